What follows belongs to an exercise in optimizing a design on an open flow for small area and a short achievable clock period; a production flow would make more cautious choices. The RTL was checked by simulation tests, not by an equivalence proof against the original design. Order is by start time. A run may have started before the one above it ended, and the first run may already hold edits. Not every run is shown, and edits may drop behaviour that the tests do not exercise.

==> design.v <==
module ohs_boost_l2 #(
  parameter data_width = 32,
  parameter data_decimal = 22
)(
  input aclk, 
  input resetn, 
  input ce,
  input signed [data_width-1:0] kL,
  input signed [data_width-1:0] kRL,
  input signed [data_width-1:0] kC,
  input signed [data_width-1:0] kR,
  input signed [data_width-1:0] vdc,
  input S1_pwm,
  output wire signed [data_width-1:0] iL,
  output wire signed [data_width-1:0] vL,
  output reg signed [data_width-1:0] iC,
  output wire signed [data_width-1:0] vC,
  output wire signed [data_width-1:0] iLoad
);
wire signed [(data_width*2)-1:0] vL_k_ds;
reg signed [data_width-1:0] v2;
wire signed [data_width-1:0] vL_k;
reg signed [data_width-1:0] v1L;
reg signed [data_width-1:0] iL_1;
wire signed [(data_width*2)-1:0] vRL_k_ds;
wire signed [data_width-1:0] vRL_k;
reg signed [data_width-1:0] iCR;
wire signed [(data_width*2)-1:0] iC_k_ds;
wire signed [data_width-1:0] iC_k;
reg signed [data_width-1:0] vC_1;
wire signed [(data_width*2)-1:0] iR_k_ds;
wire signed [data_width-1:0] iR_k;
assign vRL_k_ds = $signed({{data_width{iL[data_width-1]}}, iL} * {{data_width{kRL[data_width-1]}}, kRL});
assign vRL_k = $signed(vRL_k_ds >>> data_decimal);
always @(posedge aclk)
  if (!resetn)
    v1L <= {data_width{1'b0}};
  else
    v1L <= vdc - vRL_k;
assign vL = v1L-v2;
assign vL_k_ds = $signed({{data_width{vL[data_width-1]}}, vL} * {{data_width{kL[data_width-1]}}, kL});
assign vL_k = $signed(vL_k_ds >>> data_decimal);
assign iL = vL_k + iL_1;
always @(posedge aclk)
  if (!resetn)
    iL_1 <= {data_width{1'b0}};
  else 
    if (ce)
      iL_1 <= iL;
  always @(posedge aclk)
    if (!resetn)
      iCR <= {data_width{1'b0}};
    else
      iCR <= S1_pwm? {data_width{1'b0}}: iL;
  always @(posedge aclk)
    if (!resetn)
      iC <= {data_width{1'b0}};
    else 
      iC <= iCR - iLoad;
  assign iC_k_ds = $signed({{data_width{iC[data_width-1]}}, iC} * {{data_width{kC[data_width-1]}}, kC});
  assign iC_k = $signed(iC_k_ds >>> data_decimal);
  assign vC = iC_k + vC_1;
  always @(posedge aclk)
    if (!resetn)
      vC_1 <= {data_width{1'b0}};
    else 
      if (ce)
        vC_1 <= vC;
  always @(posedge aclk)
    if (!resetn)
      v2 <= {data_width{1'b0}};
    else 
      v2 <= S1_pwm? {data_width{1'b0}}: vC;
  assign iR_k_ds = $signed({{data_width{vC[data_width-1]}}, vC} * {{data_width{kR[data_width-1]}}, kR});
  assign iR_k = $signed(iR_k_ds >>> data_decimal); 
  assign iLoad = iR_k;
endmodule
==> run.sh <==
#!/bin/bash
# synth_recipe.tcl (not shown) runs the flow's synth.tcl, then flattens the netlist and writes it again
# the make line also repeats each setting of config.mk as NAME=value (left out here)
make -C /OpenROAD-flow-scripts/flow DESIGN_CONFIG=/design/flow/config.mk WORK_HOME=/design/flow/orfs CLKGATE_MAP_FILE= SYNTH_SCRIPT=/design/flow/synth_recipe.tcl finish
==> config.mk <==
export PLATFORM = sky130hd
export DESIGN_NAME = ohs_boost_l2
export DESIGN_NICKNAME = ohs_boost_l2
export VERILOG_FILES = /design/flow/design.v
export SDC_FILE = /design/flow/constraint.sdc
export NUM_CORES = 4
export LEC_CHECK = 0
export CAP_MARGIN = 20
export CORE_MARGIN = 2
export CORE_UTILIZATION = 40
export SLEW_MARGIN = 20
==> constraint.sdc <==
create_clock -name core_clock -period 34.0 [get_ports {aclk}]
set_input_delay 6.8000 -clock core_clock [delete_from_list [all_inputs] [get_ports {aclk}]]
set_output_delay 6.8000 -clock core_clock [all_outputs]
set_load 0.01 [all_outputs]
==> flow_summary_export.csv, run 1 <==
group,metric,value,unit
synth,ys_types,80,
synth,synthTopCellsByCount,"3,966 x inv_1, 3,809 x fa_1, 2,298 x nand2_1",
status,outcome,"finished clean",
sta,worst_pin_slew,1.157,ns
global_route,grt_overflow,0,
worst_setup_path,slowest_stage,"clkdlybuf4s50_1",
sta,clock.fmax,30.13,MHz
placement,gp_congestion,0.8945,
global_route,grt_max_degree,66,
worst_hold_path,hold_class,"flip-flop to flip-flop",
detailed_routing,wl,423800,um
global_route,grt_pass1_wl,667000,um
final_layout,fin_cells,19710,
synth,synth-edff-count,0,
sta,post-route-min-period,33.19,ns
placement,placedCellCount,19660,
sta,hold_violations,0,
cts,clk_pin_slew_worst_paths,0.08,ns
synth,ys_warn_count,1,
synth,synth_top_area_share,54.91,%
sta,skew,0.02666,ns
synth,yosysTopAreaCell,"fa_1",
final_layout,fin_util,42.86,%
floorplanning,coreArea,345900,um2
worst_setup_path,critPathArrivalTime,26.39,ns
synth,synth_most_common_cell,"inv_1",
worst_setup_path,timing.rr.start,"v1L[0]",
detailed_routing,wl_per_cell,21.50,um
worst_hold_path,hold_depth,2,
detailed_routing,drtAntennaViolNets,0,
detailed_routing,drt_iter0_markers,6627,
sta,setup_viol_count_final,0,
global_route,grt.total_usage,25.11,%
detailed_routing,drc_errors,0,
synth,syn_inst,15270,
cts,cts_tree,"done",
synth,ys_seq_area_share,2.768,%
worst_setup_path,reg2reg_slack,8.01,ns
final_layout,nNetsFinal,19920,
worst_setup_path,reg2reg_to,"v1L[31]",
global_route,antenna_found_initial,30,
cts,worst_skew_pair.late_latency,0.51,ns
sta,maxSlewHeadroom,22.34,%
synth,synth_area_leaders,"fa_1 55%, inv_1 11%, ha_1 7.5%, and2_1 7.3%, nand2_1 6.2%",
detailed_routing,vias_per_cell,5.049,
worst_hold_path,hold_path.startpoint,"iL_1[14]",
detailed_routing,dr.pass1.iters,6,
synth,async_reset_ff_share,0,%
cts,numCtsBuffers,17,
floorplanning,die_area,351900,um2
worst_setup_path,worstSetupEndpointType,"output pin",
final_layout,nFillCells,34100,
worst_setup_path,rr_worst_depth,90,
worst_setup_path,crit_top_cell,"fa_1",
sta,setup_tns,0,ns
global_route,grt_pass1_vias,108900,
worst_setup_path,path_max_fanout,21,
worst_hold_path,min_to,"iL_1[14]",
floorplanning,die_w,593.2,um
synth,avgSynthCellArea,9.092,um2
cts,cts_max_path_buffers,2,
worst_setup_path,slowest_delay,0.65,ns
worst_setup_path,path_class,"input port to output pin",
run,drv_cap,0,
final_layout,drive_gt1_share,3.088,%
worst_setup_path,startpoint_type,"input port",
worst_setup_path,cp.required,27.20,ns
cts,htree_levels,4,
floorplanning,die_h,593.2,um
final_layout,syn_to_final_growth,6.767,%
placement,hpwlAfterDp,327300,um
floorplanning,io_pins,324,
cts,cts_root_buffer,"clkbuf_16",
detailed_routing,via_count,99530,
cts,cts_num_sinks,192,
sta,finalCritPeriodShare,97.63,%
worst_setup_path,path_delay_family,"adder cells",
worst_setup_path,crit_buf_inv,14,
synth,synthFlopType,"dfxtp_1",
cts,cts-hold-fix-buffers,0,
floorplanning,start_util,40.14,%
synth,synth_nets,20080,
sta,fin_ws,0.8055,ns
placement,dp_slack,0.4018,ns
floorplanning,row_count,216,
synth,yosys_register_bits,192,
synth,synth_area,138900,um2
sta,final_max_slew_viol_count,0,
placement,io_buffers,323,
-- per-stage QoR --
step                      hold slack [ns]  cell area [um2]
after floorplan                    0.4671           138900
after global placement             0.4842           147500
after detailed placement           0.4903           147500
after CTS                          0.5011           148100
after global routing               0.5350           148300
final                              0.4994           148300
-- flip-flops by register name, indices dropped and copies added, names as in the netlist --
register / flops
v1L: 32
iCR: 32
vC_1: 32
iL_1: 32
v2: 32
iC: 32
-- logic make-up (layout without fill, tap and decap cells) --
group	after synthesis	count (layout)	synth area share [%]
AO/OA/AOI/OAI	607	607	2.843
XOR/XNOR	348	348	2.325
adder cells (fa/ha/maj)	4645	4645	62.44
buffers and inverters	4735	4582	12.80
flip-flops	192	192	2.768
multiplexers	60	60	0.4325
other	0	14	0
AND/OR/NAND/NOR	4687	4687	16.39
-- cell usage in the layout (no fill, tap or decap), types with 10 or more instances in the layout --
master	instances
inv_1	3965
fa_1	3809
nand2_1	2298
and2_1	1618
ha_1	836
nor2_1	307
clkdlybuf4s50_1	271
buf_4	259
xnor2_1	186
dfxtp_1	186
a21oi_1	178
nor2b_1	160
o21ai_0	105
nand2b_1	92
a21o_1	85
xor2_1	71
nor3_1	64
mux2i_1	60
xnor2_2	56
o21a_1	51
buf_2	45
nand3_1	39
o21bai_1	28
a211oi_1	27
nand4_1	20
xor2_4	18
and3_1	17
clkbuf_16	17
a31oi_1	15
diode_2	14
or2_2	13
or3_1	12
and4_1	10
a21boi_0	10
-- worst max-delay path by stage --
| stage | endpoint | startpoint | cells after the start |
|---|---|---|---|
| finish | iLoad[22] | kC[2] | 72 |
| global route | iLoad[22] | kC[2] | 72 |
| CTS | iLoad[22] | kC[5] | 70 |
| detailed placement | iLoad[22] | kC[5] | 73 |
| global placement | iLoad[22] | kC[5] | 70 |
| floorplan | iLoad[31] | kC[5] | 61 |
-- what timing repair did --
item / 4_1_cts / 5_1_grt
setup buffers: 0 / 2
endpoints found under the setup margin: 0 / 10
resized for setup: 0 / 9
hold endpoints to repair: 0 / 0
-- per-layer routing --
metal / wire [um] / GRT usage [%] / part of all wire [%]
met1: 177300 / 34.15 / 42
met2: 195200 / 40.39 / 46
met3: 32890 / 4.011 / 7.8
met4: 18410 / 9.564 / 4.3
met5: 40 / 0 / 0.0094
-- worst min-delay path: stages (launching register included) --
cell and delay [ns]:
dfxtp_1 0.32, nor2_1 0.08, a211oi_1 0.05
-- layout make-up --
cell class | instances | area, um2 | share of cell area, %
Tap cell | 4578 | 5728 | 3.863
Timing Repair Buffer | 582 | 4985 | 3.362
Clock buffer | 18 | 429.2 | 0.2895
Sequential cell | 192 | 3851 | 2.597
Inverter | 3968 | 14900 | 10.05
Antenna cell | 14 | 35.03 | 0.02363
Multi-Input combinational cell | 10350 | 118200 | 79.70
Clock inverter | 14 | 180.2 | 0.1215
Power of run 1 is not shown: default switching activity piles up to over one toggle a cycle in this logic, so the estimate is an artifact.
--- run 2: outline of the changes from run 1 ---
design.v: 77 -> 6724 lines; modules unchanged: 0
  ohs_boost_l2: edited, 77 -> 6716 lines, shown in part
  ohs_fa: new, 4 lines
  ohs_ha: new, 4 lines
==> module ohs_boost_l2, changes in run 2, first 79 of 6767 lines <==
@@ -4,4 +4,4 @@
 )(
-  input aclk, 
-  input resetn, 
+  input aclk,
+  input resetn,
   input ce,
@@ -15,3 +15,3 @@
   output wire signed [data_width-1:0] vL,
-  output reg signed [data_width-1:0] iC,
+  output wire signed [data_width-1:0] iC,
   output wire signed [data_width-1:0] vC,
@@ -19,59 +19,6698 @@
 );
-wire signed [(data_width*2)-1:0] vL_k_ds;
-reg signed [data_width-1:0] v2;
-wire signed [data_width-1:0] vL_k;
-reg signed [data_width-1:0] v1L;
-reg signed [data_width-1:0] iL_1;
-wire signed [(data_width*2)-1:0] vRL_k_ds;
-wire signed [data_width-1:0] vRL_k;
-reg signed [data_width-1:0] iCR;
-wire signed [(data_width*2)-1:0] iC_k_ds;
-wire signed [data_width-1:0] iC_k;
-reg signed [data_width-1:0] vC_1;
-wire signed [(data_width*2)-1:0] iR_k_ds;
-wire signed [data_width-1:0] iR_k;
-assign vRL_k_ds = $signed({{data_width{iL[data_width-1]}}, iL} * {{data_width{kRL[data_width-1]}}, kRL});
-assign vRL_k = $signed(vRL_k_ds >>> data_decimal);
+reg [31:0] vL_r, iL_1, iCR, iC_r, vC_1;
+wire [31:0] v2n, v2x;
+wire m1_one0;
+wire m1_two0;
+wire m1_neg0;
+wire [32:0] m1_pp0;
+wire m1_ns0;
+wire m1_one1;
+wire m1_two1;
+wire m1_neg1;
+wire [32:0] m1_pp1;
+wire m1_ns1;
+wire m1_one2;
+wire m1_two2;
+wire m1_neg2;
+wire [32:0] m1_pp2;
+wire m1_ns2;
+wire m1_one3;
+wire m1_two3;
+wire m1_neg3;
+wire [32:0] m1_pp3;
+wire m1_ns3;
+wire m1_one4;
+wire m1_two4;
+wire m1_neg4;
+wire [32:0] m1_pp4;
+wire m1_ns4;
+wire m1_one5;
+wire m1_two5;
+wire m1_neg5;
+wire [32:0] m1_pp5;
+wire m1_ns5;
+wire m1_one6;
+wire m1_two6;
+wire m1_neg6;
+wire [32:0] m1_pp6;
+wire m1_ns6;
+wire m1_one7;
+wire m1_two7;
+wire m1_neg7;
+wire [32:0] m1_pp7;
+wire m1_ns7;
+wire m1_one8;
+wire m1_two8;
+wire m1_neg8;
+wire [32:0] m1_pp8;
+wire m1_ns8;
+wire m1_one9;
+wire m1_two9;
+wire m1_neg9;
==> module ohs_fa as of run 2 <==
module ohs_fa(input a, input b, input c, output s, output co);
assign s = a ^ b ^ c;
assign co = (a & b) | (a & c) | (b & c);
endmodule
==> module ohs_ha as of run 2 <==
module ohs_ha(input a, input b, output s, output co);
assign s = a ^ b;
assign co = a & b;
endmodule
--- a/config.mk
+++ b/config.mk
@@ -7,2 +7,3 @@
 export LEC_CHECK = 0
+export ABC_AREA = 1
 export CAP_MARGIN = 20
@@ -11 +12,3 @@
 export SLEW_MARGIN = 20
+export SYNTH_HIERARCHICAL = 1
+export SYNTH_MINIMUM_KEEP_SIZE = 0
==> flow_summary_export.csv, run 2 <==
group,metric,value,unit
floorplanning,start_util,40.19,%
worst_setup_path,startpoint_type,"input port",
final_layout,drive_gt1_share,5.152,%
detailed_routing,drc_errors,0,
worst_setup_path,crit_top_cell,"fa_1",
synth,avgSynthCellArea,8.160,um2
sta,skew,0.04319,ns
worst_setup_path,timing.rr.start,"iC_r[9]",
worst_setup_path,path_max_fanout,26,
synth,yosys_register_bits,160,
placement,io_buffers,323,
detailed_routing,wl_met3,68790,um
sta,clock.fmax,35.07,MHz
synth,synthTopCellsByCount,"1,779 x xor2_1, 1,774 x nand2_1, 1,771 x fa_1",
cts,post_cts_buffers,0,
cts,post_cts_resized,0,
synth,synth_nets,14070,
cts,cts_num_sinks,160,
floorplanning,die_area,242700,um2
worst_hold_path,hold_class,"flip-flop to flip-flop",
synth,ys_types,71,
synth,ys_warn_count,7,
synth,synthFlopType,"dfxtp_1",
detailed_routing,drt_iter0_markers,13000,
sta,maxSlewHeadroom,17.12,%
cts,numCtsBuffers,17,
worst_hold_path,min_to,"vC_1[30]",
cts,cts_max_path_buffers,2,
cts,clk_pin_slew_worst_paths,0.06,ns
synth,async_reset_ff_share,0,%
detailed_routing,via_count,95740,
sta,worst_pin_slew,1.237,ns
status,outcome,"finished clean",
floorplanning,row_count,179,
cts,cts_tree,"done",
sta,rsz0062_at_grt,"false",
final_layout,layout_common_cells,"1,779 x xor2_1, 1,771 x fa_1, 1,751 x nand2_1",
placement,gp_congestion,1.066,
final_layout,nFillCells,23760,
synth,ys_seq_area_share,3.354,%
worst_setup_path,rr_worst_depth,56,
detailed_routing,drt-met1-wl,174100,um
cts,cts-hold-fix-buffers,0,
global_route,grt_overflow,0,
synth,synth-edff-count,0,
final_layout,nNetsFinal,13730,
cts,cts_root_buffer,"clkbuf_16",
global_route,grt_pass1_vias,97000,
sta,final_max_slew_viol_count,0,
sta,post-route-min-period,28.51,ns
synth,synth_area_leaders,"fa_1 37%, xor2_1 16%, o22ai_1 9.9%, nand2_1 7.0%, ha_1 5.7%",
final_layout,layout_commonest_cell,"xor2_1",
detailed_routing,drtAntennaViolNets,0,
detailed_routing,topRoutingLayerUsed,"met5",
synth,syn_inst,11700,
worst_hold_path,hold_depth,2,
floorplanning,die_h,492.6,um
worst_setup_path,reg2reg_to,"iC_r[31]",
sta,finalCritPeriodShare,83.86,%
worst_setup_path,path_class,"input port to output pin",
worst_setup_path,worstSetupEndpointType,"output pin",
run,drv_cap,0,
detailed_routing,vias_per_cell,6.578,
placement,hpwlAfterDp,347500,um
global_route,antenna_found_initial,24,
worst_setup_path,slowest_stage,"clkinv_1",
global_route,grt_pass1_wl,696000,um
floorplanning,die_w,492.6,um
final_layout,syn_to_final_growth,6.688,%
cts,worst_skew_pair.late_latency,0.56,ns
worst_setup_path,slowest_delay,1.10,ns
sta,hold_violations,0,
worst_hold_path,hold_path.startpoint,"vC_1[30]",
synth,yosysTopAreaCell,"fa_1",
detailed_routing,wl_per_cell,33.61,um
worst_setup_path,reg2reg_slack,16.97,ns
global_route,grt.total_usage,39.33,%
synth,synth_area,95490,um2
synth,synth_most_common_cell,"xor2_1",
sta,setup_tns,0,ns
floorplanning,io_pins,324,
synth,synth_top_area_share,37.13,%
detailed_routing,route.met2.wl,200600,um
floorplanning,coreArea,237600,um2
detailed_routing,dr.pass1.iters,9,
worst_setup_path,cp.required,27.20,ns
sta,setup_viol_count_final,0,
worst_setup_path,critPathArrivalTime,21.71,ns
detailed_routing,wl,489200,um
cts,htree_levels,4,
global_route,grt_max_degree,70,
-- run 2: changes by cell type after synthesis, moves of 160 or more --
cell,change
a21oi_1,+290
nor2b_1,-160
o22ai_1,+1505
nand3_1,+301
and2_1,-1618
inv_1,-3174
ha_1,-403
xnor2_1,-226
o21ai_0,+355
nor2_1,+281
xor2_1,+1688
nand2_1,-524
fa_1,-2038
-- run 2: cell type report --
type	instances	area (um2)	area share, %
clock inverters	14	168.9	0.1658
repair buffers	643	5640	5.536
multi-input cells	9660	85090	83.53
inverters	880	3309	3.248
flip-flops and latches	160	3243	3.183
well taps	3167	3963	3.890
diodes	12	30.03	0.02948
clock buffers	18	429.2	0.4213
-- run 2: worst max path at each step --
stage,startpoint,end,slack (ns)
after floorplan,kC[24],iLoad[30],10.19
after global placement,kC[26],iLoad[30],5.99
after detailed placement,kC[26],iLoad[30],5.89
after CTS,kC[26],iLoad[30],5.87
after global routing,kC[28],iLoad[30],5.05
final,kC[27],iLoad[30],5.49
-- run 2: per-layer routing --
layer | track usage (%) | vias to the layer above
met3 | 14.38 | 2167
met4 | 29.11 | 22
met5 | 0.7828 | -
met2 | 56.63 | 8073
li1 | - | 38260
met1 | 47.98 | 47220
-- run 2: logic make-up after synthesis --
group | Yosys count | share of synthesized area [%]
and+or+nand+nor | 2893 | 12.33
AOI/OAI and AO/OA | 2765 | 17.23
adders and majority gates | 2204 | 42.80
buffers and inverters | 1883 | 7.775
xor gates and xnor gates | 1798 | 16.51
DFF | 160 | 3.354
-- run 2: Yosys stat by module, one instance, submodules excluded --
module,area [um2],cells
ohs_fa,20.02,1
ohs_boost_l2,58190,9784
ohs_ha,12.51,1
-- run 2: through the flow --
stage | cell area (um2) | hold slack, ns | cells | worst slack (ns) | util (%)
6_report | 101900 | 0.5309 | 14550 | 5.488 | 42.87
2_1_floorplan | 95490 | 0.4555 | 11700 | 10.19 | -
3_5_place_dp | 101200 | 0.4938 | 14510 | 5.892 | 42.57
4_1_cts | 101800 | 0.5221 | 14540 | 5.874 | 42.82
3_3_place_gp | 101100 | 0.4718 | 14500 | 5.985 | 42.55
5_1_grt | 101900 | 0.5444 | 14550 | 5.053 | 42.86
-- run 2: worst max-delay path: cells and delay by family --
family / cells / cell delay [ns]
AOI/OAI and AO/OA: 5 / 1.23
adders and majority gates: 14 / 6.26
and+or+nand+nor: 19 / 3.45
xor gates and xnor gates: 2 / 0.67
buffers and inverters: 5 / 3.22
Power of run 2 is left out for the same reason.
==> run 3: too many edits to list; what changed since run 2 <==
design.v: 6724 -> 9208 lines; modules unchanged: 2
  ohs_boost_l2: edited, 6716 -> 9200 lines, shown in part
==> module ohs_boost_l2, changes in run 3, first 111 of 2536 lines <==
@@ -1082,4 +1082,299 @@
 wire [53:0] m1_rb;
-wire [53:0] m1_sum;
 wire [31:0] m1_y;
+wire [53:0] m1_g;
+wire [53:0] m1_p;
+wire m1_G985;
+wire m1_P986;
+wire m1_G987;
+wire m1_P988;
+wire m1_G989;
+wire m1_P990;
+wire m1_G991;
+wire m1_P992;
+wire m1_G993;
+wire m1_P994;
+wire m1_G995;
+wire m1_P996;
+wire m1_G997;
+wire m1_P998;
+wire m1_G999;
+wire m1_P1000;
+wire m1_G1001;
+wire m1_P1002;
+wire m1_G1003;
+wire m1_P1004;
+wire m1_G1005;
+wire m1_P1006;
+wire m1_G1007;
+wire m1_P1008;
+wire m1_G1009;
+wire m1_P1010;
+wire m1_G1011;
+wire m1_P1012;
+wire m1_G1013;
+wire m1_P1014;
+wire m1_G1015;
+wire m1_P1016;
+wire m1_G1017;
+wire m1_P1018;
+wire m1_G1019;
+wire m1_P1020;
+wire m1_G1021;
+wire m1_P1022;
+wire m1_G1023;
+wire m1_P1024;
+wire m1_G1025;
+wire m1_P1026;
+wire m1_G1027;
+wire m1_P1028;
+wire m1_G1029;
+wire m1_P1030;
+wire m1_G1031;
+wire m1_P1032;
+wire m1_G1033;
+wire m1_P1034;
+wire m1_G1035;
+wire m1_P1036;
+wire m1_G1037;
+wire m1_P1038;
+wire m1_G1039;
+wire m1_P1040;
+wire m1_G1041;
+wire m1_P1042;
+wire m1_G1043;
+wire m1_P1044;
+wire m1_G1045;
+wire m1_P1046;
+wire m1_G1047;
+wire m1_P1048;
+wire m1_G1049;
+wire m1_P1050;
+wire m1_G1051;
+wire m1_P1052;
+wire m1_G1053;
+wire m1_P1054;
+wire m1_G1055;
+wire m1_P1056;
+wire m1_G1057;
+wire m1_P1058;
+wire m1_G1059;
+wire m1_P1060;
+wire m1_G1061;
+wire m1_P1062;
+wire m1_G1063;
+wire m1_P1064;
+wire m1_G1065;
+wire m1_P1066;
+wire m1_G1067;
+wire m1_P1068;
+wire m1_G1069;
+wire m1_P1070;
+wire m1_G1071;
+wire m1_P1072;
+wire m1_G1073;
+wire m1_P1074;
+wire m1_G1075;
+wire m1_P1076;
+wire m1_G1077;
+wire m1_P1078;
+wire m1_G1079;
+wire m1_P1080;
+wire m1_G1081;
+wire m1_P1082;
+wire m1_G1083;
+wire m1_P1084;
+wire m1_G1085;
+wire m1_P1086;
+wire m1_G1087;
+wire m1_P1088;
+wire m1_G1089;
==> flow_summary_export.csv, run 3 <==
group,metric,value,unit
status,outcome,"finished clean",
cts,htree_levels,4,
worst_setup_path,cp.required,27.20,ns
sta,fin_ws,5.747,ns
final_layout,drive_gt1_share,6.070,%
worst_setup_path,crit_start,"kC[28]",
final_layout,nFillCells,22050,
synth,synth_top_area_share,39.28,%
synth,ys_types,58,
synth,synth_most_common_cell,"xor2_1",
placement,io_buffers,323,
worst_hold_path,hold_path.startpoint,"iL_1[1]",
floorplanning,coreArea,224900,um2
sta,finalCritPeriodShare,83.10,%
sta,setup_viol_count_final,0,
detailed_routing,wl,401100,um
worst_setup_path,path_delay_family,"adder cells",
sta,worst_pin_slew,1.146,ns
synth,synth_nets,12830,
sta,setup_tns,0,ns
cts,cts_num_sinks,160,
final_layout,nNetsFinal,12450,
worst_setup_path,critPathArrivalTime,21.45,ns
detailed_routing,wl_per_cell,30.64,um
floorplanning,die_h,479.6,um
synth,yosys_register_bits,160,
detailed_routing,dr.pass1.iters,9,
global_route,grt_pass1_vias,87130,
sta,skew,0.03653,ns
floorplanning,die_area,230000,um2
placement,gp_congestion,0.9783,
detailed_routing,vias_per_cell,6.440,
global_route,grt.total_usage,34.36,%
worst_setup_path,crit_buf_inv,7,
sta,final_max_slew_viol_count,0,
worst_setup_path,worstSetupEndpointType,"output pin",
detailed_routing,drc_errors,0,
worst_setup_path,crit_top_cell,"fa_1",
worst_setup_path,path_class,"input port to output pin",
synth,yosysTopAreaCell,"fa_1",
sta,hold_violations,0,
global_route,grt_overflow,0,
placement,dp_slack,5.911,ns
floorplanning,io_pins,324,
synth,synth-edff-count,0,
worst_setup_path,timing.rr.start,"iC_r[7]",
synth,async_reset_ff_share,0,%
final_layout,syn_to_final_growth,6.802,%
cts,cts_max_path_buffers,2,
cts,numCtsBuffers,17,
floorplanning,die_w,479.6,um
global_route,grt_pass1_wl,588300,um
global_route,grt_max_degree,67,
cts,post_cts_buffers,0,
synth,synth_area,90460,um2
floorplanning,start_util,40.22,%
synth,syn_inst,10470,
cts,worst_skew_pair.late_latency,0.53,ns
worst_setup_path,path_max_fanout,36,
final_layout,fin_util,42.96,%
sta,rsz0062_at_grt,"false",
synth,synthTopCellsByCount,"1,818 x xor2_1, 1,775 x fa_1, 1,711 x o22ai_1",
cts,post_cts_resized,0,
floorplanning,row_count,174,
detailed_routing,drtAntennaViolNets,0,
synth,ys_warn_count,7,
sta,clock.fmax,35.39,MHz
cts,cts_root_buffer,"clkbuf_16",
cts,cts_tree,"done",
run,drv_cap,0,
detailed_routing,via_count,84320,
detailed_routing,drt_iter0_markers,11290,
cts,clk_pin_slew_worst_paths,0.10,ns
placement,hpwlAfterDp,278800,um
sta,post-route-min-period,28.25,ns
synth,avgSynthCellArea,8.639,um2
synth,synthFlopType,"dfxtp_1",
synth,ys_seq_area_share,3.541,%
global_route,antenna_found_initial,12,
sta,maxSlewHeadroom,23.32,%
worst_setup_path,slowest_delay,0.89,ns
worst_hold_path,hold_class,"flip-flop to flip-flop",
worst_setup_path,slowest_stage,"clkinv_1",
worst_setup_path,startpoint_type,"input port",
final_layout,layout_common_cells,"1,818 x xor2_1, 1,775 x fa_1, 1,711 x o22ai_1",
final_layout,layout_commonest_cell,"xor2_1",
synth,synth_area_leaders,"fa_1 39%, xor2_1 18%, o22ai_1 12%, ha_1 5.8%, nand2_1 4.4%",
cts,cts-hold-fix-buffers,0,
==> run 3: layout make-up <==
cell class | count | area (um2) | share of cell area (%)
multi-input cells | 8460 | 80390 | 83.20
repair buffers | 650 | 5603 | 5.799
well taps | 2992 | 3744 | 3.875
flip-flops and latches | 160 | 3243 | 3.357
inverters | 797 | 2992 | 3.096
clock buffers | 18 | 439.2 | 0.4546
clock inverters | 14 | 201.4 | 0.2085
diodes | 2 | 5.005 | 0.005180
==> run 3: cell families after synthesis <==
| family | synth area share (%) |
|---|---|
| AO/OA/AOI/OAI | 17.23 |
| adder cells (fa/ha/maj) | 45.09 |
| AND/OR/NAND/NOR | 8.443 |
| buffers and inverters | 7.950 |
| XOR/XNOR | 17.75 |
| flip-flops | 3.541 |
==> run 3: metrics by stage <==
| stage | instance area [um2] | std cells | hold WS (ns) |
|---|---|---|---|
| detailed placement | 95960 | 13060 | 0.4869 |
| floorplan | 90460 | 10470 | 0.4555 |
| finish | 96620 | 13090 | 0.5119 |
| global placement | 95960 | 13060 | 0.4876 |
| global route | 96610 | 13090 | 0.5558 |
| CTS | 96600 | 13090 | 0.5179 |
==> run 3: routing by layer <==
layer	track usage, %	wire length [um]
met1	42.53	142800
met2	51.58	172100
met3	10.65	53640
met4	22.62	32450
met5	0	112
==> run 3: tightest hold or removal path: stages (launching register included) <==
cell,delay (ns)
dfxtp_1,0.36
o211ai_1,0.09
inv_1,0.05
==> run 3: per-module statistics from Yosys, one instance, submodules excluded <==
module / cells inside / times used / flops+latches / area, um2
ohs_ha: 1 / 149 / 0 / 12.51
ohs_boost_l2: 8552 / 1 / 160 / 53160
ohs_fa: 1 / 1770 / 0 / 20.02
==> run 3: worst paths after layout <==
kind                    end  slack [ns]  depth (start not counted)
setup / recovery  iLoad[30]        5.75                         48
hold / removal      iL_1[1]        0.51                          2
setup reg to reg   iC_r[18]       16.73                         65
hold reg to reg     iL_1[1]        0.51                          2
Power of run 3 is left out for the same reason.
==> inputs of run 4 (changes only) <==
==> flow/run.sh (new file) <==
#!/bin/bash
set -euo pipefail
MARGIN=9
bash standard.sh synth > synth.log 2>&1
bash standard.sh SETUP_SLACK_MARGIN=$MARGIN finish > layout.log 2>&1
==> standard.sh (new file) <==
#!/bin/bash
# synth_recipe.tcl (not shown) runs the flow's synth.tcl, then flattens the netlist and writes it again
# the make line also repeats each setting of config.mk as NAME=value (left out here)
make -C /OpenROAD-flow-scripts/flow DESIGN_CONFIG=/design/flow/config.mk WORK_HOME=/design/flow/orfs CLKGATE_MAP_FILE= SYNTH_SCRIPT=/design/flow/synth_recipe.tcl "${@:-finish}"
removed: run.sh
==> flow_summary_export.csv, run 4 <==
group,metric,value,unit
synth,synth_area_leaders,"fa_1 39%, xor2_1 18%, o22ai_1 12%, ha_1 5.8%, nand2_1 4.4%",
worst_setup_path,worstSetupEndpointType,"output pin",
synth,ys_types,58,
synth,yosys_register_bits,160,
synth,synthTopCellsByCount,"1,818 x xor2_1, 1,775 x fa_1, 1,711 x o22ai_1",
cts,htree_levels,4,
synth,synth_top_area_share,39.28,%
final_layout,layout_common_cells,"1,780 x xor2_1, 1,676 x fa_1, 1,638 x o22ai_1",
synth,synth-edff-count,0,
worst_setup_path,cp.required,27.20,ns
floorplanning,start_util,40.22,%
global_route,grt_pass1_vias,89290,
global_route,grt_max_degree,67,
synth,synth_area,90460,um2
placement,io_buffers,323,
sta,finalCritPeriodShare,74.00,%
sta,worst_pin_slew,1.171,ns
sta,final_max_slew_viol_count,0,
final_layout,nNetsFinal,12720,
worst_setup_path,path_class,"input port to output pin",
worst_hold_path,hold_class,"flip-flop to flip-flop",
final_layout,drive_gt1_share,12.90,%
worst_setup_path,slowest_stage,"fa_1",
sta,clock.fmax,39.75,MHz
sta,setup_tns,0,ns
synth,synthFlopType,"dfxtp_1",
detailed_routing,via_count,86970,
floorplanning,row_count,174,
floorplanning,coreArea,224900,um2
synth,synth_nets,12830,
synth,avgSynthCellArea,8.639,um2
floorplanning,die_w,479.6,um
floorplanning,die_h,479.6,um
detailed_routing,wl_per_cell,31.47,um
cts,cts_max_path_buffers,2,
detailed_routing,drtAntennaViolNets,0,
cts,clk_pin_slew_worst_paths,0.10,ns
sta,hold_ws,0.5126,ns
global_route,grt_pass1_wl,611300,um
synth,syn_inst,10470,
worst_setup_path,slowest_delay,0.60,ns
synth,async_reset_ff_share,0,%
cts,numCtsBuffers,17,
synth,synth_most_common_cell,"xor2_1",
global_route,grt_overflow,0,
sta,hold_violations,0,
sta,skew,0.03932,ns
run,drv_cap,0,
detailed_routing,drt_iter0_markers,12300,
worst_setup_path,critPathArrivalTime,18.36,ns
worst_setup_path,crit_top_cell,"fa_1",
placement,gp_congestion,0.9783,
worst_setup_path,path_max_fanout,11,
final_layout,syn_to_final_growth,14.00,%
global_route,grt.total_usage,35.91,%
sta,maxSlewHeadroom,21.91,%
placement,hpwlAfterDp,278800,um
detailed_routing,wl,421000,um
cts,cts_root_buffer,"clkbuf_16",
final_layout,fin_util,45.85,%
detailed_routing,dr.pass1.iters,9,
synth,ys_warn_count,7,
final_layout,layout_commonest_cell,"xor2_1",
cts,worst_skew_pair.late_latency,0.54,ns
synth,yosysTopAreaCell,"fa_1",
synth,ys_seq_area_share,3.541,%
cts,cts_num_sinks,160,
sta,post-route-min-period,25.16,ns
cts,cts-hold-fix-buffers,0,
status,outcome,"finished clean",
floorplanning,io_pins,324,
detailed_routing,vias_per_cell,6.500,
cts,cts_tree,"done",
global_route,antenna_found_initial,15,
detailed_routing,drc_errors,0,
floorplanning,die_area,230000,um2
worst_setup_path,startpoint_type,"input port",
sta,setup_viol_count_final,0,
sta,rsz0062_at_grt,"true",
run 4: logic make-up (layout without fill, tap and decap cells):
| kind of cell | after synthesis | count (layout) | share of synthesized area [%] |
|---|---|---|---|
| other | 0 | 10 | 0 |
| AO/OA/AOI/OAI | 2575 | 2576 | 17.23 |
| AND/OR/NAND/NOR | 1857 | 1861 | 8.443 |
| flip-flops | 160 | 160 | 3.541 |
| XOR/XNOR | 1833 | 1833 | 17.75 |
| buffers and inverters | 1851 | 1752 | 7.950 |
| adder cells (fa/ha/maj) | 2195 | 2195 | 45.09 |
run 4: modules after synthesis, one instance, submodules excluded:
module / area [um2] / copies in the design
ohs_boost_l2: 53160 / 1
ohs_fa: 20.02 / 1770
ohs_ha: 12.51 / 149
run 4: critical path: cells and delay by family:
| kind | cells | cell delay, ns |
|---|---|---|
| buffers and inverters | 8 | 1.66 |
| and+or+nand+nor | 5 | 0.63 |
| xor gates and xnor gates | 2 | 0.36 |
| AOI/OAI and AO/OA | 16 | 3.32 |
| adders and majority gates | 12 | 5.56 |
run 4: timing repair:
item,CTS,global route
pin swaps,138,176
cloned,51,3
gates resized for setup,545,336
endpoints found under the setup margin,32,30
setup buffers,164,60
run 4: final cells by class:
type | count | area [um2]
diodes | 10 | 25.02
clock inverters | 14 | 201.4
multi-input cells | 8465 | 82810
inverters | 797 | 3098
repair inverters | 7 | 47.55
clock buffers | 18 | 439.2
well taps | 2992 | 3744
flip-flops and latches | 160 | 3243
fillers | 21330 | 121800
repair buffers | 916 | 9519
run 4: per-stage QoR:
stage,setup slack (ns),instance area (um2),instances
2_1_floorplan,9.093,90460,10470
3_3_place_gp,5.954,95960,13060
3_5_place_dp,5.911,95960,13060
4_1_cts,8.849,101300,13310
5_1_grt,8.533,103100,13370
6_report,8.842,103100,13380
run 4: per-layer routing:
metal  wire, um  track usage, %  vias up  part of all wire [%]
met5        303          0.2278        -                 0.072
met4      37680           25.17       14                   9.0
met3      60000           12.82     2005                    14
met2     177900           53.05     7324                    42
met1     145200           43.48    42860                    34
li1           -               -    34770                     -
run 4: path summary, 6_finish.rpt:
path	from	endpoint	slack [ns]	depth (start not counted)
max reg2reg	iC_r[9]	iC_r[18]	17.40	71
min	iL_1[1]	iL_1[1]	0.51	2
min reg2reg	iL_1[1]	iL_1[1]	0.51	2
max	kC[30]	iLoad[30]	8.84	43
Power of run 4 is left out for the same reason.
## Run 5: large edit since run 4, in outline
design.v: 9208 -> 8569 lines; modules unchanged: 2
  ohs_boost_l2: edited, 9200 -> 8561 lines, shown in part
==> module ohs_boost_l2, changes in run 5, first 113 of 6143 lines <==
@@ -1060,22 +1060,2 @@
 wire m1_c964;
-wire m1_s965;
-wire m1_c966;
-wire m1_s967;
-wire m1_c968;
-wire m1_s969;
-wire m1_c970;
-wire m1_s971;
-wire m1_c972;
-wire m1_s973;
-wire m1_c974;
-wire m1_s975;
-wire m1_c976;
-wire m1_s977;
-wire m1_c978;
-wire m1_s979;
-wire m1_c980;
-wire m1_s981;
-wire m1_c982;
-wire m1_s983;
-wire m1_c984;
 wire [53:0] m1_ra;
@@ -1085,2 +1065,22 @@
 wire [53:0] m1_p;
+wire m1_G965;
+wire m1_P966;
+wire m1_G967;
+wire m1_P968;
+wire m1_G969;
+wire m1_P970;
+wire m1_G971;
+wire m1_P972;
+wire m1_G973;
+wire m1_P974;
+wire m1_G975;
+wire m1_P976;
+wire m1_G977;
+wire m1_P978;
+wire m1_G979;
+wire m1_P980;
+wire m1_G981;
+wire m1_P982;
+wire m1_G983;
+wire m1_P984;
 wire m1_G985;
@@ -1261,120 +1261,2 @@
 wire m1_P1160;
-wire m1_G1161;
-wire m1_P1162;
-wire m1_G1163;
-wire m1_P1164;
-wire m1_G1165;
-wire m1_P1166;
-wire m1_G1167;
-wire m1_P1168;
-wire m1_G1169;
-wire m1_P1170;
-wire m1_G1171;
-wire m1_P1172;
-wire m1_G1173;
-wire m1_P1174;
-wire m1_G1175;
-wire m1_P1176;
-wire m1_G1177;
-wire m1_P1178;
-wire m1_G1179;
-wire m1_P1180;
-wire m1_G1181;
-wire m1_P1182;
-wire m1_G1183;
-wire m1_P1184;
-wire m1_G1185;
-wire m1_P1186;
-wire m1_G1187;
-wire m1_P1188;
-wire m1_G1189;
-wire m1_P1190;
-wire m1_G1191;
-wire m1_P1192;
-wire m1_G1193;
-wire m1_P1194;
-wire m1_G1195;
-wire m1_P1196;
-wire m1_G1197;
-wire m1_P1198;
-wire m1_G1199;
-wire m1_P1200;
-wire m1_G1201;
-wire m1_P1202;
-wire m1_G1203;
-wire m1_P1204;
-wire m1_G1205;
-wire m1_P1206;
-wire m1_G1207;
-wire m1_P1208;
-wire m1_G1209;
-wire m1_P1210;
-wire m1_G1211;
-wire m1_P1212;
-wire m1_G1213;
-wire m1_P1214;
-wire m1_G1215;
-wire m1_P1216;
-wire m1_G1217;
-wire m1_P1218;
-wire m1_G1219;
-wire m1_P1220;
-wire m1_G1221;
-wire m1_P1222;
-wire m1_G1223;
-wire m1_P1224;
-wire m1_G1225;
==> flow_summary_export.csv, run 5 <==
group,metric,value,unit
status,outcome,"finished clean",
worst_setup_path,cp.required,27.20,ns
global_route,antenna_found_initial,21,
sta,rsz0062_at_grt,"true",
cts,cts_max_path_buffers,2,
detailed_routing,drtAntennaViolNets,0,
detailed_routing,dr.pass1.iters,8,
worst_setup_path,crit_top_cell,"fa_1",
worst_hold_path,min_to,"iL_1[31]",
synth,synth_area_leaders,"fa_1 42%, xor2_1 20%, o22ai_1 14%, ha_1 6.2%, dfxtp_1 3.6%",
synth,async_reset_ff_share,0,%
synth,yosysTopAreaCell,"fa_1",
worst_setup_path,worstSetupEndpointType,"output pin",
synth,ys_types,42,
sta,setup_viol_count_final,0,
synth,synthFlopType,"dfxtp_1",
cts,htree_levels,4,
synth,synth_most_common_cell,"xor2_1",
synth,synth_top_area_share,41.88,%
floorplanning,row_count,171,
synth,ys_seq_area_share,3.650,%
floorplanning,start_util,40.33,%
placement,gp_congestion,0.9863,
worst_setup_path,critPathArrivalTime,18.24,ns
global_route,grt_overflow,0,
final_layout,layout_commonest_cell,"xor2_1",
sta,final_max_slew_viol_count,0,
global_route,grt_max_degree,69,
detailed_routing,wl,413300,um
final_layout,drive_gt1_share,14.22,%
sta,finalCritPeriodShare,73.65,%
final_layout,nFillCells,20010,
detailed_routing,wl_per_cell,34.04,um
synth,synth-edff-count,0,
synth,syn_inst,9381,
worst_setup_path,startpoint_type,"input port",
worst_hold_path,hold_path.startpoint,"iL_1[31]",
floorplanning,die_w,472.4,um
worst_setup_path,slowest_delay,0.64,ns
worst_setup_path,path_max_fanout,14,
worst_setup_path,timing.rr.start,"iC_r[21]",
sta,skew,0.04144,ns
worst_setup_path,path_class,"input port to output pin",
synth,avgSynthCellArea,9.356,um2
worst_setup_path,reg2reg_to,"iC_r[31]",
synth,ys_warn_count,7,
final_layout,nNetsFinal,11700,
floorplanning,die_h,472.4,um
global_route,grt.total_usage,35.82,%
global_route,grt_pass1_wl,589500,um
final_layout,final-seq-area,3243,um2
cts,clk_pin_slew_worst_paths,0.08,ns
worst_setup_path,rr_worst_depth,56,
worst_hold_path,hold_class,"flip-flop to flip-flop",
floorplanning,die_area,223200,um2
cts,cts_tree,"done",
final_layout,syn_to_final_growth,15.24,%
run,drv_cap,0,
synth,synthTopCellsByCount,"1,994 x xor2_1, 1,894 x o22ai_1, 1,836 x fa_1",
global_route,grt_pass1_vias,85780,
sta,clock.fmax,39.93,MHz
sta,worst_pin_slew,1.210,ns
cts,worst_skew_pair.late_latency,0.55,ns
sta,post-route-min-period,25.04,ns
placement,hpwlAfterDp,255300,um
cts,cts_root_buffer,"clkbuf_16",
detailed_routing,via_count,81780,
worst_setup_path,slowest_stage,"fa_2",
placement,io_buffers,323,
synth,synth_area,87760,um2
worst_setup_path,reg2reg_slack,17.65,ns
detailed_routing,vias_per_cell,6.736,
floorplanning,coreArea,217600,um2
synth,yosys_register_bits,160,
final_layout,multi_input_area,81130,um2
sta,hold_violations,0,
floorplanning,io_pins,324,
sta,maxSlewHeadroom,19.02,%
detailed_routing,drc_errors,0,
synth,synth_nets,11820,
sta,setup_tns,0,ns
detailed_routing,drt_iter0_markers,12360,
cts,cts_num_sinks,160,
cts,numCtsBuffers,17,
final_layout,layout_common_cells,"1,913 x xor2_1, 1,792 x o22ai_1, 1,659 x fa_1",
worst_hold_path,hold_depth,2,
## run 5: cell count changes after synthesis, sizes merged, moves of 129 or more
cell / before / now
xor2: 1818 / 1994
nand3: 177 / 48
o21ai: 371 / 168
nor2: 482 / 256
o22ai: 1711 / 1894
nand2: 1109 / 440
## run 5: final cells by class
cell class | instances | area share [%]
Antenna cell | 8 | 0.01979
Clock buffer | 17 | 0.4206
Clock inverter | 15 | 0.2091
Inverter | 697 | 2.692
Multi-Input combinational cell | 7467 | 80.22
Sequential cell | 160 | 3.207
Tap cell | 2854 | 3.531
Timing Repair Buffer | 917 | 9.677
Timing Repair inverter | 5 | 0.02845
## run 5: how the worst max path moves through the flow
stage	startpoint	slack, ns	cells past startpoint	endpoint
2_1_floorplan	kC[25]	9.70	43	iLoad[31]
3_3_place_gp	kC[28]	6.18	41	iLoad[29]
3_5_place_dp	kC[28]	6.17	41	iLoad[29]
4_1_cts	kC[14]	8.83	43	iLoad[30]
5_1_grt	kC[26]	8.80	42	iLoad[30]
6_report	kC[24]	8.96	46	iLoad[29]
## run 5: layer usage
metal / vias to the layer above / routed length, um / track usage (%)
met5: - / 418 / 0.1947
met4: 30 / 36750 / 24.39
met3: 2200 / 64060 / 14.99
met2: 7541 / 169500 / 51.26
met1: 40750 / 142500 / 43.67
li1: 31260 / - / -
## run 5: per-stage QoR
stage	util (%)	area, um2	worst slack, ns	hold WS, ns	std cells
after floorplan	-	87760	9.701	0.4695	9381
after global placement	42.97	93490	6.184	0.4851	11820
after detailed placement	42.97	93490	6.172	0.4952	11820
after CTS	45.13	98190	8.826	0.5176	12010
after global routing	46.47	101100	8.798	0.5398	12130
final	46.48	101100	8.959	0.5142	12140
## run 5: kinds of logic (layout without fill, tap and decap cells)
logic type / count (synthesis) / in the layout / synth area share (%)
adders and majority gates: 2270 / 2270 / 48.07
DFF: 160 / 160 / 3.650
other: 0 / 8 / 0
xor gates and xnor gates: 2033 / 2033 / 20.30
buffers and inverters: 1754 / 1651 / 7.775
and+or+nand+nor: 799 / 799 / 3.681
AOI/OAI and AO/OA: 2365 / 2365 / 16.53
## run 5: timing repair
item / 4_1_cts / 5_1_grt
gates cloned: 45 / 21
buffers inserted: 117 / 97
hold endpoints to repair: 0 / 0
endpoints found under the setup margin: 32 / 32
resized for setup: 521 / 390
pin swaps: 135 / 189
hold buffers: 0 / 0
## run 5: modules after synthesis, one instance, submodules excluded
module | cells | flops+latches
ohs_fa | 1 | 0
ohs_boost_l2 | 7482 | 160
ohs_ha | 1 | 0
## run 5: worst max-delay path: cells and delay by family
family | cells | cell delay [ns]
adder cells (fa/ha/maj) | 16 | 7.00
AND/OR/NAND/NOR | 11 | 1.59
buffers and inverters | 10 | 1.19
XOR/XNOR | 4 | 0.94
AO/OA/AOI/OAI | 5 | 0.69
Power of run 5 is left out for the same reason.
==> inputs of run 6 (changes only) <==
==> flow/run.sh (replaced) <==
#!/bin/bash
set -euo pipefail
MARGIN=9
bash standard.sh synth > synth.log 2>&1
bash standard.sh SETUP_SLACK_MARGIN=$MARGIN "BUFFER_PORTS_ARGS=-buffer_cell sky130_fd_sc_hd__buf_2" finish > layout.log 2>&1
--- a/config.mk
+++ b/config.mk
@@ -10,3 +10,3 @@
 export CORE_MARGIN = 2
-export CORE_UTILIZATION = 40
+export CORE_UTILIZATION = 55
 export SLEW_MARGIN = 20
==> flow_summary_export.csv, run 6 <==
group,metric,value,unit
placement,placed_area,90870,um2
floorplanning,die_h,403.5,um
placement,io_buffers,323,
synth,synth_area,87760,um2
final_layout,drive_gt1_share,12.00,%
floorplanning,die_w,403.5,um
synth,synth_most_common_cell,"xor2_1",
detailed_routing,via_count,79770,
final_layout,layout_common_cells,"1,962 x xor2_1, 1,869 x o22ai_1, 1,773 x fa_1",
sta,skew,0.03304,ns
synth,yosys_register_bits,160,
worst_hold_path,hold_class,"flip-flop to flip-flop",
final_layout,syn_to_final_growth,7.145,%
floorplanning,start_util,55.41,%
detailed_routing,vias_per_cell,7.158,
worst_setup_path,slowest_stage,"fa_1",
floorplanning,die_area,162800,um2
worst_setup_path,cp.required,27.20,ns
synth,syn_inst,9381,
synth,ys_warn_count,7,
cts,worst_skew_pair.late_latency,0.52,ns
detailed_routing,drt_iter0_markers,11330,
detailed_routing,drtAntennaViolNets,0,
global_route,antenna_found_initial,12,
worst_setup_path,startpoint_type,"input port",
final_layout,nNetsFinal,11490,
sta,final_max_slew_viol_count,0,
global_route,grt_max_degree,64,
worst_setup_path,path_class,"input port to output pin",
synth,avgSynthCellArea,9.356,um2
synth,synthFlopType,"dfxtp_1",
floorplanning,io_pins,324,
synth,yosysTopAreaCell,"fa_1",
cts,cts_tree,"done",
synth,synth_nets,11820,
synth,synth-edff-count,0,
synth,synth_area_leaders,"fa_1 42%, xor2_1 20%, o22ai_1 14%, ha_1 6.2%, dfxtp_1 3.6%",
sta,finalCritPeriodShare,73.10,%
sta,hold_violations,0,
synth,synth_top_area_share,41.88,%
synth,async_reset_ff_share,0,%
sta,setup_tns,0,ns
cts,htree_levels,4,
global_route,grt_overflow,0,
detailed_routing,drc_errors,0,
placement,gp_congestion,0.9648,
detailed_routing,wl_per_cell,34.35,um
worst_setup_path,crit_top_cell,"fa_1",
cts,clk_pin_slew_worst_paths,0.10,ns
sta,worst_pin_slew,1.215,ns
cts,cts_num_sinks,160,
global_route,grt.total_usage,46.11,%
global_route,grt_pass1_vias,82640,
cts,cts_root_buffer,"clkbuf_16",
sta,post-route-min-period,24.85,ns
sta,clock.fmax,40.23,MHz
final_layout,layout_commonest_cell,"xor2_1",
cts,numCtsBuffers,17,
global_route,grt_pass1_wl,554600,um
sta,setup_viol_count_final,0,
run,drv_cap,0,
placement,hpwlAfterDp,244700,um
synth,ys_types,42,
floorplanning,row_count,146,
detailed_routing,dr.pass1.iters,9,
final_layout,fin_area,94040,um2
synth,synthTopCellsByCount,"1,994 x xor2_1, 1,894 x o22ai_1, 1,836 x fa_1",
sta,rsz0062_at_grt,"true",
cts,cts-hold-fix-buffers,0,
detailed_routing,wl,382800,um
sta,maxSlewHeadroom,18.16,%
floorplanning,coreArea,158400,um2
worst_setup_path,path_max_fanout,32,
worst_setup_path,critPathArrivalTime,18.05,ns
worst_setup_path,worstSetupEndpointType,"output pin",
synth,ys_seq_area_share,3.650,%
worst_setup_path,slowest_delay,0.58,ns
status,outcome,"finished clean",
cts,cts_max_path_buffers,2,
-- run 6: cell counts after synthesis --
No cell type changed its count.
-- run 6: worst paths after layout --
path | cells after the start | slack (ns) | end | from
worst min register to register | 2 | 0.53 | iL_1[31] | iL_1[31]
worst min-delay path | 2 | 0.53 | iL_1[31] | iL_1[31]
worst max-delay path | 43 | 9.15 | iLoad[28] | kC[4]
worst max register to register | 56 | 17.97 | iC_r[29] | iC_r[3]
-- run 6: timing repair --
item                                   4_1_cts  5_1_grt
setup endpoints to repair                   31       30
endpoints found under the hold margin        0        0
gates resized for setup                    134      159
cloned                                       9       21
pin swaps                                    6       43
setup buffers                                7       39
-- run 6: layout make-up --
class	count	area [um2]
Timing Repair Buffer	709	5722
Clock buffer	17	425.4
Multi-Input combinational cell	7467	79170
Fill cell	13800	64340
Timing Repair inverter	1	5.005
Sequential cell	160	3243
Inverter	697	2670
Tap cell	2072	2592
Antenna cell	6	15.01
Clock inverter	15	188.9
-- run 6: kinds of logic (layout without fill, tap and decap cells) --
kind of cell / count (synthesis) / count (layout) / share of synthesized area, %
XOR/XNOR: 2033 / 2033 / 20.30
buffers and inverters: 1754 / 1439 / 7.775
other: 0 / 6 / 0
AO/OA/AOI/OAI: 2365 / 2365 / 16.53
adder cells (fa/ha/maj): 2270 / 2270 / 48.07
AND/OR/NAND/NOR: 799 / 799 / 3.681
flip-flops: 160 / 160 / 3.650
-- run 6: metrics by stage --
stage / utilization (%) / hold WS [ns] / instances / setup WS, ns
2_1_floorplan: - / 0.4695 / 9381 / 9.701
3_3_place_gp: 57.38 / 0.4859 / 11030 / 8.380
3_5_place_dp: 57.38 / 0.5055 / 11030 / 8.145
4_1_cts: 58.32 / 0.5304 / 11080 / 9.014
5_1_grt: 59.36 / 0.5729 / 11140 / 8.802
6_report: 59.37 / 0.5274 / 11140 / 9.146
-- run 6: worst max-delay path: cells and delay by family --
kind	cells	cell delay, ns
AO/OA/AOI/OAI	6	1.17
AND/OR/NAND/NOR	12	1.52
buffers and inverters	7	0.93
adder cells (fa/ha/maj)	16	7.20
XOR/XNOR	2	0.37
-- run 6: Yosys stat by module, one instance, submodules excluded --
module,cells,times used
ohs_boost_l2,7482,1
ohs_fa,1,1756
ohs_ha,1,143
-- run 6: metal layers --
layer | vias up | part of all wire (%) | global-route usage (%)
li1 | 30830 | - | -
met1 | 39770 | 35 | 59.27
met2 | 7289 | 42 | 66.08
met3 | 1861 | 16 | 18.92
met4 | 20 | 7.0 | 24.93
met5 | - | 0.077 | 0.1487
Power of run 6 is left out for the same reason.
==> inputs of run 7 (changes only) <==
--- a/design.v
+++ b/design.v
@@ -1261,2 +1261,100 @@
 wire m1_P1160;
+wire m1_G1161;
+wire m1_P1162;
+wire m1_G1163;
+wire m1_P1164;
+wire m1_G1165;
+wire m1_P1166;
+wire m1_G1167;
+wire m1_P1168;
+wire m1_G1169;
+wire m1_P1170;
+wire m1_G1171;
+wire m1_P1172;
+wire m1_G1173;
+wire m1_P1174;
+wire m1_G1175;
+wire m1_P1176;
+wire m1_G1177;
+wire m1_P1178;
+wire m1_G1179;
+wire m1_P1180;
+wire m1_G1181;
+wire m1_P1182;
+wire m1_G1183;
+wire m1_P1184;
+wire m1_G1185;
+wire m1_P1186;
+wire m1_G1187;
+wire m1_P1188;
+wire m1_G1189;
+wire m1_P1190;
+wire m1_G1191;
+wire m1_P1192;
+wire m1_G1193;
+wire m1_P1194;
+wire m1_G1195;
+wire m1_P1196;
+wire m1_G1197;
+wire m1_P1198;
+wire m1_G1199;
+wire m1_P1200;
+wire m1_G1201;
+wire m1_P1202;
+wire m1_G1203;
+wire m1_P1204;
+wire m1_G1205;
+wire m1_P1206;
+wire m1_G1207;
+wire m1_P1208;
+wire m1_G1209;
+wire m1_P1210;
+wire m1_G1211;
+wire m1_P1212;
+wire m1_G1213;
+wire m1_P1214;
+wire m1_G1215;
+wire m1_P1216;
+wire m1_G1217;
+wire m1_P1218;
+wire m1_G1219;
+wire m1_P1220;
+wire m1_G1221;
+wire m1_P1222;
+wire m1_G1223;
+wire m1_P1224;
+wire m1_G1225;
+wire m1_P1226;
+wire m1_G1227;
+wire m1_P1228;
+wire m1_G1229;
+wire m1_P1230;
+wire m1_G1231;
+wire m1_P1232;
+wire m1_G1233;
+wire m1_P1234;
+wire m1_G1235;
+wire m1_P1236;
+wire m1_G1237;
+wire m1_P1238;
+wire m1_G1239;
+wire m1_P1240;
+wire m1_G1241;
+wire m1_P1242;
+wire m1_G1243;
+wire m1_P1244;
+wire m1_G1245;
+wire m1_P1246;
+wire m1_G1247;
+wire m1_P1248;
+wire m1_G1249;
+wire m1_P1250;
+wire m1_G1251;
+wire m1_P1252;
+wire m1_G1253;
+wire m1_P1254;
+wire m1_G1255;
+wire m1_P1256;
+wire m1_G1257;
+wire m1_P1258;
 assign m1_one0 = iC_r[0] ^ 1'b0;
@@ -1888,176 +1986,274 @@
 assign m1_P1018 = m1_p[53] & m1_p[52];
-assign m1_G1019 = m1_G967 | (m1_P968 & m1_G965);
-assign m1_P1020 = m1_P968 & m1_P966;
-assign m1_G1021 = m1_G971 | (m1_P972 & m1_G969);
-assign m1_P1022 = m1_P972 & m1_P970;
-assign m1_G1023 = m1_G975 | (m1_P976 & m1_G973);
-assign m1_P1024 = m1_P976 & m1_P974;
-assign m1_G1025 = m1_G979 | (m1_P980 & m1_G977);
-assign m1_P1026 = m1_P980 & m1_P978;
-assign m1_G1027 = m1_G983 | (m1_P984 & m1_G981);
-assign m1_P1028 = m1_P984 & m1_P982;
-assign m1_G1029 = m1_G987 | (m1_P988 & m1_G985);
-assign m1_P1030 = m1_P988 & m1_P986;
-assign m1_G1031 = m1_G991 | (m1_P992 & m1_G989);
-assign m1_P1032 = m1_P992 & m1_P990;
-assign m1_G1033 = m1_G995 | (m1_P996 & m1_G993);
-assign m1_P1034 = m1_P996 & m1_P994;
-assign m1_G1035 = m1_G999 | (m1_P1000 & m1_G997);
-assign m1_P1036 = m1_P1000 & m1_P998;
-assign m1_G1037 = m1_G1003 | (m1_P1004 & m1_G1001);
-assign m1_P1038 = m1_P1004 & m1_P1002;
-assign m1_G1039 = m1_G1007 | (m1_P1008 & m1_G1005);
-assign m1_P1040 = m1_P1008 & m1_P1006;
-assign m1_G1041 = m1_G1011 | (m1_P1012 & m1_G1009);
-assign m1_P1042 = m1_P1012 & m1_P1010;
-assign m1_G1043 = m1_G1015 | (m1_P1016 & m1_G1013);
-assign m1_P1044 = m1_P1016 & m1_P1014;
-assign m1_G1045 = m1_G1021 | (m1_P1022 & m1_G1019);
-assign m1_P1046 = m1_P1022 & m1_P1020;
-assign m1_G1047 = m1_G1025 | (m1_P1026 & m1_G1023);
-assign m1_P1048 = m1_P1026 & m1_P1024;
-assign m1_G1049 = m1_G1029 | (m1_P1030 & m1_G1027);
-assign m1_P1050 = m1_P1030 & m1_P1028;
-assign m1_G1051 = m1_G1033 | (m1_P1034 & m1_G1031);
-assign m1_P1052 = m1_P1034 & m1_P1032;
-assign m1_G1053 = m1_G1037 | (m1_P1038 & m1_G1035);
-assign m1_P1054 = m1_P1038 & m1_P1036;
-assign m1_G1055 = m1_G1041 | (m1_P1042 & m1_G1039);
-assign m1_P1056 = m1_P1042 & m1_P1040;
-assign m1_G1057 = m1_G1047 | (m1_P1048 & m1_G1045);
-assign m1_P1058 = m1_P1048 & m1_P1046;
-assign m1_G1059 = m1_G1051 | (m1_P1052 & m1_G1049);
-assign m1_P1060 = m1_P1052 & m1_P1050;
-assign m1_G1061 = m1_G1055 | (m1_P1056 & m1_G1053);
-assign m1_P1062 = m1_P1056 & m1_P1054;
-assign m1_G1063 = m1_G1059 | (m1_P1060 & m1_G1057);
-assign m1_P1064 = m1_P1060 & m1_P1058;
-assign m1_G1065 = m1_G1061 | (m1_P1062 & m1_G1063);
-assign m1_P1066 = m1_P1062 & m1_P1064;
-assign m1_G1067 = m1_G1049 | (m1_P1050 & m1_G1057);
-assign m1_P1068 = m1_P1050 & m1_P1058;
-assign m1_G1069 = m1_G1053 | (m1_P1054 & m1_G1063);
-assign m1_P1070 = m1_P1054 & m1_P1064;
-assign m1_G1071 = m1_G1023 | (m1_P1024 & m1_G1045);
-assign m1_P1072 = m1_P1024 & m1_P1046;
-assign m1_G1073 = m1_G1027 | (m1_P1028 & m1_G1057);
-assign m1_P1074 = m1_P1028 & m1_P1058;
-assign m1_G1075 = m1_G1031 | (m1_P1032 & m1_G1067);
-assign m1_P1076 = m1_P1032 & m1_P1068;
-assign m1_G1077 = m1_G1035 | (m1_P1036 & m1_G1063);
-assign m1_P1078 = m1_P1036 & m1_P1064;
-assign m1_G1079 = m1_G1039 | (m1_P1040 & m1_G1069);
-assign m1_P1080 = m1_P1040 & m1_P1070;
-assign m1_G1081 = m1_G1043 | (m1_P1044 & m1_G1065);
-assign m1_P1082 = m1_P1044 & m1_P1066;
-assign m1_G1083 = m1_G969 | (m1_P970 & m1_G1019);
-assign m1_P1084 = m1_P970 & m1_P1020;
-assign m1_G1085 = m1_G973 | (m1_P974 & m1_G1045);
-assign m1_P1086 = m1_P974 & m1_P1046;
-assign m1_G1087 = m1_G977 | (m1_P978 & m1_G1071);
-assign m1_P1088 = m1_P978 & m1_P1072;
-assign m1_G1089 = m1_G981 | (m1_P982 & m1_G1057);
-assign m1_P1090 = m1_P982 & m1_P1058;
-assign m1_G1091 = m1_G985 | (m1_P986 & m1_G1073);
-assign m1_P1092 = m1_P986 & m1_P1074;
-assign m1_G1093 = m1_G989 | (m1_P990 & m1_G1067);
-assign m1_P1094 = m1_P990 & m1_P1068;
-assign m1_G1095 = m1_G993 | (m1_P994 & m1_G1075);
-assign m1_P1096 = m1_P994 & m1_P1076;
-assign m1_G1097 = m1_G997 | (m1_P998 & m1_G1063);
-assign m1_P1098 = m1_P998 & m1_P1064;
-assign m1_G1099 = m1_G1001 | (m1_P1002 & m1_G1077);
-assign m1_P1100 = m1_P1002 & m1_P1078;
-assign m1_G1101 = m1_G1005 | (m1_P1006 & m1_G1069);
-assign m1_P1102 = m1_P1006 & m1_P1070;
-assign m1_G1103 = m1_G1009 | (m1_P1010 & m1_G1079);
-assign m1_P1104 = m1_P1010 & m1_P1080;
-assign m1_G1105 = m1_G1013 | (m1_P1014 & m1_G1065);
-assign m1_P1106 = m1_P1014 & m1_P1066;
-assign m1_G1107 = m1_G1017 | (m1_P1018 & m1_G1081);
-assign m1_P1108 = m1_P1018 & m1_P1082;
-assign m1_G1109 = m1_g[2] | (m1_p[2] & m1_G965);
-assign m1_P1110 = m1_p[2] & m1_P966;
-assign m1_G1111 = m1_g[4] | (m1_p[4] & m1_G1019);
-assign m1_P1112 = m1_p[4] & m1_P1020;
-assign m1_G1113 = m1_g[6] | (m1_p[6] & m1_G1083);
-assign m1_P1114 = m1_p[6] & m1_P1084;
-assign m1_G1115 = m1_g[8] | (m1_p[8] & m1_G1045);
-assign m1_P1116 = m1_p[8] & m1_P1046;
-assign m1_G1117 = m1_g[10] | (m1_p[10] & m1_G1085);
-assign m1_P1118 = m1_p[10] & m1_P1086;
-assign m1_G1119 = m1_g[12] | (m1_p[12] & m1_G1071);
-assign m1_P1120 = m1_p[12] & m1_P1072;
-assign m1_G1121 = m1_g[14] | (m1_p[14] & m1_G1087);
-assign m1_P1122 = m1_p[14] & m1_P1088;
-assign m1_G1123 = m1_g[16] | (m1_p[16] & m1_G1057);
-assign m1_P1124 = m1_p[16] & m1_P1058;
-assign m1_G1125 = m1_g[18] | (m1_p[18] & m1_G1089);
-assign m1_P1126 = m1_p[18] & m1_P1090;
-assign m1_G1127 = m1_g[20] | (m1_p[20] & m1_G1073);
-assign m1_P1128 = m1_p[20] & m1_P1074;
-assign m1_G1129 = m1_g[22] | (m1_p[22] & m1_G1091);
-assign m1_P1130 = m1_p[22] & m1_P1092;
-assign m1_G1131 = m1_g[24] | (m1_p[24] & m1_G1067);
-assign m1_P1132 = m1_p[24] & m1_P1068;
-assign m1_G1133 = m1_g[26] | (m1_p[26] & m1_G1093);
-assign m1_P1134 = m1_p[26] & m1_P1094;
-assign m1_G1135 = m1_g[28] | (m1_p[28] & m1_G1075);
-assign m1_P1136 = m1_p[28] & m1_P1076;
-assign m1_G1137 = m1_g[30] | (m1_p[30] & m1_G1095);
-assign m1_P1138 = m1_p[30] & m1_P1096;
-assign m1_G1139 = m1_g[32] | (m1_p[32] & m1_G1063);
-assign m1_P1140 = m1_p[32] & m1_P1064;
-assign m1_G1141 = m1_g[34] | (m1_p[34] & m1_G1097);
-assign m1_P1142 = m1_p[34] & m1_P1098;
-assign m1_G1143 = m1_g[36] | (m1_p[36] & m1_G1077);
-assign m1_P1144 = m1_p[36] & m1_P1078;
-assign m1_G1145 = m1_g[38] | (m1_p[38] & m1_G1099);
-assign m1_P1146 = m1_p[38] & m1_P1100;
-assign m1_G1147 = m1_g[40] | (m1_p[40] & m1_G1069);
-assign m1_P1148 = m1_p[40] & m1_P1070;
-assign m1_G1149 = m1_g[42] | (m1_p[42] & m1_G1101);
-assign m1_P1150 = m1_p[42] & m1_P1102;
-assign m1_G1151 = m1_g[44] | (m1_p[44] & m1_G1079);
-assign m1_P1152 = m1_p[44] & m1_P1080;
-assign m1_G1153 = m1_g[46] | (m1_p[46] & m1_G1103);
-assign m1_P1154 = m1_p[46] & m1_P1104;
-assign m1_G1155 = m1_g[48] | (m1_p[48] & m1_G1065);
-assign m1_P1156 = m1_p[48] & m1_P1066;
-assign m1_G1157 = m1_g[50] | (m1_p[50] & m1_G1105);
-assign m1_P1158 = m1_p[50] & m1_P1106;
-assign m1_G1159 = m1_g[52] | (m1_p[52] & m1_G1081);
-assign m1_P1160 = m1_p[52] & m1_P1082;
-assign m1_y[0] = m1_p[22] ^ m1_G1091;
-assign m1_y[1] = m1_p[23] ^ m1_G1129;
-assign m1_y[2] = m1_p[24] ^ m1_G1067;
-assign m1_y[3] = m1_p[25] ^ m1_G1131;
-assign m1_y[4] = m1_p[26] ^ m1_G1093;
-assign m1_y[5] = m1_p[27] ^ m1_G1133;
-assign m1_y[6] = m1_p[28] ^ m1_G1075;
-assign m1_y[7] = m1_p[29] ^ m1_G1135;
-assign m1_y[8] = m1_p[30] ^ m1_G1095;
-assign m1_y[9] = m1_p[31] ^ m1_G1137;
-assign m1_y[10] = m1_p[32] ^ m1_G1063;
-assign m1_y[11] = m1_p[33] ^ m1_G1139;
-assign m1_y[12] = m1_p[34] ^ m1_G1097;
-assign m1_y[13] = m1_p[35] ^ m1_G1141;
-assign m1_y[14] = m1_p[36] ^ m1_G1077;
-assign m1_y[15] = m1_p[37] ^ m1_G1143;
-assign m1_y[16] = m1_p[38] ^ m1_G1099;
-assign m1_y[17] = m1_p[39] ^ m1_G1145;
-assign m1_y[18] = m1_p[40] ^ m1_G1069;
-assign m1_y[19] = m1_p[41] ^ m1_G1147;
-assign m1_y[20] = m1_p[42] ^ m1_G1101;
-assign m1_y[21] = m1_p[43] ^ m1_G1149;
-assign m1_y[22] = m1_p[44] ^ m1_G1079;
-assign m1_y[23] = m1_p[45] ^ m1_G1151;
-assign m1_y[24] = m1_p[46] ^ m1_G1103;
-assign m1_y[25] = m1_p[47] ^ m1_G1153;
-assign m1_y[26] = m1_p[48] ^ m1_G1065;
-assign m1_y[27] = m1_p[49] ^ m1_G1155;
-assign m1_y[28] = m1_p[50] ^ m1_G1105;
-assign m1_y[29] = m1_p[51] ^ m1_G1157;
-assign m1_y[30] = m1_p[52] ^ m1_G1081;
-assign m1_y[31] = m1_p[53] ^ m1_G1159;
+assign m1_G1019 = m1_g[2] | (m1_p[2] & m1_G965);
+assign m1_P1020 = m1_p[2] & m1_P966;
+assign m1_G1021 = m1_G967 | (m1_P968 & m1_G965);
+assign m1_P1022 = m1_P968 & m1_P966;
+assign m1_G1023 = m1_g[6] | (m1_p[6] & m1_G969);
+assign m1_P1024 = m1_p[6] & m1_P970;
+assign m1_G1025 = m1_G971 | (m1_P972 & m1_G969);
+assign m1_P1026 = m1_P972 & m1_P970;
+assign m1_G1027 = m1_g[10] | (m1_p[10] & m1_G973);
+assign m1_P1028 = m1_p[10] & m1_P974;
+assign m1_G1029 = m1_G975 | (m1_P976 & m1_G973);
+assign m1_P1030 = m1_P976 & m1_P974;
+assign m1_G1031 = m1_g[14] | (m1_p[14] & m1_G977);
+assign m1_P1032 = m1_p[14] & m1_P978;
+assign m1_G1033 = m1_G979 | (m1_P980 & m1_G977);
+assign m1_P1034 = m1_P980 & m1_P978;
+assign m1_G1035 = m1_g[18] | (m1_p[18] & m1_G981);
+assign m1_P1036 = m1_p[18] & m1_P982;
+assign m1_G1037 = m1_G983 | (m1_P984 & m1_G981);
+assign m1_P1038 = m1_P984 & m1_P982;
+assign m1_G1039 = m1_g[22] | (m1_p[22] & m1_G985);
+assign m1_P1040 = m1_p[22] & m1_P986;
+assign m1_G1041 = m1_G987 | (m1_P988 & m1_G985);
+assign m1_P1042 = m1_P988 & m1_P986;
+assign m1_G1043 = m1_g[26] | (m1_p[26] & m1_G989);
+assign m1_P1044 = m1_p[26] & m1_P990;
+assign m1_G1045 = m1_G991 | (m1_P992 & m1_G989);
+assign m1_P1046 = m1_P992 & m1_P990;
+assign m1_G1047 = m1_g[30] | (m1_p[30] & m1_G993);
+assign m1_P1048 = m1_p[30] & m1_P994;
+assign m1_G1049 = m1_G995 | (m1_P996 & m1_G993);
+assign m1_P1050 = m1_P996 & m1_P994;
+assign m1_G1051 = m1_g[34] | (m1_p[34] & m1_G997);
+assign m1_P1052 = m1_p[34] & m1_P998;
+assign m1_G1053 = m1_G999 | (m1_P1000 & m1_G997);
+assign m1_P1054 = m1_P1000 & m1_P998;
+assign m1_G1055 = m1_g[38] | (m1_p[38] & m1_G1001);
+assign m1_P1056 = m1_p[38] & m1_P1002;
+assign m1_G1057 = m1_G1003 | (m1_P1004 & m1_G1001);
+assign m1_P1058 = m1_P1004 & m1_P1002;
+assign m1_G1059 = m1_g[42] | (m1_p[42] & m1_G1005);
+assign m1_P1060 = m1_p[42] & m1_P1006;
+assign m1_G1061 = m1_G1007 | (m1_P1008 & m1_G1005);
+assign m1_P1062 = m1_P1008 & m1_P1006;
+assign m1_G1063 = m1_g[46] | (m1_p[46] & m1_G1009);
+assign m1_P1064 = m1_p[46] & m1_P1010;
+assign m1_G1065 = m1_G1011 | (m1_P1012 & m1_G1009);
+assign m1_P1066 = m1_P1012 & m1_P1010;
+assign m1_G1067 = m1_g[50] | (m1_p[50] & m1_G1013);
+assign m1_P1068 = m1_p[50] & m1_P1014;
+assign m1_G1069 = m1_G1015 | (m1_P1016 & m1_G1013);
+assign m1_P1070 = m1_P1016 & m1_P1014;
+assign m1_G1071 = m1_g[4] | (m1_p[4] & m1_G1021);
+assign m1_P1072 = m1_p[4] & m1_P1022;
+assign m1_G1073 = m1_G969 | (m1_P970 & m1_G1021);
+assign m1_P1074 = m1_P970 & m1_P1022;
+assign m1_G1075 = m1_G1023 | (m1_P1024 & m1_G1021);
+assign m1_P1076 = m1_P1024 & m1_P1022;
+assign m1_G1077 = m1_G1025 | (m1_P1026 & m1_G1021);
+assign m1_P1078 = m1_P1026 & m1_P1022;
+assign m1_G1079 = m1_g[12] | (m1_p[12] & m1_G1029);
+assign m1_P1080 = m1_p[12] & m1_P1030;
+assign m1_G1081 = m1_G977 | (m1_P978 & m1_G1029);
+assign m1_P1082 = m1_P978 & m1_P1030;
+assign m1_G1083 = m1_G1031 | (m1_P1032 & m1_G1029);
+assign m1_P1084 = m1_P1032 & m1_P1030;
+assign m1_G1085 = m1_G1033 | (m1_P1034 & m1_G1029);
+assign m1_P1086 = m1_P1034 & m1_P1030;
+assign m1_G1087 = m1_g[20] | (m1_p[20] & m1_G1037);
+assign m1_P1088 = m1_p[20] & m1_P1038;
+assign m1_G1089 = m1_G985 | (m1_P986 & m1_G1037);
+assign m1_P1090 = m1_P986 & m1_P1038;
+assign m1_G1091 = m1_G1039 | (m1_P1040 & m1_G1037);
+assign m1_P1092 = m1_P1040 & m1_P1038;
+assign m1_G1093 = m1_G1041 | (m1_P1042 & m1_G1037);
+assign m1_P1094 = m1_P1042 & m1_P1038;
+assign m1_G1095 = m1_g[28] | (m1_p[28] & m1_G1045);
+assign m1_P1096 = m1_p[28] & m1_P1046;
+assign m1_G1097 = m1_G993 | (m1_P994 & m1_G1045);
+assign m1_P1098 = m1_P994 & m1_P1046;
+assign m1_G1099 = m1_G1047 | (m1_P1048 & m1_G1045);
+assign m1_P1100 = m1_P1048 & m1_P1046;
+assign m1_G1101 = m1_G1049 | (m1_P1050 & m1_G1045);
+assign m1_P1102 = m1_P1050 & m1_P1046;
+assign m1_G1103 = m1_g[36] | (m1_p[36] & m1_G1053);
+assign m1_P1104 = m1_p[36] & m1_P1054;
+assign m1_G1105 = m1_G1001 | (m1_P1002 & m1_G1053);
+assign m1_P1106 = m1_P1002 & m1_P1054;
+assign m1_G1107 = m1_G1055 | (m1_P1056 & m1_G1053);
+assign m1_P1108 = m1_P1056 & m1_P1054;
+assign m1_G1109 = m1_G1057 | (m1_P1058 & m1_G1053);
+assign m1_P1110 = m1_P1058 & m1_P1054;
+assign m1_G1111 = m1_g[44] | (m1_p[44] & m1_G1061);
+assign m1_P1112 = m1_p[44] & m1_P1062;
+assign m1_G1113 = m1_G1009 | (m1_P1010 & m1_G1061);
+assign m1_P1114 = m1_P1010 & m1_P1062;
+assign m1_G1115 = m1_G1063 | (m1_P1064 & m1_G1061);
+assign m1_P1116 = m1_P1064 & m1_P1062;
+assign m1_G1117 = m1_G1065 | (m1_P1066 & m1_G1061);
+assign m1_P1118 = m1_P1066 & m1_P1062;
+assign m1_G1119 = m1_g[52] | (m1_p[52] & m1_G1069);
+assign m1_P1120 = m1_p[52] & m1_P1070;
+assign m1_G1121 = m1_G1017 | (m1_P1018 & m1_G1069);
+assign m1_P1122 = m1_P1018 & m1_P1070;
+assign m1_G1123 = m1_g[8] | (m1_p[8] & m1_G1077);
+assign m1_P1124 = m1_p[8] & m1_P1078;
+assign m1_G1125 = m1_G973 | (m1_P974 & m1_G1077);
+assign m1_P1126 = m1_P974 & m1_P1078;
+assign m1_G1127 = m1_G1027 | (m1_P1028 & m1_G1077);
+assign m1_P1128 = m1_P1028 & m1_P1078;
+assign m1_G1129 = m1_G1029 | (m1_P1030 & m1_G1077);
+assign m1_P1130 = m1_P1030 & m1_P1078;
+assign m1_G1131 = m1_G1079 | (m1_P1080 & m1_G1077);
+assign m1_P1132 = m1_P1080 & m1_P1078;
+assign m1_G1133 = m1_G1081 | (m1_P1082 & m1_G1077);
+assign m1_P1134 = m1_P1082 & m1_P1078;
+assign m1_G1135 = m1_G1083 | (m1_P1084 & m1_G1077);
+assign m1_P1136 = m1_P1084 & m1_P1078;
+assign m1_G1137 = m1_G1085 | (m1_P1086 & m1_G1077);
+assign m1_P1138 = m1_P1086 & m1_P1078;
+assign m1_G1139 = m1_g[24] | (m1_p[24] & m1_G1093);
+assign m1_P1140 = m1_p[24] & m1_P1094;
+assign m1_G1141 = m1_G989 | (m1_P990 & m1_G1093);
+assign m1_P1142 = m1_P990 & m1_P1094;
+assign m1_G1143 = m1_G1043 | (m1_P1044 & m1_G1093);
+assign m1_P1144 = m1_P1044 & m1_P1094;
+assign m1_G1145 = m1_G1045 | (m1_P1046 & m1_G1093);
+assign m1_P1146 = m1_P1046 & m1_P1094;
+assign m1_G1147 = m1_G1095 | (m1_P1096 & m1_G1093);
+assign m1_P1148 = m1_P1096 & m1_P1094;
+assign m1_G1149 = m1_G1097 | (m1_P1098 & m1_G1093);
+assign m1_P1150 = m1_P1098 & m1_P1094;
+assign m1_G1151 = m1_G1099 | (m1_P1100 & m1_G1093);
+assign m1_P1152 = m1_P1100 & m1_P1094;
+assign m1_G1153 = m1_G1101 | (m1_P1102 & m1_G1093);
+assign m1_P1154 = m1_P1102 & m1_P1094;
+assign m1_G1155 = m1_g[40] | (m1_p[40] & m1_G1109);
+assign m1_P1156 = m1_p[40] & m1_P1110;
+assign m1_G1157 = m1_G1005 | (m1_P1006 & m1_G1109);
+assign m1_P1158 = m1_P1006 & m1_P1110;
+assign m1_G1159 = m1_G1059 | (m1_P1060 & m1_G1109);
+assign m1_P1160 = m1_P1060 & m1_P1110;
+assign m1_G1161 = m1_G1061 | (m1_P1062 & m1_G1109);
+assign m1_P1162 = m1_P1062 & m1_P1110;
+assign m1_G1163 = m1_G1111 | (m1_P1112 & m1_G1109);
+assign m1_P1164 = m1_P1112 & m1_P1110;
+assign m1_G1165 = m1_G1113 | (m1_P1114 & m1_G1109);
+assign m1_P1166 = m1_P1114 & m1_P1110;
+assign m1_G1167 = m1_G1115 | (m1_P1116 & m1_G1109);
+assign m1_P1168 = m1_P1116 & m1_P1110;
+assign m1_G1169 = m1_G1117 | (m1_P1118 & m1_G1109);
+assign m1_P1170 = m1_P1118 & m1_P1110;
+assign m1_G1171 = m1_g[16] | (m1_p[16] & m1_G1137);
+assign m1_P1172 = m1_p[16] & m1_P1138;
+assign m1_G1173 = m1_G981 | (m1_P982 & m1_G1137);
+assign m1_P1174 = m1_P982 & m1_P1138;
+assign m1_G1175 = m1_G1035 | (m1_P1036 & m1_G1137);
+assign m1_P1176 = m1_P1036 & m1_P1138;
+assign m1_G1177 = m1_G1037 | (m1_P1038 & m1_G1137);
+assign m1_P1178 = m1_P1038 & m1_P1138;
+assign m1_G1179 = m1_G1087 | (m1_P1088 & m1_G1137);
+assign m1_P1180 = m1_P1088 & m1_P1138;
+assign m1_G1181 = m1_G1089 | (m1_P1090 & m1_G1137);
+assign m1_P1182 = m1_P1090 & m1_P1138;
+assign m1_G1183 = m1_G1091 | (m1_P1092 & m1_G1137);
+assign m1_P1184 = m1_P1092 & m1_P1138;
+assign m1_G1185 = m1_G1093 | (m1_P1094 & m1_G1137);
+assign m1_P1186 = m1_P1094 & m1_P1138;
+assign m1_G1187 = m1_G1139 | (m1_P1140 & m1_G1137);
+assign m1_P1188 = m1_P1140 & m1_P1138;
+assign m1_G1189 = m1_G1141 | (m1_P1142 & m1_G1137);
+assign m1_P1190 = m1_P1142 & m1_P1138;
+assign m1_G1191 = m1_G1143 | (m1_P1144 & m1_G1137);
+assign m1_P1192 = m1_P1144 & m1_P1138;
+assign m1_G1193 = m1_G1145 | (m1_P1146 & m1_G1137);
+assign m1_P1194 = m1_P1146 & m1_P1138;
+assign m1_G1195 = m1_G1147 | (m1_P1148 & m1_G1137);
+assign m1_P1196 = m1_P1148 & m1_P1138;
+assign m1_G1197 = m1_G1149 | (m1_P1150 & m1_G1137);
+assign m1_P1198 = m1_P1150 & m1_P1138;
+assign m1_G1199 = m1_G1151 | (m1_P1152 & m1_G1137);
+assign m1_P1200 = m1_P1152 & m1_P1138;
+assign m1_G1201 = m1_G1153 | (m1_P1154 & m1_G1137);
+assign m1_P1202 = m1_P1154 & m1_P1138;
+assign m1_G1203 = m1_g[48] | (m1_p[48] & m1_G1169);
+assign m1_P1204 = m1_p[48] & m1_P1170;
+assign m1_G1205 = m1_G1013 | (m1_P1014 & m1_G1169);
+assign m1_P1206 = m1_P1014 & m1_P1170;
+assign m1_G1207 = m1_G1067 | (m1_P1068 & m1_G1169);
+assign m1_P1208 = m1_P1068 & m1_P1170;
+assign m1_G1209 = m1_G1069 | (m1_P1070 & m1_G1169);
+assign m1_P1210 = m1_P1070 & m1_P1170;
+assign m1_G1211 = m1_G1119 | (m1_P1120 & m1_G1169);
+assign m1_P1212 = m1_P1120 & m1_P1170;
+assign m1_G1213 = m1_G1121 | (m1_P1122 & m1_G1169);
+assign m1_P1214 = m1_P1122 & m1_P1170;
+assign m1_G1215 = m1_g[32] | (m1_p[32] & m1_G1201);
+assign m1_P1216 = m1_p[32] & m1_P1202;
+assign m1_G1217 = m1_G997 | (m1_P998 & m1_G1201);
+assign m1_P1218 = m1_P998 & m1_P1202;
+assign m1_G1219 = m1_G1051 | (m1_P1052 & m1_G1201);
+assign m1_P1220 = m1_P1052 & m1_P1202;
+assign m1_G1221 = m1_G1053 | (m1_P1054 & m1_G1201);
+assign m1_P1222 = m1_P1054 & m1_P1202;
+assign m1_G1223 = m1_G1103 | (m1_P1104 & m1_G1201);
+assign m1_P1224 = m1_P1104 & m1_P1202;
+assign m1_G1225 = m1_G1105 | (m1_P1106 & m1_G1201);
+assign m1_P1226 = m1_P1106 & m1_P1202;
+assign m1_G1227 = m1_G1107 | (m1_P1108 & m1_G1201);
+assign m1_P1228 = m1_P1108 & m1_P1202;
+assign m1_G1229 = m1_G1109 | (m1_P1110 & m1_G1201);
+assign m1_P1230 = m1_P1110 & m1_P1202;
+assign m1_G1231 = m1_G1155 | (m1_P1156 & m1_G1201);
+assign m1_P1232 = m1_P1156 & m1_P1202;
+assign m1_G1233 = m1_G1157 | (m1_P1158 & m1_G1201);
+assign m1_P1234 = m1_P1158 & m1_P1202;
+assign m1_G1235 = m1_G1159 | (m1_P1160 & m1_G1201);
+assign m1_P1236 = m1_P1160 & m1_P1202;
+assign m1_G1237 = m1_G1161 | (m1_P1162 & m1_G1201);
+assign m1_P1238 = m1_P1162 & m1_P1202;
+assign m1_G1239 = m1_G1163 | (m1_P1164 & m1_G1201);
+assign m1_P1240 = m1_P1164 & m1_P1202;
+assign m1_G1241 = m1_G1165 | (m1_P1166 & m1_G1201);
+assign m1_P1242 = m1_P1166 & m1_P1202;
+assign m1_G1243 = m1_G1167 | (m1_P1168 & m1_G1201);
+assign m1_P1244 = m1_P1168 & m1_P1202;
+assign m1_G1245 = m1_G1169 | (m1_P1170 & m1_G1201);
+assign m1_P1246 = m1_P1170 & m1_P1202;
+assign m1_G1247 = m1_G1203 | (m1_P1204 & m1_G1201);
+assign m1_P1248 = m1_P1204 & m1_P1202;
+assign m1_G1249 = m1_G1205 | (m1_P1206 & m1_G1201);
+assign m1_P1250 = m1_P1206 & m1_P1202;
+assign m1_G1251 = m1_G1207 | (m1_P1208 & m1_G1201);
+assign m1_P1252 = m1_P1208 & m1_P1202;
+assign m1_G1253 = m1_G1209 | (m1_P1210 & m1_G1201);
+assign m1_P1254 = m1_P1210 & m1_P1202;
+assign m1_G1255 = m1_G1211 | (m1_P1212 & m1_G1201);
+assign m1_P1256 = m1_P1212 & m1_P1202;
+assign m1_G1257 = m1_G1213 | (m1_P1214 & m1_G1201);
+assign m1_P1258 = m1_P1214 & m1_P1202;
+assign m1_y[0] = m1_p[22] ^ m1_G1181;
+assign m1_y[1] = m1_p[23] ^ m1_G1183;
+assign m1_y[2] = m1_p[24] ^ m1_G1185;
+assign m1_y[3] = m1_p[25] ^ m1_G1187;
+assign m1_y[4] = m1_p[26] ^ m1_G1189;
+assign m1_y[5] = m1_p[27] ^ m1_G1191;
+assign m1_y[6] = m1_p[28] ^ m1_G1193;
+assign m1_y[7] = m1_p[29] ^ m1_G1195;
+assign m1_y[8] = m1_p[30] ^ m1_G1197;
+assign m1_y[9] = m1_p[31] ^ m1_G1199;
+assign m1_y[10] = m1_p[32] ^ m1_G1201;
+assign m1_y[11] = m1_p[33] ^ m1_G1215;
+assign m1_y[12] = m1_p[34] ^ m1_G1217;
+assign m1_y[13] = m1_p[35] ^ m1_G1219;
+assign m1_y[14] = m1_p[36] ^ m1_G1221;
+assign m1_y[15] = m1_p[37] ^ m1_G1223;
+assign m1_y[16] = m1_p[38] ^ m1_G1225;
+assign m1_y[17] = m1_p[39] ^ m1_G1227;
+assign m1_y[18] = m1_p[40] ^ m1_G1229;
+assign m1_y[19] = m1_p[41] ^ m1_G1231;
+assign m1_y[20] = m1_p[42] ^ m1_G1233;
+assign m1_y[21] = m1_p[43] ^ m1_G1235;
+assign m1_y[22] = m1_p[44] ^ m1_G1237;
+assign m1_y[23] = m1_p[45] ^ m1_G1239;
+assign m1_y[24] = m1_p[46] ^ m1_G1241;
+assign m1_y[25] = m1_p[47] ^ m1_G1243;
+assign m1_y[26] = m1_p[48] ^ m1_G1245;
+assign m1_y[27] = m1_p[49] ^ m1_G1247;
+assign m1_y[28] = m1_p[50] ^ m1_G1249;
+assign m1_y[29] = m1_p[51] ^ m1_G1251;
+assign m1_y[30] = m1_p[52] ^ m1_G1253;
+assign m1_y[31] = m1_p[53] ^ m1_G1255;
 wire m2_one0;
@@ -3258,2 +3454,100 @@
 wire m2_P1116;
+wire m2_G1117;
+wire m2_P1118;
+wire m2_G1119;
+wire m2_P1120;
+wire m2_G1121;
+wire m2_P1122;
+wire m2_G1123;
+wire m2_P1124;
+wire m2_G1125;
+wire m2_P1126;
+wire m2_G1127;
+wire m2_P1128;
+wire m2_G1129;
+wire m2_P1130;
+wire m2_G1131;
+wire m2_P1132;
+wire m2_G1133;
+wire m2_P1134;
+wire m2_G1135;
+wire m2_P1136;
+wire m2_G1137;
+wire m2_P1138;
+wire m2_G1139;
+wire m2_P1140;
+wire m2_G1141;
+wire m2_P1142;
+wire m2_G1143;
+wire m2_P1144;
+wire m2_G1145;
+wire m2_P1146;
+wire m2_G1147;
+wire m2_P1148;
+wire m2_G1149;
+wire m2_P1150;
+wire m2_G1151;
+wire m2_P1152;
+wire m2_G1153;
+wire m2_P1154;
+wire m2_G1155;
+wire m2_P1156;
+wire m2_G1157;
+wire m2_P1158;
+wire m2_G1159;
+wire m2_P1160;
+wire m2_G1161;
+wire m2_P1162;
+wire m2_G1163;
+wire m2_P1164;
+wire m2_G1165;
+wire m2_P1166;
+wire m2_G1167;
+wire m2_P1168;
+wire m2_G1169;
+wire m2_P1170;
+wire m2_G1171;
+wire m2_P1172;
+wire m2_G1173;
+wire m2_P1174;
+wire m2_G1175;
+wire m2_P1176;
+wire m2_G1177;
+wire m2_P1178;
+wire m2_G1179;
+wire m2_P1180;
+wire m2_G1181;
+wire m2_P1182;
+wire m2_G1183;
+wire m2_P1184;
+wire m2_G1185;
+wire m2_P1186;
+wire m2_G1187;
+wire m2_P1188;
+wire m2_G1189;
+wire m2_P1190;
+wire m2_G1191;
+wire m2_P1192;
+wire m2_G1193;
+wire m2_P1194;
+wire m2_G1195;
+wire m2_P1196;
+wire m2_G1197;
+wire m2_P1198;
+wire m2_G1199;
+wire m2_P1200;
+wire m2_G1201;
+wire m2_P1202;
+wire m2_G1203;
+wire m2_P1204;
+wire m2_G1205;
+wire m2_P1206;
+wire m2_G1207;
+wire m2_P1208;
+wire m2_G1209;
+wire m2_P1210;
+wire m2_G1211;
+wire m2_P1212;
+wire m2_G1213;
+wire m2_P1214;
 assign m2_one0 = kR[0] ^ 1'b0;
@@ -3863,176 +4157,274 @@
 assign m2_P974 = m2_p[53] & m2_p[52];
-assign m2_G975 = m2_G923 | (m2_P924 & m2_G921);
-assign m2_P976 = m2_P924 & m2_P922;
-assign m2_G977 = m2_G927 | (m2_P928 & m2_G925);
-assign m2_P978 = m2_P928 & m2_P926;
-assign m2_G979 = m2_G931 | (m2_P932 & m2_G929);
-assign m2_P980 = m2_P932 & m2_P930;
-assign m2_G981 = m2_G935 | (m2_P936 & m2_G933);
-assign m2_P982 = m2_P936 & m2_P934;
-assign m2_G983 = m2_G939 | (m2_P940 & m2_G937);
-assign m2_P984 = m2_P940 & m2_P938;
-assign m2_G985 = m2_G943 | (m2_P944 & m2_G941);
-assign m2_P986 = m2_P944 & m2_P942;
-assign m2_G987 = m2_G947 | (m2_P948 & m2_G945);
-assign m2_P988 = m2_P948 & m2_P946;
-assign m2_G989 = m2_G951 | (m2_P952 & m2_G949);
-assign m2_P990 = m2_P952 & m2_P950;
-assign m2_G991 = m2_G955 | (m2_P956 & m2_G953);
-assign m2_P992 = m2_P956 & m2_P954;
-assign m2_G993 = m2_G959 | (m2_P960 & m2_G957);
-assign m2_P994 = m2_P960 & m2_P958;
-assign m2_G995 = m2_G963 | (m2_P964 & m2_G961);
-assign m2_P996 = m2_P964 & m2_P962;
-assign m2_G997 = m2_G967 | (m2_P968 & m2_G965);
-assign m2_P998 = m2_P968 & m2_P966;
-assign m2_G999 = m2_G971 | (m2_P972 & m2_G969);
-assign m2_P1000 = m2_P972 & m2_P970;
-assign m2_G1001 = m2_G977 | (m2_P978 & m2_G975);
-assign m2_P1002 = m2_P978 & m2_P976;
-assign m2_G1003 = m2_G981 | (m2_P982 & m2_G979);
-assign m2_P1004 = m2_P982 & m2_P980;
-assign m2_G1005 = m2_G985 | (m2_P986 & m2_G983);
-assign m2_P1006 = m2_P986 & m2_P984;
-assign m2_G1007 = m2_G989 | (m2_P990 & m2_G987);
-assign m2_P1008 = m2_P990 & m2_P988;
-assign m2_G1009 = m2_G993 | (m2_P994 & m2_G991);
-assign m2_P1010 = m2_P994 & m2_P992;
-assign m2_G1011 = m2_G997 | (m2_P998 & m2_G995);
-assign m2_P1012 = m2_P998 & m2_P996;
-assign m2_G1013 = m2_G1003 | (m2_P1004 & m2_G1001);
-assign m2_P1014 = m2_P1004 & m2_P1002;
-assign m2_G1015 = m2_G1007 | (m2_P1008 & m2_G1005);
-assign m2_P1016 = m2_P1008 & m2_P1006;
-assign m2_G1017 = m2_G1011 | (m2_P1012 & m2_G1009);
-assign m2_P1018 = m2_P1012 & m2_P1010;
-assign m2_G1019 = m2_G1015 | (m2_P1016 & m2_G1013);
-assign m2_P1020 = m2_P1016 & m2_P1014;
-assign m2_G1021 = m2_G1017 | (m2_P1018 & m2_G1019);
-assign m2_P1022 = m2_P1018 & m2_P1020;
-assign m2_G1023 = m2_G1005 | (m2_P1006 & m2_G1013);
-assign m2_P1024 = m2_P1006 & m2_P1014;
-assign m2_G1025 = m2_G1009 | (m2_P1010 & m2_G1019);
-assign m2_P1026 = m2_P1010 & m2_P1020;
-assign m2_G1027 = m2_G979 | (m2_P980 & m2_G1001);
-assign m2_P1028 = m2_P980 & m2_P1002;
-assign m2_G1029 = m2_G983 | (m2_P984 & m2_G1013);
-assign m2_P1030 = m2_P984 & m2_P1014;
-assign m2_G1031 = m2_G987 | (m2_P988 & m2_G1023);
-assign m2_P1032 = m2_P988 & m2_P1024;
-assign m2_G1033 = m2_G991 | (m2_P992 & m2_G1019);
-assign m2_P1034 = m2_P992 & m2_P1020;
-assign m2_G1035 = m2_G995 | (m2_P996 & m2_G1025);
-assign m2_P1036 = m2_P996 & m2_P1026;
-assign m2_G1037 = m2_G999 | (m2_P1000 & m2_G1021);
-assign m2_P1038 = m2_P1000 & m2_P1022;
-assign m2_G1039 = m2_G925 | (m2_P926 & m2_G975);
-assign m2_P1040 = m2_P926 & m2_P976;
-assign m2_G1041 = m2_G929 | (m2_P930 & m2_G1001);
-assign m2_P1042 = m2_P930 & m2_P1002;
-assign m2_G1043 = m2_G933 | (m2_P934 & m2_G1027);
-assign m2_P1044 = m2_P934 & m2_P1028;
-assign m2_G1045 = m2_G937 | (m2_P938 & m2_G1013);
-assign m2_P1046 = m2_P938 & m2_P1014;
-assign m2_G1047 = m2_G941 | (m2_P942 & m2_G1029);
-assign m2_P1048 = m2_P942 & m2_P1030;
-assign m2_G1049 = m2_G945 | (m2_P946 & m2_G1023);
-assign m2_P1050 = m2_P946 & m2_P1024;
-assign m2_G1051 = m2_G949 | (m2_P950 & m2_G1031);
-assign m2_P1052 = m2_P950 & m2_P1032;
-assign m2_G1053 = m2_G953 | (m2_P954 & m2_G1019);
-assign m2_P1054 = m2_P954 & m2_P1020;
-assign m2_G1055 = m2_G957 | (m2_P958 & m2_G1033);
-assign m2_P1056 = m2_P958 & m2_P1034;
-assign m2_G1057 = m2_G961 | (m2_P962 & m2_G1025);
-assign m2_P1058 = m2_P962 & m2_P1026;
-assign m2_G1059 = m2_G965 | (m2_P966 & m2_G1035);
-assign m2_P1060 = m2_P966 & m2_P1036;
-assign m2_G1061 = m2_G969 | (m2_P970 & m2_G1021);
-assign m2_P1062 = m2_P970 & m2_P1022;
-assign m2_G1063 = m2_G973 | (m2_P974 & m2_G1037);
-assign m2_P1064 = m2_P974 & m2_P1038;
-assign m2_G1065 = m2_g[2] | (m2_p[2] & m2_G921);
-assign m2_P1066 = m2_p[2] & m2_P922;
-assign m2_G1067 = m2_g[4] | (m2_p[4] & m2_G975);
-assign m2_P1068 = m2_p[4] & m2_P976;
-assign m2_G1069 = m2_g[6] | (m2_p[6] & m2_G1039);
-assign m2_P1070 = m2_p[6] & m2_P1040;
-assign m2_G1071 = m2_g[8] | (m2_p[8] & m2_G1001);
-assign m2_P1072 = m2_p[8] & m2_P1002;
-assign m2_G1073 = m2_g[10] | (m2_p[10] & m2_G1041);
-assign m2_P1074 = m2_p[10] & m2_P1042;
-assign m2_G1075 = m2_g[12] | (m2_p[12] & m2_G1027);
-assign m2_P1076 = m2_p[12] & m2_P1028;
-assign m2_G1077 = m2_g[14] | (m2_p[14] & m2_G1043);
-assign m2_P1078 = m2_p[14] & m2_P1044;
-assign m2_G1079 = m2_g[16] | (m2_p[16] & m2_G1013);
-assign m2_P1080 = m2_p[16] & m2_P1014;
-assign m2_G1081 = m2_g[18] | (m2_p[18] & m2_G1045);
-assign m2_P1082 = m2_p[18] & m2_P1046;
-assign m2_G1083 = m2_g[20] | (m2_p[20] & m2_G1029);
-assign m2_P1084 = m2_p[20] & m2_P1030;
-assign m2_G1085 = m2_g[22] | (m2_p[22] & m2_G1047);
-assign m2_P1086 = m2_p[22] & m2_P1048;
-assign m2_G1087 = m2_g[24] | (m2_p[24] & m2_G1023);
-assign m2_P1088 = m2_p[24] & m2_P1024;
-assign m2_G1089 = m2_g[26] | (m2_p[26] & m2_G1049);
-assign m2_P1090 = m2_p[26] & m2_P1050;
-assign m2_G1091 = m2_g[28] | (m2_p[28] & m2_G1031);
-assign m2_P1092 = m2_p[28] & m2_P1032;
-assign m2_G1093 = m2_g[30] | (m2_p[30] & m2_G1051);
-assign m2_P1094 = m2_p[30] & m2_P1052;
-assign m2_G1095 = m2_g[32] | (m2_p[32] & m2_G1019);
-assign m2_P1096 = m2_p[32] & m2_P1020;
-assign m2_G1097 = m2_g[34] | (m2_p[34] & m2_G1053);
-assign m2_P1098 = m2_p[34] & m2_P1054;
-assign m2_G1099 = m2_g[36] | (m2_p[36] & m2_G1033);
-assign m2_P1100 = m2_p[36] & m2_P1034;
-assign m2_G1101 = m2_g[38] | (m2_p[38] & m2_G1055);
-assign m2_P1102 = m2_p[38] & m2_P1056;
-assign m2_G1103 = m2_g[40] | (m2_p[40] & m2_G1025);
-assign m2_P1104 = m2_p[40] & m2_P1026;
-assign m2_G1105 = m2_g[42] | (m2_p[42] & m2_G1057);
-assign m2_P1106 = m2_p[42] & m2_P1058;
-assign m2_G1107 = m2_g[44] | (m2_p[44] & m2_G1035);
-assign m2_P1108 = m2_p[44] & m2_P1036;
-assign m2_G1109 = m2_g[46] | (m2_p[46] & m2_G1059);
-assign m2_P1110 = m2_p[46] & m2_P1060;
-assign m2_G1111 = m2_g[48] | (m2_p[48] & m2_G1021);
-assign m2_P1112 = m2_p[48] & m2_P1022;
-assign m2_G1113 = m2_g[50] | (m2_p[50] & m2_G1061);
-assign m2_P1114 = m2_p[50] & m2_P1062;
-assign m2_G1115 = m2_g[52] | (m2_p[52] & m2_G1037);
-assign m2_P1116 = m2_p[52] & m2_P1038;
-assign m2_y[0] = m2_p[22] ^ m2_G1047;
-assign m2_y[1] = m2_p[23] ^ m2_G1085;
-assign m2_y[2] = m2_p[24] ^ m2_G1023;
-assign m2_y[3] = m2_p[25] ^ m2_G1087;
-assign m2_y[4] = m2_p[26] ^ m2_G1049;
-assign m2_y[5] = m2_p[27] ^ m2_G1089;
-assign m2_y[6] = m2_p[28] ^ m2_G1031;
-assign m2_y[7] = m2_p[29] ^ m2_G1091;
-assign m2_y[8] = m2_p[30] ^ m2_G1051;
-assign m2_y[9] = m2_p[31] ^ m2_G1093;
-assign m2_y[10] = m2_p[32] ^ m2_G1019;
-assign m2_y[11] = m2_p[33] ^ m2_G1095;
-assign m2_y[12] = m2_p[34] ^ m2_G1053;
-assign m2_y[13] = m2_p[35] ^ m2_G1097;
-assign m2_y[14] = m2_p[36] ^ m2_G1033;
-assign m2_y[15] = m2_p[37] ^ m2_G1099;
-assign m2_y[16] = m2_p[38] ^ m2_G1055;
-assign m2_y[17] = m2_p[39] ^ m2_G1101;
-assign m2_y[18] = m2_p[40] ^ m2_G1025;
-assign m2_y[19] = m2_p[41] ^ m2_G1103;
-assign m2_y[20] = m2_p[42] ^ m2_G1057;
-assign m2_y[21] = m2_p[43] ^ m2_G1105;
-assign m2_y[22] = m2_p[44] ^ m2_G1035;
-assign m2_y[23] = m2_p[45] ^ m2_G1107;
-assign m2_y[24] = m2_p[46] ^ m2_G1059;
-assign m2_y[25] = m2_p[47] ^ m2_G1109;
-assign m2_y[26] = m2_p[48] ^ m2_G1021;
-assign m2_y[27] = m2_p[49] ^ m2_G1111;
-assign m2_y[28] = m2_p[50] ^ m2_G1061;
-assign m2_y[29] = m2_p[51] ^ m2_G1113;
-assign m2_y[30] = m2_p[52] ^ m2_G1037;
-assign m2_y[31] = m2_p[53] ^ m2_G1115;
+assign m2_G975 = m2_g[2] | (m2_p[2] & m2_G921);
+assign m2_P976 = m2_p[2] & m2_P922;
+assign m2_G977 = m2_G923 | (m2_P924 & m2_G921);
+assign m2_P978 = m2_P924 & m2_P922;
+assign m2_G979 = m2_g[6] | (m2_p[6] & m2_G925);
+assign m2_P980 = m2_p[6] & m2_P926;
+assign m2_G981 = m2_G927 | (m2_P928 & m2_G925);
+assign m2_P982 = m2_P928 & m2_P926;
+assign m2_G983 = m2_g[10] | (m2_p[10] & m2_G929);
+assign m2_P984 = m2_p[10] & m2_P930;
+assign m2_G985 = m2_G931 | (m2_P932 & m2_G929);
+assign m2_P986 = m2_P932 & m2_P930;
+assign m2_G987 = m2_g[14] | (m2_p[14] & m2_G933);
+assign m2_P988 = m2_p[14] & m2_P934;
+assign m2_G989 = m2_G935 | (m2_P936 & m2_G933);
+assign m2_P990 = m2_P936 & m2_P934;
+assign m2_G991 = m2_g[18] | (m2_p[18] & m2_G937);
+assign m2_P992 = m2_p[18] & m2_P938;
+assign m2_G993 = m2_G939 | (m2_P940 & m2_G937);
+assign m2_P994 = m2_P940 & m2_P938;
+assign m2_G995 = m2_g[22] | (m2_p[22] & m2_G941);
+assign m2_P996 = m2_p[22] & m2_P942;
+assign m2_G997 = m2_G943 | (m2_P944 & m2_G941);
+assign m2_P998 = m2_P944 & m2_P942;
+assign m2_G999 = m2_g[26] | (m2_p[26] & m2_G945);
+assign m2_P1000 = m2_p[26] & m2_P946;
+assign m2_G1001 = m2_G947 | (m2_P948 & m2_G945);
+assign m2_P1002 = m2_P948 & m2_P946;
+assign m2_G1003 = m2_g[30] | (m2_p[30] & m2_G949);
+assign m2_P1004 = m2_p[30] & m2_P950;
+assign m2_G1005 = m2_G951 | (m2_P952 & m2_G949);
+assign m2_P1006 = m2_P952 & m2_P950;
+assign m2_G1007 = m2_g[34] | (m2_p[34] & m2_G953);
+assign m2_P1008 = m2_p[34] & m2_P954;
+assign m2_G1009 = m2_G955 | (m2_P956 & m2_G953);
+assign m2_P1010 = m2_P956 & m2_P954;
+assign m2_G1011 = m2_g[38] | (m2_p[38] & m2_G957);
+assign m2_P1012 = m2_p[38] & m2_P958;
+assign m2_G1013 = m2_G959 | (m2_P960 & m2_G957);
+assign m2_P1014 = m2_P960 & m2_P958;
+assign m2_G1015 = m2_g[42] | (m2_p[42] & m2_G961);
+assign m2_P1016 = m2_p[42] & m2_P962;
+assign m2_G1017 = m2_G963 | (m2_P964 & m2_G961);
+assign m2_P1018 = m2_P964 & m2_P962;
+assign m2_G1019 = m2_g[46] | (m2_p[46] & m2_G965);
+assign m2_P1020 = m2_p[46] & m2_P966;
+assign m2_G1021 = m2_G967 | (m2_P968 & m2_G965);
+assign m2_P1022 = m2_P968 & m2_P966;
+assign m2_G1023 = m2_g[50] | (m2_p[50] & m2_G969);
+assign m2_P1024 = m2_p[50] & m2_P970;
+assign m2_G1025 = m2_G971 | (m2_P972 & m2_G969);
+assign m2_P1026 = m2_P972 & m2_P970;
+assign m2_G1027 = m2_g[4] | (m2_p[4] & m2_G977);
+assign m2_P1028 = m2_p[4] & m2_P978;
+assign m2_G1029 = m2_G925 | (m2_P926 & m2_G977);
+assign m2_P1030 = m2_P926 & m2_P978;
+assign m2_G1031 = m2_G979 | (m2_P980 & m2_G977);
+assign m2_P1032 = m2_P980 & m2_P978;
+assign m2_G1033 = m2_G981 | (m2_P982 & m2_G977);
+assign m2_P1034 = m2_P982 & m2_P978;
+assign m2_G1035 = m2_g[12] | (m2_p[12] & m2_G985);
+assign m2_P1036 = m2_p[12] & m2_P986;
+assign m2_G1037 = m2_G933 | (m2_P934 & m2_G985);
+assign m2_P1038 = m2_P934 & m2_P986;
+assign m2_G1039 = m2_G987 | (m2_P988 & m2_G985);
+assign m2_P1040 = m2_P988 & m2_P986;
+assign m2_G1041 = m2_G989 | (m2_P990 & m2_G985);
+assign m2_P1042 = m2_P990 & m2_P986;
+assign m2_G1043 = m2_g[20] | (m2_p[20] & m2_G993);
+assign m2_P1044 = m2_p[20] & m2_P994;
+assign m2_G1045 = m2_G941 | (m2_P942 & m2_G993);
+assign m2_P1046 = m2_P942 & m2_P994;
+assign m2_G1047 = m2_G995 | (m2_P996 & m2_G993);
+assign m2_P1048 = m2_P996 & m2_P994;
+assign m2_G1049 = m2_G997 | (m2_P998 & m2_G993);
+assign m2_P1050 = m2_P998 & m2_P994;
+assign m2_G1051 = m2_g[28] | (m2_p[28] & m2_G1001);
+assign m2_P1052 = m2_p[28] & m2_P1002;
+assign m2_G1053 = m2_G949 | (m2_P950 & m2_G1001);
+assign m2_P1054 = m2_P950 & m2_P1002;
+assign m2_G1055 = m2_G1003 | (m2_P1004 & m2_G1001);
+assign m2_P1056 = m2_P1004 & m2_P1002;
+assign m2_G1057 = m2_G1005 | (m2_P1006 & m2_G1001);
+assign m2_P1058 = m2_P1006 & m2_P1002;
+assign m2_G1059 = m2_g[36] | (m2_p[36] & m2_G1009);
+assign m2_P1060 = m2_p[36] & m2_P1010;
+assign m2_G1061 = m2_G957 | (m2_P958 & m2_G1009);
+assign m2_P1062 = m2_P958 & m2_P1010;
+assign m2_G1063 = m2_G1011 | (m2_P1012 & m2_G1009);
+assign m2_P1064 = m2_P1012 & m2_P1010;
+assign m2_G1065 = m2_G1013 | (m2_P1014 & m2_G1009);
+assign m2_P1066 = m2_P1014 & m2_P1010;
+assign m2_G1067 = m2_g[44] | (m2_p[44] & m2_G1017);
+assign m2_P1068 = m2_p[44] & m2_P1018;
+assign m2_G1069 = m2_G965 | (m2_P966 & m2_G1017);
+assign m2_P1070 = m2_P966 & m2_P1018;
+assign m2_G1071 = m2_G1019 | (m2_P1020 & m2_G1017);
+assign m2_P1072 = m2_P1020 & m2_P1018;
+assign m2_G1073 = m2_G1021 | (m2_P1022 & m2_G1017);
+assign m2_P1074 = m2_P1022 & m2_P1018;
+assign m2_G1075 = m2_g[52] | (m2_p[52] & m2_G1025);
+assign m2_P1076 = m2_p[52] & m2_P1026;
+assign m2_G1077 = m2_G973 | (m2_P974 & m2_G1025);
+assign m2_P1078 = m2_P974 & m2_P1026;
+assign m2_G1079 = m2_g[8] | (m2_p[8] & m2_G1033);
+assign m2_P1080 = m2_p[8] & m2_P1034;
+assign m2_G1081 = m2_G929 | (m2_P930 & m2_G1033);
+assign m2_P1082 = m2_P930 & m2_P1034;
+assign m2_G1083 = m2_G983 | (m2_P984 & m2_G1033);
+assign m2_P1084 = m2_P984 & m2_P1034;
+assign m2_G1085 = m2_G985 | (m2_P986 & m2_G1033);
+assign m2_P1086 = m2_P986 & m2_P1034;
+assign m2_G1087 = m2_G1035 | (m2_P1036 & m2_G1033);
+assign m2_P1088 = m2_P1036 & m2_P1034;
+assign m2_G1089 = m2_G1037 | (m2_P1038 & m2_G1033);
+assign m2_P1090 = m2_P1038 & m2_P1034;
+assign m2_G1091 = m2_G1039 | (m2_P1040 & m2_G1033);
+assign m2_P1092 = m2_P1040 & m2_P1034;
+assign m2_G1093 = m2_G1041 | (m2_P1042 & m2_G1033);
+assign m2_P1094 = m2_P1042 & m2_P1034;
+assign m2_G1095 = m2_g[24] | (m2_p[24] & m2_G1049);
+assign m2_P1096 = m2_p[24] & m2_P1050;
+assign m2_G1097 = m2_G945 | (m2_P946 & m2_G1049);
+assign m2_P1098 = m2_P946 & m2_P1050;
+assign m2_G1099 = m2_G999 | (m2_P1000 & m2_G1049);
+assign m2_P1100 = m2_P1000 & m2_P1050;
+assign m2_G1101 = m2_G1001 | (m2_P1002 & m2_G1049);
+assign m2_P1102 = m2_P1002 & m2_P1050;
+assign m2_G1103 = m2_G1051 | (m2_P1052 & m2_G1049);
+assign m2_P1104 = m2_P1052 & m2_P1050;
+assign m2_G1105 = m2_G1053 | (m2_P1054 & m2_G1049);
+assign m2_P1106 = m2_P1054 & m2_P1050;
+assign m2_G1107 = m2_G1055 | (m2_P1056 & m2_G1049);
+assign m2_P1108 = m2_P1056 & m2_P1050;
+assign m2_G1109 = m2_G1057 | (m2_P1058 & m2_G1049);
+assign m2_P1110 = m2_P1058 & m2_P1050;
+assign m2_G1111 = m2_g[40] | (m2_p[40] & m2_G1065);
+assign m2_P1112 = m2_p[40] & m2_P1066;
+assign m2_G1113 = m2_G961 | (m2_P962 & m2_G1065);
+assign m2_P1114 = m2_P962 & m2_P1066;
+assign m2_G1115 = m2_G1015 | (m2_P1016 & m2_G1065);
+assign m2_P1116 = m2_P1016 & m2_P1066;
+assign m2_G1117 = m2_G1017 | (m2_P1018 & m2_G1065);
+assign m2_P1118 = m2_P1018 & m2_P1066;
+assign m2_G1119 = m2_G1067 | (m2_P1068 & m2_G1065);
+assign m2_P1120 = m2_P1068 & m2_P1066;
+assign m2_G1121 = m2_G1069 | (m2_P1070 & m2_G1065);
+assign m2_P1122 = m2_P1070 & m2_P1066;
+assign m2_G1123 = m2_G1071 | (m2_P1072 & m2_G1065);
+assign m2_P1124 = m2_P1072 & m2_P1066;
+assign m2_G1125 = m2_G1073 | (m2_P1074 & m2_G1065);
+assign m2_P1126 = m2_P1074 & m2_P1066;
+assign m2_G1127 = m2_g[16] | (m2_p[16] & m2_G1093);
+assign m2_P1128 = m2_p[16] & m2_P1094;
+assign m2_G1129 = m2_G937 | (m2_P938 & m2_G1093);
+assign m2_P1130 = m2_P938 & m2_P1094;
+assign m2_G1131 = m2_G991 | (m2_P992 & m2_G1093);
+assign m2_P1132 = m2_P992 & m2_P1094;
+assign m2_G1133 = m2_G993 | (m2_P994 & m2_G1093);
+assign m2_P1134 = m2_P994 & m2_P1094;
+assign m2_G1135 = m2_G1043 | (m2_P1044 & m2_G1093);
+assign m2_P1136 = m2_P1044 & m2_P1094;
+assign m2_G1137 = m2_G1045 | (m2_P1046 & m2_G1093);
+assign m2_P1138 = m2_P1046 & m2_P1094;
+assign m2_G1139 = m2_G1047 | (m2_P1048 & m2_G1093);
+assign m2_P1140 = m2_P1048 & m2_P1094;
+assign m2_G1141 = m2_G1049 | (m2_P1050 & m2_G1093);
+assign m2_P1142 = m2_P1050 & m2_P1094;
+assign m2_G1143 = m2_G1095 | (m2_P1096 & m2_G1093);
+assign m2_P1144 = m2_P1096 & m2_P1094;
+assign m2_G1145 = m2_G1097 | (m2_P1098 & m2_G1093);
+assign m2_P1146 = m2_P1098 & m2_P1094;
+assign m2_G1147 = m2_G1099 | (m2_P1100 & m2_G1093);
+assign m2_P1148 = m2_P1100 & m2_P1094;
+assign m2_G1149 = m2_G1101 | (m2_P1102 & m2_G1093);
+assign m2_P1150 = m2_P1102 & m2_P1094;
+assign m2_G1151 = m2_G1103 | (m2_P1104 & m2_G1093);
+assign m2_P1152 = m2_P1104 & m2_P1094;
+assign m2_G1153 = m2_G1105 | (m2_P1106 & m2_G1093);
+assign m2_P1154 = m2_P1106 & m2_P1094;
+assign m2_G1155 = m2_G1107 | (m2_P1108 & m2_G1093);
+assign m2_P1156 = m2_P1108 & m2_P1094;
+assign m2_G1157 = m2_G1109 | (m2_P1110 & m2_G1093);
+assign m2_P1158 = m2_P1110 & m2_P1094;
+assign m2_G1159 = m2_g[48] | (m2_p[48] & m2_G1125);
+assign m2_P1160 = m2_p[48] & m2_P1126;
+assign m2_G1161 = m2_G969 | (m2_P970 & m2_G1125);
+assign m2_P1162 = m2_P970 & m2_P1126;
+assign m2_G1163 = m2_G1023 | (m2_P1024 & m2_G1125);
+assign m2_P1164 = m2_P1024 & m2_P1126;
+assign m2_G1165 = m2_G1025 | (m2_P1026 & m2_G1125);
+assign m2_P1166 = m2_P1026 & m2_P1126;
+assign m2_G1167 = m2_G1075 | (m2_P1076 & m2_G1125);
+assign m2_P1168 = m2_P1076 & m2_P1126;
+assign m2_G1169 = m2_G1077 | (m2_P1078 & m2_G1125);
+assign m2_P1170 = m2_P1078 & m2_P1126;
+assign m2_G1171 = m2_g[32] | (m2_p[32] & m2_G1157);
+assign m2_P1172 = m2_p[32] & m2_P1158;
+assign m2_G1173 = m2_G953 | (m2_P954 & m2_G1157);
+assign m2_P1174 = m2_P954 & m2_P1158;
+assign m2_G1175 = m2_G1007 | (m2_P1008 & m2_G1157);
+assign m2_P1176 = m2_P1008 & m2_P1158;
+assign m2_G1177 = m2_G1009 | (m2_P1010 & m2_G1157);
+assign m2_P1178 = m2_P1010 & m2_P1158;
+assign m2_G1179 = m2_G1059 | (m2_P1060 & m2_G1157);
+assign m2_P1180 = m2_P1060 & m2_P1158;
+assign m2_G1181 = m2_G1061 | (m2_P1062 & m2_G1157);
+assign m2_P1182 = m2_P1062 & m2_P1158;
+assign m2_G1183 = m2_G1063 | (m2_P1064 & m2_G1157);
+assign m2_P1184 = m2_P1064 & m2_P1158;
+assign m2_G1185 = m2_G1065 | (m2_P1066 & m2_G1157);
+assign m2_P1186 = m2_P1066 & m2_P1158;
+assign m2_G1187 = m2_G1111 | (m2_P1112 & m2_G1157);
+assign m2_P1188 = m2_P1112 & m2_P1158;
+assign m2_G1189 = m2_G1113 | (m2_P1114 & m2_G1157);
+assign m2_P1190 = m2_P1114 & m2_P1158;
+assign m2_G1191 = m2_G1115 | (m2_P1116 & m2_G1157);
+assign m2_P1192 = m2_P1116 & m2_P1158;
+assign m2_G1193 = m2_G1117 | (m2_P1118 & m2_G1157);
+assign m2_P1194 = m2_P1118 & m2_P1158;
+assign m2_G1195 = m2_G1119 | (m2_P1120 & m2_G1157);
+assign m2_P1196 = m2_P1120 & m2_P1158;
+assign m2_G1197 = m2_G1121 | (m2_P1122 & m2_G1157);
+assign m2_P1198 = m2_P1122 & m2_P1158;
+assign m2_G1199 = m2_G1123 | (m2_P1124 & m2_G1157);
+assign m2_P1200 = m2_P1124 & m2_P1158;
+assign m2_G1201 = m2_G1125 | (m2_P1126 & m2_G1157);
+assign m2_P1202 = m2_P1126 & m2_P1158;
+assign m2_G1203 = m2_G1159 | (m2_P1160 & m2_G1157);
+assign m2_P1204 = m2_P1160 & m2_P1158;
+assign m2_G1205 = m2_G1161 | (m2_P1162 & m2_G1157);
+assign m2_P1206 = m2_P1162 & m2_P1158;
+assign m2_G1207 = m2_G1163 | (m2_P1164 & m2_G1157);
+assign m2_P1208 = m2_P1164 & m2_P1158;
+assign m2_G1209 = m2_G1165 | (m2_P1166 & m2_G1157);
+assign m2_P1210 = m2_P1166 & m2_P1158;
+assign m2_G1211 = m2_G1167 | (m2_P1168 & m2_G1157);
+assign m2_P1212 = m2_P1168 & m2_P1158;
+assign m2_G1213 = m2_G1169 | (m2_P1170 & m2_G1157);
+assign m2_P1214 = m2_P1170 & m2_P1158;
+assign m2_y[0] = m2_p[22] ^ m2_G1137;
+assign m2_y[1] = m2_p[23] ^ m2_G1139;
+assign m2_y[2] = m2_p[24] ^ m2_G1141;
+assign m2_y[3] = m2_p[25] ^ m2_G1143;
+assign m2_y[4] = m2_p[26] ^ m2_G1145;
+assign m2_y[5] = m2_p[27] ^ m2_G1147;
+assign m2_y[6] = m2_p[28] ^ m2_G1149;
+assign m2_y[7] = m2_p[29] ^ m2_G1151;
+assign m2_y[8] = m2_p[30] ^ m2_G1153;
+assign m2_y[9] = m2_p[31] ^ m2_G1155;
+assign m2_y[10] = m2_p[32] ^ m2_G1157;
+assign m2_y[11] = m2_p[33] ^ m2_G1171;
+assign m2_y[12] = m2_p[34] ^ m2_G1173;
+assign m2_y[13] = m2_p[35] ^ m2_G1175;
+assign m2_y[14] = m2_p[36] ^ m2_G1177;
+assign m2_y[15] = m2_p[37] ^ m2_G1179;
+assign m2_y[16] = m2_p[38] ^ m2_G1181;
+assign m2_y[17] = m2_p[39] ^ m2_G1183;
+assign m2_y[18] = m2_p[40] ^ m2_G1185;
+assign m2_y[19] = m2_p[41] ^ m2_G1187;
+assign m2_y[20] = m2_p[42] ^ m2_G1189;
+assign m2_y[21] = m2_p[43] ^ m2_G1191;
+assign m2_y[22] = m2_p[44] ^ m2_G1193;
+assign m2_y[23] = m2_p[45] ^ m2_G1195;
+assign m2_y[24] = m2_p[46] ^ m2_G1197;
+assign m2_y[25] = m2_p[47] ^ m2_G1199;
+assign m2_y[26] = m2_p[48] ^ m2_G1201;
+assign m2_y[27] = m2_p[49] ^ m2_G1203;
+assign m2_y[28] = m2_p[50] ^ m2_G1205;
+assign m2_y[29] = m2_p[51] ^ m2_G1207;
+assign m2_y[30] = m2_p[52] ^ m2_G1209;
+assign m2_y[31] = m2_p[53] ^ m2_G1211;
 wire m3_one0;
--- a/config.mk
+++ b/config.mk
@@ -10,3 +10,3 @@
 export CORE_MARGIN = 2
-export CORE_UTILIZATION = 55
+export CORE_UTILIZATION = 40
 export SLEW_MARGIN = 20
==> flow_summary_export.csv, run 7 <==
group,metric,value,unit
detailed_routing,vias_per_cell,6.725,
global_route,antenna_found_initial,35,
detailed_routing,dr.pass1.iters,7,
detailed_routing,wl_per_cell,33.52,um
worst_setup_path,critPathArrivalTime,18.23,ns
final_layout,nFillCells,20820,
synth,synthFlopType,"dfxtp_1",
synth,synth_area_leaders,"fa_1 41%, xor2_1 19%, o22ai_1 13%, ha_1 6.2%, dfxtp_1 3.6%",
sta,finalCritPeriodShare,73.62,%
cts,cts_max_path_buffers,2,
cts,cts-hold-fix-buffers,0,
sta,maxSlewHeadroom,10.98,%
floorplanning,die_area,224200,um2
detailed_routing,drt_iter0_markers,12290,
global_route,grt_pass1_wl,587000,um
worst_hold_path,hold_class,"flip-flop to flip-flop",
cts,clk_pin_slew_worst_paths,0.06,ns
sta,worst_pin_slew,1.321,ns
synth,syn_inst,9586,
synth,ys_warn_count,7,
status,outcome,"finished clean",
synth,avgSynthCellArea,9.197,um2
cts,numCtsBuffers,17,
global_route,grt_max_degree,65,
worst_hold_path,min_to,"iL_1[31]",
global_route,grt.total_usage,35.40,%
worst_hold_path,hold_path.startpoint,"iL_1[31]",
sta,skew,0.02547,ns
synth,synth_most_common_cell,"xor2_1",
cts,cts_num_sinks,160,
placement,dp_slack,7.070,ns
worst_setup_path,reg2reg_to,"vL_r[29]",
worst_setup_path,worstSetupEndpointType,"output pin",
worst_setup_path,slowest_delay,0.57,ns
worst_setup_path,path_class,"input port to output pin",
synth,ys_types,46,
worst_setup_path,reg2reg_slack,17.21,ns
cts,htree_levels,4,
synth,synthTopCellsByCount,"1,937 x xor2_1, 1,805 x fa_1, 1,769 x o22ai_1",
placement,hpwlAfterDp,259700,um
floorplanning,coreArea,219300,um2
worst_hold_path,hold_depth,2,
global_route,grt_overflow,0,
placement,placed_area,92110,um2
global_route,grt_pass1_vias,86020,
sta,rsz0062_at_grt,"true",
cts,cts_root_buffer,"clkbuf_16",
cts,worst_skew_pair.late_latency,0.51,ns
worst_setup_path,rr_worst_depth,52,
final_layout,nNetsFinal,11750,
synth,async_reset_ff_share,0,%
sta,clock.fmax,39.95,MHz
sta,fin_ws,8.969,ns
worst_setup_path,crit_top_cell,"fa_1",
synth,yosys_register_bits,160,
floorplanning,row_count,172,
placement,io_buffers,323,
sta,setup_viol_count_final,0,
final_layout,syn_to_final_growth,10.63,%
run,drv_cap,0,
sta,setup_tns,0,ns
detailed_routing,drtAntennaViolNets,0,
synth,synth_nets,11990,
final_layout,fin_util,44.48,%
final_layout,layout_common_cells,"1,888 x xor2_1, 1,740 x o22ai_1, 1,666 x fa_1",
sta,post-route-min-period,25.03,ns
worst_setup_path,slowest_stage,"fa_1",
floorplanning,io_pins,324,
synth,ys_seq_area_share,3.633,%
worst_setup_path,path_max_fanout,15,
cts,cts_tree,"done",
final_layout,layout_commonest_cell,"xor2_1",
detailed_routing,via_count,82320,
floorplanning,start_util,40.20,%
sta,hold_violations,0,
worst_setup_path,timing.rr.start,"vL_r[5]",
detailed_routing,drc_errors,0,
floorplanning,die_h,473.5,um
final_layout,drive_gt1_share,15.31,%
worst_setup_path,startpoint_type,"input port",
floorplanning,die_w,473.5,um
synth,yosysTopAreaCell,"fa_1",
worst_setup_path,cp.required,27.20,ns
synth,synth_top_area_share,40.98,%
synth,synth_area,88170,um2
final_layout,fin_area,97530,um2
detailed_routing,wl,410300,um
placement,gp_congestion,0.9958,
synth,synth-edff-count,0,
worst_setup_path,crit_start,"kC[18]",
sta,final_max_slew_viol_count,0,
[run 7: cell types whose count changed after synthesis, sizes merged, moves of 42 or more]
cell	delta
a21oi	+42
buf	-50
nand2	+149
nor2	+66
o21ai	+81
o22ai	-62
xor2	-57
[run 7: kinds of logic after synthesis]
kind of cell               count (synthesis)  share of synthesized area (%)
and+or+nand+nor                         1028                          4.685
xor gates and xnor gates                1970                          19.57
DFF                                      160                          3.633
adders and majority gates               2241                          47.17
buffers and inverters                   1755                          7.741
AOI/OAI and AO/OA                       2432                          17.20
[run 7: modules after synthesis, one instance, submodules excluded]
module        times used  cells  area [um2]  flip-flops and latches
ohs_boost_l2           1   7687       51220                     160
ohs_fa              1756      1       20.02                       0
ohs_ha               143      1       12.51                       0
[run 7: layout make-up]
type | count | area [um2] | area share, %
clock inverter | 14 | 200.2 | 0.2053
sequential | 160 | 3243 | 3.325
multi-input combinational | 7672 | 80660 | 82.70
timing repair inverter | 2 | 10.01 | 0.01026
timing repair buffer | 782 | 6610 | 6.777
tap | 2871 | 3592 | 3.683
clock buffer | 18 | 429.2 | 0.4400
antenna | 14 | 35.03 | 0.03592
inverter | 708 | 2751 | 2.821
[run 7: worst max path at each step]
stage / end / cells after the start
floorplan: iLoad[30] / 44
global placement: iLoad[30] / 49
detailed placement: iLoad[30] / 49
CTS: iLoad[30] / 61
global route: iLoad[27] / 54
finish: iLoad[29] / 50
[run 7: stage by stage]
step / hold WS, ns / std cells
floorplan: 0.4695 / 9586
global placement: 0.4874 / 12040
detailed placement: 0.5016 / 12040
CTS: 0.5178 / 12140
global route: 0.5321 / 12230
finish: 0.5155 / 12240
[run 7: what timing repair did]
action                     in CTS  in global routing
gates cloned                   16                 15
setup buffers                  50                 71
gates resized for setup       267                366
pin swaps                      53                140
setup endpoints to repair      31                 29
[run 7: critical path: cells and delay by family]
| family | cells | cell delay [ns] |
|---|---|---|
| adders and majority gates | 14 | 6.07 |
| xor gates and xnor gates | 3 | 0.46 |
| and+or+nand+nor | 8 | 1.13 |
| AOI/OAI and AO/OA | 11 | 1.71 |
| buffers and inverters | 14 | 1.98 |
[run 7: routing by layer]
| layer | global-route usage, % | wire length (um) |
|---|---|---|
| met2 | 50.51 | 167200 |
| met5 | 0 | 285 |
| met3 | 14.61 | 64640 |
| met4 | 23.87 | 35320 |
| met1 | 43.46 | 142800 |
Power of run 7 is left out for the same reason.
==> inputs of run 8 (changes only) <==
--- a/flow/run.sh
+++ b/flow/run.sh
@@ -2,3 +2,3 @@
 set -euo pipefail
-MARGIN=9
+MARGIN=10
 bash standard.sh synth > synth.log 2>&1
--- a/config.mk
+++ b/config.mk
@@ -10,3 +10,5 @@
 export CORE_MARGIN = 2
-export CORE_UTILIZATION = 40
+export CORE_UTILIZATION = 55
+export CTS_CLUSTER_DIAMETER = 40
+export CTS_CLUSTER_SIZE = 10
 export SLEW_MARGIN = 20
==> flow_summary_export.csv, run 8 <==
group,metric,value,unit
global_route,grt_pass1_wl,567300,um
status,outcome,"finished clean",
floorplanning,die_h,404.4,um
floorplanning,row_count,146,
final_layout,nNetsFinal,11880,
synth,syn_inst,9586,
synth,async_reset_ff_share,0,%
detailed_routing,drtAntennaViolNets,0,
detailed_routing,drc_errors,0,
placement,hpwlAfterDp,242900,um
sta,worst_pin_slew,1.197,ns
final_layout,layout_commonest_cell,"xor2_1",
placement,dp_slack,8.118,ns
sta,finalCritPeriodShare,73.07,%
floorplanning,coreArea,158700,um2
sta,post-route-min-period,24.85,ns
cts,cts_num_sinks,160,
global_route,grt_pass1_vias,85220,
worst_setup_path,cp.required,27.20,ns
worst_setup_path,path_delay_family,"adder cells",
synth,ys_seq_area_share,3.633,%
cts,htree_levels,4,
worst_setup_path,path_class,"input port to output pin",
worst_setup_path,critPathArrivalTime,18.05,ns
worst_hold_path,hold_class,"flip-flop to flip-flop",
sta,hold_violations,0,
sta,maxSlewHeadroom,20.08,%
synth,synth_top_area_share,40.98,%
final_layout,final-seq-area,3243,um2
detailed_routing,topRoutingLayerUsed,"met5",
sta,setup_viol_count_final,0,
final_layout,layout_common_cells,"1,864 x xor2_1, 1,713 x o22ai_1, 1,657 x fa_1",
worst_setup_path,reg2reg_slack,17.40,ns
final_layout,syn_to_final_growth,12.52,%
detailed_routing,wl_per_cell,33.64,um
detailed_routing,drt-met1-wl,137000,um
floorplanning,die_w,404.4,um
cts,cts_tree,"done",
synth,ys_types,46,
floorplanning,start_util,55.54,%
global_route,grt.total_usage,46.98,%
cts,numCtsBuffers,17,
worst_hold_path,hold_depth,2,
worst_setup_path,cp_num_cells,51,
sta,final_max_slew_viol_count,0,
cts,worst_skew_pair.late_latency,0.54,ns
worst_setup_path,path_max_fanout,13,
synth,synth_most_common_cell,"xor2_1",
detailed_routing,via_count,82340,
placement,io_buffers,323,
run,drv_cap,0,
worst_setup_path,startpoint_type,"input port",
detailed_routing,drt_iter0_markers,11300,
detailed_routing,wl,389200,um
synth,synth_nets,11990,
detailed_routing,dr.pass1.iters,10,
placement,gp_congestion,0.9652,
synth,synthFlopType,"dfxtp_1",
sta,skew,0.02847,ns
worst_setup_path,worstSetupEndpointType,"output pin",
global_route,grt_max_degree,66,
sta,rsz0062_at_grt,"true",
synth,synth-edff-count,0,
sta,clock.fmax,40.25,MHz
cts,cts_root_buffer,"clkbuf_16",
final_layout,multi_input_area,81620,um2
synth,synth_area,88170,um2
detailed_routing,wl_met3,62740,um
worst_setup_path,slowest_stage,"fa_1",
synth,yosys_register_bits,160,
synth,ys_warn_count,7,
detailed_routing,vias_per_cell,7.118,
cts,cts_max_path_buffers,2,
sta,fin_ws,9.155,ns
worst_setup_path,slowest_delay,0.65,ns
global_route,antenna_found_initial,16,
cts,clk_pin_slew_worst_paths,0.07,ns
worst_setup_path,crit_buf_inv,13,
global_route,grt_overflow,0,
synth,avgSynthCellArea,9.197,um2
final_layout,drive_gt1_share,17.74,%
synth,yosysTopAreaCell,"fa_1",
floorplanning,io_pins,324,
synth,synthTopCellsByCount,"1,937 x xor2_1, 1,805 x fa_1, 1,769 x o22ai_1",
worst_setup_path,crit_top_cell,"nand2_4",
synth,synth_area_leaders,"fa_1 41%, xor2_1 19%, o22ai_1 13%, ha_1 6.2%, dfxtp_1 3.6%",
detailed_routing,route.met2.wl,161100,um
floorplanning,die_area,163500,um2
final_layout,nFillCells,13180,
sta,setup_tns,0,ns
worst_setup_path,rr_worst_depth,49,
## run 8: cell counts after synthesis
Identical to the previous run, type by type.
## run 8: cells by family after synthesis
logic type                 after synthesis  synth area share, %
buffers and inverters                 1755                7.741
xor gates and xnor gates              1970                19.57
DFF                                    160                3.633
AOI/OAI and AO/OA                     2432                17.20
adders and majority gates             2241                47.17
and+or+nand+nor                       1028                4.685
## run 8: repair_timing
action,4_1_cts,5_1_grt
setup buffers,151,80
pin swaps,143,151
hold buffers,0,0
resized for setup,554,306
endpoints found under the setup margin,32,32
gates cloned,40,8
## run 8: per-module statistics from Yosys (local to each module, per instance)
module,area [um2],cells,flops+latches,copies in the design
ohs_ha,12.51,1,0,143
ohs_fa,20.02,1,0,1756
ohs_boost_l2,51220,7687,160,1
## run 8: per-stage QoR
step / hold WS, ns / area [um2] / instances / util [%]
after detailed placement: 0.5053 / 91200 / 11250 / 57.45
after floorplan: 0.4695 / 88210 / 9586 / -
after CTS: 0.5228 / 96800 / 11470 / 60.98
after global routing: 0.5585 / 99180 / 11560 / 62.48
after global placement: 0.4940 / 91170 / 11250 / 57.43
final: 0.5189 / 99200 / 11570 / 62.49
## run 8: metal layers
metal	global-route usage, %	vias up
li1	-	31890
met1	59.27	40830
met2	66.73	7472
met3	20.69	2125
met4	26.99	20
met5	0	-
## run 8: cell type report
type                       instances  area share, %
inverter                         708          2.737
timing repair inverter             1       0.007568
timing repair buffer             913          8.463
clock inverter                    15         0.1816
multi-input combinational       7673          82.28
sequential                       160          3.269
antenna                            9        0.02270
clock buffer                      17         0.4288
tap                             2072          2.613
## run 8: path summary, 6_finish.rpt
| check | end | from |
|---|---|---|
| worst min register to register | iL_1[31] | iL_1[31] |
| worst min-delay path | iL_1[31] | iL_1[31] |
| worst max-delay path | iLoad[27] | kC[14] |
| worst max register to register | vL_r[29] | vL_r[7] |
## run 8: worst register-to-register path, delay by kind of cell, from the launching register on
family | cells | cell delay (ns)
and+or+nand+nor | 13 | 2.32
xor gates and xnor gates | 3 | 0.85
buffers and inverters | 5 | 1.19
adders and majority gates | 15 | 7.62
DFF | 1 | 0.32
AOI/OAI and AO/OA | 13 | 4.15
Power of run 8 is left out for the same reason.
==> inputs of run 9 (changes only) <==
==> design.v: back to that of run 5 <==
--- a/flow/run.sh
+++ b/flow/run.sh
@@ -2,3 +2,3 @@
 set -euo pipefail
-MARGIN=10
+MARGIN=9
 bash standard.sh synth > synth.log 2>&1
--- a/config.mk
+++ b/config.mk
@@ -10,3 +10,3 @@
 export CORE_MARGIN = 2
-export CORE_UTILIZATION = 55
+export CORE_UTILIZATION = 65
 export CTS_CLUSTER_DIAMETER = 40
==> flow_summary_export.csv, run 9 <==
group,metric,value,unit
global_route,grt.total_usage,52.43,%
detailed_routing,drc_errors,0,
status,outcome,"finished clean",
global_route,grt_max_degree,61,
worst_setup_path,crit_top_cell,"fa_1",
worst_setup_path,crit_buf_inv,7,
sta,setup_tns,0,ns
worst_setup_path,critPathArrivalTime,18.05,ns
synth,synth-edff-count,0,
global_route,grt_pass1_vias,84040,
worst_setup_path,slowest_delay,0.58,ns
floorplanning,die_w,371.5,um
worst_setup_path,worstSetupEndpointType,"output pin",
worst_setup_path,crit_start,"kC[21]",
floorplanning,die_area,138000,um2
final_layout,fin_util,70.40,%
synth,yosys_register_bits,160,
global_route,grt_pass1_wl,535700,um
worst_setup_path,path_class,"input port to output pin",
cts,cts-hold-fix-buffers,0,
sta,hold_violations,0,
synth,synth_area_leaders,"fa_1 42%, xor2_1 20%, o22ai_1 14%, ha_1 6.2%, dfxtp_1 3.6%",
synth,synth_area,87760,um2
cts,cts_root_buffer,"clkbuf_16",
cts,numCtsBuffers,17,
cts,htree_levels,4,
worst_setup_path,slowest_stage,"fa_2",
worst_setup_path,startpoint_type,"input port",
detailed_routing,wl,368100,um
final_layout,nNetsFinal,11530,
final_layout,drive_gt1_share,12.73,%
sta,finalCritPeriodShare,73.09,%
floorplanning,io_pins,324,
synth,ys_types,42,
run,drv_cap,0,
synth,synthFlopType,"dfxtp_1",
detailed_routing,via_count,81080,
floorplanning,start_util,65.60,%
worst_setup_path,reg2reg_to,"iC_r[27]",
sta,post-route-min-period,24.85,ns
sta,final_max_slew_viol_count,0,
worst_setup_path,timing.rr.start,"iC_r[5]",
sta,skew,0.03173,ns
cts,cts_tree,"done",
final_layout,layout_common_cells,"1,957 x xor2_1, 1,861 x o22ai_1, 1,755 x fa_1",
worst_setup_path,path_delay_family,"adder cells",
sta,setup_viol_count_final,0,
synth,synth_nets,11820,
worst_setup_path,path_max_fanout,16,
detailed_routing,wl_per_cell,33.83,um
synth,yosysTopAreaCell,"fa_1",
synth,async_reset_ff_share,0,%
final_layout,syn_to_final_growth,7.318,%
global_route,grt_overflow,0,
worst_setup_path,rr_worst_depth,54,
synth,syn_inst,9381,
worst_hold_path,hold_depth,2,
worst_setup_path,reg2reg_slack,18.11,ns
cts,cts_max_path_buffers,2,
floorplanning,row_count,134,
cts,cts_num_sinks,160,
worst_hold_path,min_to,"vC_1[31]",
placement,io_buffers,323,
synth,synth_top_area_share,41.88,%
synth,synth_most_common_cell,"xor2_1",
floorplanning,coreArea,133800,um2
detailed_routing,vias_per_cell,7.453,
synth,ys_warn_count,7,
synth,avgSynthCellArea,9.356,um2
placement,gp_congestion,0.9779,
final_layout,layout_commonest_cell,"xor2_1",
sta,maxSlewHeadroom,25.19,%
global_route,antenna_found_initial,22,
worst_hold_path,hold_path.startpoint,"vC_1[31]",
synth,ys_seq_area_share,3.650,%
detailed_routing,drt_iter0_markers,12780,
detailed_routing,dr.pass1.iters,10,
final_layout,nFillCells,10330,
sta,worst_pin_slew,1.110,ns
cts,clk_pin_slew_worst_paths,0.07,ns
floorplanning,die_h,371.5,um
placement,hpwlAfterDp,234800,um
sta,rsz0062_at_grt,"true",
detailed_routing,drtAntennaViolNets,0,
sta,clock.fmax,40.24,MHz
cts,worst_skew_pair.late_latency,0.54,ns
sta,hold_ws,0.5274,ns
worst_setup_path,cp.required,27.20,ns
worst_hold_path,hold_class,"flip-flop to flip-flop",
synth,synthTopCellsByCount,"1,994 x xor2_1, 1,894 x o22ai_1, 1,836 x fa_1",
## run 9: cells by family after synthesis
| logic type | Yosys count | share of synthesized area, % |
|---|---|---|
| compound gates | 2365 | 16.53 |
| fa+ha+maj | 2270 | 48.07 |
| xor+xnor | 2033 | 20.30 |
| buf+inv | 1754 | 7.775 |
| simple gates | 799 | 3.681 |
| flops | 160 | 3.650 |
## run 9: worst max-delay path by stage
| stage | end | cells past startpoint |
|---|---|---|
| final | iLoad[29] | 44 |
| after global routing | iLoad[29] | 46 |
| after CTS | iLoad[27] | 46 |
| after detailed placement | iLoad[24] | 44 |
| after global placement | iLoad[24] | 44 |
| after floorplan | iLoad[31] | 43 |
## run 9: worst min-delay path: stages (launching register included)
cell	delay, ns
dfxtp_1	0.36
o211ai_1	0.09
inv_1	0.05
## run 9: per-module statistics from Yosys (local to each module, per instance)
module        cells  flops+latches  copies in the design
ohs_boost_l2   7482            160                     1
ohs_ha            1              0                   143
ohs_fa            1              0                  1756
## run 9: cell type report
class,count,area (um2),share of cell area [%]
Timing Repair inverter,1,5.005,0.005314
Multi-Input combinational cell,7467,79340,84.24
Tap cell,1768,2212,2.349
Inverter,697,2655,2.819
Antenna cell,5,12.51,0.01328
Clock inverter,14,197.7,0.2099
Sequential cell,160,3243,3.443
Clock buffer,18,439.2,0.4663
Timing Repair Buffer,750,6083,6.459
## run 9: stage by stage
stage | std cells | cell area, um2 | worst slack (ns)
after floorplan | 9381 | 87760 | 9.701
after global placement | 10730 | 90500 | 8.451
after detailed placement | 10730 | 90500 | 8.283
after CTS | 10780 | 91900 | 9.002
after global routing | 10880 | 94170 | 8.842
final | 10880 | 94190 | 9.149
## run 9: what timing repair did
action / in CTS / in global routing
resized for setup: 123 / 238
buffers inserted: 8 / 66
cloned: 7 / 29
pin swaps: 4 / 87
endpoints found under the setup margin: 32 / 29
## run 9: metal layers
| metal | up-vias | GRT usage (%) | wire length (um) |
|---|---|---|---|
| met5 | - | 0.7692 | 541 |
| met4 | 46 | 31.36 | 30360 |
| met3 | 2578 | 26.17 | 67720 |
| met2 | 8223 | 73.63 | 148500 |
| met1 | 39310 | 64.57 | 120900 |
| li1 | 30930 | - | - |
Power of run 9 is left out for the same reason.
==> inputs of run 10 (changes only) <==
--- a/config.mk
+++ b/config.mk
@@ -10,5 +10,3 @@
 export CORE_MARGIN = 2
-export CORE_UTILIZATION = 65
-export CTS_CLUSTER_DIAMETER = 40
-export CTS_CLUSTER_SIZE = 10
+export CORE_UTILIZATION = 55
 export SLEW_MARGIN = 20
@@ -16 +14,2 @@
 export SYNTH_MINIMUM_KEEP_SIZE = 0
+export TNS_END_PERCENT = 10
==> flow_summary_export.csv, run 10 <==
group,metric,value,unit
status,outcome,"finished clean",
worst_setup_path,startpoint_type,"input port",
cts,cts_max_path_buffers,2,
cts,cts_tree,"done",
worst_setup_path,critPathArrivalTime,18.18,ns
placement,io_buffers,323,
floorplanning,die_h,403.5,um
worst_setup_path,cp.required,27.20,ns
sta,fin_ws,9.020,ns
global_route,grt_max_degree,64,
sta,post-route-min-period,24.98,ns
synth,ys_seq_area_share,3.650,%
cts,clk_pin_slew_worst_paths,0.10,ns
synth,yosys_register_bits,160,
global_route,grt_pass1_vias,82640,
detailed_routing,drtAntennaViolNets,0,
synth,avgSynthCellArea,9.356,um2
worst_setup_path,timing.rr.start,"iC_r[3]",
placement,placedCellCount,11030,
detailed_routing,wl_per_cell,34.23,um
global_route,antenna_found_initial,12,
placement,gp_congestion,0.9648,
placement,hpwlAfterDp,244700,um
synth,synth_nets,11820,
synth,synthTopCellsByCount,"1,994 x xor2_1, 1,894 x o22ai_1, 1,836 x fa_1",
cts,htree_levels,4,
detailed_routing,via_count,79680,
synth,synth_most_common_cell,"xor2_1",
final_layout,drive_gt1_share,11.47,%
final_layout,nNetsFinal,11470,
worst_setup_path,crit_start,"kC[3]",
final_layout,syn_to_final_growth,6.641,%
floorplanning,die_w,403.5,um
floorplanning,coreArea,158400,um2
placement,dp_slack,8.145,ns
sta,rsz0062_at_grt,"true",
worst_hold_path,hold_class,"flip-flop to flip-flop",
synth,yosysTopAreaCell,"fa_1",
detailed_routing,vias_per_cell,7.163,
detailed_routing,drc_errors,0,
sta,setup_viol_count_final,0,
cts,cts_num_sinks,160,
sta,skew,0.03376,ns
sta,hold_ws,0.5305,ns
synth,ys_types,42,
cts,worst_skew_pair.late_latency,0.53,ns
final_layout,fin_cells,11120,
worst_setup_path,path_class,"input port to output pin",
synth,synth_area,87760,um2
cts,cts-hold-fix-buffers,0,
sta,finalCritPeriodShare,73.47,%
worst_setup_path,worstSetupEndpointType,"output pin",
sta,maxSlewHeadroom,17.37,%
synth,synth_top_area_share,41.88,%
floorplanning,start_util,55.41,%
floorplanning,die_area,162800,um2
detailed_routing,drt_iter0_markers,11320,
worst_setup_path,path_max_fanout,35,
cts,cts_root_buffer,"clkbuf_16",
sta,final_max_slew_viol_count,0,
final_layout,layout_commonest_cell,"xor2_1",
worst_setup_path,slowest_delay,0.59,ns
floorplanning,row_count,146,
global_route,grt_overflow,0,
synth,ys_warn_count,7,
sta,worst_pin_slew,1.227,ns
global_route,grt_pass1_wl,554600,um
worst_setup_path,slowest_stage,"fa_1",
detailed_routing,wl,380800,um
synth,async_reset_ff_share,0,%
floorplanning,io_pins,324,
synth,synth-edff-count,0,
global_route,grt.total_usage,46.11,%
sta,hold_violations,0,
synth,syn_inst,9381,
worst_hold_path,hold_path.startpoint,"iL_1[31]",
sta,setup_tns,0,ns
final_layout,layout_common_cells,"1,963 x xor2_1, 1,875 x o22ai_1, 1,783 x fa_1",
synth,synth_area_leaders,"fa_1 42%, xor2_1 20%, o22ai_1 14%, ha_1 6.2%, dfxtp_1 3.6%",
worst_setup_path,crit_top_cell,"fa_1",
sta,clock.fmax,40.03,MHz
run,drv_cap,0,
detailed_routing,dr.pass1.iters,9,
cts,numCtsBuffers,17,
synth,synthFlopType,"dfxtp_1",
[run 10: cell counts after synthesis]
Identical to the previous run, type by type.
[run 10: cell families after synthesis]
| group | Yosys count | share of synthesized area, % |
|---|---|---|
| AO/OA/AOI/OAI | 2365 | 16.53 |
| XOR/XNOR | 2033 | 20.30 |
| adder cells (fa/ha/maj) | 2270 | 48.07 |
| buffers and inverters | 1754 | 7.775 |
| flip-flops | 160 | 3.650 |
| AND/OR/NAND/NOR | 799 | 3.681 |
[run 10: routing by layer]
metal  part of all wire (%)  global-route usage, %
met1                     35                  59.27
met2                     42                  66.08
met3                     17                  18.92
met4                    6.8                  24.93
met5                  0.034                 0.1487
[run 10: what timing repair did]
item / 4_1_cts / 5_1_grt
resized for setup: 134 / 121
pin swaps: 6 / 38
buffers inserted: 7 / 25
endpoints found under the setup margin: 31 / 30
gates cloned: 9 / 16
[run 10: Yosys stat by module, one instance, submodules excluded]
module        copies in the design  flip-flops and latches
ohs_fa                        1756                       0
ohs_boost_l2                     1                     160
ohs_ha                         143                       0
[run 10: critical path, delay by kind of cell]
kind / cells / cell delay, ns
fa+ha+maj: 14 / 6.50
xor+xnor: 3 / 0.90
compound gates: 3 / 0.59
simple gates: 9 / 1.48
buf+inv: 9 / 1.82
[run 10: metrics by stage]
| step | utilization (%) | area [um2] |
|---|---|---|
| finish | 59.09 | 93590 |
| global route | 59.09 | 93580 |
| CTS | 58.32 | 92370 |
| floorplan | - | 87760 |
| global placement | 57.38 | 90870 |
| detailed placement | 57.38 | 90870 |
[run 10: final timing paths]
check	cells after the start	endpoint	slack (ns)
hold / removal	2	iL_1[31]	0.53
hold reg to reg	2	iL_1[31]	0.53
setup / recovery	38	iLoad[7]	9.02
setup reg to reg	54	iC_r[29]	17.94
[run 10: layout make-up]
type | instances | area (um2)
Multi-Input combinational cell | 7467 | 79030
Fill cell | 13840 | 64790
Timing Repair Buffer | 690 | 5439
Sequential cell | 160 | 3243
Inverter | 697 | 2659
Tap cell | 2072 | 2592
Clock buffer | 17 | 425.4
Clock inverter | 15 | 188.9
Antenna cell | 5 | 12.51
Timing Repair inverter | 1 | 5.005
Power of run 10 is left out for the same reason.
==> inputs of run 11 (changes only) <==
--- a/config.mk
+++ b/config.mk
@@ -8,6 +8,6 @@
 export ABC_AREA = 1
-export CAP_MARGIN = 20
+export CAP_MARGIN = 10
 export CORE_MARGIN = 2
-export CORE_UTILIZATION = 55
-export SLEW_MARGIN = 20
+export CORE_UTILIZATION = 60
+export SLEW_MARGIN = 10
 export SYNTH_HIERARCHICAL = 1
==> flow_summary_export.csv, run 11 <==
group,metric,value,unit
cts,numCtsBuffers,17,
worst_setup_path,slowest_stage,"fa_1",
sta,final_max_slew_viol_count,0,
final_layout,syn_to_final_growth,6.946,%
detailed_routing,drc_errors,0,
synth,synthTopCellsByCount,"1,994 x xor2_1, 1,894 x o22ai_1, 1,836 x fa_1",
cts,htree_levels,4,
synth,ys_types,42,
sta,hold_violations,0,
cts,cts_max_path_buffers,2,
final_layout,nNetsFinal,11500,
worst_setup_path,critPathArrivalTime,18.12,ns
detailed_routing,wl,373800,um
sta,clock.fmax,40.13,MHz
final_layout,drive_gt1_share,12.02,%
worst_setup_path,worstSetupEndpointType,"output pin",
synth,synth_area_leaders,"fa_1 42%, xor2_1 20%, o22ai_1 14%, ha_1 6.2%, dfxtp_1 3.6%",
cts,worst_skew_pair.late_latency,0.53,ns
synth,async_reset_ff_share,0,%
synth,avgSynthCellArea,9.356,um2
detailed_routing,drtAntennaViolNets,0,
sta,setup_viol_count_final,0,
detailed_routing,wl_per_cell,33.98,um
synth,synth-edff-count,0,
placement,dp_slack,8.330,ns
cts,clk_pin_slew_worst_paths,0.08,ns
final_layout,layout_commonest_cell,"xor2_1",
cts,cts_tree,"done",
worst_setup_path,startpoint_type,"input port",
synth,synth_nets,11820,
cts,cts-hold-fix-buffers,0,
synth,ys_warn_count,7,
placement,io_buffers,323,
synth,synthMuxAreaShare,0,%
global_route,grt_overflow,0,
synth,syn_inst,9381,
final_layout,layout_common_cells,"1,958 x xor2_1, 1,870 x o22ai_1, 1,764 x fa_1",
global_route,grt_max_degree,63,
synth,synth_area,87760,um2
floorplanning,row_count,140,
floorplanning,die_area,149300,um2
sta,finalCritPeriodShare,73.29,%
sta,fin_ws,9.081,ns
worst_setup_path,path_class,"input port to output pin",
synth,synth_xor_area_share,20.30,%
global_route,grt_pass1_wl,544100,um
detailed_routing,dr.pass1.iters,9,
synth,synth_top_family_by_area,"adder cells",
global_route,grt.total_usage,48.88,%
synth,yosys_register_bits,160,
floorplanning,start_util,60.36,%
synth,synth_fa_ha_area_share,48.07,%
worst_hold_path,hold_class,"flip-flop to flip-flop",
worst_setup_path,path_max_fanout,16,
sta,maxSlewHeadroom,21.07,%
sta,rsz0062_at_grt,"true",
global_route,grt_pass1_vias,82550,
worst_setup_path,crit_top_cell,"fa_1",
sta,worst_pin_slew,1.184,ns
detailed_routing,via_count,79990,
synth,synth-compound-area-share,16.53,%
placement,hpwlAfterDp,238800,um
worst_setup_path,slowest_delay,0.60,ns
floorplanning,io_pins,324,
sta,skew,0.03207,ns
floorplanning,die_w,386.5,um
sta,setup_tns,0,ns
synth,synth_top_area_share,41.88,%
worst_setup_path,cp.required,27.20,ns
synth,synth_most_common_cell,"xor2_1",
placement,gp_congestion,1.002,
global_route,antenna_found_initial,17,
floorplanning,die_h,386.5,um
final_layout,nFillCells,12250,
floorplanning,coreArea,145400,um2
synth,synthFlopType,"dfxtp_1",
detailed_routing,drt_iter0_markers,11860,
cts,cts_root_buffer,"clkbuf_16",
sta,post-route-min-period,24.92,ns
synth,ys_seq_area_share,3.650,%
synth,yosysTopAreaCell,"fa_1",
detailed_routing,vias_per_cell,7.272,
synth,synth_simple_gate_area_share,3.681,%
cts,cts_num_sinks,160,
run,drv_cap,0,
status,outcome,"finished clean",
==> run 11: cell counts after synthesis <==
No cell type changed its count.
==> run 11: final cells by class <==
| class | count | area [um2] | area share (%) |
|---|---|---|---|
| antenna | 7 | 17.52 | 0.01866 |
| clock buffer | 18 | 439.2 | 0.4679 |
| clock inverter | 14 | 182.7 | 0.1946 |
| inverter | 697 | 2651 | 2.825 |
| multi-input combinational | 7467 | 79240 | 84.42 |
| sequential | 160 | 3243 | 3.455 |
| tap | 1917 | 2399 | 2.555 |
| timing repair buffer | 719 | 5679 | 6.051 |
| timing repair inverter | 1 | 7.507 | 0.007998 |
==> run 11: critical path: cells and delay by family <==
| kind | cells | cell delay, ns |
|---|---|---|
| buf+inv | 10 | 1.42 |
| compound gates | 6 | 0.89 |
| simple gates | 9 | 1.32 |
| xor+xnor | 3 | 0.86 |
| fa+ha+maj | 15 | 6.76 |
==> run 11: worst paths after layout <==
path	slack, ns	from	cells past startpoint	endpoint
min reg2reg	0.53	iL_1[31]	2	iL_1[31]
max reg2reg	17.66	iC_r[3]	58	iC_r[31]
min	0.53	iL_1[31]	2	iL_1[31]
max	9.08	kC[23]	43	iLoad[9]
==> run 11: what timing repair did <==
item / 4_1_cts / 5_1_grt
resized for setup: 101 / 220
endpoints found under the hold margin: 0 / 0
setup buffers: 4 / 51
pin swaps: 2 / 70
cloned: 4 / 23
setup endpoints to repair: 31 / 31
==> run 11: stage by stage <==
step / hold WS [ns] / cells / util, % / instance area, um2
5_1_grt: 0.5544 / 10990 / 64.55 / 93840
4_1_cts: 0.5225 / 10920 / 63.17 / 91850
6_report: 0.5259 / 11000 / 64.56 / 93860
3_5_place_dp: 0.5041 / 10880 / 62.37 / 90670
2_1_floorplan: 0.4695 / 9381 / - / 87760
3_3_place_gp: 0.4935 / 10880 / 62.37 / 90670
==> run 11: kinds of logic after synthesis <==
family                     count (synthesis)
adders and majority gates               2270
DFF                                      160
xor gates and xnor gates                2033
and+or+nand+nor                          799
AOI/OAI and AO/OA                       2365
buffers and inverters                   1754
==> run 11: routing by layer <==
metal | part of all wire (%) | GRT usage, % | wire length (um)
met1 | 34 | 62.64 | 128800
met2 | 41 | 69.95 | 154800
met3 | 17 | 20.07 | 63560
met4 | 7.1 | 27.36 | 26530
met5 | 0.033 | 0 | 124
==> run 11: modules after synthesis (local to each module, per instance) <==
module / cell area (um2) / copies in the design / flops+latches / cells
ohs_fa: 20.02 / 1756 / 0 / 1
ohs_ha: 12.51 / 143 / 0 / 1
ohs_boost_l2: 50820 / 1 / 160 / 7482
Power of run 11 is left out for the same reason.
==> inputs of run 12 (changes only) <==
==> flow/run.sh (replaced) <==
#!/bin/bash
set -euo pipefail
MARGIN=9
bash standard.sh synth > synth.log 2>&1
bash standard.sh SETUP_SLACK_MARGIN=$MARGIN "BUFFER_PORTS_ARGS=-buffer_cell sky130_fd_sc_hd__buf_1" finish > layout.log 2>&1
--- a/config.mk
+++ b/config.mk
@@ -10,3 +10,3 @@
 export CORE_MARGIN = 2
-export CORE_UTILIZATION = 60
+export CORE_UTILIZATION = 55
 export SLEW_MARGIN = 10
==> flow_summary_export.csv, run 12 <==
group,metric,value,unit
status,outcome,"finished clean",
sta,setup_viol_count_final,0,
placement,gp_congestion,0.9562,
final_layout,syn_to_final_growth,6.598,%
detailed_routing,wl,384100,um
detailed_routing,via_count,79540,
synth,synth_area_leaders,"fa_1 42%, xor2_1 20%, o22ai_1 14%, ha_1 6.2%, dfxtp_1 3.6%",
synth,synth-edff-count,0,
synth,synth-compound-area-share,16.53,%
synth,synth_fa_ha_area_share,48.07,%
floorplanning,die_area,162800,um2
synth,synth_simple_gate_area_share,3.681,%
worst_setup_path,slowest_delay,0.69,ns
worst_setup_path,slowest_stage,"fa_1",
synth,ys_seq_area_share,3.650,%
worst_setup_path,critPathArrivalTime,18.03,ns
worst_setup_path,crit_buf_inv,10,
final_layout,layout_commonest_cell,"xor2_1",
sta,skew,0.03150,ns
global_route,grt_max_degree,90,
floorplanning,start_util,55.41,%
synth,ys_warn_count,7,
floorplanning,die_h,403.5,um
placement,io_buffers,323,
floorplanning,die_w,403.5,um
synth,synth_area,87760,um2
cts,cts_root_buffer,"clkbuf_16",
worst_setup_path,crit_start,"kC[13]",
worst_setup_path,path_max_fanout,16,
run,drv_cap,0,
synth,synth_top_area_share,41.88,%
floorplanning,coreArea,158400,um2
sta,final_max_slew_viol_count,0,
worst_hold_path,hold_class,"flip-flop to flip-flop",
cts,htree_levels,4,
cts,cts_max_path_buffers,2,
synth,yosys_register_bits,160,
sta,finalCritPeriodShare,73.03,%
synth,synth_nets,11820,
final_layout,layout_common_cells,"1,962 x xor2_1, 1,868 x o22ai_1, 1,772 x fa_1",
worst_setup_path,reg2reg_to,"iC_r[31]",
worst_setup_path,worstSetupEndpointType,"output pin",
worst_setup_path,cp_num_cells,43,
detailed_routing,drc_errors,0,
worst_setup_path,crit_top_cell,"fa_1",
cts,cts_num_sinks,160,
synth,synth_top_family_by_area,"adder cells",
synth,yosysTopAreaCell,"fa_1",
sta,clock.fmax,40.27,MHz
detailed_routing,drtAntennaViolNets,0,
synth,synth_xor_area_share,20.30,%
detailed_routing,wl_per_cell,34.46,um
final_layout,nNetsFinal,11490,
global_route,grt_overflow,0,
cts,numCtsBuffers,17,
worst_setup_path,startpoint_type,"input port",
sta,post-route-min-period,24.83,ns
global_route,antenna_found_initial,22,
worst_setup_path,cp.required,27.20,ns
synth,synthMuxAreaShare,0,%
worst_setup_path,path_class,"input port to output pin",
detailed_routing,drt_iter0_markers,11210,
sta,rsz0062_at_grt,"true",
cts,clk_pin_slew_worst_paths,0.06,ns
sta,setup_tns,0,ns
global_route,grt_pass1_vias,82730,
synth,syn_inst,9381,
worst_setup_path,crit_end,"iLoad[8]",
placement,hpwlAfterDp,245100,um
detailed_routing,dr.pass1.iters,7,
detailed_routing,vias_per_cell,7.136,
final_layout,drive_gt1_share,8.701,%
synth,async_reset_ff_share,0,%
floorplanning,io_pins,324,
cts,cts_tree,"done",
synth,synth_most_common_cell,"xor2_1",
synth,ys_types,42,
cts,worst_skew_pair.late_latency,0.54,ns
synth,synthFlopType,"dfxtp_1",
floorplanning,row_count,146,
worst_setup_path,path_delay_family,"adder cells",
cts,cts-hold-fix-buffers,0,
global_route,grt.total_usage,46.46,%
worst_setup_path,timing.rr.start,"iC_r[5]",
synth,synthTopCellsByCount,"1,994 x xor2_1, 1,894 x o22ai_1, 1,836 x fa_1",
sta,maxSlewHeadroom,18.36,%
worst_setup_path,rr_worst_depth,57,
worst_setup_path,reg2reg_slack,17.61,ns
final_layout,nFillCells,13830,
synth,avgSynthCellArea,9.356,um2
sta,worst_pin_slew,1.222,ns
sta,hold_violations,0,
global_route,grt_pass1_wl,557200,um
sta,hold_ws,0.5230,ns
## run 12: area by class of cell
type | count | area [um2] | share of cell area [%]
Sequential cell | 160 | 3243 | 3.467
Timing Repair inverter | 2 | 12.51 | 0.01337
Tap cell | 2072 | 2592 | 2.771
Antenna cell | 6 | 15.01 | 0.01605
Multi-Input combinational cell | 7467 | 79110 | 84.56
Timing Repair Buffer | 711 | 5383 | 5.753
Clock buffer | 19 | 432.9 | 0.4627
Clock inverter | 12 | 136.4 | 0.1458
Inverter | 697 | 2633 | 2.814
## run 12: through the flow
| stage | area (um2) | std cells | utilization, % | setup WS [ns] |
|---|---|---|---|---|
| floorplan | 87760 | 9381 | - | 9.701 |
| global placement | 90480 | 11030 | 57.13 | 8.338 |
| detailed placement | 90480 | 11030 | 57.13 | 8.145 |
| CTS | 92100 | 11090 | 58.15 | 8.994 |
| global route | 93540 | 11140 | 59.06 | 8.911 |
| finish | 93550 | 11150 | 59.07 | 9.169 |
## run 12: cells by family (layout without fill, tap and decap cells)
family | count (synthesis) | after routing
adder cells (fa/ha/maj) | 2270 | 2270
AO/OA/AOI/OAI | 2365 | 2365
other | 0 | 6
AND/OR/NAND/NOR | 799 | 799
flip-flops | 160 | 160
XOR/XNOR | 2033 | 2033
buffers and inverters | 1754 | 1441
## run 12: worst min-delay path, delay by kind of cell (launching register included)
family	cells	cell delay [ns]
compound gates	1	0.09
buf+inv	1	0.05
flops	1	0.36
## run 12: timing repair
item                                    4_1_cts  5_1_grt
setup buffers                                10       36
endpoints found under the setup margin       31       31
resized for setup                           138      170
pin swaps                                     3       59
cloned                                       15       18
## run 12: worst min path at each step
stage	from	to	slack, ns	cells past startpoint
floorplan	iL_1[31]	iL_1[31]	0.47	2
global placement	iL_1[31]	iL_1[31]	0.50	2
detailed placement	vC_1[31]	vC_1[31]	0.50	2
CTS	vC_1[31]	vC_1[31]	0.52	2
global route	vC_1[31]	vC_1[31]	0.56	2
finish	vC_1[31]	vC_1[31]	0.52	2
## run 12: layer usage
metal,part of all wire (%),vias up,track usage [%]
met5,0.064,-,0
met4,7.5,38,27.40
met3,17,1954,19.79
met2,41,7334,65.05
met1,35,39360,59.68
li1,-,30860,-
## run 12: modules after synthesis, one instance, submodules excluded
module	copies in the design	cells
ohs_boost_l2	1	7482
ohs_fa	1756	1
ohs_ha	143	1
Power of run 12 is left out for the same reason.

## separate check: timing with driven ports
The results above use ideal ports. As a check the final layouts listed here were re-extracted and re-timed, cells and wires unchanged. Step 1: set_driving_cell puts a clkbuf_16 on aclk and a buf_2 on each other input, an assumption about the parent block. Step 2 also shifts input and output timing later by t, the mid clock arrival at the registers, as if the neighbouring blocks saw the same clock. Slacks: no drivers / after step 1 / after step 2; pairs: no drivers / after step 1.
run | shift t [ns] | slack for setup (ns) | worst setup path at the end | worst data-port slew with drivers (ns)
run 1 | 0.589 | 0.806 / 0.764 / 0.764 | input to output | 0.28
run 2 | 0.611 | 5.488 / 5.452 / 5.452 | input to output | 0.16
run 3 | 0.587 | 5.747 / 5.715 / 5.715 | input to output | 0.11
run 4 | 0.591 | 8.842 / 8.804 / 8.804 | input to output | 0.11
run 5 | 0.605 | 8.959 / 8.936 / 8.936 | input to output | 0.07
run 6 | 0.570 | 9.146 / 9.126 / 9.126 | input to output | 0.22
run 7 | 0.577 | 8.969 / 8.928 / 8.928 | input to output | 0.13
run 8 | 0.614 | 9.155 / 9.133 / 9.133 | input to output | 0.08
run 9 | 0.583 | 9.149 / 9.125 / 9.125 | input to output | 0.09
run 10 | 0.576 | 9.020 / 8.998 / 8.998 | input to output | 0.20
run 11 | 0.574 | 9.081 / 9.060 / 9.060 | input to output | 0.10
run 12 | 0.594 | 9.169 / 9.144 / 9.144 | input to output | 0.18
After both steps setup and hold are still met in every run listed. The setup slack of run 1, which loses most, moves by -0.042 ns with the drivers and by -0.042 ns with both steps.
